Source: an optimization exercise on an open RTL-to-GDS flow (aim: small area, a short achievable clock period and few clock cycles). Production flows keep margins and buffers that such runs may drop.
RTL that was checked went through simulation tests only; none was proved equivalent to the original.
Runs are listed by start time; runs that overlapped did not see each other's results, and the first one shown may already differ from the original design.
The series may have gaps, and a smaller design here may also do less where the tests do not look.
No functional check of the RTL was part of runs 3 to 5 and 11.

### design/flow/run.sh
#!/bin/bash
# synth_recipe.tcl (not shown) runs the flow's synth.tcl, then flattens the netlist and writes it again
# the make line also repeats each setting of config.mk as NAME=value (left out here)
make -C /OpenROAD-flow-scripts/flow DESIGN_CONFIG=/design/flow/config.mk WORK_HOME=/design/flow/orfs CLKGATE_MAP_FILE= SYNTH_SCRIPT=/design/flow/synth_recipe.tcl finish
### design/flow/config.mk
export PLATFORM = sky130hd
export DESIGN_NAME = fft_core
export DESIGN_NICKNAME = fft_core
export VERILOG_FILES = /design/flow/design.v
export SDC_FILE = /design/flow/constraint.sdc
export NUM_CORES = 4
export LEC_CHECK = 0
export CAP_MARGIN = 20
export CORE_MARGIN = 2
export CORE_UTILIZATION = 40
export PLACE_DENSITY = 0.6
export SLEW_MARGIN = 20
### design/flow/constraint.sdc
create_clock -name core_clock -period 7.0 [get_ports {clk}]
set_input_delay 1.4000 -clock core_clock [delete_from_list [all_inputs] [get_ports {clk}]]
set_output_delay 1.4000 -clock core_clock [all_outputs]
set_load 0.01 [all_outputs]
### design/flow/design.v
module fft_core #(
    parameter DATA_WIDTH = 16,
    parameter N = 16
)(
    input  wire clk,
    input  wire reset,
    input  wire start_fft,
    input  wire [N*DATA_WIDTH-1:0] real_in,    
    input  wire [N*DATA_WIDTH-1:0] imag_in,    
    output wire [N*DATA_WIDTH-1:0] real_out,   
    output wire [N*DATA_WIDTH-1:0] imag_out,   
    output reg  fft_done                       
);
    localparam W = DATA_WIDTH;
    wire [N*W-1:0] s1_r, s1_i;
    reg  [N*W-1:0] st_r, st_i;
    genvar g;
    generate
        for (g = 0; g < 4; g = g + 1) begin : s1
            wire [W-1:0] a_r = real_in[(4*g+0)*W +: W], a_i = imag_in[(4*g+0)*W +: W];
            wire [W-1:0] b_r = real_in[(4*g+1)*W +: W], b_i = imag_in[(4*g+1)*W +: W];
            wire [W-1:0] c_r = real_in[(4*g+2)*W +: W], c_i = imag_in[(4*g+2)*W +: W];
            wire [W-1:0] d_r = real_in[(4*g+3)*W +: W], d_i = imag_in[(4*g+3)*W +: W];
            wire [W-1:0] p = a_r + c_r, q = a_r - c_r;
            wire [W-1:0] r = a_i + c_i, s = a_i - c_i;
            wire [W-1:0] t = b_r + d_r, u = b_r - d_r;
            wire [W-1:0] v = b_i + d_i;
            assign s1_r[(4*g+0)*W +: W] = p + t;
            assign s1_i[(4*g+0)*W +: W] = r + v;
            assign s1_r[(4*g+1)*W +: W] = p - v;
            assign s1_i[(4*g+1)*W +: W] = s + u;
            assign s1_r[(4*g+2)*W +: W] = p - t;
            assign s1_i[(4*g+2)*W +: W] = r - v;
            assign s1_r[(4*g+3)*W +: W] = q + v;
            assign s1_i[(4*g+3)*W +: W] = s - u;
        end
        for (g = 0; g < 4; g = g + 1) begin : s2
            wire [W-1:0] a_r = st_r[(g+0)*W +: W],  a_i = st_i[(g+0)*W +: W];
            wire [W-1:0] b_r = st_r[(g+4)*W +: W],  b_i = st_i[(g+4)*W +: W];
            wire [W-1:0] c_r = st_r[(g+8)*W +: W],  c_i = st_i[(g+8)*W +: W];
            wire [W-1:0] d_r = st_r[(g+12)*W +: W], d_i = st_i[(g+12)*W +: W];
            wire [W-1:0] p = a_r + c_r, q = a_r - c_r;
            wire [W-1:0] r = a_i + c_i, s = a_i - c_i;
            wire [W-1:0] t = b_r + d_r, u = b_r - d_r;
            wire [W-1:0] v = b_i + d_i;
            assign real_out[(g+0)*W +: W]  = p + t;
            assign imag_out[(g+0)*W +: W]  = r + v;
            assign real_out[(g+4)*W +: W]  = p - v;
            assign imag_out[(g+4)*W +: W]  = s + u;
            assign real_out[(g+8)*W +: W]  = p - t;
            assign imag_out[(g+8)*W +: W]  = r - v;
            assign real_out[(g+12)*W +: W] = q + v;
            assign imag_out[(g+12)*W +: W] = s - u;
        end
    endgenerate
    always @(posedge clk) begin
        st_r <= s1_r;
        st_i <= s1_i;
    end
    always @(posedge clk or posedge reset) begin
        if (reset) fft_done <= 1'b0;
        else       fft_done <= start_fft;
    end
endmodule
==> summary.md, run 1 <==
| Metric | Value |
|---|---|
| Outcome | `finished clean` |
| Die Height | `471.8 um` |
| Fraction of layout cells with a size suffix above 1 | `0.04750` |
| Critical Path, Cell by Cell | `inv_1 > ha_1 > or3_1 > o211ai_1 > o31a_1 > a21oi_1 > nor2_1 > nor2_1 > xor2_2 > ha_1 > or4_1 > o21ba_2 > o31ai_2 > a21oi_1 > o21bai_1 > xnor2_1 > clkdlybuf4s50_1` |
| Core area | `217,400 um2` |
| Synthesized area | `87,550 um2` |
| Top cells by area, synth | `ha_1, dfxtp_1, xnor2_1` |
| Slew @ Worst Pin | `1.225 ns` |
| Asr flop ratio synth | `0.001996` |
| HP Class | `in2async` |
| EDFF count, synth | `0` |
| Clk slew on worst S/H paths | `0.07 ns` |
| Most repeated cell in the gate-level netlist after synthesis | `inv_1` |
| # nets final | `14.76k` |
| Finished Layout Cells | `15.17k` |
| Core Rows | `171` |
| Final HPWL DP | `352,700 um` |
| DR vias | `82.63k` |
| Max Fclk | `146.0 MHz` |
| Buf/Inv on CP | `2` |
| Slowest cell on crit path | `or4_1` |
| Ports | `1,028` |
| Wire per inst | `25.96 um` |
| Critical path peak fanout | `7` |
| CP Data Required Time | `5.60 ns` |
| CTS Buffer Depth | `3` |
| Max Slew Vio Count | `0` |
| CTS H-tree depth | `3` |
| DRC Markers | `0` |
| Yosys warns | `1` |
| Max_cap viols | `0` |
| Final setup viols | `0` |
| Area share of the largest cell type after synthesis | `0.2547` |
| Syn Area/Cell | `7.801 um2` |
| Final WL | `394,000 um` |
| Synth Flop Type | `dfxtp_1` |
| Synthesis-to-finish area growth | `20.10%` |
| Cell taking the most area after synthesis | `ha_1` |
| Seq cells post-synth | `501` |
| Min Tclk post-route | `6.850 ns` |
| Commonest cells post-synth | `inv_1, ha_1, xnor2_1, a21oi_1, nor2_1` |
| Drt via density | `5.446` |
| CTS tree | `built` |
| Largest net degree at the start of global routing | `17` |
| Mapped Nets | `13.74k` |
| Final cycle utilization of the critical path | `0.9786` |
| DRT antenna net count | `0` |
| Overall routing resource usage | `0.3395` |
| Die width | `471.8 um` |
| Starting Density | `0.4027` |
| DP Cell Count | `15.01k` |
| CP Capture Type | `output port` |
| Slowest stage delay, CP | `0.58 ns` |
| Gpl congestion | `1.035` |
| Initial antenna violation count | `59` |
| Die area | `222,600 um2` |
| Cts bufs inserted | `67` |
| Synth cell types | `101` |
| Drt pass-1 iters | `5` |
| IO buf count | `1,027` |
| CTS Sinks | `501` |
| RSZ-0062 raised after global routing | `yes` |
| Kind of cell adding the most delay to the critical path | `compound AO/OA/AOI/OAI gates` |
| GRT overflow | `0` |
| Critical setup path kind | `reg2out` |
| Relative slew slack | `0.1774` |
| Worst-case hold slack | `0.8719 ns` |
| Seq/Total Area, Yosys | `0.1146` |
| Clock Root Buffer | `clkbuf_16` |
| Synth Instances | `11.22k` |
| CP Launch Type | `register` |
| Arrival time of the worst setup path | `5.45 ns` |
| Fin. Hold Viols | `0` |
| Vias in the first global route | `80.36k` |
| First-pass GRT wire length | `552,100 um` |
| Starting DRT DRC Count | `6,123` |
[layer usage]
metal / share of wire / global-route usage
met5: 0.00034 / 0
met4: 0.053 / 0.1507
met3: 0.056 / 0.03576
met2: 0.45 / 0.5633
met1: 0.44 / 0.4431
[cells by family after synthesis]
group                    after synthesis  share of synthesized area
adder cells (fa/ha/maj)             2006                     0.3059
buffers and inverters               2056                    0.08951
multiplexers                          21                   0.002444
XOR/XNOR                            1503                     0.1518
AO/OA/AOI/OAI                       2938                     0.2151
flip-flops                           501                     0.1146
AND/OR/NAND/NOR                     2198                     0.1206
[layout by cell type, fill, tap and decap left out, types with 70 or more instances in the layout]
cell type / instances
clkdlybuf4s50_1: 1004
a21o_1: 255
nand2b_1: 141
o21ai_0: 402
dfxtp_1: 498
nor2_1: 885
xnor2_1: 1099
nand2_1: 306
inv_1: 1789
buf_4: 186
nand3_1: 89
xor2_1: 343
nor3_1: 219
a21oi_1: 1051
o21bai_1: 373
o31ai_1: 79
nor2b_1: 190
o21a_1: 87
fa_1: 221
a211oi_1: 70
ha_1: 1758
[worst paths after layout]
kind	endpoint	cells after the start	slack [ns]	start
min in group core_clock	fft_done	1	1.17	start_fft
hold / removal	fft_done	2	0.87	reset
max in group asynchronous	fft_done	2	6.04	reset
setup / recovery	real_out[190]	17	0.15	st_r[180]
[final cells by class]
class / instances / area [um2]
clock inverter: 38 / 519.2
tap: 2854 / 3571
inverter: 1792 / 6726
timing repair buffer: 1212 / 11660
antenna: 25 / 62.56
fill: 21260 / 112200
sequential: 501 / 10040
multi-input combinational: 8666 / 70750
clock buffer: 85 / 1815
[flip-flops by register name, indices dropped and copies added, names as in the netlist]
register / count
st_r: 252
fft_done: 1
st_i: 248
[through the flow]
step	area [um2]	worst slack [ns]	util	setup TNS (ns)
finish	105100	0.1500	0.4837	0
global route	105100	-0.02571	0.4834	-0.1293
CTS	104300	-0.02009	0.4798	-0.02009
detailed placement	101600	0.04899	0.4672	0
global placement	101500	0.1577	0.4671	0
floorplan	87550	1.207	-	0
[repair_timing]
action | in CTS | in global routing
pin swaps | 12 | 36
hold endpoints to repair | 0 | 0
setup buffers | 6 | 12
resized for setup | 86 | 160
endpoints found under the setup margin | 62 | 91
hold buffers | 0 | 0
Testbench counts, summed over its fixed seeds: cycles 2,056.
Power of run 1 is left out: the tool's default activity adds up to more than one toggle a clock period on the data nets, which glitch-free logic cannot reach.
==> run 2: changes to the inputs <==
==> design/flow/flow/run.sh (new file) <==
#!/bin/bash
set -o pipefail
cp standard.sh standard.sh.txt 2>/dev/null
export BUFFER_PORTS_ARGS="-buffer_cell sky130_fd_sc_hd__buf_2"
bash standard.sh > standard.log 2>&1
==> design/flow/standard.sh (new file) <==
#!/bin/bash
# synth_recipe.tcl (not shown) runs the flow's synth.tcl, then flattens the netlist and writes it again
# the make line also repeats each setting of config.mk as NAME=value (left out here)
make -C /OpenROAD-flow-scripts/flow DESIGN_CONFIG=/design/flow/config.mk WORK_HOME=/design/flow/orfs CLKGATE_MAP_FILE= SYNTH_SCRIPT=/design/flow/synth_recipe.tcl "${@:-finish}"
removed: design/flow/run.sh
==> run 2 against run 1 <==
Effect of this change: count of clock-buffer cells in the layout down 13; critical path type unchanged; still clean on timing, DRC and antenna; non-clock buffer count down 67; worst hold slack worse by 0.38 ns; largest cell class unchanged.
==> summary.md, run 2 <==
| Metric | Value |
|---|---|
| Max Slew Vio Count | `0 (unchanged)` |
| Commonest non-fill, non-tap cell in the layout | `inv_1` |
| Synth cell types | `101 (unchanged)` |
| CP Capture Type | `output port` |
| Starting DRT DRC Count | `6,545 (+6.9%)` |
| DRC Markers | `0 (unchanged)` |
| Crit path top cell by count | `a21oi_2` |
| Fill cells | `21.90k (+3.0%)` |
| Die width | `471.8 um (unchanged)` |
| CTS Sinks | `501 (unchanged)` |
| DRT antenna net count | `0 (unchanged)` |
| Relative slew slack | `0.08919 (-0.08825)` |
| Core Rows | `171 (unchanged)` |
| Largest registers | `st_r x252, st_i x248, fft_done x1` |
| Seq cells post-synth | `501 (unchanged)` |
| Dpl cell area | `95,970 um2 (-5.5%)` |
| Most frequent cells in the layout | `inv_1, ha_1, xnor2_1` |
| Critical path peak fanout | `6 (-1)` |
| Commonest cells post-synth | `inv_1, ha_1, xnor2_1, a21oi_1, nor2_1` |
| Min Tclk post-route | `6.788 ns (-0.06167 ns)` |
| Largest net degree at the start of global routing | `18 (+1)` |
| CTS Buffer Depth | `3 (unchanged)` |
| Gpl congestion | `1.020 (-1.4%)` |
| Critical Path, Cell by Cell | `ha_2 > fa_1 > a21o_1 > a21oi_2 > o21bai_1 > a21oi_2 > o21ai_1 > a41o_1 > a21oi_2 > o21bai_2 > xnor2_2 > fa_1 > inv_1 > ha_1 > a21o_1 > a21oi_1 > nor2b_1 > a311oi_2 > xor2_1 > xnor2_1 > buf_2` |
| Cell taking the most area after synthesis | `ha_1` |
| Mapped Nets | `13.74k (unchanged)` |
| Syn Area/Cell | `7.801 um2 (unchanged)` |
| GRT overflow | `0 (unchanged)` |
| EDFF count, synth | `0 (unchanged)` |
| CP Launch Type | `register` |
| Wire per inst | `25.50 um (-1.8%)` |
| Sum Neg Setup Slack | `0 ns (unchanged)` |
| Clk slew on worst S/H paths | `0.07 ns (about the same)` |
| Cts bufs inserted | `61 (-9.0%)` |
| CP Data Required Time | `5.60 ns (about the same)` |
| HP Class | `in2async` |
| Finished Cell Area | `98,930 um2 (-5.9%)` |
| Most repeated cell in the gate-level netlist after synthesis | `inv_1` |
| Fin. Hold Viols | `0 (unchanged)` |
| First-pass GRT wire length | `541,000 um (-2.0%)` |
| Ports | `1,028 (unchanged)` |
| Post-layout utilization of the core | `0.4551 (-0.02855)` |
| Drt pass-1 iters | `8 (+3)` |
| Slowest cell on crit path | `fa_1` |
| Overall routing resource usage | `0.3309 (-0.008573)` |
| Yosys warns | `1 (unchanged)` |
| # hold bufs at CTS | `0 (unchanged)` |
| Synth Flop Type | `dfxtp_1` |
| Largest register FFs | `252 (unchanged)` |
| Synthesized area | `87,550 um2 (unchanged)` |
| Initial antenna violation count | `93 (+58%)` |
| # nets final | `14.69k (-0.49%)` |
| Starting Density | `0.4027 (unchanged)` |
| Synthesis-to-finish area growth | `13.01%` |
| Critical setup path kind | `reg2out` |
| Final setup viols | `0 (unchanged)` |
| Asr flop ratio synth | `0.001996 (unchanged)` |
| Drt via density | `5.481 (+0.64%)` |
| Outcome | `finished clean` |
| Area share of the largest cell type after synthesis | `0.2547 (unchanged)` |
| Max_cap viols | `0 (unchanged)` |
| Seq/Total Area, Yosys | `0.1146 (unchanged)` |
| Largest Register | `st_r` |
| Core area | `217,400 um2 (unchanged)` |
| Slowest stage delay, CP | `0.53 ns (-0.05 ns)` |
| Die area | `222,600 um2 (unchanged)` |
| Synth Instances | `11.22k (unchanged)` |
| Fraction of layout cells with a size suffix above 1 | `0.1178 (+0.07026)` |
| Slew @ Worst Pin | `1.356 ns (+0.1314 ns)` |
| Vias in the first global route | `79.85k (-0.64%)` |
| DR vias | `82.88k (+0.31%)` |
| Die Height | `471.8 um (unchanged)` |
| Final HPWL DP | `344,700 um (-2.3%)` |
| Final WL | `385,600 um (-2.1%)` |
| IO buf count | `1,027 (unchanged)` |
| Final cycle utilization of the critical path | `0.9698 (-0.008810)` |
| Top cells by area, synth | `ha_1, dfxtp_1, xnor2_1` |
| Max Fclk | `147.3 MHz (+0.91%)` |
| Arrival time of the worst setup path | `5.39 ns (-0.06 ns)` |
| Clock Root Buffer | `clkbuf_16` |
| CTS H-tree depth | `2 (-1)` |
| CTS tree | `built` |
-- run 2: worst paths after layout --
check,to,startpoint
max in group asynchronous,fft_done,reset
min,fft_done,reset
max,real_out[255],st_i[112]
min in group core_clock,fft_done,start_fft
-- run 2: critical path: cells and delay by family (launching register included) --
kind / cells / cell delay, ns
AOI/OAI and AO/OA: 11 / 1.97
xor gates and xnor gates: 3 / 0.64
adders and majority gates: 4 / 1.52
buffers and inverters: 2 / 0.24
DFF: 1 / 0.30
and+or+nand+nor: 1 / 0.07
-- run 2: area by class of cell --
class | instances | area, um2 | area share
diodes | 50 | 125.1 | 0.001265
clock buffers | 72 | 1618 | 0.01635
clock inverters | 43 | 675.6 | 0.006829
inverters | 1792 | 6726 | 0.06799
multi-input cells | 8666 | 70150 | 0.7091
flip-flops and latches | 501 | 10030 | 0.1014
well taps | 2854 | 3571 | 0.03609
repair buffers | 1145 | 6030 | 0.06095
-- run 2: per-layer routing --
layer	part of all wire	track usage	wire, um
met1	0.43	0.4296	165100
met4	0.054	0.1475	20860
met2	0.45	0.5520	175200
met5	0.00048	0	184
met3	0.063	0.03440	24280
-- run 2: cells by family (layout without fill, tap and decap cells) --
family,Yosys count,after routing,synth area share
compound gates,2938,2938,0.2151
simple gates,2198,2198,0.1206
buf+inv,2056,3052,0.08951
fa+ha+maj,2006,2006,0.3059
xor+xnor,1503,1503,0.1518
flops,501,501,0.1146
mux,21,21,0.002444
other cells,0,50,0
-- run 2: what timing repair did --
action                                 CTS  global route
gates cloned                             0             0
buffers inserted                         3             7
resized for setup                       18            74
setup endpoints to repair               21            52
endpoints found under the hold margin    0             0
pin swaps                                5            17
-- run 2: stage by stage --
stage,instances,setup WS (ns),hold WS [ns]
after floorplan,11220,1.207,1.129
after global placement,14950,0.3034,1.232
after detailed placement,14950,0.3249,1.233
after CTS,15070,0.0001421,0.4424
after global routing,15090,-0.03952,0.4718
final,15120,0.2117,0.4966
Power of run 2 is left out for the same reason.
==> run 3: changes to the inputs <==
==> design/flow/design.v (replaced) <==
module fft_core #(
    parameter DATA_WIDTH = 16,
    parameter N = 16
)(
    input  wire clk,
    input  wire reset,
    input  wire start_fft,
    input  wire [N*DATA_WIDTH-1:0] real_in,    
    input  wire [N*DATA_WIDTH-1:0] imag_in,    
    output wire [N*DATA_WIDTH-1:0] real_out,   
    output wire [N*DATA_WIDTH-1:0] imag_out,   
    output reg  fft_done                       
);
    localparam W = DATA_WIDTH;
    wire [N*W-1:0] s1_r, s1_i;    
    reg  [N*W-1:0] st_r, st_i;    
    generate if (1) begin : s1g0
            wire [W-1:0] a_r = real_in[0*W +: W], a_i = imag_in[0*W +: W];
            wire [W-1:0] b_r = real_in[1*W +: W], b_i = imag_in[1*W +: W];
            wire [W-1:0] c_r = real_in[2*W +: W], c_i = imag_in[2*W +: W];
            wire [W-1:0] d_r = real_in[3*W +: W], d_i = imag_in[3*W +: W];
            wire [W-1:0] p, q, r, s, t, u, v;
            add_sk add1 (.a(a_r), .b(c_r), .ci(1'b0), .s(p));
            add_sk add2 (.a(a_r), .b(~c_r), .ci(1'b1), .s(q));
            add_sk add3 (.a(a_i), .b(c_i), .ci(1'b0), .s(r));
            add_sk add4 (.a(a_i), .b(~c_i), .ci(1'b1), .s(s));
            add_sk add5 (.a(b_r), .b(d_r), .ci(1'b0), .s(t));
            add_sk add6 (.a(b_r), .b(~d_r), .ci(1'b1), .s(u));
            add_sk add7 (.a(b_i), .b(d_i), .ci(1'b0), .s(v));
            add_sk add8 (.a(p), .b(t), .ci(1'b0), .s(s1_r[0*W +: W]));
            add_sk add9 (.a(r), .b(v), .ci(1'b0), .s(s1_i[0*W +: W]));
            add_sk add10 (.a(p), .b(~v), .ci(1'b1), .s(s1_r[1*W +: W]));
            add_sk add11 (.a(s), .b(u), .ci(1'b0), .s(s1_i[1*W +: W]));
            add_sk add12 (.a(p), .b(~t), .ci(1'b1), .s(s1_r[2*W +: W]));
            add_sk add13 (.a(r), .b(~v), .ci(1'b1), .s(s1_i[2*W +: W]));
            add_sk add14 (.a(q), .b(v), .ci(1'b0), .s(s1_r[3*W +: W]));
            add_sk add15 (.a(s), .b(~u), .ci(1'b1), .s(s1_i[3*W +: W]));
    end endgenerate
    generate if (1) begin : s1g1
            wire [W-1:0] a_r = real_in[4*W +: W], a_i = imag_in[4*W +: W];
            wire [W-1:0] b_r = real_in[5*W +: W], b_i = imag_in[5*W +: W];
            wire [W-1:0] c_r = real_in[6*W +: W], c_i = imag_in[6*W +: W];
            wire [W-1:0] d_r = real_in[7*W +: W], d_i = imag_in[7*W +: W];
            wire [W-1:0] p, q, r, s, t, u, v;
            add_sk add16 (.a(a_r), .b(c_r), .ci(1'b0), .s(p));
            add_sk add17 (.a(a_r), .b(~c_r), .ci(1'b1), .s(q));
            add_sk add18 (.a(a_i), .b(c_i), .ci(1'b0), .s(r));
            add_sk add19 (.a(a_i), .b(~c_i), .ci(1'b1), .s(s));
            add_sk add20 (.a(b_r), .b(d_r), .ci(1'b0), .s(t));
            add_sk add21 (.a(b_r), .b(~d_r), .ci(1'b1), .s(u));
            add_sk add22 (.a(b_i), .b(d_i), .ci(1'b0), .s(v));
            add_sk add23 (.a(p), .b(t), .ci(1'b0), .s(s1_r[4*W +: W]));
            add_sk add24 (.a(r), .b(v), .ci(1'b0), .s(s1_i[4*W +: W]));
            add_sk add25 (.a(p), .b(~v), .ci(1'b1), .s(s1_r[5*W +: W]));
            add_sk add26 (.a(s), .b(u), .ci(1'b0), .s(s1_i[5*W +: W]));
            add_sk add27 (.a(p), .b(~t), .ci(1'b1), .s(s1_r[6*W +: W]));
            add_sk add28 (.a(r), .b(~v), .ci(1'b1), .s(s1_i[6*W +: W]));
            add_sk add29 (.a(q), .b(v), .ci(1'b0), .s(s1_r[7*W +: W]));
            add_sk add30 (.a(s), .b(~u), .ci(1'b1), .s(s1_i[7*W +: W]));
    end endgenerate
    generate if (1) begin : s1g2
            wire [W-1:0] a_r = real_in[8*W +: W], a_i = imag_in[8*W +: W];
            wire [W-1:0] b_r = real_in[9*W +: W], b_i = imag_in[9*W +: W];
            wire [W-1:0] c_r = real_in[10*W +: W], c_i = imag_in[10*W +: W];
            wire [W-1:0] d_r = real_in[11*W +: W], d_i = imag_in[11*W +: W];
            wire [W-1:0] p, q, r, s, t, u, v;
            add_sk add31 (.a(a_r), .b(c_r), .ci(1'b0), .s(p));
            add_sk add32 (.a(a_r), .b(~c_r), .ci(1'b1), .s(q));
            add_sk add33 (.a(a_i), .b(c_i), .ci(1'b0), .s(r));
            add_sk add34 (.a(a_i), .b(~c_i), .ci(1'b1), .s(s));
            add_sk add35 (.a(b_r), .b(d_r), .ci(1'b0), .s(t));
            add_sk add36 (.a(b_r), .b(~d_r), .ci(1'b1), .s(u));
            add_sk add37 (.a(b_i), .b(d_i), .ci(1'b0), .s(v));
            add_sk add38 (.a(p), .b(t), .ci(1'b0), .s(s1_r[8*W +: W]));
            add_sk add39 (.a(r), .b(v), .ci(1'b0), .s(s1_i[8*W +: W]));
            add_sk add40 (.a(p), .b(~v), .ci(1'b1), .s(s1_r[9*W +: W]));
            add_sk add41 (.a(s), .b(u), .ci(1'b0), .s(s1_i[9*W +: W]));
            add_sk add42 (.a(p), .b(~t), .ci(1'b1), .s(s1_r[10*W +: W]));
            add_sk add43 (.a(r), .b(~v), .ci(1'b1), .s(s1_i[10*W +: W]));
            add_sk add44 (.a(q), .b(v), .ci(1'b0), .s(s1_r[11*W +: W]));
            add_sk add45 (.a(s), .b(~u), .ci(1'b1), .s(s1_i[11*W +: W]));
    end endgenerate
    generate if (1) begin : s1g3
            wire [W-1:0] a_r = real_in[12*W +: W], a_i = imag_in[12*W +: W];
            wire [W-1:0] b_r = real_in[13*W +: W], b_i = imag_in[13*W +: W];
            wire [W-1:0] c_r = real_in[14*W +: W], c_i = imag_in[14*W +: W];
            wire [W-1:0] d_r = real_in[15*W +: W], d_i = imag_in[15*W +: W];
            wire [W-1:0] p, q, r, s, t, u, v;
            add_sk add46 (.a(a_r), .b(c_r), .ci(1'b0), .s(p));
            add_sk add47 (.a(a_r), .b(~c_r), .ci(1'b1), .s(q));
            add_sk add48 (.a(a_i), .b(c_i), .ci(1'b0), .s(r));
            add_sk add49 (.a(a_i), .b(~c_i), .ci(1'b1), .s(s));
            add_sk add50 (.a(b_r), .b(d_r), .ci(1'b0), .s(t));
            add_sk add51 (.a(b_r), .b(~d_r), .ci(1'b1), .s(u));
            add_sk add52 (.a(b_i), .b(d_i), .ci(1'b0), .s(v));
            add_sk add53 (.a(p), .b(t), .ci(1'b0), .s(s1_r[12*W +: W]));
            add_sk add54 (.a(r), .b(v), .ci(1'b0), .s(s1_i[12*W +: W]));
            add_sk add55 (.a(p), .b(~v), .ci(1'b1), .s(s1_r[13*W +: W]));
            add_sk add56 (.a(s), .b(u), .ci(1'b0), .s(s1_i[13*W +: W]));
            add_sk add57 (.a(p), .b(~t), .ci(1'b1), .s(s1_r[14*W +: W]));
            add_sk add58 (.a(r), .b(~v), .ci(1'b1), .s(s1_i[14*W +: W]));
            add_sk add59 (.a(q), .b(v), .ci(1'b0), .s(s1_r[15*W +: W]));
            add_sk add60 (.a(s), .b(~u), .ci(1'b1), .s(s1_i[15*W +: W]));
    end endgenerate
    generate if (1) begin : s2g0
            wire [W-1:0] a_r = st_r[0*W +: W], a_i = st_i[0*W +: W];
            wire [W-1:0] b_r = st_r[4*W +: W], b_i = st_i[4*W +: W];
            wire [W-1:0] c_r = st_r[8*W +: W], c_i = st_i[8*W +: W];
            wire [W-1:0] d_r = st_r[12*W +: W], d_i = st_i[12*W +: W];
            wire [W-1:0] p, q, r, s, t, u, v;
            add_sk add61 (.a(a_r), .b(c_r), .ci(1'b0), .s(p));
            add_sk add62 (.a(a_r), .b(~c_r), .ci(1'b1), .s(q));
            add_sk add63 (.a(a_i), .b(c_i), .ci(1'b0), .s(r));
            add_sk add64 (.a(a_i), .b(~c_i), .ci(1'b1), .s(s));
            add_sk add65 (.a(b_r), .b(d_r), .ci(1'b0), .s(t));
            add_sk add66 (.a(b_r), .b(~d_r), .ci(1'b1), .s(u));
            add_sk add67 (.a(b_i), .b(d_i), .ci(1'b0), .s(v));
            add_sk add68 (.a(p), .b(t), .ci(1'b0), .s(real_out[0*W +: W]));
            add_sk add69 (.a(r), .b(v), .ci(1'b0), .s(imag_out[0*W +: W]));
            add_sk add70 (.a(p), .b(~v), .ci(1'b1), .s(real_out[4*W +: W]));
            add_sk add71 (.a(s), .b(u), .ci(1'b0), .s(imag_out[4*W +: W]));
            add_sk add72 (.a(p), .b(~t), .ci(1'b1), .s(real_out[8*W +: W]));
            add_sk add73 (.a(r), .b(~v), .ci(1'b1), .s(imag_out[8*W +: W]));
            add_sk add74 (.a(q), .b(v), .ci(1'b0), .s(real_out[12*W +: W]));
            add_sk add75 (.a(s), .b(~u), .ci(1'b1), .s(imag_out[12*W +: W]));
    end endgenerate
    generate if (1) begin : s2g1
            wire [W-1:0] a_r = st_r[1*W +: W], a_i = st_i[1*W +: W];
            wire [W-1:0] b_r = st_r[5*W +: W], b_i = st_i[5*W +: W];
            wire [W-1:0] c_r = st_r[9*W +: W], c_i = st_i[9*W +: W];
            wire [W-1:0] d_r = st_r[13*W +: W], d_i = st_i[13*W +: W];
            wire [W-1:0] p, q, r, s, t, u, v;
            add_sk add76 (.a(a_r), .b(c_r), .ci(1'b0), .s(p));
            add_sk add77 (.a(a_r), .b(~c_r), .ci(1'b1), .s(q));
            add_sk add78 (.a(a_i), .b(c_i), .ci(1'b0), .s(r));
            add_sk add79 (.a(a_i), .b(~c_i), .ci(1'b1), .s(s));
            add_sk add80 (.a(b_r), .b(d_r), .ci(1'b0), .s(t));
            add_sk add81 (.a(b_r), .b(~d_r), .ci(1'b1), .s(u));
            add_sk add82 (.a(b_i), .b(d_i), .ci(1'b0), .s(v));
            add_sk add83 (.a(p), .b(t), .ci(1'b0), .s(real_out[1*W +: W]));
            add_sk add84 (.a(r), .b(v), .ci(1'b0), .s(imag_out[1*W +: W]));
            add_sk add85 (.a(p), .b(~v), .ci(1'b1), .s(real_out[5*W +: W]));
            add_sk add86 (.a(s), .b(u), .ci(1'b0), .s(imag_out[5*W +: W]));
            add_sk add87 (.a(p), .b(~t), .ci(1'b1), .s(real_out[9*W +: W]));
            add_sk add88 (.a(r), .b(~v), .ci(1'b1), .s(imag_out[9*W +: W]));
            add_sk add89 (.a(q), .b(v), .ci(1'b0), .s(real_out[13*W +: W]));
            add_sk add90 (.a(s), .b(~u), .ci(1'b1), .s(imag_out[13*W +: W]));
    end endgenerate
    generate if (1) begin : s2g2
            wire [W-1:0] a_r = st_r[2*W +: W], a_i = st_i[2*W +: W];
            wire [W-1:0] b_r = st_r[6*W +: W], b_i = st_i[6*W +: W];
            wire [W-1:0] c_r = st_r[10*W +: W], c_i = st_i[10*W +: W];
            wire [W-1:0] d_r = st_r[14*W +: W], d_i = st_i[14*W +: W];
            wire [W-1:0] p, q, r, s, t, u, v;
            add_sk add91 (.a(a_r), .b(c_r), .ci(1'b0), .s(p));
            add_sk add92 (.a(a_r), .b(~c_r), .ci(1'b1), .s(q));
            add_sk add93 (.a(a_i), .b(c_i), .ci(1'b0), .s(r));
            add_sk add94 (.a(a_i), .b(~c_i), .ci(1'b1), .s(s));
            add_sk add95 (.a(b_r), .b(d_r), .ci(1'b0), .s(t));
            add_sk add96 (.a(b_r), .b(~d_r), .ci(1'b1), .s(u));
            add_sk add97 (.a(b_i), .b(d_i), .ci(1'b0), .s(v));
            add_sk add98 (.a(p), .b(t), .ci(1'b0), .s(real_out[2*W +: W]));
            add_sk add99 (.a(r), .b(v), .ci(1'b0), .s(imag_out[2*W +: W]));
            add_sk add100 (.a(p), .b(~v), .ci(1'b1), .s(real_out[6*W +: W]));
            add_sk add101 (.a(s), .b(u), .ci(1'b0), .s(imag_out[6*W +: W]));
            add_sk add102 (.a(p), .b(~t), .ci(1'b1), .s(real_out[10*W +: W]));
            add_sk add103 (.a(r), .b(~v), .ci(1'b1), .s(imag_out[10*W +: W]));
            add_sk add104 (.a(q), .b(v), .ci(1'b0), .s(real_out[14*W +: W]));
            add_sk add105 (.a(s), .b(~u), .ci(1'b1), .s(imag_out[14*W +: W]));
    end endgenerate
    generate if (1) begin : s2g3
            wire [W-1:0] a_r = st_r[3*W +: W], a_i = st_i[3*W +: W];
            wire [W-1:0] b_r = st_r[7*W +: W], b_i = st_i[7*W +: W];
            wire [W-1:0] c_r = st_r[11*W +: W], c_i = st_i[11*W +: W];
            wire [W-1:0] d_r = st_r[15*W +: W], d_i = st_i[15*W +: W];
            wire [W-1:0] p, q, r, s, t, u, v;
            add_sk add106 (.a(a_r), .b(c_r), .ci(1'b0), .s(p));
            add_sk add107 (.a(a_r), .b(~c_r), .ci(1'b1), .s(q));
            add_sk add108 (.a(a_i), .b(c_i), .ci(1'b0), .s(r));
            add_sk add109 (.a(a_i), .b(~c_i), .ci(1'b1), .s(s));
            add_sk add110 (.a(b_r), .b(d_r), .ci(1'b0), .s(t));
            add_sk add111 (.a(b_r), .b(~d_r), .ci(1'b1), .s(u));
            add_sk add112 (.a(b_i), .b(d_i), .ci(1'b0), .s(v));
            add_sk add113 (.a(p), .b(t), .ci(1'b0), .s(real_out[3*W +: W]));
            add_sk add114 (.a(r), .b(v), .ci(1'b0), .s(imag_out[3*W +: W]));
            add_sk add115 (.a(p), .b(~v), .ci(1'b1), .s(real_out[7*W +: W]));
            add_sk add116 (.a(s), .b(u), .ci(1'b0), .s(imag_out[7*W +: W]));
            add_sk add117 (.a(p), .b(~t), .ci(1'b1), .s(real_out[11*W +: W]));
            add_sk add118 (.a(r), .b(~v), .ci(1'b1), .s(imag_out[11*W +: W]));
            add_sk add119 (.a(q), .b(v), .ci(1'b0), .s(real_out[15*W +: W]));
            add_sk add120 (.a(s), .b(~u), .ci(1'b1), .s(imag_out[15*W +: W]));
    end endgenerate
    always @(posedge clk) begin
        st_r <= s1_r;
        st_i <= s1_i;
    end
    always @(posedge clk or posedge reset) begin
        if (reset) fft_done <= 1'b0;
        else       fft_done <= start_fft;
    end
endmodule
module add_sk (
    input  wire [15:0] a,
    input  wire [15:0] b,
    input  wire        ci,
    output wire [15:0] s
);
    wire [15:0] x = a ^ b;
    wire [15:0] y = a & b;
    wire g0_1 = y[0] | (x[0] & ci);
    wire g0_3 = y[2] | (x[2] & y[1]);
    wire p0_3 = x[2] & x[1];
    wire g0_5 = y[4] | (x[4] & y[3]);
    wire p0_5 = x[4] & x[3];
    wire g0_7 = y[6] | (x[6] & y[5]);
    wire p0_7 = x[6] & x[5];
    wire g0_9 = y[8] | (x[8] & y[7]);
    wire p0_9 = x[8] & x[7];
    wire g0_11 = y[10] | (x[10] & y[9]);
    wire p0_11 = x[10] & x[9];
    wire g0_13 = y[12] | (x[12] & y[11]);
    wire p0_13 = x[12] & x[11];
    wire g0_15 = y[14] | (x[14] & y[13]);
    wire p0_15 = x[14] & x[13];
    wire g1_2 = y[1] | (x[1] & g0_1);
    wire g1_3 = g0_3 | (p0_3 & g0_1);
    wire g1_6 = y[5] | (x[5] & g0_5);
    wire p1_6 = x[5] & p0_5;
    wire g1_7 = g0_7 | (p0_7 & g0_5);
    wire p1_7 = p0_7 & p0_5;
    wire g1_10 = y[9] | (x[9] & g0_9);
    wire p1_10 = x[9] & p0_9;
    wire g1_11 = g0_11 | (p0_11 & g0_9);
    wire p1_11 = p0_11 & p0_9;
    wire g1_14 = y[13] | (x[13] & g0_13);
    wire p1_14 = x[13] & p0_13;
    wire g1_15 = g0_15 | (p0_15 & g0_13);
    wire p1_15 = p0_15 & p0_13;
    wire g2_4 = y[3] | (x[3] & g1_3);
    wire g2_5 = g0_5 | (p0_5 & g1_3);
    wire g2_6 = g1_6 | (p1_6 & g1_3);
    wire g2_7 = g1_7 | (p1_7 & g1_3);
    wire g2_12 = y[11] | (x[11] & g1_11);
    wire p2_12 = x[11] & p1_11;
    wire g2_13 = g0_13 | (p0_13 & g1_11);
    wire p2_13 = p0_13 & p1_11;
    wire g2_14 = g1_14 | (p1_14 & g1_11);
    wire p2_14 = p1_14 & p1_11;
    wire g2_15 = g1_15 | (p1_15 & g1_11);
    wire p2_15 = p1_15 & p1_11;
    wire g3_8 = y[7] | (x[7] & g2_7);
    wire g3_9 = g0_9 | (p0_9 & g2_7);
    wire g3_10 = g1_10 | (p1_10 & g2_7);
    wire g3_11 = g1_11 | (p1_11 & g2_7);
    wire g3_12 = g2_12 | (p2_12 & g2_7);
    wire g3_13 = g2_13 | (p2_13 & g2_7);
    wire g3_14 = g2_14 | (p2_14 & g2_7);
    wire g3_15 = g2_15 | (p2_15 & g2_7);
    assign s[0] = x[0] ^ ci;
    assign s[1] = x[1] ^ g0_1;
    assign s[2] = x[2] ^ g1_2;
    assign s[3] = x[3] ^ g1_3;
    assign s[4] = x[4] ^ g2_4;
    assign s[5] = x[5] ^ g2_5;
    assign s[6] = x[6] ^ g2_6;
    assign s[7] = x[7] ^ g2_7;
    assign s[8] = x[8] ^ g3_8;
    assign s[9] = x[9] ^ g3_9;
    assign s[10] = x[10] ^ g3_10;
    assign s[11] = x[11] ^ g3_11;
    assign s[12] = x[12] ^ g3_12;
    assign s[13] = x[13] ^ g3_13;
    assign s[14] = x[14] ^ g3_14;
    assign s[15] = x[15] ^ g3_15;
endmodule
==> run 3 against run 2 <==
Effect of this change: area after synthesis fell by 9.4%; setup slack got worse by 0.063 ns; core utilization rose by 0.56 points; critical path depth fell by 5; fmax fell by 0.92%; synthesized cell count fell by 18%; non-clock buffer count fell by 3; critical path type unchanged; largest cell class unchanged; highest routed layer unchanged.
==> summary.md, run 3 <==
| Metric | Value |
|---|---|
| Outcome | `finished clean` |
| Final cycle utilization of the critical path | `0.9787 (+0.008969)` |
| Mapped Nets | `11.86k (-14%)` |
| Levels on crit path | `16 (-24%)` |
| Core Rows | `163 (-4.7%)` |
| Global routing usage on met1 | `0.4094 (-0.02014)` |
| DRT antenna net count | `0 (unchanged)` |
| Ports | `1,028 (unchanged)` |
| Max Fclk | `146.0 MHz (-0.92%)` |
| Synthesized area | `79,330 um2 (-9.4%)` |
| EDFF count, synth | `0 (unchanged)` |
| Largest registers | `st_r x252, st_i x248, fft_done x1` |
| Relative slew slack | `0.1455 (+0.05634)` |
| Top cells by area, synth | `ha_1, dfxtp_1, xnor2_1` |
| CTS H-tree depth | `2 (unchanged)` |
| Overall routing resource usage | `0.3240 (-0.006904)` |
| CP Capture Type | `output port` |
| Starting DRT DRC Count | `4,901 (-25%)` |
| Drt pass-1 iters | `8 (unchanged)` |
| Kind of cell adding the most delay to the critical path | `adder cells` |
| CTS Buffer Depth | `3 (unchanged)` |
| First-pass GRT wire length | `475,200 um (-12%)` |
| Max Slew Vio Count | `0 (unchanged)` |
| Final setup viols | `0 (unchanged)` |
| Synth cell types | `94 (-6.9%)` |
| Fin. Hold Viols | `0 (unchanged)` |
| Syn Area/Cell | `8.573 um2 (+9.9%)` |
| Largest net degree at the start of global routing | `17 (-1)` |
| Buf/Inv on CP | `1 (-1)` |
| # hold bufs at CTS | `0 (unchanged)` |
| Critical path peak fanout | `7 (+1)` |
| Synth Flop Type | `dfxtp_1` |
| Cts bufs inserted | `61 (unchanged)` |
| Asr flop ratio synth | `0.001996 (unchanged)` |
| Synth Instances | `9,253 (-18%)` |
| Final HPWL DP | `306,700 um (-11%)` |
| Drt via density | `5.309 (-3.1%)` |
| Critical setup path kind | `reg2out` |
| Largest register FFs | `252 (unchanged)` |
| Initial antenna violation count | `64 (-31%)` |
| Most repeated cell in the gate-level netlist after synthesis | `ha_1` |
| Starting Density | `0.4022 (-0.0004878)` |
| Cell taking the most area after synthesis | `ha_1` |
| Arrival time of the worst setup path | `5.45 ns (+0.06 ns)` |
| Slew @ Worst Pin | `1.277 ns (-0.07910 ns)` |
| # nets final | `12.97k (-12%)` |
| Fill cells | `19.42k (-11%)` |
| Sum Neg Setup Slack | `0 ns (unchanged)` |
| Vias in the first global route | `68.79k (-14%)` |
| Top Usage Layer GRT | `met2` |
| Max_cap viols | `0 (unchanged)` |
| Worst setup slack after layout | `0.1489 ns (-0.06278 ns)` |
| Clk slew on worst S/H paths | `0.08 ns (about the same)` |
| Pre-CTS setup slack | `0.6217 ns (+0.2968 ns)` |
| IO buf count | `1,027 (unchanged)` |
| Die area | `201,900 um2 (-9.3%)` |
| Seq cells post-synth | `501 (unchanged)` |
| Multi-input gate area | `63,980 um2 (-8.8%)` |
| Synthesis-to-finish area growth | `14.53%` |
| Largest Register | `st_r` |
| Wire per inst | `25.94 um (+1.8%)` |
| DRC Markers | `0 (unchanged)` |
| Reg area | `10,040 um2 (about the same)` |
| Commonest cells post-synth | `ha_1, inv_1, xnor2_1, nor2_1, a21oi_1` |
| Fraction of layout cells with a size suffix above 1 | `0.1420 (+0.02427)` |
| Clock Root Buffer | `clkbuf_16` |
| Die width | `449.3 um (-4.8%)` |
| DR vias | `69.48k (-16%)` |
| CTS Sinks | `501 (unchanged)` |
| CTS tree | `built` |
| Yosys warns | `1 (unchanged)` |
| Area share of the largest cell type after synthesis | `0.2738 (+0.01912)` |
| Core area | `197,200 um2 (-9.3%)` |
| Worst-case hold slack | `0.4940 ns (-0.002574 ns)` |
| RSZ-0062 raised after global routing | `no` |
| Commonest non-fill, non-tap cell in the layout | `ha_1` |
| M2 GR Usage | `0.5403 (-0.01174)` |
| HP Class | `in2async` |
| Final WL | `339,500 um (-12%)` |
| Critical Path, Cell by Cell | `ha_1 > a21o_1 > a21o_1 > fa_1 > ha_1 > o21ai_0 > nor2_1 > or4_1 > o2111ai_1 > a21oi_1 > maj3_2 > and2_1 > o32a_1 > a41o_1 > xnor2_1 > buf_2` |
| Die Height | `449.3 um (-4.8%)` |
| Most frequent cells in the layout | `ha_1, inv_1, buf_2` |
| CP Data Required Time | `5.60 ns (about the same)` |
| GRT overflow | `0 (unchanged)` |
| Seq/Total Area, Yosys | `0.1265 (+0.01187)` |
| CP Launch Type | `register` |
| Min Tclk post-route | `6.851 ns (+0.06278 ns)` |
| Gpl congestion | `1.025 (+0.56%)` |
| Global-route met3 utilization | `0.04250 (+0.008098)` |
| Slowest cell on crit path | `fa_1` |
| Slowest stage delay, CP | `0.85 ns (+0.32 ns)` |
-- run 3: changes by cell type after synthesis, moves of 122 or more --
cell	change
o21ai_0	-205
o21bai_1	-124
fa_1	+136
inv_1	-371
nor2_1	-193
a21oi_1	-549
xnor2_1	-224
xor2_1	+176
clkbuf_1	-144
a21o_1	-122
-- run 3: routing by layer --
| layer | vias to the layer above | wire (um) |
|---|---|---|
| li1 | 33070 | - |
| met1 | 33780 | 144400 |
| met2 | 2130 | 156500 |
| met3 | 468 | 18490 |
| met4 | 32 | 19950 |
| met5 | - | 214 |
-- run 3: cell families after synthesis --
| logic type | synth area share |
|---|---|
| AO/OA/AOI/OAI | 0.1580 |
| XOR/XNOR | 0.1616 |
| adder cells (fa/ha/maj) | 0.3670 |
| buffers and inverters | 0.07277 |
| flip-flops | 0.1265 |
| multiplexers | 0.0007571 |
| AND/OR/NAND/NOR | 0.1134 |
-- run 3: layout make-up --
| class | count | share of cell area |
|---|---|---|
| diodes | 33 | 0.0009089 |
| clock buffers | 77 | 0.01847 |
| clock inverters | 37 | 0.004820 |
| inverters | 1421 | 0.05875 |
| multi-input cells | 7235 | 0.7042 |
| flip-flops and latches | 501 | 0.1105 |
| well taps | 2640 | 0.03636 |
| repair buffers | 1142 | 0.06607 |
-- run 3: path summary, 6_finish.rpt --
kind                           start             to  slack (ns)
min in group core_clock    start_fft       fft_done        0.80
min                            reset       fft_done        0.49
max                         st_i[97]  real_out[239]        0.15
max in group asynchronous      reset       fft_done        6.42
-- run 3: metrics by stage --
| step | instance area, um2 | cells | utilization |
|---|---|---|---|
| floorplan | 79330 | 9253 | - |
| global route | 90820 | 13070 | 0.4605 |
| global placement | 88200 | 12930 | 0.4473 |
| CTS | 90330 | 13040 | 0.4580 |
| detailed placement | 88200 | 12930 | 0.4473 |
| finish | 90860 | 13090 | 0.4607 |
-- run 3: repair_timing --
| item | CTS | global route |
|---|---|---|
| pin swaps | 0 | 7 |
| buffers inserted | 0 | 9 |
| resized for setup | 2 | 66 |
| setup endpoints to repair | 2 | 48 |
Power of run 3 is left out for the same reason.
==> run 4: changes to the inputs <==
--- a/design/flow/config.mk
+++ b/design/flow/config.mk
@@ -9,4 +9,5 @@
 export CORE_MARGIN = 2
 export CORE_UTILIZATION = 40
 export PLACE_DENSITY = 0.6
+export SETUP_SLACK_MARGIN = 1.5
 export SLEW_MARGIN = 20
==> run 4 against run 3 <==
Effect of this change: the layout now fails its checks (max-capacitance violations, max-slew violations); global-route usage up 0.87 points; fmax up 9.4%; core utilization up 7.3 points; first-iteration DRC count up 4.6%; critical path depth up 5; area after synthesis unchanged; synthesized cell count unchanged; final area up 16%; die area unchanged; cell count up 4.1%; critical path type unchanged; critical endpoint is now real_out[175].
==> summary.md, run 4 <==
| Metric | Value |
|---|---|
| Largest net degree at the start of global routing | `14 (-3)` |
| Yosys warns | `1 (unchanged)` |
| Wire per inst | `26.26 um (+1.2%)` |
| Drt via density | `5.341 (+0.59%)` |
| CTS Buffer Depth | `3 (unchanged)` |
| Fin. Hold Viols | `0 (unchanged)` |
| Post-layout utilization of the core | `0.5335 (+0.07279)` |
| Arrival time of the worst setup path | `4.86 ns (-0.59 ns)` |
| Dpl cell area | `88,220 um2 (about the same)` |
| Max_cap viols | `1 (+1)` |
| Critical setup path kind | `reg2out` |
| Gpl congestion | `1.004 (-2.1%)` |
| Kind of cell adding the most delay to the critical path | `compound AO/OA/AOI/OAI gates` |
| Overall routing resource usage | `0.3327 (+0.008732)` |
| Worst setup slack after layout | `0.7351 ns (+0.5861 ns)` |
| Pre-CTS setup slack | `0.6977 ns (+0.07603 ns)` |
| Synthesis-to-finish area growth | `32.63%` |
| Synth Instances | `9,253 (unchanged)` |
| CTS Sinks | `501 (unchanged)` |
| Most frequent cells in the layout | `ha_1, inv_1, buf_2` |
| RSZ-0062 raised after global routing | `yes` |
| Mapped Nets | `11.86k (unchanged)` |
| EDFF count, synth | `0 (unchanged)` |
| IO buf count | `1,027 (unchanged)` |
| Final HPWL DP | `307,800 um (+0.34%)` |
| CP Data Required Time | `5.60 ns (about the same)` |
| Final WL | `357,700 um (+5.3%)` |
| Max Slew Vio Count | `4 (+4)` |
| Relative slew slack | `-0.008547 (-0.1541)` |
| First-pass GRT wire length | `488,300 um (+2.7%)` |
| Slew @ Worst Pin | `1.500 ns (+0.2226 ns)` |
| Final cycle utilization of the critical path | `0.8950 (-0.08373)` |
| Synth cell types | `94 (unchanged)` |
| Fail Reasons | `max-capacitance violations, max-slew violations` |
| Crit path top cell by count | `nor2_1` |
| Most repeated cell in the gate-level netlist after synthesis | `ha_1` |
| Cell taking the most area after synthesis | `ha_1` |
| Cts bufs inserted | `67 (+9.8%)` |
| Initial antenna violation count | `88 (+38%)` |
| HP Class | `in2async` |
| Fraction of layout cells with a size suffix above 1 | `0.2971 (+0.1550)` |
| Vias in the first global route | `70.96k (+3.2%)` |
| Core area | `197,200 um2 (unchanged)` |
| Ports | `1,028 (unchanged)` |
| Sum Neg Setup Slack | `0 ns (unchanged)` |
| Starting Density | `0.4022 (unchanged)` |
| GRT overflow | `0 (unchanged)` |
| DRT antenna net count | `0 (unchanged)` |
| Slowest cell on crit path | `dfxtp_2` |
| CP Launch Type | `register` |
| CTS tree | `built` |
| Core Rows | `163 (unchanged)` |
| Largest Register | `st_r` |
| DR vias | `72.75k (+4.7%)` |
| Finished Cell Area | `105,200 um2 (+16%)` |
| Critical Path, Cell by Cell | `inv_4 > ha_4 > nand2b_4 > a221oi_4 > nor2_1 > nor2_1 > nor2_1 > xor2_2 > ha_2 > or3_1 > a221oi_2 > o41ai_2 > buf_4 > a21oi_4 > o21bai_2 > a21oi_2 > o21bai_2 > a221o_1 > a221o_1 > xor2_2 > buf_2` |
| DRC Markers | `0 (unchanged)` |
| Clk slew on worst S/H paths | `0.07 ns (about the same)` |
| Syn Area/Cell | `8.573 um2 (unchanged)` |
| Final setup viols | `0 (unchanged)` |
| Largest register FFs | `252 (unchanged)` |
| Buf/Inv on CP | `3 (+2)` |
| Synthesized area | `79,330 um2 (unchanged)` |
| Outcome | `complete, but fails checks` |
| Die area | `201,900 um2 (unchanged)` |
| Max Fclk | `159.6 MHz (+9.4%)` |
| Critical path peak fanout | `3 (-4)` |
| Fill cells | `18.00k (-7.3%)` |
| Synth Flop Type | `dfxtp_1` |
| # nets final | `13.51k (+4.1%)` |
| Starting DRT DRC Count | `5,127 (+4.6%)` |
| Area share of the largest cell type after synthesis | `0.2738 (unchanged)` |
| Min Tclk post-route | `6.265 ns (-0.5861 ns)` |
| Commonest non-fill, non-tap cell in the layout | `ha_1` |
| CP Capture Type | `output port` |
| Die Height | `449.3 um (unchanged)` |
| Die width | `449.3 um (unchanged)` |
| Asr flop ratio synth | `0.001996 (unchanged)` |
| Seq/Total Area, Yosys | `0.1265 (unchanged)` |
| Drt pass-1 iters | `6 (-2)` |
| Commonest cells post-synth | `ha_1, inv_1, xnor2_1, nor2_1, a21oi_1` |
| Clock Root Buffer | `clkbuf_16` |
| Largest registers | `st_r x252, st_i x248, fft_done x1` |
| CTS H-tree depth | `3 (+1)` |
| Top cells by area, synth | `ha_1, dfxtp_1, xnor2_1` |
| Slowest stage delay, CP | `0.37 ns (-0.48 ns)` |
| Seq cells post-synth | `501 (unchanged)` |
==> run 4: path summary, 6_finish.rpt <==
path / from / depth (start not counted) / end
worst max-delay path: st_r[161] / 21 / real_out[175]
worst min-delay path: reset / 2 / fft_done
max in group asynchronous: reset / 2 / fft_done
min in group core_clock: start_fft / 1 / fft_done
==> run 4: cell families (layout without fill, tap and decap cells) <==
logic type / after synthesis / after routing / synth area share
flops: 501 / 501 / 0.1265
mux: 6 / 6 / 0.0007571
xor+xnor: 1452 / 1452 / 0.1616
compound gates: 1834 / 1834 / 0.1580
simple gates: 1829 / 1829 / 0.1134
other cells: 0 / 31 / 0
buf+inv: 1517 / 3215 / 0.07277
fa+ha+maj: 2114 / 2114 / 0.3670
==> run 4: cell type report <==
type                    count  area (um2)  area share
clock buffers              85        1836     0.01745
multi-input cells        7235       72910      0.6929
repair buffers           1673       10970      0.1043
inverters                1421        5384     0.05117
diodes                     31       77.57   0.0007373
well taps                2640        3303     0.03140
flip-flops and latches    501       10230     0.09725
clock inverters            36       500.5    0.004757
==> run 4: repair_timing <==
item / CTS / global route
pin swaps: 252 / 636
resized for setup: 601 / 1416
setup buffers: 198 / 347
endpoints found under the setup margin: 308 / 314
endpoints found under the hold margin: 0 / 0
hold buffers: 0 / 0
==> run 4: through the flow <==
step	hold slack [ns]	std cells
after global routing	0.5111	13610
final	0.5151	13620
after detailed placement	1.235	12930
after CTS	0.4657	13240
after global placement	1.231	12930
after floorplan	1.129	9253
==> run 4: layer usage <==
layer,up-vias,GRT usage,routed length (um),share of wire
met3,584,0.03730,19550,0.055
met2,2281,0.5548,164400,0.46
met4,16,0.1751,25290,0.071
li1,34090,-,-,-
met5,-,0,110,0.00031
met1,35780,0.4212,148300,0.41
Power of run 4 is left out for the same reason.
==> run 5: changes to the inputs <==
==> design/flow/design.v (replaced) <==
module fft_core #(
    parameter DATA_WIDTH = 16,
    parameter N = 16
)(
    input  wire clk,
    input  wire reset,
    input  wire start_fft,
    input  wire [N*DATA_WIDTH-1:0] real_in,    
    input  wire [N*DATA_WIDTH-1:0] imag_in,    
    output wire [N*DATA_WIDTH-1:0] real_out,   
    output wire [N*DATA_WIDTH-1:0] imag_out,   
    output reg  fft_done                       
);
    localparam W = DATA_WIDTH;
    wire [N*W-1:0] s1_r, s1_i;    
    wire [4*7*W-1:0] t2;          
    reg  [4*7*W-1:0] st_t;        
    generate if (1) begin : s1g0
        wire [W-1:0] p, q, r, s, t, u, v;
        addsub_sk u1 (.a(real_in[0*W +: W]), .b(real_in[2*W +: W]), .s(p), .d(q));
        addsub_sk u2 (.a(imag_in[0*W +: W]), .b(imag_in[2*W +: W]), .s(r), .d(s));
        addsub_sk u3 (.a(real_in[1*W +: W]), .b(real_in[3*W +: W]), .s(t), .d(u));
        addsub_sk u4 (.a(imag_in[1*W +: W]), .b(imag_in[3*W +: W]), .s(v), .d());
        addsub_sk u5 (.a(p), .b(t), .s(s1_r[0*W +: W]), .d(s1_r[2*W +: W]));
        addsub_sk u6 (.a(r), .b(v), .s(s1_i[0*W +: W]), .d(s1_i[2*W +: W]));
        addsub_sk u7 (.a(s), .b(u), .s(s1_i[1*W +: W]), .d(s1_i[3*W +: W]));
        addsub_sk u8 (.a(p), .b(v), .s(), .d(s1_r[1*W +: W]));
        addsub_sk u9 (.a(q), .b(v), .s(s1_r[3*W +: W]), .d());
    end endgenerate
    generate if (1) begin : s1g1
        wire [W-1:0] p, q, r, s, t, u, v;
        addsub_sk u10 (.a(real_in[4*W +: W]), .b(real_in[6*W +: W]), .s(p), .d(q));
        addsub_sk u11 (.a(imag_in[4*W +: W]), .b(imag_in[6*W +: W]), .s(r), .d(s));
        addsub_sk u12 (.a(real_in[5*W +: W]), .b(real_in[7*W +: W]), .s(t), .d(u));
        addsub_sk u13 (.a(imag_in[5*W +: W]), .b(imag_in[7*W +: W]), .s(v), .d());
        addsub_sk u14 (.a(p), .b(t), .s(s1_r[4*W +: W]), .d(s1_r[6*W +: W]));
        addsub_sk u15 (.a(r), .b(v), .s(s1_i[4*W +: W]), .d(s1_i[6*W +: W]));
        addsub_sk u16 (.a(s), .b(u), .s(s1_i[5*W +: W]), .d(s1_i[7*W +: W]));
        addsub_sk u17 (.a(p), .b(v), .s(), .d(s1_r[5*W +: W]));
        addsub_sk u18 (.a(q), .b(v), .s(s1_r[7*W +: W]), .d());
    end endgenerate
    generate if (1) begin : s1g2
        wire [W-1:0] p, q, r, s, t, u, v;
        addsub_sk u19 (.a(real_in[8*W +: W]), .b(real_in[10*W +: W]), .s(p), .d(q));
        addsub_sk u20 (.a(imag_in[8*W +: W]), .b(imag_in[10*W +: W]), .s(r), .d(s));
        addsub_sk u21 (.a(real_in[9*W +: W]), .b(real_in[11*W +: W]), .s(t), .d(u));
        addsub_sk u22 (.a(imag_in[9*W +: W]), .b(imag_in[11*W +: W]), .s(v), .d());
        addsub_sk u23 (.a(p), .b(t), .s(s1_r[8*W +: W]), .d(s1_r[10*W +: W]));
        addsub_sk u24 (.a(r), .b(v), .s(s1_i[8*W +: W]), .d(s1_i[10*W +: W]));
        addsub_sk u25 (.a(s), .b(u), .s(s1_i[9*W +: W]), .d(s1_i[11*W +: W]));
        addsub_sk u26 (.a(p), .b(v), .s(), .d(s1_r[9*W +: W]));
        addsub_sk u27 (.a(q), .b(v), .s(s1_r[11*W +: W]), .d());
    end endgenerate
    generate if (1) begin : s1g3
        wire [W-1:0] p, q, r, s, t, u, v;
        addsub_sk u28 (.a(real_in[12*W +: W]), .b(real_in[14*W +: W]), .s(p), .d(q));
        addsub_sk u29 (.a(imag_in[12*W +: W]), .b(imag_in[14*W +: W]), .s(r), .d(s));
        addsub_sk u30 (.a(real_in[13*W +: W]), .b(real_in[15*W +: W]), .s(t), .d(u));
        addsub_sk u31 (.a(imag_in[13*W +: W]), .b(imag_in[15*W +: W]), .s(v), .d());
        addsub_sk u32 (.a(p), .b(t), .s(s1_r[12*W +: W]), .d(s1_r[14*W +: W]));
        addsub_sk u33 (.a(r), .b(v), .s(s1_i[12*W +: W]), .d(s1_i[14*W +: W]));
        addsub_sk u34 (.a(s), .b(u), .s(s1_i[13*W +: W]), .d(s1_i[15*W +: W]));
        addsub_sk u35 (.a(p), .b(v), .s(), .d(s1_r[13*W +: W]));
        addsub_sk u36 (.a(q), .b(v), .s(s1_r[15*W +: W]), .d());
    end endgenerate
    generate if (1) begin : s2g0
        addsub_sk u37 (.a(s1_r[0*W +: W]), .b(s1_r[8*W +: W]), .s(t2[0*W +: W]), .d(t2[1*W +: W]));
        addsub_sk u38 (.a(s1_i[0*W +: W]), .b(s1_i[8*W +: W]), .s(t2[2*W +: W]), .d(t2[3*W +: W]));
        addsub_sk u39 (.a(s1_r[4*W +: W]), .b(s1_r[12*W +: W]), .s(t2[4*W +: W]), .d(t2[5*W +: W]));
        addsub_sk u40 (.a(s1_i[4*W +: W]), .b(s1_i[12*W +: W]), .s(t2[6*W +: W]), .d());
        addsub_sk u41 (.a(st_t[0*W +: W]), .b(st_t[4*W +: W]), .s(real_out[0*W +: W]), .d(real_out[8*W +: W]));
        addsub_sk u42 (.a(st_t[2*W +: W]), .b(st_t[6*W +: W]), .s(imag_out[0*W +: W]), .d(imag_out[8*W +: W]));
        addsub_sk u43 (.a(st_t[3*W +: W]), .b(st_t[5*W +: W]), .s(imag_out[4*W +: W]), .d(imag_out[12*W +: W]));
        addsub_sk u44 (.a(st_t[0*W +: W]), .b(st_t[6*W +: W]), .s(), .d(real_out[4*W +: W]));
        addsub_sk u45 (.a(st_t[1*W +: W]), .b(st_t[6*W +: W]), .s(real_out[12*W +: W]), .d());
    end endgenerate
    generate if (1) begin : s2g1
        addsub_sk u46 (.a(s1_r[1*W +: W]), .b(s1_r[9*W +: W]), .s(t2[7*W +: W]), .d(t2[8*W +: W]));
        addsub_sk u47 (.a(s1_i[1*W +: W]), .b(s1_i[9*W +: W]), .s(t2[9*W +: W]), .d(t2[10*W +: W]));
        addsub_sk u48 (.a(s1_r[5*W +: W]), .b(s1_r[13*W +: W]), .s(t2[11*W +: W]), .d(t2[12*W +: W]));
        addsub_sk u49 (.a(s1_i[5*W +: W]), .b(s1_i[13*W +: W]), .s(t2[13*W +: W]), .d());
        addsub_sk u50 (.a(st_t[7*W +: W]), .b(st_t[11*W +: W]), .s(real_out[1*W +: W]), .d(real_out[9*W +: W]));
        addsub_sk u51 (.a(st_t[9*W +: W]), .b(st_t[13*W +: W]), .s(imag_out[1*W +: W]), .d(imag_out[9*W +: W]));
        addsub_sk u52 (.a(st_t[10*W +: W]), .b(st_t[12*W +: W]), .s(imag_out[5*W +: W]), .d(imag_out[13*W +: W]));
        addsub_sk u53 (.a(st_t[7*W +: W]), .b(st_t[13*W +: W]), .s(), .d(real_out[5*W +: W]));
        addsub_sk u54 (.a(st_t[8*W +: W]), .b(st_t[13*W +: W]), .s(real_out[13*W +: W]), .d());
    end endgenerate
    generate if (1) begin : s2g2
        addsub_sk u55 (.a(s1_r[2*W +: W]), .b(s1_r[10*W +: W]), .s(t2[14*W +: W]), .d(t2[15*W +: W]));
        addsub_sk u56 (.a(s1_i[2*W +: W]), .b(s1_i[10*W +: W]), .s(t2[16*W +: W]), .d(t2[17*W +: W]));
        addsub_sk u57 (.a(s1_r[6*W +: W]), .b(s1_r[14*W +: W]), .s(t2[18*W +: W]), .d(t2[19*W +: W]));
        addsub_sk u58 (.a(s1_i[6*W +: W]), .b(s1_i[14*W +: W]), .s(t2[20*W +: W]), .d());
        addsub_sk u59 (.a(st_t[14*W +: W]), .b(st_t[18*W +: W]), .s(real_out[2*W +: W]), .d(real_out[10*W +: W]));
        addsub_sk u60 (.a(st_t[16*W +: W]), .b(st_t[20*W +: W]), .s(imag_out[2*W +: W]), .d(imag_out[10*W +: W]));
        addsub_sk u61 (.a(st_t[17*W +: W]), .b(st_t[19*W +: W]), .s(imag_out[6*W +: W]), .d(imag_out[14*W +: W]));
        addsub_sk u62 (.a(st_t[14*W +: W]), .b(st_t[20*W +: W]), .s(), .d(real_out[6*W +: W]));
        addsub_sk u63 (.a(st_t[15*W +: W]), .b(st_t[20*W +: W]), .s(real_out[14*W +: W]), .d());
    end endgenerate
    generate if (1) begin : s2g3
        addsub_sk u64 (.a(s1_r[3*W +: W]), .b(s1_r[11*W +: W]), .s(t2[21*W +: W]), .d(t2[22*W +: W]));
        addsub_sk u65 (.a(s1_i[3*W +: W]), .b(s1_i[11*W +: W]), .s(t2[23*W +: W]), .d(t2[24*W +: W]));
        addsub_sk u66 (.a(s1_r[7*W +: W]), .b(s1_r[15*W +: W]), .s(t2[25*W +: W]), .d(t2[26*W +: W]));
        addsub_sk u67 (.a(s1_i[7*W +: W]), .b(s1_i[15*W +: W]), .s(t2[27*W +: W]), .d());
        addsub_sk u68 (.a(st_t[21*W +: W]), .b(st_t[25*W +: W]), .s(real_out[3*W +: W]), .d(real_out[11*W +: W]));
        addsub_sk u69 (.a(st_t[23*W +: W]), .b(st_t[27*W +: W]), .s(imag_out[3*W +: W]), .d(imag_out[11*W +: W]));
        addsub_sk u70 (.a(st_t[24*W +: W]), .b(st_t[26*W +: W]), .s(imag_out[7*W +: W]), .d(imag_out[15*W +: W]));
        addsub_sk u71 (.a(st_t[21*W +: W]), .b(st_t[27*W +: W]), .s(), .d(real_out[7*W +: W]));
        addsub_sk u72 (.a(st_t[22*W +: W]), .b(st_t[27*W +: W]), .s(real_out[15*W +: W]), .d());
    end endgenerate
    always @(posedge clk) begin
        st_t <= t2;
    end
    always @(posedge clk or posedge reset) begin
        if (reset) fft_done <= 1'b0;
        else       fft_done <= start_fft;
    end
endmodule
module addsub_sk (
    input  wire [15:0] a,
    input  wire [15:0] b,
    output wire [15:0] s,
    output wire [15:0] d
);
    wire [15:0] x = a ^ b;
    wire [15:0] y = a & b;
    wire [15:0] z = a & x;      
    wire [15:0] xn = ~x;        
    wire sg0_1 = y[0] | (x[0] & 1'b0);
    wire sg0_3 = y[2] | (x[2] & y[1]);
    wire sp0_3 = x[2] & x[1];
    wire sg0_5 = y[4] | (x[4] & y[3]);
    wire sp0_5 = x[4] & x[3];
    wire sg0_7 = y[6] | (x[6] & y[5]);
    wire sp0_7 = x[6] & x[5];
    wire sg0_9 = y[8] | (x[8] & y[7]);
    wire sp0_9 = x[8] & x[7];
    wire sg0_11 = y[10] | (x[10] & y[9]);
    wire sp0_11 = x[10] & x[9];
    wire sg0_13 = y[12] | (x[12] & y[11]);
    wire sp0_13 = x[12] & x[11];
    wire sg0_15 = y[14] | (x[14] & y[13]);
    wire sp0_15 = x[14] & x[13];
    wire sg1_2 = y[1] | (x[1] & sg0_1);
    wire sg1_3 = sg0_3 | (sp0_3 & sg0_1);
    wire sg1_6 = y[5] | (x[5] & sg0_5);
    wire sp1_6 = x[5] & sp0_5;
    wire sg1_7 = sg0_7 | (sp0_7 & sg0_5);
    wire sp1_7 = sp0_7 & sp0_5;
    wire sg1_10 = y[9] | (x[9] & sg0_9);
    wire sp1_10 = x[9] & sp0_9;
    wire sg1_11 = sg0_11 | (sp0_11 & sg0_9);
    wire sp1_11 = sp0_11 & sp0_9;
    wire sg1_14 = y[13] | (x[13] & sg0_13);
    wire sp1_14 = x[13] & sp0_13;
    wire sg1_15 = sg0_15 | (sp0_15 & sg0_13);
    wire sp1_15 = sp0_15 & sp0_13;
    wire sg2_4 = y[3] | (x[3] & sg1_3);
    wire sg2_5 = sg0_5 | (sp0_5 & sg1_3);
    wire sg2_6 = sg1_6 | (sp1_6 & sg1_3);
    wire sg2_7 = sg1_7 | (sp1_7 & sg1_3);
    wire sg2_12 = y[11] | (x[11] & sg1_11);
    wire sp2_12 = x[11] & sp1_11;
    wire sg2_13 = sg0_13 | (sp0_13 & sg1_11);
    wire sp2_13 = sp0_13 & sp1_11;
    wire sg2_14 = sg1_14 | (sp1_14 & sg1_11);
    wire sp2_14 = sp1_14 & sp1_11;
    wire sg2_15 = sg1_15 | (sp1_15 & sg1_11);
    wire sp2_15 = sp1_15 & sp1_11;
    wire sg3_8 = y[7] | (x[7] & sg2_7);
    wire sg3_9 = sg0_9 | (sp0_9 & sg2_7);
    wire sg3_10 = sg1_10 | (sp1_10 & sg2_7);
    wire sg3_11 = sg1_11 | (sp1_11 & sg2_7);
    wire sg3_12 = sg2_12 | (sp2_12 & sg2_7);
    wire sg3_13 = sg2_13 | (sp2_13 & sg2_7);
    wire sg3_14 = sg2_14 | (sp2_14 & sg2_7);
    wire sg3_15 = sg2_15 | (sp2_15 & sg2_7);
    wire dg0_1 = z[0] | (xn[0] & 1'b1);
    wire dg0_3 = z[2] | (xn[2] & z[1]);
    wire dp0_3 = xn[2] & xn[1];
    wire dg0_5 = z[4] | (xn[4] & z[3]);
    wire dp0_5 = xn[4] & xn[3];
    wire dg0_7 = z[6] | (xn[6] & z[5]);
    wire dp0_7 = xn[6] & xn[5];
    wire dg0_9 = z[8] | (xn[8] & z[7]);
    wire dp0_9 = xn[8] & xn[7];
    wire dg0_11 = z[10] | (xn[10] & z[9]);
    wire dp0_11 = xn[10] & xn[9];
    wire dg0_13 = z[12] | (xn[12] & z[11]);
    wire dp0_13 = xn[12] & xn[11];
    wire dg0_15 = z[14] | (xn[14] & z[13]);
    wire dp0_15 = xn[14] & xn[13];
    wire dg1_2 = z[1] | (xn[1] & dg0_1);
    wire dg1_3 = dg0_3 | (dp0_3 & dg0_1);
    wire dg1_6 = z[5] | (xn[5] & dg0_5);
    wire dp1_6 = xn[5] & dp0_5;
    wire dg1_7 = dg0_7 | (dp0_7 & dg0_5);
    wire dp1_7 = dp0_7 & dp0_5;
    wire dg1_10 = z[9] | (xn[9] & dg0_9);
    wire dp1_10 = xn[9] & dp0_9;
    wire dg1_11 = dg0_11 | (dp0_11 & dg0_9);
    wire dp1_11 = dp0_11 & dp0_9;
    wire dg1_14 = z[13] | (xn[13] & dg0_13);
    wire dp1_14 = xn[13] & dp0_13;
    wire dg1_15 = dg0_15 | (dp0_15 & dg0_13);
    wire dp1_15 = dp0_15 & dp0_13;
    wire dg2_4 = z[3] | (xn[3] & dg1_3);
    wire dg2_5 = dg0_5 | (dp0_5 & dg1_3);
    wire dg2_6 = dg1_6 | (dp1_6 & dg1_3);
    wire dg2_7 = dg1_7 | (dp1_7 & dg1_3);
    wire dg2_12 = z[11] | (xn[11] & dg1_11);
    wire dp2_12 = xn[11] & dp1_11;
    wire dg2_13 = dg0_13 | (dp0_13 & dg1_11);
    wire dp2_13 = dp0_13 & dp1_11;
    wire dg2_14 = dg1_14 | (dp1_14 & dg1_11);
    wire dp2_14 = dp1_14 & dp1_11;
    wire dg2_15 = dg1_15 | (dp1_15 & dg1_11);
    wire dp2_15 = dp1_15 & dp1_11;
    wire dg3_8 = z[7] | (xn[7] & dg2_7);
    wire dg3_9 = dg0_9 | (dp0_9 & dg2_7);
    wire dg3_10 = dg1_10 | (dp1_10 & dg2_7);
    wire dg3_11 = dg1_11 | (dp1_11 & dg2_7);
    wire dg3_12 = dg2_12 | (dp2_12 & dg2_7);
    wire dg3_13 = dg2_13 | (dp2_13 & dg2_7);
    wire dg3_14 = dg2_14 | (dp2_14 & dg2_7);
    wire dg3_15 = dg2_15 | (dp2_15 & dg2_7);
    assign s[0] = x[0] ^ 1'b0;
    assign d[0] = xn[0] ^ 1'b1;
    assign s[1] = x[1] ^ sg0_1;
    assign d[1] = xn[1] ^ dg0_1;
    assign s[2] = x[2] ^ sg1_2;
    assign d[2] = xn[2] ^ dg1_2;
    assign s[3] = x[3] ^ sg1_3;
    assign d[3] = xn[3] ^ dg1_3;
    assign s[4] = x[4] ^ sg2_4;
    assign d[4] = xn[4] ^ dg2_4;
    assign s[5] = x[5] ^ sg2_5;
    assign d[5] = xn[5] ^ dg2_5;
    assign s[6] = x[6] ^ sg2_6;
    assign d[6] = xn[6] ^ dg2_6;
    assign s[7] = x[7] ^ sg2_7;
    assign d[7] = xn[7] ^ dg2_7;
    assign s[8] = x[8] ^ sg3_8;
    assign d[8] = xn[8] ^ dg3_8;
    assign s[9] = x[9] ^ sg3_9;
    assign d[9] = xn[9] ^ dg3_9;
    assign s[10] = x[10] ^ sg3_10;
    assign d[10] = xn[10] ^ dg3_10;
    assign s[11] = x[11] ^ sg3_11;
    assign d[11] = xn[11] ^ dg3_11;
    assign s[12] = x[12] ^ sg3_12;
    assign d[12] = xn[12] ^ dg3_12;
    assign s[13] = x[13] ^ sg3_13;
    assign d[13] = xn[13] ^ dg3_13;
    assign s[14] = x[14] ^ sg3_14;
    assign d[14] = xn[14] ^ dg3_14;
    assign s[15] = x[15] ^ sg3_15;
    assign d[15] = xn[15] ^ dg3_15;
endmodule
--- a/design/flow/config.mk
+++ b/design/flow/config.mk
@@ -9,5 +9,4 @@
 export CORE_MARGIN = 2
 export CORE_UTILIZATION = 40
 export PLACE_DENSITY = 0.6
-export SETUP_SLACK_MARGIN = 1.5
 export SLEW_MARGIN = 20
==> run 5 against run 4 <==
Effect of this change: the run now finishes clean; non-clock buffer count increased by 234; core utilization decreased by 4.4 points; synthesized cell count decreased by 5.0%; wire length decreased by 11%; area after synthesis decreased by 8.4%; critical path depth decreased by 7; flip-flop and latch count decreased by 72; fmax decreased by 8.4%; first-iteration DRC count decreased by 12%; die area decreased by 8.3%; count of clock-buffer cells in the layout decreased by 9; largest cell class unchanged.
==> summary.md, run 5 <==
| Metric | Value |
|---|---|
| Commonest non-fill, non-tap cell in the layout | `ha_1` |
| Clock Root Buffer | `clkbuf_16` |
| Min Tclk post-route | `6.837 ns (+0.5720 ns)` |
| CTS H-tree depth | `2 (-1)` |
| Largest family of logic cells by synthesized area | `adder cells` |
| Outcome | `finished clean` |
| Starting Density | `0.4022 (about the same)` |
| Drt via density | `5.375 (+0.65%)` |
| DRC Markers | `0 (unchanged)` |
| Max Fclk | `146.3 MHz (-8.4%)` |
| Fin. Hold Viols | `0 (unchanged)` |
| DRT antenna net count | `0 (unchanged)` |
| Crit path top cell by count | `nand2_1` |
| Final cycle utilization of the critical path | `0.9767 (+0.08172)` |
| Slowest stage delay, CP | `0.69 ns (+0.32 ns)` |
| Slowest cell on crit path | `o311ai_0` |
| Cts bufs inserted | `56 (-16%)` |
| Largest register FFs | `428 (+70%)` |
| Critical path peak fanout | `5 (+2)` |
| Arrival time of the worst setup path | `5.44 ns (+0.58 ns)` |
| Largest net degree at the start of global routing | `16 (+2)` |
| Area share of the largest cell type after synthesis | `0.2351 (-0.03868)` |
| Synth cell types | `119 (+27%)` |
| Vias in the first global route | `68.09k (-4.0%)` |
| Buf/Inv on CP | `1 (-2)` |
| Clk slew on worst S/H paths | `0.06 ns (about the same)` |
| Gpl congestion | `1.025 (+2.0%)` |
| IO buf count | `1,027 (unchanged)` |
| Core Rows | `156 (-4.3%)` |
| Overall routing resource usage | `0.3294 (-0.003338)` |
| Seq cells post-synth | `429 (-14%)` |
| HP Class | `in2async` |
| # nets final | `12.59k (-6.8%)` |
| Final setup viols | `0 (unchanged)` |
| Largest registers | `st_t x428, fft_done x1` |
| Synth Instances | `8,793 (-5.0%)` |
| Largest Register | `st_t` |
| Wire per inst | `24.45 um (-6.9%)` |
| CTS tree | `built` |
| Asr flop ratio synth | `0.002331 (+0.0003350)` |
| Drt pass-1 iters | `7 (+1)` |
| Area share of fa/ha/maj cells after synthesis | `0.2909 (-0.07609)` |
| Top cells by area, synth | `ha_1, xnor2_1, dfxtp_1` |
| CP Capture Type | `output port` |
| Critical Path, Cell by Cell | `ha_1 > nor2b_1 > o311a_1 > o311ai_0 > a221oi_1 > o31a_1 > nand2_1 > nand2_1 > a31oi_1 > o21ai_0 > a211oi_1 > a21oi_1 > xnor2_1 > buf_2` |
| Slew @ Worst Pin | `1.134 ns (-0.3656 ns)` |
| Starting DRT DRC Count | `4,499 (-12%)` |
| GRT overflow | `0 (unchanged)` |
| First-pass GRT wire length | `445,400 um (-8.8%)` |
| Ports | `1,028 (unchanged)` |
| Max Slew Vio Count | `0 (-4)` |
| Post-CTS Setup Repair Bufs | `0 (-100%)` |
| EDFF count, synth | `0 (unchanged)` |
| CP Launch Type | `register` |
| XOR/XNOR share of the synthesized area | `0.1932 (+0.03170)` |
| Post-Synth Simple-Gate Area | `0.1171 (+0.003666)` |
| DR vias | `69.68k (-4.2%)` |
| Multiplexer share of the synthesized area | `0.02072 (+0.01997)` |
| Synthesis-to-finish area growth | `21.66%` |
| Die area | `185,100 um2 (-8.3%)` |
| Die Height | `430.3 um (-4.2%)` |
| Die width | `430.3 um (-4.2%)` |
| Synthesized area | `72,690 um2 (-8.4%)` |
| Yosys warns | `1 (unchanged)` |
| RSZ-0062 raised after global routing | `no` |
| Commonest cells post-synth | `ha_1, inv_1, xnor2_1, a21oi_1` |
| Initial antenna violation count | `44 (-50%)` |
| Cell taking the most area after synthesis | `ha_1` |
| Core area | `180,700 um2 (-8.4%)` |
| Fraction of layout cells with a size suffix above 1 | `0.2053 (-0.09178)` |
| Post-layout utilization of the core | `0.4893 (-0.04420)` |
| Post-synthesis compound-gate area fraction | `0.1893 (+0.03134)` |
| CTS Sinks | `429 (-14%)` |
| Final WL | `316,900 um (-11%)` |
| Final HPWL DP | `284,600 um (-7.5%)` |
| Synth Flop Type | `dfxtp_1` |
| Relative slew slack | `0.2342 (+0.2427)` |
| Seq/Total Area, Yosys | `0.1182 (-0.008274)` |
| Most frequent cells in the layout | `ha_1, inv_1, buf_2` |
| Max_cap viols | `0 (-1)` |
| Kind of cell adding the most delay to the critical path | `compound AO/OA/AOI/OAI gates` |
| Syn Area/Cell | `8.267 um2 (-3.6%)` |
| Mapped Nets | `10.87k (-8.4%)` |
| Critical setup path kind | `reg2out` |
| CTS Buffer Depth | `3 (unchanged)` |
| CP Data Required Time | `5.60 ns (about the same)` |
| Most repeated cell in the gate-level netlist after synthesis | `ha_1` |
run 5: changes by cell type in the layout (fill, tap and decap cells not counted), sizes merged, moves of 48 or more:
cell / before / now
o21ai: 220 / 292
nand2: 200 / 359
buf: 1673 / 1907
fa: 360 / 196
nor2: 693 / 527
a21o: 133 / 186
a22oi: 1 / 49
xnor2: 913 / 1032
ha: 1736 / 1366
inv: 1426 / 1091
o31ai: 40 / 106
mux2i: 6 / 122
o21bai: 251 / 128
dfxtp: 500 / 428
run 5: area by class of cell:
class,count,area [um2]
flip-flops and latches,429,8593
clock buffers,76,1608
well taps,2370,2965
repair buffers,1907,11780
inverters,1086,4076
diodes,35,87.58
fillers,17600,92310
multi-input cells,7034,58980
clock inverters,25,337.8
run 5: what timing repair did:
action,in CTS,in global routing
setup endpoints to repair,0,1
hold buffers,0,0
resized for setup,0,1
hold endpoints to repair,0,0
run 5: worst max path at each step:
| stage | from | to | slack, ns | cells after the start |
|---|---|---|---|---|
| after floorplan | imag_in[192] | st_t[223] | 0.35 | 23 |
| after global placement | imag_in[209] | st_t[415] | -0.37 | 25 |
| after detailed placement | imag_in[209] | st_t[415] | -0.29 | 25 |
| after CTS | st_t[209] | real_out[95] | 0.16 | 15 |
| after global routing | st_t[209] | real_out[95] | 0.07 | 15 |
| final | st_t[113] | real_out[159] | 0.16 | 14 |
run 5: stage by stage:
step                      cells  hold slack (ns)  area (um2)  worst slack (ns)  TNS, ns
after floorplan            8793            1.129       72690            0.3546        0
after global placement    12830            1.233       86390           -0.3654   -1.429
after detailed placement  12830            1.235       86390           -0.2851   -1.512
after CTS                 12930           0.5141       88340            0.1575        0
after global routing      12950           0.5264       88390           0.06732        0
final                     12960           0.5522       88430            0.1630        0
run 5: kinds of logic (layout without fill, tap and decap cells):
logic type / after synthesis / count (layout)
fa+ha+maj: 1575 / 1575
other cells: 0 / 35
mux: 147 / 147
xor+xnor: 1573 / 1573
simple gates: 1745 / 1745
buf+inv: 1330 / 3094
flops: 429 / 429
compound gates: 1994 / 1994
run 5: routing by layer:
metal | wire length (um) | vias up | GRT usage
met3 | 17250 | 495 | 0.03026
met2 | 142800 | 2212 | 0.5421
met5 | 55 | - | 0
met4 | 22100 | 8 | 0.1951
met1 | 134800 | 33480 | 0.4189
li1 | - | 33480 | -
Power of run 5 is left out for the same reason.
==> run 6: changes to the inputs <==
==> design/flow/design.v (replaced) <==
module fft_core #(
    parameter DATA_WIDTH = 16,
    parameter N = 16
)(
    input  wire clk,
    input  wire reset,
    input  wire start_fft,
    input  wire [N*DATA_WIDTH-1:0] real_in,    
    input  wire [N*DATA_WIDTH-1:0] imag_in,    
    output wire [N*DATA_WIDTH-1:0] real_out,   
    output wire [N*DATA_WIDTH-1:0] imag_out,   
    output reg  fft_done                       
);
    localparam W = DATA_WIDTH;
    wire [N*W-1:0] s1_r, s1_i;    
    wire [4*7*W-1:0] t2;          
    reg  [4*7*W-1:0] st_t;        
    generate if (1) begin : s1g0
        wire [W-1:0] p, q, r, s, t, u, v;
        addsub_blk4 u1 (.a(real_in[0*W +: W]), .b(real_in[2*W +: W]), .s(p), .d(q));
        addsub_blk4 u2 (.a(imag_in[0*W +: W]), .b(imag_in[2*W +: W]), .s(r), .d(s));
        addsub_blk4 u3 (.a(real_in[1*W +: W]), .b(real_in[3*W +: W]), .s(t), .d(u));
        addsub_blk4 u4 (.a(imag_in[1*W +: W]), .b(imag_in[3*W +: W]), .s(v), .d());
        addsub_blk4 u5 (.a(p), .b(t), .s(s1_r[0*W +: W]), .d(s1_r[2*W +: W]));
        addsub_blk4 u6 (.a(r), .b(v), .s(s1_i[0*W +: W]), .d(s1_i[2*W +: W]));
        addsub_blk4 u7 (.a(s), .b(u), .s(s1_i[1*W +: W]), .d(s1_i[3*W +: W]));
        addsub_blk4 u8 (.a(p), .b(v), .s(), .d(s1_r[1*W +: W]));
        addsub_blk4 u9 (.a(q), .b(v), .s(s1_r[3*W +: W]), .d());
    end endgenerate
    generate if (1) begin : s1g1
        wire [W-1:0] p, q, r, s, t, u, v;
        addsub_blk4 u10 (.a(real_in[4*W +: W]), .b(real_in[6*W +: W]), .s(p), .d(q));
        addsub_blk4 u11 (.a(imag_in[4*W +: W]), .b(imag_in[6*W +: W]), .s(r), .d(s));
        addsub_blk4 u12 (.a(real_in[5*W +: W]), .b(real_in[7*W +: W]), .s(t), .d(u));
        addsub_blk4 u13 (.a(imag_in[5*W +: W]), .b(imag_in[7*W +: W]), .s(v), .d());
        addsub_blk4 u14 (.a(p), .b(t), .s(s1_r[4*W +: W]), .d(s1_r[6*W +: W]));
        addsub_blk4 u15 (.a(r), .b(v), .s(s1_i[4*W +: W]), .d(s1_i[6*W +: W]));
        addsub_blk4 u16 (.a(s), .b(u), .s(s1_i[5*W +: W]), .d(s1_i[7*W +: W]));
        addsub_blk4 u17 (.a(p), .b(v), .s(), .d(s1_r[5*W +: W]));
        addsub_blk4 u18 (.a(q), .b(v), .s(s1_r[7*W +: W]), .d());
    end endgenerate
    generate if (1) begin : s1g2
        wire [W-1:0] p, q, r, s, t, u, v;
        addsub_blk4 u19 (.a(real_in[8*W +: W]), .b(real_in[10*W +: W]), .s(p), .d(q));
        addsub_blk4 u20 (.a(imag_in[8*W +: W]), .b(imag_in[10*W +: W]), .s(r), .d(s));
        addsub_blk4 u21 (.a(real_in[9*W +: W]), .b(real_in[11*W +: W]), .s(t), .d(u));
        addsub_blk4 u22 (.a(imag_in[9*W +: W]), .b(imag_in[11*W +: W]), .s(v), .d());
        addsub_blk4 u23 (.a(p), .b(t), .s(s1_r[8*W +: W]), .d(s1_r[10*W +: W]));
        addsub_blk4 u24 (.a(r), .b(v), .s(s1_i[8*W +: W]), .d(s1_i[10*W +: W]));
        addsub_blk4 u25 (.a(s), .b(u), .s(s1_i[9*W +: W]), .d(s1_i[11*W +: W]));
        addsub_blk4 u26 (.a(p), .b(v), .s(), .d(s1_r[9*W +: W]));
        addsub_blk4 u27 (.a(q), .b(v), .s(s1_r[11*W +: W]), .d());
    end endgenerate
    generate if (1) begin : s1g3
        wire [W-1:0] p, q, r, s, t, u, v;
        addsub_blk4 u28 (.a(real_in[12*W +: W]), .b(real_in[14*W +: W]), .s(p), .d(q));
        addsub_blk4 u29 (.a(imag_in[12*W +: W]), .b(imag_in[14*W +: W]), .s(r), .d(s));
        addsub_blk4 u30 (.a(real_in[13*W +: W]), .b(real_in[15*W +: W]), .s(t), .d(u));
        addsub_blk4 u31 (.a(imag_in[13*W +: W]), .b(imag_in[15*W +: W]), .s(v), .d());
        addsub_blk4 u32 (.a(p), .b(t), .s(s1_r[12*W +: W]), .d(s1_r[14*W +: W]));
        addsub_blk4 u33 (.a(r), .b(v), .s(s1_i[12*W +: W]), .d(s1_i[14*W +: W]));
        addsub_blk4 u34 (.a(s), .b(u), .s(s1_i[13*W +: W]), .d(s1_i[15*W +: W]));
        addsub_blk4 u35 (.a(p), .b(v), .s(), .d(s1_r[13*W +: W]));
        addsub_blk4 u36 (.a(q), .b(v), .s(s1_r[15*W +: W]), .d());
    end endgenerate
    generate if (1) begin : s2g0
        addsub_blk4 u37 (.a(s1_r[0*W +: W]), .b(s1_r[8*W +: W]), .s(t2[0*W +: W]), .d(t2[1*W +: W]));
        addsub_blk4 u38 (.a(s1_i[0*W +: W]), .b(s1_i[8*W +: W]), .s(t2[2*W +: W]), .d(t2[3*W +: W]));
        addsub_blk4 u39 (.a(s1_r[4*W +: W]), .b(s1_r[12*W +: W]), .s(t2[4*W +: W]), .d(t2[5*W +: W]));
        addsub_blk4 u40 (.a(s1_i[4*W +: W]), .b(s1_i[12*W +: W]), .s(t2[6*W +: W]), .d());
        addsub_blk4 u41 (.a(st_t[0*W +: W]), .b(st_t[4*W +: W]), .s(real_out[0*W +: W]), .d(real_out[8*W +: W]));
        addsub_blk4 u42 (.a(st_t[2*W +: W]), .b(st_t[6*W +: W]), .s(imag_out[0*W +: W]), .d(imag_out[8*W +: W]));
        addsub_blk4 u43 (.a(st_t[3*W +: W]), .b(st_t[5*W +: W]), .s(imag_out[4*W +: W]), .d(imag_out[12*W +: W]));
        addsub_blk4 u44 (.a(st_t[0*W +: W]), .b(st_t[6*W +: W]), .s(), .d(real_out[4*W +: W]));
        addsub_blk4 u45 (.a(st_t[1*W +: W]), .b(st_t[6*W +: W]), .s(real_out[12*W +: W]), .d());
    end endgenerate
    generate if (1) begin : s2g1
        addsub_blk4 u46 (.a(s1_r[1*W +: W]), .b(s1_r[9*W +: W]), .s(t2[7*W +: W]), .d(t2[8*W +: W]));
        addsub_blk4 u47 (.a(s1_i[1*W +: W]), .b(s1_i[9*W +: W]), .s(t2[9*W +: W]), .d(t2[10*W +: W]));
        addsub_blk4 u48 (.a(s1_r[5*W +: W]), .b(s1_r[13*W +: W]), .s(t2[11*W +: W]), .d(t2[12*W +: W]));
        addsub_blk4 u49 (.a(s1_i[5*W +: W]), .b(s1_i[13*W +: W]), .s(t2[13*W +: W]), .d());
        addsub_blk4 u50 (.a(st_t[7*W +: W]), .b(st_t[11*W +: W]), .s(real_out[1*W +: W]), .d(real_out[9*W +: W]));
        addsub_blk4 u51 (.a(st_t[9*W +: W]), .b(st_t[13*W +: W]), .s(imag_out[1*W +: W]), .d(imag_out[9*W +: W]));
        addsub_blk4 u52 (.a(st_t[10*W +: W]), .b(st_t[12*W +: W]), .s(imag_out[5*W +: W]), .d(imag_out[13*W +: W]));
        addsub_blk4 u53 (.a(st_t[7*W +: W]), .b(st_t[13*W +: W]), .s(), .d(real_out[5*W +: W]));
        addsub_blk4 u54 (.a(st_t[8*W +: W]), .b(st_t[13*W +: W]), .s(real_out[13*W +: W]), .d());
    end endgenerate
    generate if (1) begin : s2g2
        addsub_blk4 u55 (.a(s1_r[2*W +: W]), .b(s1_r[10*W +: W]), .s(t2[14*W +: W]), .d(t2[15*W +: W]));
        addsub_blk4 u56 (.a(s1_i[2*W +: W]), .b(s1_i[10*W +: W]), .s(t2[16*W +: W]), .d(t2[17*W +: W]));
        addsub_blk4 u57 (.a(s1_r[6*W +: W]), .b(s1_r[14*W +: W]), .s(t2[18*W +: W]), .d(t2[19*W +: W]));
        addsub_blk4 u58 (.a(s1_i[6*W +: W]), .b(s1_i[14*W +: W]), .s(t2[20*W +: W]), .d());
        addsub_blk4 u59 (.a(st_t[14*W +: W]), .b(st_t[18*W +: W]), .s(real_out[2*W +: W]), .d(real_out[10*W +: W]));
        addsub_blk4 u60 (.a(st_t[16*W +: W]), .b(st_t[20*W +: W]), .s(imag_out[2*W +: W]), .d(imag_out[10*W +: W]));
        addsub_blk4 u61 (.a(st_t[17*W +: W]), .b(st_t[19*W +: W]), .s(imag_out[6*W +: W]), .d(imag_out[14*W +: W]));
        addsub_blk4 u62 (.a(st_t[14*W +: W]), .b(st_t[20*W +: W]), .s(), .d(real_out[6*W +: W]));
        addsub_blk4 u63 (.a(st_t[15*W +: W]), .b(st_t[20*W +: W]), .s(real_out[14*W +: W]), .d());
    end endgenerate
    generate if (1) begin : s2g3
        addsub_blk4 u64 (.a(s1_r[3*W +: W]), .b(s1_r[11*W +: W]), .s(t2[21*W +: W]), .d(t2[22*W +: W]));
        addsub_blk4 u65 (.a(s1_i[3*W +: W]), .b(s1_i[11*W +: W]), .s(t2[23*W +: W]), .d(t2[24*W +: W]));
        addsub_blk4 u66 (.a(s1_r[7*W +: W]), .b(s1_r[15*W +: W]), .s(t2[25*W +: W]), .d(t2[26*W +: W]));
        addsub_blk4 u67 (.a(s1_i[7*W +: W]), .b(s1_i[15*W +: W]), .s(t2[27*W +: W]), .d());
        addsub_blk4 u68 (.a(st_t[21*W +: W]), .b(st_t[25*W +: W]), .s(real_out[3*W +: W]), .d(real_out[11*W +: W]));
        addsub_blk4 u69 (.a(st_t[23*W +: W]), .b(st_t[27*W +: W]), .s(imag_out[3*W +: W]), .d(imag_out[11*W +: W]));
        addsub_blk4 u70 (.a(st_t[24*W +: W]), .b(st_t[26*W +: W]), .s(imag_out[7*W +: W]), .d(imag_out[15*W +: W]));
        addsub_blk4 u71 (.a(st_t[21*W +: W]), .b(st_t[27*W +: W]), .s(), .d(real_out[7*W +: W]));
        addsub_blk4 u72 (.a(st_t[22*W +: W]), .b(st_t[27*W +: W]), .s(real_out[15*W +: W]), .d());
    end endgenerate
    always @(posedge clk) begin
        st_t <= t2;
    end
    always @(posedge clk or posedge reset) begin
        if (reset) fft_done <= 1'b0;
        else       fft_done <= start_fft;
    end
endmodule
module addsub_blk4 (
    input  wire [15:0] a,
    input  wire [15:0] b,
    output wire [15:0] s,
    output wire [15:0] d
);
    wire [15:0] x = a ^ b;
    wire [15:0] y = a & b;
    wire [15:0] z = a & x;      
    wire [15:0] xn = ~x;        
    wire sg0_1 = y[0] | (x[0] & 1'b0);
    wire sg0_5 = y[4] | (x[4] & y[3]);
    wire sp0_5 = x[4] & x[3];
    wire sg0_9 = y[8] | (x[8] & y[7]);
    wire sp0_9 = x[8] & x[7];
    wire sg0_13 = y[12] | (x[12] & y[11]);
    wire sp0_13 = x[12] & x[11];
    wire sg1_2 = y[1] | (x[1] & sg0_1);
    wire sg1_6 = y[5] | (x[5] & sg0_5);
    wire sp1_6 = x[5] & sp0_5;
    wire sg1_10 = y[9] | (x[9] & sg0_9);
    wire sp1_10 = x[9] & sp0_9;
    wire sg1_14 = y[13] | (x[13] & sg0_13);
    wire sp1_14 = x[13] & sp0_13;
    wire sg2_3 = y[2] | (x[2] & sg1_2);
    wire sg2_7 = y[6] | (x[6] & sg1_6);
    wire sp2_7 = x[6] & sp1_6;
    wire sg2_11 = y[10] | (x[10] & sg1_10);
    wire sp2_11 = x[10] & sp1_10;
    wire sg2_15 = y[14] | (x[14] & sg1_14);
    wire sp2_15 = x[14] & sp1_14;
    wire sg3_7 = sg2_7 | (sp2_7 & sg2_3);
    wire sg3_15 = sg2_15 | (sp2_15 & sg2_11);
    wire sp3_15 = sp2_15 & sp2_11;
    wire sg4_11 = sg2_11 | (sp2_11 & sg3_7);
    wire sg4_15 = sg3_15 | (sp3_15 & sg3_7);
    wire sg5_4 = y[3] | (x[3] & sg2_3);
    wire sg5_5 = sg0_5 | (sp0_5 & sg2_3);
    wire sg5_6 = sg1_6 | (sp1_6 & sg2_3);
    wire sg5_8 = y[7] | (x[7] & sg3_7);
    wire sg5_9 = sg0_9 | (sp0_9 & sg3_7);
    wire sg5_10 = sg1_10 | (sp1_10 & sg3_7);
    wire sg5_12 = y[11] | (x[11] & sg4_11);
    wire sg5_13 = sg0_13 | (sp0_13 & sg4_11);
    wire sg5_14 = sg1_14 | (sp1_14 & sg4_11);
    wire dg0_1 = z[0] | (xn[0] & 1'b1);
    wire dg0_5 = z[4] | (xn[4] & z[3]);
    wire dp0_5 = xn[4] & xn[3];
    wire dg0_9 = z[8] | (xn[8] & z[7]);
    wire dp0_9 = xn[8] & xn[7];
    wire dg0_13 = z[12] | (xn[12] & z[11]);
    wire dp0_13 = xn[12] & xn[11];
    wire dg1_2 = z[1] | (xn[1] & dg0_1);
    wire dg1_6 = z[5] | (xn[5] & dg0_5);
    wire dp1_6 = xn[5] & dp0_5;
    wire dg1_10 = z[9] | (xn[9] & dg0_9);
    wire dp1_10 = xn[9] & dp0_9;
    wire dg1_14 = z[13] | (xn[13] & dg0_13);
    wire dp1_14 = xn[13] & dp0_13;
    wire dg2_3 = z[2] | (xn[2] & dg1_2);
    wire dg2_7 = z[6] | (xn[6] & dg1_6);
    wire dp2_7 = xn[6] & dp1_6;
    wire dg2_11 = z[10] | (xn[10] & dg1_10);
    wire dp2_11 = xn[10] & dp1_10;
    wire dg2_15 = z[14] | (xn[14] & dg1_14);
    wire dp2_15 = xn[14] & dp1_14;
    wire dg3_7 = dg2_7 | (dp2_7 & dg2_3);
    wire dg3_15 = dg2_15 | (dp2_15 & dg2_11);
    wire dp3_15 = dp2_15 & dp2_11;
    wire dg4_11 = dg2_11 | (dp2_11 & dg3_7);
    wire dg4_15 = dg3_15 | (dp3_15 & dg3_7);
    wire dg5_4 = z[3] | (xn[3] & dg2_3);
    wire dg5_5 = dg0_5 | (dp0_5 & dg2_3);
    wire dg5_6 = dg1_6 | (dp1_6 & dg2_3);
    wire dg5_8 = z[7] | (xn[7] & dg3_7);
    wire dg5_9 = dg0_9 | (dp0_9 & dg3_7);
    wire dg5_10 = dg1_10 | (dp1_10 & dg3_7);
    wire dg5_12 = z[11] | (xn[11] & dg4_11);
    wire dg5_13 = dg0_13 | (dp0_13 & dg4_11);
    wire dg5_14 = dg1_14 | (dp1_14 & dg4_11);
    assign s[0] = x[0] ^ 1'b0;
    assign d[0] = xn[0] ^ 1'b1;
    assign s[1] = x[1] ^ sg0_1;
    assign d[1] = xn[1] ^ dg0_1;
    assign s[2] = x[2] ^ sg1_2;
    assign d[2] = xn[2] ^ dg1_2;
    assign s[3] = x[3] ^ sg2_3;
    assign d[3] = xn[3] ^ dg2_3;
    assign s[4] = x[4] ^ sg5_4;
    assign d[4] = xn[4] ^ dg5_4;
    assign s[5] = x[5] ^ sg5_5;
    assign d[5] = xn[5] ^ dg5_5;
    assign s[6] = x[6] ^ sg5_6;
    assign d[6] = xn[6] ^ dg5_6;
    assign s[7] = x[7] ^ sg3_7;
    assign d[7] = xn[7] ^ dg3_7;
    assign s[8] = x[8] ^ sg5_8;
    assign d[8] = xn[8] ^ dg5_8;
    assign s[9] = x[9] ^ sg5_9;
    assign d[9] = xn[9] ^ dg5_9;
    assign s[10] = x[10] ^ sg5_10;
    assign d[10] = xn[10] ^ dg5_10;
    assign s[11] = x[11] ^ sg4_11;
    assign d[11] = xn[11] ^ dg4_11;
    assign s[12] = x[12] ^ sg5_12;
    assign d[12] = xn[12] ^ dg5_12;
    assign s[13] = x[13] ^ sg5_13;
    assign d[13] = xn[13] ^ dg5_13;
    assign s[14] = x[14] ^ sg5_14;
    assign d[14] = xn[14] ^ dg5_14;
    assign s[15] = x[15] ^ sg4_15;
    assign d[15] = xn[15] ^ dg4_15;
endmodule
==> run 6 against run 5 <==
Effect of this change: still clean; cell count shrank 2.3%; area after synthesis shrank 8.0%; via count shrank 7.0%; first-iteration DRC count shrank 15%; count of clock-buffer cells in the layout shrank 5; flip-flop and latch count is the same; highest routed layer unchanged.
==> summary.md, run 6 <==
| Metric | Value |
|---|---|
| Dpl cell area | `85,300 um2 (-1.3%)` |
| CTS Sinks | `429 (unchanged)` |
| Yosys warns | `1 (unchanged)` |
| Core Rows | `150 (-3.8%)` |
| Ports | `1,028 (unchanged)` |
| Fin. Hold Viols | `0 (unchanged)` |
| DRT antenna net count | `0 (unchanged)` |
| Arrival time of the worst setup path | `5.54 ns (+0.10 ns)` |
| Final setup viols | `0 (unchanged)` |
| Overall routing resource usage | `0.3428 (+0.01343)` |
| DR WL met3 | `18,060 um (+4.7%)` |
| Synth Flop Type | `dfxtp_1` |
| Min Tclk post-route | `6.937 ns (+0.09960 ns)` |
| Die Height | `412.9 um (-4.0%)` |
| Seq/Total Area, Yosys | `0.1285 (+0.01029)` |
| Largest register FFs | `428 (unchanged)` |
| Slew @ Worst Pin | `1.217 ns (+0.08230 ns)` |
| Top cells by area, synth | `ha_1, dfxtp_1, xnor2_1` |
| DP Cell Count | `12.51k (-2.5%)` |
| # nets final | `12.32k (-2.1%)` |
| CP Launch Type | `register` |
| Slowest cell on crit path | `fa_1` |
| Drt via density | `5.116 (-4.8%)` |
| Largest Register | `st_t` |
| CTS Buffer Depth | `3 (unchanged)` |
| Cts bufs inserted | `58 (+3.6%)` |
| Starting DRT DRC Count | `3,824 (-15%)` |
| Clk slew on worst S/H paths | `0.07 ns (about the same)` |
| Wire per inst | `23.81 um (-2.6%)` |
| Finished Layout Cells | `12.66k (-2.3%)` |
| Largest net degree at the start of global routing | `17 (+1)` |
| DRC Markers | `0 (unchanged)` |
| GRT overflow | `0 (unchanged)` |
| Final HPWL DP | `273,600 um (-3.9%)` |
| Crit path launch | `st_t[320]` |
| Met2 WL | `142,300 um (-0.30%)` |
| Critical setup path kind | `reg2out` |
| IO buf count | `1,027 (unchanged)` |
| Slowest stage delay, CP | `0.50 ns (-0.19 ns)` |
| Mapped Nets | `9,897 (-9.0%)` |
| CTS tree | `built` |
| CTS H-tree depth | `2 (unchanged)` |
| Die area | `170,500 um2 (-7.9%)` |
| Fraction of layout cells with a size suffix above 1 | `0.2673 (+0.06205)` |
| Critical Path, Cell by Cell | `ha_1 > inv_1 > fa_1 > inv_1 > fa_1 > nor2b_1 > o21ai_0 > a21boi_0 > buf_4 > o21ai_0 > a21oi_1 > o21ai_1 > a21boi_2 > o21ai_1 > a21oi_1 > o21ai_1 > a21boi_0 > nor4_1 > a311oi_2 > buf_2` |
| Max Slew Vio Count | `0 (unchanged)` |
| Synthesized area | `66,870 um2 (-8.0%)` |
| Most frequent cells in the layout | `buf_4, ha_1, inv_1` |
| Drt pass-1 iters | `5 (-2)` |
| Cell taking the most area after synthesis | `ha_1` |
| Relative slew slack | `0.1861 (-0.04802)` |
| Syn Area/Cell | `8.422 um2 (+1.9%)` |
| # hold bufs at CTS | `0 (unchanged)` |
| DR top layer | `met5` |
| Post-layout utilization of the core | `0.5253 (+0.03604)` |
| Most repeated cell in the gate-level netlist after synthesis | `ha_1` |
| Outcome | `finished clean` |
| DR vias | `64.77k (-7.0%)` |
| Asr flop ratio synth | `0.002331 (unchanged)` |
| Commonest non-fill, non-tap cell in the layout | `buf_4` |
| CP Data Required Time | `5.60 ns (about the same)` |
| EDFF count, synth | `0 (unchanged)` |
| Die width | `412.9 um (-4.0%)` |
| Synth Instances | `7,940 (-9.7%)` |
| Max Fclk | `144.2 MHz (-1.4%)` |
| Vias in the first global route | `64.75k (-4.9%)` |
| Seq cells post-synth | `429 (unchanged)` |
| Final WL | `301,500 um (-4.9%)` |
| CP Capture Type | `output port` |
| Synth cell types | `104 (-13%)` |
| M1 WL | `130,200 um (-3.4%)` |
| Crit path top cell by count | `o21ai_1` |
| Sum Neg Setup Slack | `0 ns (unchanged)` |
| Worst Setup EP | `imag_out[15]` |
| Largest registers | `st_t x428, fft_done x1` |
| Core area | `166,700 um2 (-7.8%)` |
| Starting Density | `0.4012 (-0.0009247)` |
| Finished Cell Area | `87,550 um2 (-1.0%)` |
| Clock Root Buffer | `clkbuf_16` |
| Critical path peak fanout | `4 (-1)` |
| Initial antenna violation count | `101 (+130%)` |
| HP Class | `in2async` |
| Commonest cells post-synth | `ha_1, inv_1, xnor2_1, xor2_1, nor2_1` |
| Max_cap viols | `0 (unchanged)` |
| Final cycle utilization of the critical path | `0.9909 (+0.01423)` |
| Synthesis-to-finish area growth | `30.92%` |
| First-pass GRT wire length | `420,600 um (-5.6%)` |
| Area share of the largest cell type after synthesis | `0.2099 (-0.02520)` |
| Gpl congestion | `1.015 (-0.89%)` |
run 6: cell count changes in the layout (fill, tap and decap cells not counted), sizes merged, moves of 33 or more:
cell | before | now
nor2b | 135 | 182
xnor2 | 1032 | 884
ha | 1366 | 1122
a21oi | 548 | 484
nand2b | 202 | 129
a211oi | 60 | 103
nand3 | 72 | 34
a22oi | 49 | 16
nor3 | 177 | 103
a21o | 186 | 135
and2 | 59 | 106
buf | 1907 | 2511
fa | 196 | 320
run 6: through the flow:
stage / worst slack (ns) / hold WS [ns]
3_5_place_dp: -0.4723 / 1.235
5_1_grt: -0.01865 / 0.5077
2_1_floorplan: 0.07084 / 1.129
4_1_cts: 0.005369 / 0.4807
6_report: 0.06343 / 0.5178
3_3_place_gp: -0.4671 / 1.233
run 6: worst max-delay path, delay by kind of cell (launching register included):
family	cells	cell delay [ns]
compound gates	11	2.38
fa+ha+maj	3	0.95
buf+inv	4	0.57
simple gates	2	0.54
flops	1	0.39
run 6: repair_timing:
action,4_1_cts,5_1_grt
gates resized for setup,12,37
endpoints found under the setup margin,14,43
setup buffers,0,0
pin swaps,0,0
run 6: metal layers:
layer | GRT usage | vias up
met5 | 0 | -
met3 | 0.04560 | 399
met1 | 0.4391 | 31070
met2 | 0.5903 | 1901
met4 | 0.1143 | 36
li1 | - | 31370
run 6: final cells by class:
type | instances | area, um2
fillers | 16080 | 79110
well taps | 2204 | 2758
repair buffers | 2511 | 16320
clock inverters | 36 | 469.2
clock buffers | 71 | 1592
flip-flops and latches | 429 | 8594
diodes | 46 | 115.1
inverters | 1106 | 4151
multi-input cells | 6258 | 53550
run 6: worst min path at each step:
stage / from / endpoint / cells past startpoint
2_1_floorplan: reset / fft_done / 1
5_1_grt: reset / fft_done / 2
3_3_place_gp: reset / fft_done / 2
6_report: reset / fft_done / 2
4_1_cts: reset / fft_done / 2
3_5_place_dp: reset / fft_done / 2
run 6: cell families (layout without fill, tap and decap cells):
| family | count (synthesis) | in the layout | share of synthesized area |
|---|---|---|---|
| multiplexers | 133 | 133 | 0.02038 |
| buffers and inverters | 1253 | 3724 | 0.07181 |
| adder cells (fa/ha/maj) | 1474 | 1474 | 0.3108 |
| AND/OR/NAND/NOR | 1555 | 1555 | 0.1121 |
| flip-flops | 429 | 429 | 0.1285 |
| AO/OA/AOI/OAI | 1661 | 1661 | 0.1658 |
| other | 0 | 46 | 0 |
| XOR/XNOR | 1435 | 1435 | 0.1907 |
Testbench counts for the RTL of run 6, summed over its fixed seeds: cycles 2,056.
Power of run 6 is left out for the same reason.
==> run 7: changes to the inputs <==
--- a/design/flow/config.mk
+++ b/design/flow/config.mk
@@ -7,6 +7,8 @@
 export LEC_CHECK = 0
 export CAP_MARGIN = 20
 export CORE_MARGIN = 2
-export CORE_UTILIZATION = 40
-export PLACE_DENSITY = 0.6
+export CORE_UTILIZATION = 55
+export GPL_TIMING_DRIVEN = 0
+export PLACE_DENSITY = 0.7
+export SETUP_SLACK_MARGIN = 0.2
 export SLEW_MARGIN = 20
==> run 7 against run 6 <==
Effect of this change: wire length fell by 13%; cell count fell by 15%; via count fell by 5.1%; setup slack improved by 0.12 ns; count of clock-buffer cells in the layout fell by 2; global-route usage rose by 6.3 points; final area fell by 10%; highest routed layer unchanged; sequential share of layout area rose by 1.1 points; core utilization rose by 13 points.
==> summary.md, run 7 <==
| Metric | Value |
|---|---|
| Starting Density | `0.5559 (+0.1547)` |
| RSZ-0062 raised after global routing | `yes` |
| Die area | `124,400 um2 (-27%)` |
| Largest net degree at the start of global routing | `15 (-2)` |
| DRT antenna net count | `0 (unchanged)` |
| DR vias | `61.48k (-5.1%)` |
| Most frequent cells in the layout | `ha_1, inv_1, buf_2` |
| Ports | `1,028 (unchanged)` |
| Cell taking the most area after synthesis | `ha_1` |
| Seq/Total Area, Yosys | `0.1285 (unchanged)` |
| Drt pass-1 iters | `8 (+3)` |
| DP Cell Count | `10.58k (-15%)` |
| Global routing usage on met1 | `0.5008 (+0.06172)` |
| Reg area | `8593 um2 (about the same)` |
| Final HPWL DP | `230,200 um (-16%)` |
| Critical setup path kind | `in2reg` |
| Commonest cells post-synth | `ha_1, inv_1, xnor2_1, xor2_1, nor2_1` |
| Cts bufs inserted | `53 (-8.6%)` |
| Die width | `352.7 um (-15%)` |
| Outcome | `finished clean` |
| Wire per inst | `24.30 um (+2.1%)` |
| Drt via density | `5.698 (+11%)` |
| Gpl congestion | `1.021 (+0.53%)` |
| DRC Markers | `0 (unchanged)` |
| Synthesized area | `66,870 um2 (unchanged)` |
| Top cells by area, synth | `ha_1, dfxtp_1, xnor2_1` |
| Synth Instances | `7,940 (unchanged)` |
| Commonest non-fill, non-tap cell in the layout | `ha_1` |
| Critical path peak fanout | `4 (unchanged)` |
| Clk slew on worst S/H paths | `0.07 ns (about the same)` |
| First-pass GRT wire length | `373,100 um (-11%)` |
| Die Height | `352.7 um (-15%)` |
| EDFF count, synth | `0 (unchanged)` |
| Core area | `120,300 um2 (-28%)` |
| Initial antenna violation count | `96 (-5.0%)` |
| Multi-input gate area | `55,510 um2 (+3.7%)` |
| Mapped Nets | `9,897 (unchanged)` |
| Max Fclk | `146.6 MHz (+1.7%)` |
| Final setup viols | `0 (unchanged)` |
| CP Data Required Time | `7.47 ns (+1.87 ns)` |
| Seq cells post-synth | `429 (unchanged)` |
| Final cycle utilization of the critical path | `0.9743 (-0.01667)` |
| Overall routing resource usage | `0.4055 (+0.06270)` |
| Slew @ Worst Pin | `1.209 ns (-0.008124 ns)` |
| Relative slew slack | `0.1885 (+0.002377)` |
| Clock Root Buffer | `clkbuf_16` |
| Fin. Hold Viols | `0 (unchanged)` |
| Syn Area/Cell | `8.422 um2 (unchanged)` |
| Yosys warns | `1 (unchanged)` |
| Core Rows | `127 (-15%)` |
| HP Class | `in2async` |
| Vias in the first global route | `60.25k (-6.9%)` |
| Finished Layout Cells | `10.79k (-15%)` |
| CTS Buffer Depth | `3 (unchanged)` |
| Final WL | `262,200 um (-13%)` |
| Max Slew Vio Count | `0 (unchanged)` |
| Largest register FFs | `428 (unchanged)` |
| CTS tree | `built` |
| Fill cells | `10.38k (-35%)` |
| # hold bufs at CTS | `0 (unchanged)` |
| IO buf count | `1,027 (unchanged)` |
| Asr flop ratio synth | `0.002331 (unchanged)` |
| Synth cell types | `104 (unchanged)` |
| CTS H-tree depth | `2 (unchanged)` |
| # nets final | `11.05k (-10%)` |
| Area share of the largest cell type after synthesis | `0.2099 (unchanged)` |
| Global-route met3 utilization | `0.06111 (+0.01552)` |
| Arrival time of the worst setup path | `7.29 ns (+1.75 ns)` |
| Largest registers | `st_t x428, fft_done x1` |
| Synth Flop Type | `dfxtp_1` |
| Starting DRT DRC Count | `4,965 (+30%)` |
| Min Tclk post-route | `6.820 ns (-0.1167 ns)` |
| CTS Sinks | `429 (unchanged)` |
| CP Capture Type | `register` |
| Most repeated cell in the gate-level netlist after synthesis | `ha_1` |
| Max_cap viols | `0 (unchanged)` |
| M2 GR Usage | `0.6910 (+0.1007)` |
| Largest Register | `st_t` |
| Top Usage Layer GRT | `met2` |
| Synthesis-to-finish area growth | `17.46%` |
| GRT overflow | `0 (unchanged)` |
| Fraction of layout cells with a size suffix above 1 | `0.1855 (-0.08179)` |
| CP Launch Type | `input pin` |
run 7: cell counts after synthesis:
Identical to the previous run, type by type.
run 7: metal layers:
layer | vias to the layer above | share of wire
met5 | - | 0.00080
met4 | 30 | 0.058
met3 | 572 | 0.083
met2 | 2565 | 0.47
met1 | 29510 | 0.39
li1 | 28800 | -
run 7: area by class of cell:
| type | count | area share |
|---|---|---|
| Multi-Input combinational cell | 6258 | 0.7067 |
| Sequential cell | 429 | 0.1094 |
| Timing Repair Buffer | 1093 | 0.07216 |
| Inverter | 1106 | 0.05285 |
| Tap cell | 1612 | 0.02568 |
| Clock buffer | 69 | 0.01907 |
| Buffer | 147 | 0.008634 |
| Clock inverter | 29 | 0.004014 |
| Antenna cell | 47 | 0.001497 |
run 7: final timing paths:
kind                               from         to  slack [ns]  depth (start not counted)
min in group core_clock       start_fft   fft_done        0.86                          1
worst min-delay path              reset   fft_done        0.57                          2
worst max-delay path       imag_in[208]  st_t[335]        0.18                         24
max in group asynchronous         reset   fft_done        6.34                          2
run 7: cells by family (layout without fill, tap and decap cells):
| group | after synthesis | count (layout) | synth area share |
|---|---|---|---|
| AO/OA/AOI/OAI | 1661 | 1661 | 0.1658 |
| XOR/XNOR | 1435 | 1435 | 0.1907 |
| adder cells (fa/ha/maj) | 1474 | 1474 | 0.3108 |
| buffers and inverters | 1253 | 2444 | 0.07181 |
| flip-flops | 429 | 429 | 0.1285 |
| multiplexers | 133 | 133 | 0.02038 |
| other | 0 | 47 | 0 |
| AND/OR/NAND/NOR | 1555 | 1555 | 0.1121 |
run 7: stage by stage:
stage	hold WS [ns]	worst slack, ns	cell area [um2]	utilization	setup TNS, ns
detailed placement	1.239	-1.873	74050	0.6156	-114.77
global placement	1.235	-1.849	74050	0.6156	-103.39
global route	0.5753	0.02630	78500	0.6526	0
finish	0.5744	0.1801	78550	0.6530	0
floorplan	1.129	0.2113	66890	-	0
CTS	0.5441	0.1176	76810	0.6385	0
run 7: critical path, cell delays in order:
cell      delay (ns)
buf_2           0.10
ha_1            0.20
inv_1           0.08
fa_2            0.22
fa_2            0.29
nor2b_2         0.07
o31a_1          0.29
buf_4           0.18
o211ai_1        0.37
a21oi_1         0.16
or3_1           0.42
fa_1            0.42
xnor2_2         0.40
inv_1           0.14
ha_1            0.38
or2_2           0.30
o22ai_2         0.22
o21ai_2         0.12
xnor2_1         0.14
ha_1            0.37
a21oi_1         0.16
o21ai_1         0.10
xnor2_1         0.17
xnor2_2         0.56
run 7: repair_timing:
action / CTS / global route
endpoints found under the setup margin: 123 / 125
setup buffers: 18 / 48
pin swaps: 37 / 92
resized for setup: 192 / 288
Power of run 7 is left out for the same reason.
==> run 8: changes to the inputs <==
==> design/flow/flow/run.sh (replaced) <==
#!/bin/bash
set -o pipefail
cp standard.sh standard.sh.txt 2>/dev/null
export BUFFER_PORTS_ARGS="-buffer_cell sky130_fd_sc_hd__buf_1"
bash standard.sh > standard.log 2>&1
--- a/design/flow/config.mk
+++ b/design/flow/config.mk
@@ -7,8 +7,9 @@
 export LEC_CHECK = 0
 export CAP_MARGIN = 20
 export CORE_MARGIN = 2
-export CORE_UTILIZATION = 55
+export CORE_UTILIZATION = 65
+export CTS_BUF_LIST = sky130_fd_sc_hd__clkbuf_8
 export GPL_TIMING_DRIVEN = 0
-export PLACE_DENSITY = 0.7
+export PLACE_DENSITY = 0.8
 export SETUP_SLACK_MARGIN = 0.2
 export SLEW_MARGIN = 20
==> run 8 against run 7 <==
Effect of this change: non-clock buffer count down 26; sequential share of layout area up 0.32 points; fmax down 0.55%; synthesized cell count unchanged; first-iteration DRC count up 25%; core utilization up 9.6 points; final area down 2.8%; count of clock-buffer cells in the layout up 34; largest cell class unchanged; critical path depth down 5; via count up 3.8%; cell count down 1.9%; still clean; wire length down 0.53%.
==> summary.md, run 8 <==
| Metric | Value |
|---|---|
| Most frequent cells in the layout | `inv_1, ha_1, buf_1` |
| Wire per inst | `24.64 um (+1.4%)` |
| Largest register FFs | `428 (unchanged)` |
| Post-layout utilization of the core | `0.7491 (+0.09610)` |
| CP Launch Type | `input pin` |
| Top cells by area, synth | `ha_1, dfxtp_1, xnor2_1` |
| Pre-CTS setup slack | `-1.658 ns (+0.2148 ns)` |
| Gpl congestion | `1.047 (+2.5%)` |
| Cell taking the most area after synthesis | `ha_1` |
| CTS Sinks | `429 (unchanged)` |
| Core area | `101,900 um2 (-15%)` |
| IO buf count | `1,027 (unchanged)` |
| Syn Area/Cell | `8.422 um2 (unchanged)` |
| Clk slew on worst S/H paths | `0.07 ns (about the same)` |
| Final setup viols | `0 (unchanged)` |
| Commonest non-fill, non-tap cell in the layout | `inv_1` |
| RSZ-0062 raised after global routing | `yes` |
| Critical setup path kind | `in2reg` |
| Vias in the first global route | `62.68k (+4.0%)` |
| CP Data Required Time | `7.66 ns (+0.19 ns)` |
| # nets final | `11.05k (+0.045%)` |
| Max Fclk | `145.8 MHz (-0.55%)` |
| Fraction of layout cells with a size suffix above 1 | `0.06888 (-0.1166)` |
| DRT antenna net count | `0 (unchanged)` |
| CP Capture Type | `register` |
| Core Rows | `117 (-7.9%)` |
| Final WL | `260,900 um (-0.53%)` |
| Final HPWL DP | `224,500 um (-2.5%)` |
| Seq/Total Area, Yosys | `0.1285 (unchanged)` |
| Cts bufs inserted | `84 (+58%)` |
| Largest registers | `st_t x428, fft_done x1` |
| Min Tclk post-route | `6.858 ns (+0.03764 ns)` |
| Relative slew slack | `0.1202 (-0.06827)` |
| CTS tree | `built` |
| Ports | `1,028 (unchanged)` |
| Die Height | `324.8 um (-7.9%)` |
| Max_cap viols | `0 (unchanged)` |
| CTS Buffer Depth | `3 (unchanged)` |
| Arrival time of the worst setup path | `7.52 ns (+0.23 ns)` |
| Finished Cell Area | `76,320 um2 (-2.8%)` |
| Largest Register | `st_t` |
| Starting DRT DRC Count | `6,203 (+25%)` |
| Commonest cells post-synth | `ha_1, inv_1, xnor2_1, xor2_1, nor2_1` |
| GRT overflow | `0 (unchanged)` |
| Fill cells | `7,493 (-28%)` |
| Area share of the largest cell type after synthesis | `0.2099 (unchanged)` |
| Seq cells post-synth | `429 (unchanged)` |
| First-pass GRT wire length | `371,300 um (-0.49%)` |
| Outcome | `finished clean` |
| Die area | `105,500 um2 (-15%)` |
| Yosys warns | `1 (unchanged)` |
| Clock Root Buffer | `clkbuf_8` |
| DRC Markers | `0 (unchanged)` |
| EDFF count, synth | `0 (unchanged)` |
| Overall routing resource usage | `0.4704 (+0.06485)` |
| Slew @ Worst Pin | `1.310 ns (+0.1017 ns)` |
| Max Slew Vio Count | `0 (unchanged)` |
| Fin. Hold Viols | `0 (unchanged)` |
| Die width | `324.8 um (-7.9%)` |
| DR vias | `63.82k (+3.8%)` |
| CTS H-tree depth | `3 (+1)` |
| Drt pass-1 iters | `22 (+14)` |
| Worst setup slack after layout | `0.1425 ns (-0.03764 ns)` |
| Synth cell types | `104 (unchanged)` |
| Synth Instances | `7,940 (unchanged)` |
| Final cycle utilization of the critical path | `0.9796 (+0.005377)` |
| Synth Flop Type | `dfxtp_1` |
| Largest net degree at the start of global routing | `12 (-3)` |
| Most repeated cell in the gate-level netlist after synthesis | `ha_1` |
| Drt via density | `6.029 (+5.8%)` |
| Starting Density | `0.6563 (+0.1004)` |
| Initial antenna violation count | `90 (-6.3%)` |
| Synthesized area | `66,870 um2 (unchanged)` |
| Mapped Nets | `9,897 (unchanged)` |
| Dpl cell area | `72,460 um2 (-2.1%)` |
| Synthesis-to-finish area growth | `14.13%` |
| HP Class | `in2async` |
| Critical path peak fanout | `4 (unchanged)` |
| Asr flop ratio synth | `0.002331 (unchanged)` |
run 8: routing by layer:
layer | up-vias | share of wire | wire [um] | global-route usage
met3 | 1099 | 0.12 | 30180 | 0.1208
met4 | 46 | 0.086 | 22480 | 0.3437
li1 | 28830 | - | - | -
met2 | 3626 | 0.45 | 117600 | 0.7677
met5 | - | 0.0016 | 413 | 0
met1 | 30220 | 0.35 | 90230 | 0.5326
run 8: stage by stage:
stage / std cells / hold WS (ns) / TNS [ns]
2_1_floorplan: 7940 / 1.129 / 0
3_3_place_gp: 10340 / 1.209 / -81.65
3_5_place_dp: 10340 / 1.211 / -83.84
4_1_cts: 10500 / 0.4245 / 0
5_1_grt: 10560 / 0.4559 / 0
6_report: 10590 / 0.4439 / 0
run 8: kinds of logic after synthesis:
group	share of synthesized area
fa+ha+maj	0.3108
compound gates	0.1658
flops	0.1285
simple gates	0.1121
mux	0.02038
xor+xnor	0.1907
buf+inv	0.07181
run 8: final cells by class:
class | instances | area, um2 | share of cell area
multi-input combinational | 6258 | 55020 | 0.7209
timing repair buffer | 1067 | 4182 | 0.05479
inverter | 1106 | 4151 | 0.05439
tap | 1368 | 1712 | 0.02243
clock inverter | 51 | 432.9 | 0.005672
sequential | 429 | 8596 | 0.1126
buffer | 147 | 669.4 | 0.008771
clock buffer | 103 | 1418 | 0.01857
antenna | 57 | 142.6 | 0.001869
run 8: worst max-delay path, cell delays in order:
cell and delay [ns]:
buf_1 0.11, ha_1 0.35, and2_1 0.20, o311ai_0 0.82, a211o_1 0.33, a311oi_1 0.22
o311ai_1 0.76, a21bo_2 0.23, a21bo_2 0.22, ha_1 0.37, o21a_1 0.15, o31ai_2 0.13
nand2b_1 0.16, fa_1 0.59, ha_1 0.46, a211oi_2 0.41, o31ai_1 0.16, a21oi_1 0.19
xor2_1 0.25
run 8: path summary, 6_finish.rpt:
check | endpoint | start | depth (start not counted)
setup / recovery | st_t[367] | real_in[129] | 19
hold / removal | fft_done | reset | 2
max in group asynchronous | fft_done | reset | 2
min in group core_clock | fft_done | start_fft | 1
run 8: what timing repair did:
action                     CTS  global route
setup endpoints to repair  103           141
setup buffers                7            33
pin swaps                   12            52
resized for setup          138           263
hold buffers                 0             0
Power of run 8 is left out for the same reason.
==> run 9: changes to the inputs <==
--- a/design/flow/config.mk
+++ b/design/flow/config.mk
@@ -7,9 +7,9 @@
 export LEC_CHECK = 0
 export CAP_MARGIN = 20
 export CORE_MARGIN = 2
-export CORE_UTILIZATION = 65
+export CORE_UTILIZATION = 55
 export CTS_BUF_LIST = sky130_fd_sc_hd__clkbuf_8
 export GPL_TIMING_DRIVEN = 0
-export PLACE_DENSITY = 0.8
-export SETUP_SLACK_MARGIN = 0.2
+export PLACE_DENSITY = 0.7
+export SETUP_SLACK_MARGIN = 0.6
 export SLEW_MARGIN = 20
==> run 9 against run 8 <==
Effect of this change: fmax grew 5.6%; critical path depth is 4 higher; cell count up 3.2%; wire length is 2.7% higher; critical path type unchanged; sequential share of layout area is 0.59 points lower; first-iteration DRC count decreased by 13%; via count down 2.3%; non-clock buffer count increased by 128; worst hold slack got worse by 0.0010 ns; final area rose by 5.6%; core utilization fell by 7.9 points; global-route usage fell by 6.2 points.
==> summary.md, run 9 <==
| Metric | Value |
|---|---|
| Outcome | `finished clean` |
| Syn Area/Cell | `8.422 um2 (unchanged)` |
| Finished Layout Cells | `10.93k (+3.2%)` |
| Sum Neg Setup Slack | `0 ns (unchanged)` |
| DR vias | `62.37k (-2.3%)` |
| Most repeated cell in the gate-level netlist after synthesis | `ha_1` |
| Asr flop ratio synth | `0.002331 (unchanged)` |
| Cts bufs inserted | `85 (+1.2%)` |
| # hold bufs at CTS | `0 (unchanged)` |
| Synthesized area | `66,870 um2 (unchanged)` |
| Final WL | `268,000 um (+2.7%)` |
| Ports | `1,028 (unchanged)` |
| EDFF count, synth | `0 (unchanged)` |
| Core area | `120,300 um2 (+18%)` |
| Vias in the first global route | `60.20k (-4.0%)` |
| Finished Cell Area | `80,610 um2 (+5.6%)` |
| Arrival time of the worst setup path | `7.08 ns (-0.44 ns)` |
| Critical setup path kind | `in2reg` |
| Drt via density | `5.708 (-5.3%)` |
| Synth cell types | `104 (unchanged)` |
| Critical path peak fanout | `4 (unchanged)` |
| Max Slew Vio Count | `0 (unchanged)` |
| Most frequent cells in the layout | `inv_1, ha_1, buf_1` |
| Die Height | `352.7 um (+8.6%)` |
| Largest Register | `st_t` |
| Relative slew slack | `0.1653 (+0.04507)` |
| Clock Root Buffer | `clkbuf_8` |
| Drt pass-1 iters | `12 (-45%)` |
| Seq cells post-synth | `429 (unchanged)` |
| Wire per inst | `24.52 um (-0.48%)` |
| Largest net degree at the start of global routing | `13 (+1)` |
| Die width | `352.7 um (+8.6%)` |
| Slew @ Worst Pin | `1.243 ns (-0.06712 ns)` |
| Cell taking the most area after synthesis | `ha_1` |
| Area share of the largest cell type after synthesis | `0.2099 (unchanged)` |
| Crit path launch | `imag_in[96]` |
| Mapped Nets | `9,897 (unchanged)` |
| CTS tree | `built` |
| GRT overflow | `0 (unchanged)` |
| CTS H-tree depth | `3 (unchanged)` |
| CP Capture Type | `register` |
| Final setup viols | `0 (unchanged)` |
| Starting Density | `0.5559 (-0.1004)` |
| Starting DRT DRC Count | `5,405 (-13%)` |
| DRT antenna net count | `0 (unchanged)` |
| Fraction of layout cells with a size suffix above 1 | `0.1303 (+0.06141)` |
| CP Data Required Time | `7.58 ns (-0.08 ns)` |
| Die area | `124,400 um2 (+18%)` |
| Max_cap viols | `0 (unchanged)` |
| Overall routing resource usage | `0.4088 (-0.06157)` |
| Gpl congestion | `1.042 (-0.44%)` |
| Min Tclk post-route | `6.493 ns (-0.3643 ns)` |
| Core Rows | `127 (+8.5%)` |
| CP Launch Type | `input pin` |
| DP Cell Count | `10.58k (+2.4%)` |
| Max Fclk | `154.0 MHz (+5.6%)` |
| Worst-case hold slack | `0.4429 ns (-0.001000 ns)` |
| IO buf count | `1,027 (unchanged)` |
| Top cells by area, synth | `ha_1, dfxtp_1, xnor2_1` |
| Final cycle utilization of the critical path | `0.9276 (-0.05204)` |
| Yosys warns | `1 (unchanged)` |
| Synth Instances | `7,940 (unchanged)` |
| RSZ-0062 raised after global routing | `yes` |
| Final HPWL DP | `231,100 um (+2.9%)` |
| CTS Buffer Depth | `3 (unchanged)` |
| Largest register FFs | `428 (unchanged)` |
| Clk slew on worst S/H paths | `0.06 ns (about the same)` |
| Commonest cells post-synth | `ha_1, inv_1, xnor2_1, xor2_1, nor2_1` |
| Seq/Total Area, Yosys | `0.1285 (unchanged)` |
| CTS Sinks | `429 (unchanged)` |
| HP Class | `in2async` |
| First-pass GRT wire length | `375,100 um (+1.0%)` |
| Dpl cell area | `73,220 um2 (+1.0%)` |
| # nets final | `11.18k (+1.2%)` |
| Initial antenna violation count | `68 (-24%)` |
| Fin. Hold Viols | `0 (unchanged)` |
| Largest registers | `st_t x428, fft_done x1` |
| DRC Markers | `0 (unchanged)` |
| Synth Flop Type | `dfxtp_1` |
| Synthesis-to-finish area growth | `20.55%` |
| Commonest non-fill, non-tap cell in the layout | `inv_1` |
-- run 9: cell types whose count changed in the layout (fill, tap and decap cells not counted), sizes merged --
cell and change:
inv -4, buf +127, diode -29, clkinvlp -1, clkbuf +2, clkinv +3, bufinv -1
-- run 9: path summary, 6_finish.rpt --
path / to / slack [ns] / cells past startpoint
max in group asynchronous: fft_done / 6.47 / 2
min: fft_done / 0.44 / 2
min in group core_clock: fft_done / 0.75 / 1
max: st_t[335] / 0.51 / 23
-- run 9: repair_timing --
item	4_1_cts	5_1_grt
pin swaps	73	226
endpoints found under the setup margin	208	166
resized for setup	353	584
endpoints found under the hold margin	0	0
setup buffers	51	116
-- run 9: routing by layer --
metal  vias to the layer above  GRT usage  part of all wire
met5                         -          0           0.00069
li1                      29020          -                 -
met2                      2586     0.6937              0.47
met1                     30160     0.5049              0.39
met3                       573    0.06292             0.084
met4                        28     0.1970             0.059
-- run 9: per-stage QoR --
step	setup WS [ns]	utilization
global placement	-1.478	0.6087
CTS	0.4432	0.6399
finish	0.5067	0.6702
floorplan	0.4774	-
detailed placement	-1.519	0.6087
global route	0.4109	0.6699
-- run 9: cell type report --
class,instances,area (um2)
diodes,28,70.07
plain buffers,147,733.2
clock buffers,104,1431
clock inverters,48,416.7
fillers,10290,39670
inverters,1106,4161
multi-input cells,6258,57960
flip-flops and latches,429,8603
well taps,1612,2017
repair buffers,1195,5224
-- run 9: worst max-delay path, stage by stage --
cell	delay [ns]
buf_1	0.14
ha_1	0.18
inv_1	0.06
fa_1	0.37
fa_2	0.39
o21bai_1	0.15
a21oi_1	0.15
o21bai_1	0.29
a21o_1	0.24
a21o_1	0.20
a41oi_4	0.20
nand2b_1	0.20
fa_2	0.51
ha_2	0.35
a211oi_4	0.34
a21oi_1	0.10
xor2_1	0.19
ha_2	0.23
buf_4	0.14
o41ai_4	0.41
o21ai_1	0.12
xnor2_1	0.17
xnor2_2	0.53
-- run 9: cells by family after synthesis --
kind of cell / count (synthesis) / synth area share
AOI/OAI and AO/OA: 1661 / 0.1658
and+or+nand+nor: 1555 / 0.1121
adders and majority gates: 1474 / 0.3108
xor gates and xnor gates: 1435 / 0.1907
buffers and inverters: 1253 / 0.07181
DFF: 429 / 0.1285
muxes: 133 / 0.02038
Power of run 9 is left out for the same reason.
==> run 10: changes to the inputs <==
--- a/design/flow/config.mk
+++ b/design/flow/config.mk
@@ -11,5 +11,5 @@
 export CTS_BUF_LIST = sky130_fd_sc_hd__clkbuf_8
 export GPL_TIMING_DRIVEN = 0
 export PLACE_DENSITY = 0.7
-export SETUP_SLACK_MARGIN = 0.6
+export SETUP_SLACK_MARGIN = 0.2
 export SLEW_MARGIN = 20
==> run 10 against run 9 <==
Effect of this change: still clean on timing, DRC and antenna; first-iteration DRC count decreased by 12%; count of clock-buffer cells in the layout stayed put; area after synthesis did not move; synthesized cell count unchanged; highest routed layer unchanged.
==> summary.md, run 10 <==
| Metric | Value |
|---|---|
| DRC Markers | `0 (unchanged)` |
| Syn Area/Cell | `8.422 um2 (unchanged)` |
| Die width | `352.7 um (unchanged)` |
| Area share of fa/ha/maj cells after synthesis | `0.3108 (unchanged)` |
| Yosys warns | `1 (unchanged)` |
| Wire per inst | `24.11 um (-1.7%)` |
| Initial antenna violation count | `71 (+4.4%)` |
| Slew @ Worst Pin | `1.277 ns (+0.03403 ns)` |
| Largest registers | `st_t x428, fft_done x1` |
| Max Fclk | `147.6 MHz (-4.2%)` |
| CTS tree | `built` |
| Clk slew on worst S/H paths | `0.06 ns (about the same)` |
| Max Slew Vio Count | `0 (unchanged)` |
| Multi-input gate area | `55,220 um2 (-4.7%)` |
| Seq/Total Area, Yosys | `0.1285 (unchanged)` |
| Cell taking the most area after synthesis | `ha_1` |
| Ports | `1,028 (unchanged)` |
| CTS H-tree depth | `3 (unchanged)` |
| Drt pass-1 iters | `8 (-4)` |
| Overall routing resource usage | `0.4040 (-0.004776)` |
| Starting Density | `0.5559 (unchanged)` |
| Post-Synth Simple-Gate Area | `0.1121 (unchanged)` |
| Slowest cell on crit path | `fa_2` |
| Die area | `124,400 um2 (unchanged)` |
| Final HPWL DP | `229,100 um (-0.88%)` |
| Most frequent cells in the layout | `inv_1, ha_1, buf_1` |
| Asr flop ratio synth | `0.002331 (unchanged)` |
| Synth Instances | `7,940 (unchanged)` |
| DRT antenna net count | `0 (unchanged)` |
| Largest Register | `st_t` |
| Buf/Inv on CP | `6 (+3)` |
| Reg area | `8594 um2 (-0.10%)` |
| Commonest cells post-synth | `ha_1, inv_1, xnor2_1, xor2_1, nor2_1` |
| Core area | `120,300 um2 (unchanged)` |
| Outcome | `finished clean` |
| Top cells by area, synth | `ha_1, dfxtp_1, xnor2_1` |
| First-pass GRT wire length | `370,300 um (-1.3%)` |
| Multiplexer share of the synthesized area | `0.02038 (unchanged)` |
| Cts bufs inserted | `88 (+3.5%)` |
| Clock Root Buffer | `clkbuf_8` |
| CTS Sinks | `429 (unchanged)` |
| Mapped Nets | `9,897 (unchanged)` |
| DR vias | `61.41k (-1.5%)` |
| Synth Flop Type | `dfxtp_1` |
| Post-synthesis compound-gate area fraction | `0.1658 (unchanged)` |
| DP Cell Count | `10.58k (unchanged)` |
| EDFF count, synth | `0 (unchanged)` |
| Starting DRT DRC Count | `4,768 (-12%)` |
| Largest family of logic cells by synthesized area | `adder cells` |
| Synthesized area | `66,870 um2 (unchanged)` |
| CP Capture Type | `register` |
| Relative slew slack | `0.1425 (-0.02285)` |
| Critical Path, Cell by Cell | `buf_1 > ha_1 > inv_1 > fa_1 > fa_2 > fa_2 > inv_1 > ha_4 > o311a_4 > o31ai_2 > maj3_1 > a21o_1 > mux2i_1 > xnor2_1 > inv_1 > ha_1 > inv_1 > o21bai_1 > a21oi_1 > o21bai_1 > inv_1 > fa_1 > xnor2_1` |
| Die Height | `352.7 um (unchanged)` |
| Kind of cell adding the most delay to the critical path | `adder cells` |
| Fraction of layout cells with a size suffix above 1 | `0.07133 (-0.05896)` |
| Max_cap viols | `0 (unchanged)` |
| # nets final | `11.06k (-1.1%)` |
| CP Launch Type | `input pin` |
| Final setup viols | `0 (unchanged)` |
| Arrival time of the worst setup path | `7.41 ns (+0.33 ns)` |
| RSZ-0062 raised after global routing | `yes` |
| Min Tclk post-route | `6.776 ns (+0.2828 ns)` |
| Crit path launch | `real_in[0]` |
| Fill cells | `10.78k (+4.8%)` |
| Slowest stage delay, CP | `0.61 ns (+0.08 ns)` |
| Finished Layout Cells | `10.82k (-1.0%)` |
| Largest register FFs | `428 (unchanged)` |
| Final cycle utilization of the critical path | `0.9680 (+0.04040)` |
| Synth cell types | `104 (unchanged)` |
| XOR/XNOR share of the synthesized area | `0.1907 (unchanged)` |
| IO buf count | `1,027 (unchanged)` |
| CTS Buffer Depth | `3 (unchanged)` |
| GRT overflow | `0 (unchanged)` |
| Critical path peak fanout | `5 (+1)` |
| Vias in the first global route | `59.57k (-1.0%)` |
| Fin. Hold Viols | `0 (unchanged)` |
| Seq cells post-synth | `429 (unchanged)` |
| Most repeated cell in the gate-level netlist after synthesis | `ha_1` |
| HP Class | `in2async` |
| Final WL | `260,900 um (-2.6%)` |
| CP Data Required Time | `7.63 ns (+0.05 ns)` |
| Largest net degree at the start of global routing | `13 (unchanged)` |
| # hold bufs at CTS | `0 (unchanged)` |
| Synthesis-to-finish area growth | `14.92%` |
| Area share of the largest cell type after synthesis | `0.2099 (unchanged)` |
| Gpl congestion | `1.012 (-2.9%)` |
| Commonest non-fill, non-tap cell in the layout | `inv_1` |
| Core Rows | `127 (unchanged)` |
| Critical setup path kind | `in2reg` |
| Drt via density | `5.676 (-0.55%)` |
| Crit path top cell by count | `inv_1` |
==> run 10: changes by cell type in the layout (fill, tap and decap cells not counted), moves of 33 or more <==
cell | before | now
a21oi_1 | 415 | 459
a21oi_2 | 62 | 22
buf_4 | 184 | 68
fa_1 | 253 | 294
fa_2 | 67 | 26
ha_1 | 1060 | 1106
ha_4 | 41 | 8
o21ai_0 | 183 | 224
xnor2_1 | 802 | 839
==> run 10: cell type report <==
type                    count  area share
diodes                     37    0.001205
plain buffers             147    0.008694
clock buffers             104     0.01863
clock inverters            52    0.005894
inverters                1106     0.05402
multi-input cells        6258      0.7185
flip-flops and latches    429      0.1118
well taps                1612     0.02624
repair buffers           1073     0.05498
==> run 10: worst max-delay path by stage <==
stage | slack [ns] | end | cells after the start
after floorplan | 0.21 | st_t[431] | 24
after global placement | -2.01 | st_t[335] | 24
after detailed placement | -2.11 | st_t[335] | 23
after CTS | 0.03 | st_t[335] | 24
after global routing | 0.07 | st_t[271] | 25
final | 0.22 | st_t[124] | 23
==> run 10: cells by family (layout without fill, tap and decap cells) <==
logic type,Yosys count,count (layout)
muxes,133,133
buffers and inverters,1253,2482
AOI/OAI and AO/OA,1661,1661
adders and majority gates,1474,1474
xor gates and xnor gates,1435,1435
other,0,37
DFF,429,429
and+or+nand+nor,1555,1555
==> run 10: per-stage QoR <==
stage / setup TNS [ns] / setup slack [ns] / cell area (um2) / util / hold slack [ns]
final: 0 / 0.2239 / 76850 / 0.6389 / 0.4515
after global routing: 0 / 0.07225 / 76820 / 0.6387 / 0.4362
after CTS: 0 / 0.03152 / 75370 / 0.6266 / 0.3917
after detailed placement: -114.93 / -2.110 / 72770 / 0.6050 / 1.219
after global placement: -106.12 / -2.007 / 72760 / 0.6049 / 1.210
after floorplan: 0 / 0.2113 / 66890 / - / 1.129
==> run 10: what timing repair did <==
action | CTS | global route
buffers inserted | 18 | 27
pin swaps | 24 | 54
setup endpoints to repair | 132 | 131
gates resized for setup | 151 | 276
==> run 10: metal layers <==
layer	routed length, um	vias up	GRT usage
li1	-	28820	-
met1	103300	29650	0.5010
met2	121400	2391	0.6814
met3	20770	527	0.05625
met4	15240	22	0.2079
met5	139	-	0
Power of run 10 is left out for the same reason.
==> run 11: changes to the inputs <==
==> design/flow/design.v (replaced) <==
module fft_core #(
    parameter DATA_WIDTH = 16,
    parameter N = 16
)(
    input  wire clk,
    input  wire reset,
    input  wire start_fft,
    input  wire [N*DATA_WIDTH-1:0] real_in,    
    input  wire [N*DATA_WIDTH-1:0] imag_in,    
    output wire [N*DATA_WIDTH-1:0] real_out,   
    output wire [N*DATA_WIDTH-1:0] imag_out,   
    output reg  fft_done                       
);
    localparam W = DATA_WIDTH;
    wire [N*W-1:0] s1_r, s1_i;    
    wire [4*7*W-1:0] t2;          
    reg  [4*7*W-1:0] st_t;        
    generate if (1) begin : s1g0
        wire [W-1:0] p, q, r, s, t, u, v;
        addsub_blk5 u1 (.a(real_in[0*W +: W]), .b(real_in[2*W +: W]), .s(p), .d(q));
        addsub_blk5 u2 (.a(imag_in[0*W +: W]), .b(imag_in[2*W +: W]), .s(r), .d(s));
        addsub_blk5 u3 (.a(real_in[1*W +: W]), .b(real_in[3*W +: W]), .s(t), .d(u));
        addsub_blk5 u4 (.a(imag_in[1*W +: W]), .b(imag_in[3*W +: W]), .s(v), .d());
        addsub_blk5 u5 (.a(p), .b(t), .s(s1_r[0*W +: W]), .d(s1_r[2*W +: W]));
        addsub_blk5 u6 (.a(r), .b(v), .s(s1_i[0*W +: W]), .d(s1_i[2*W +: W]));
        addsub_blk5 u7 (.a(s), .b(u), .s(s1_i[1*W +: W]), .d(s1_i[3*W +: W]));
        addsub_blk5 u8 (.a(p), .b(v), .s(), .d(s1_r[1*W +: W]));
        addsub_blk5 u9 (.a(q), .b(v), .s(s1_r[3*W +: W]), .d());
    end endgenerate
    generate if (1) begin : s1g1
        wire [W-1:0] p, q, r, s, t, u, v;
        addsub_blk5 u10 (.a(real_in[4*W +: W]), .b(real_in[6*W +: W]), .s(p), .d(q));
        addsub_blk5 u11 (.a(imag_in[4*W +: W]), .b(imag_in[6*W +: W]), .s(r), .d(s));
        addsub_blk5 u12 (.a(real_in[5*W +: W]), .b(real_in[7*W +: W]), .s(t), .d(u));
        addsub_blk5 u13 (.a(imag_in[5*W +: W]), .b(imag_in[7*W +: W]), .s(v), .d());
        addsub_blk5 u14 (.a(p), .b(t), .s(s1_r[4*W +: W]), .d(s1_r[6*W +: W]));
        addsub_blk5 u15 (.a(r), .b(v), .s(s1_i[4*W +: W]), .d(s1_i[6*W +: W]));
        addsub_blk5 u16 (.a(s), .b(u), .s(s1_i[5*W +: W]), .d(s1_i[7*W +: W]));
        addsub_blk5 u17 (.a(p), .b(v), .s(), .d(s1_r[5*W +: W]));
        addsub_blk5 u18 (.a(q), .b(v), .s(s1_r[7*W +: W]), .d());
    end endgenerate
    generate if (1) begin : s1g2
        wire [W-1:0] p, q, r, s, t, u, v;
        addsub_blk5 u19 (.a(real_in[8*W +: W]), .b(real_in[10*W +: W]), .s(p), .d(q));
        addsub_blk5 u20 (.a(imag_in[8*W +: W]), .b(imag_in[10*W +: W]), .s(r), .d(s));
        addsub_blk5 u21 (.a(real_in[9*W +: W]), .b(real_in[11*W +: W]), .s(t), .d(u));
        addsub_blk5 u22 (.a(imag_in[9*W +: W]), .b(imag_in[11*W +: W]), .s(v), .d());
        addsub_blk5 u23 (.a(p), .b(t), .s(s1_r[8*W +: W]), .d(s1_r[10*W +: W]));
        addsub_blk5 u24 (.a(r), .b(v), .s(s1_i[8*W +: W]), .d(s1_i[10*W +: W]));
        addsub_blk5 u25 (.a(s), .b(u), .s(s1_i[9*W +: W]), .d(s1_i[11*W +: W]));
        addsub_blk5 u26 (.a(p), .b(v), .s(), .d(s1_r[9*W +: W]));
        addsub_blk5 u27 (.a(q), .b(v), .s(s1_r[11*W +: W]), .d());
    end endgenerate
    generate if (1) begin : s1g3
        wire [W-1:0] p, q, r, s, t, u, v;
        addsub_blk5 u28 (.a(real_in[12*W +: W]), .b(real_in[14*W +: W]), .s(p), .d(q));
        addsub_blk5 u29 (.a(imag_in[12*W +: W]), .b(imag_in[14*W +: W]), .s(r), .d(s));
        addsub_blk5 u30 (.a(real_in[13*W +: W]), .b(real_in[15*W +: W]), .s(t), .d(u));
        addsub_blk5 u31 (.a(imag_in[13*W +: W]), .b(imag_in[15*W +: W]), .s(v), .d());
        addsub_blk5 u32 (.a(p), .b(t), .s(s1_r[12*W +: W]), .d(s1_r[14*W +: W]));
        addsub_blk5 u33 (.a(r), .b(v), .s(s1_i[12*W +: W]), .d(s1_i[14*W +: W]));
        addsub_blk5 u34 (.a(s), .b(u), .s(s1_i[13*W +: W]), .d(s1_i[15*W +: W]));
        addsub_blk5 u35 (.a(p), .b(v), .s(), .d(s1_r[13*W +: W]));
        addsub_blk5 u36 (.a(q), .b(v), .s(s1_r[15*W +: W]), .d());
    end endgenerate
    generate if (1) begin : s2g0
        addsub_blk5 u37 (.a(s1_r[0*W +: W]), .b(s1_r[8*W +: W]), .s(t2[0*W +: W]), .d(t2[1*W +: W]));
        addsub_blk5 u38 (.a(s1_i[0*W +: W]), .b(s1_i[8*W +: W]), .s(t2[2*W +: W]), .d(t2[3*W +: W]));
        addsub_blk5 u39 (.a(s1_r[4*W +: W]), .b(s1_r[12*W +: W]), .s(t2[4*W +: W]), .d(t2[5*W +: W]));
        addsub_blk5 u40 (.a(s1_i[4*W +: W]), .b(s1_i[12*W +: W]), .s(t2[6*W +: W]), .d());
        addsub_blk5 u41 (.a(st_t[0*W +: W]), .b(st_t[4*W +: W]), .s(real_out[0*W +: W]), .d(real_out[8*W +: W]));
        addsub_blk5 u42 (.a(st_t[2*W +: W]), .b(st_t[6*W +: W]), .s(imag_out[0*W +: W]), .d(imag_out[8*W +: W]));
        addsub_blk5 u43 (.a(st_t[3*W +: W]), .b(st_t[5*W +: W]), .s(imag_out[4*W +: W]), .d(imag_out[12*W +: W]));
        addsub_blk5 u44 (.a(st_t[0*W +: W]), .b(st_t[6*W +: W]), .s(), .d(real_out[4*W +: W]));
        addsub_blk5 u45 (.a(st_t[1*W +: W]), .b(st_t[6*W +: W]), .s(real_out[12*W +: W]), .d());
    end endgenerate
    generate if (1) begin : s2g1
        addsub_blk5 u46 (.a(s1_r[1*W +: W]), .b(s1_r[9*W +: W]), .s(t2[7*W +: W]), .d(t2[8*W +: W]));
        addsub_blk5 u47 (.a(s1_i[1*W +: W]), .b(s1_i[9*W +: W]), .s(t2[9*W +: W]), .d(t2[10*W +: W]));
        addsub_blk5 u48 (.a(s1_r[5*W +: W]), .b(s1_r[13*W +: W]), .s(t2[11*W +: W]), .d(t2[12*W +: W]));
        addsub_blk5 u49 (.a(s1_i[5*W +: W]), .b(s1_i[13*W +: W]), .s(t2[13*W +: W]), .d());
        addsub_blk5 u50 (.a(st_t[7*W +: W]), .b(st_t[11*W +: W]), .s(real_out[1*W +: W]), .d(real_out[9*W +: W]));
        addsub_blk5 u51 (.a(st_t[9*W +: W]), .b(st_t[13*W +: W]), .s(imag_out[1*W +: W]), .d(imag_out[9*W +: W]));
        addsub_blk5 u52 (.a(st_t[10*W +: W]), .b(st_t[12*W +: W]), .s(imag_out[5*W +: W]), .d(imag_out[13*W +: W]));
        addsub_blk5 u53 (.a(st_t[7*W +: W]), .b(st_t[13*W +: W]), .s(), .d(real_out[5*W +: W]));
        addsub_blk5 u54 (.a(st_t[8*W +: W]), .b(st_t[13*W +: W]), .s(real_out[13*W +: W]), .d());
    end endgenerate
    generate if (1) begin : s2g2
        addsub_blk5 u55 (.a(s1_r[2*W +: W]), .b(s1_r[10*W +: W]), .s(t2[14*W +: W]), .d(t2[15*W +: W]));
        addsub_blk5 u56 (.a(s1_i[2*W +: W]), .b(s1_i[10*W +: W]), .s(t2[16*W +: W]), .d(t2[17*W +: W]));
        addsub_blk5 u57 (.a(s1_r[6*W +: W]), .b(s1_r[14*W +: W]), .s(t2[18*W +: W]), .d(t2[19*W +: W]));
        addsub_blk5 u58 (.a(s1_i[6*W +: W]), .b(s1_i[14*W +: W]), .s(t2[20*W +: W]), .d());
        addsub_blk5 u59 (.a(st_t[14*W +: W]), .b(st_t[18*W +: W]), .s(real_out[2*W +: W]), .d(real_out[10*W +: W]));
        addsub_blk5 u60 (.a(st_t[16*W +: W]), .b(st_t[20*W +: W]), .s(imag_out[2*W +: W]), .d(imag_out[10*W +: W]));
        addsub_blk5 u61 (.a(st_t[17*W +: W]), .b(st_t[19*W +: W]), .s(imag_out[6*W +: W]), .d(imag_out[14*W +: W]));
        addsub_blk5 u62 (.a(st_t[14*W +: W]), .b(st_t[20*W +: W]), .s(), .d(real_out[6*W +: W]));
        addsub_blk5 u63 (.a(st_t[15*W +: W]), .b(st_t[20*W +: W]), .s(real_out[14*W +: W]), .d());
    end endgenerate
    generate if (1) begin : s2g3
        addsub_blk5 u64 (.a(s1_r[3*W +: W]), .b(s1_r[11*W +: W]), .s(t2[21*W +: W]), .d(t2[22*W +: W]));
        addsub_blk5 u65 (.a(s1_i[3*W +: W]), .b(s1_i[11*W +: W]), .s(t2[23*W +: W]), .d(t2[24*W +: W]));
        addsub_blk5 u66 (.a(s1_r[7*W +: W]), .b(s1_r[15*W +: W]), .s(t2[25*W +: W]), .d(t2[26*W +: W]));
        addsub_blk5 u67 (.a(s1_i[7*W +: W]), .b(s1_i[15*W +: W]), .s(t2[27*W +: W]), .d());
        addsub_blk5 u68 (.a(st_t[21*W +: W]), .b(st_t[25*W +: W]), .s(real_out[3*W +: W]), .d(real_out[11*W +: W]));
        addsub_blk5 u69 (.a(st_t[23*W +: W]), .b(st_t[27*W +: W]), .s(imag_out[3*W +: W]), .d(imag_out[11*W +: W]));
        addsub_blk5 u70 (.a(st_t[24*W +: W]), .b(st_t[26*W +: W]), .s(imag_out[7*W +: W]), .d(imag_out[15*W +: W]));
        addsub_blk5 u71 (.a(st_t[21*W +: W]), .b(st_t[27*W +: W]), .s(), .d(real_out[7*W +: W]));
        addsub_blk5 u72 (.a(st_t[22*W +: W]), .b(st_t[27*W +: W]), .s(real_out[15*W +: W]), .d());
    end endgenerate
    always @(posedge clk) begin
        st_t <= t2;
    end
    always @(posedge clk or posedge reset) begin
        if (reset) fft_done <= 1'b0;
        else       fft_done <= start_fft;
    end
endmodule
module addsub_blk5 (
    input  wire [15:0] a,
    input  wire [15:0] b,
    output wire [15:0] s,
    output wire [15:0] d
);
    wire [15:0] x = a ^ b;
    wire [15:0] y = a & b;
    wire [15:0] z = a & x;      
    wire [15:0] xn = ~x;        
    wire sg0_1 = y[0] | (x[0] & 1'b0);
    wire sg0_6 = y[5] | (x[5] & y[4]);
    wire sp0_6 = x[5] & x[4];
    wire sg0_11 = y[10] | (x[10] & y[9]);
    wire sp0_11 = x[10] & x[9];
    wire sg1_2 = y[1] | (x[1] & sg0_1);
    wire sg1_7 = y[6] | (x[6] & sg0_6);
    wire sp1_7 = x[6] & sp0_6;
    wire sg1_12 = y[11] | (x[11] & sg0_11);
    wire sp1_12 = x[11] & sp0_11;
    wire sg2_3 = y[2] | (x[2] & sg1_2);
    wire sg2_8 = y[7] | (x[7] & sg1_7);
    wire sp2_8 = x[7] & sp1_7;
    wire sg2_13 = y[12] | (x[12] & sg1_12);
    wire sp2_13 = x[12] & sp1_12;
    wire sg3_4 = y[3] | (x[3] & sg2_3);
    wire sg3_9 = y[8] | (x[8] & sg2_8);
    wire sp3_9 = x[8] & sp2_8;
    wire sg3_14 = y[13] | (x[13] & sg2_13);
    wire sp3_14 = x[13] & sp2_13;
    wire sg4_9 = sg3_9 | (sp3_9 & sg3_4);
    wire sg5_14 = sg3_14 | (sp3_14 & sg4_9);
    wire sg6_5 = y[4] | (x[4] & sg3_4);
    wire sg6_6 = sg0_6 | (sp0_6 & sg3_4);
    wire sg6_7 = sg1_7 | (sp1_7 & sg3_4);
    wire sg6_8 = sg2_8 | (sp2_8 & sg3_4);
    wire sg6_10 = y[9] | (x[9] & sg4_9);
    wire sg6_11 = sg0_11 | (sp0_11 & sg4_9);
    wire sg6_12 = sg1_12 | (sp1_12 & sg4_9);
    wire sg6_13 = sg2_13 | (sp2_13 & sg4_9);
    wire sg6_15 = y[14] | (x[14] & sg5_14);
    wire dg0_1 = z[0] | (xn[0] & 1'b1);
    wire dg0_6 = z[5] | (xn[5] & z[4]);
    wire dp0_6 = xn[5] & xn[4];
    wire dg0_11 = z[10] | (xn[10] & z[9]);
    wire dp0_11 = xn[10] & xn[9];
    wire dg1_2 = z[1] | (xn[1] & dg0_1);
    wire dg1_7 = z[6] | (xn[6] & dg0_6);
    wire dp1_7 = xn[6] & dp0_6;
    wire dg1_12 = z[11] | (xn[11] & dg0_11);
    wire dp1_12 = xn[11] & dp0_11;
    wire dg2_3 = z[2] | (xn[2] & dg1_2);
    wire dg2_8 = z[7] | (xn[7] & dg1_7);
    wire dp2_8 = xn[7] & dp1_7;
    wire dg2_13 = z[12] | (xn[12] & dg1_12);
    wire dp2_13 = xn[12] & dp1_12;
    wire dg3_4 = z[3] | (xn[3] & dg2_3);
    wire dg3_9 = z[8] | (xn[8] & dg2_8);
    wire dp3_9 = xn[8] & dp2_8;
    wire dg3_14 = z[13] | (xn[13] & dg2_13);
    wire dp3_14 = xn[13] & dp2_13;
    wire dg4_9 = dg3_9 | (dp3_9 & dg3_4);
    wire dg5_14 = dg3_14 | (dp3_14 & dg4_9);
    wire dg6_5 = z[4] | (xn[4] & dg3_4);
    wire dg6_6 = dg0_6 | (dp0_6 & dg3_4);
    wire dg6_7 = dg1_7 | (dp1_7 & dg3_4);
    wire dg6_8 = dg2_8 | (dp2_8 & dg3_4);
    wire dg6_10 = z[9] | (xn[9] & dg4_9);
    wire dg6_11 = dg0_11 | (dp0_11 & dg4_9);
    wire dg6_12 = dg1_12 | (dp1_12 & dg4_9);
    wire dg6_13 = dg2_13 | (dp2_13 & dg4_9);
    wire dg6_15 = z[14] | (xn[14] & dg5_14);
    assign s[0] = x[0] ^ 1'b0;
    assign d[0] = xn[0] ^ 1'b1;
    assign s[1] = x[1] ^ sg0_1;
    assign d[1] = xn[1] ^ dg0_1;
    assign s[2] = x[2] ^ sg1_2;
    assign d[2] = xn[2] ^ dg1_2;
    assign s[3] = x[3] ^ sg2_3;
    assign d[3] = xn[3] ^ dg2_3;
    assign s[4] = x[4] ^ sg3_4;
    assign d[4] = xn[4] ^ dg3_4;
    assign s[5] = x[5] ^ sg6_5;
    assign d[5] = xn[5] ^ dg6_5;
    assign s[6] = x[6] ^ sg6_6;
    assign d[6] = xn[6] ^ dg6_6;
    assign s[7] = x[7] ^ sg6_7;
    assign d[7] = xn[7] ^ dg6_7;
    assign s[8] = x[8] ^ sg6_8;
    assign d[8] = xn[8] ^ dg6_8;
    assign s[9] = x[9] ^ sg4_9;
    assign d[9] = xn[9] ^ dg4_9;
    assign s[10] = x[10] ^ sg6_10;
    assign d[10] = xn[10] ^ dg6_10;
    assign s[11] = x[11] ^ sg6_11;
    assign d[11] = xn[11] ^ dg6_11;
    assign s[12] = x[12] ^ sg6_12;
    assign d[12] = xn[12] ^ dg6_12;
    assign s[13] = x[13] ^ sg6_13;
    assign d[13] = xn[13] ^ dg6_13;
    assign s[14] = x[14] ^ sg5_14;
    assign d[14] = xn[14] ^ dg5_14;
    assign s[15] = x[15] ^ sg6_15;
    assign d[15] = xn[15] ^ dg6_15;
endmodule
==> run 11 against run 10 <==
Effect of this change: global-route usage increased by 1.1 points; worst hold slack worse by 0.054 ns; critical path depth is 3 higher; via count shrank 3.0%; first-iteration DRC count up 13%; largest cell class unchanged; area after synthesis fell by 3.5%; critical endpoint is now st_t[351]; synthesized cell count fell by 5.8%; sequential share of layout area down 0.13 points; setup slack worse by 0.011 ns.
==> summary.md, run 11 <==
| Metric | Value |
|---|---|
| Top cells by area, synth | `ha_1, dfxtp_1, xnor2_1` |
| Buf/Inv on CP | `3 (-3)` |
| HP Class | `in2async` |
| Initial antenna violation count | `66 (-7.0%)` |
| Die Height | `346.5 um (-1.7%)` |
| Slowest stage delay, CP | `0.66 ns (+0.05 ns)` |
| Synthesized area | `64,530 um2 (-3.5%)` |
| Commonest non-fill, non-tap cell in the layout | `buf_1` |
| RSZ-0062 raised after global routing | `yes` |
| CTS Buffer Depth | `3 (unchanged)` |
| Gpl congestion | `1.034 (+2.1%)` |
| GRT overflow | `0 (unchanged)` |
| Largest net degree at the start of global routing | `14 (+1)` |
| Vias in the first global route | `57.29k (-3.8%)` |
| Max Slew Vio Count | `0 (unchanged)` |
| Die width | `346.5 um (-1.7%)` |
| CP Data Required Time | `7.67 ns (+0.04 ns)` |
| Relative slew slack | `0.1623 (+0.01980)` |
| DR vias | `59.59k (-3.0%)` |
| DRC Markers | `0 (unchanged)` |
| Fin. Hold Viols | `0 (unchanged)` |
| Seq/Total Area, Yosys | `0.1332 (+0.004659)` |
| Outcome | `finished clean` |
| CTS tree | `built` |
| Critical path peak fanout | `5 (unchanged)` |
| CP Capture Type | `register` |
| Slowest cell on crit path | `nor3_1` |
| DRT antenna net count | `0 (unchanged)` |
| Die area | `120,100 um2 (-3.5%)` |
| Largest Register | `st_t` |
| Starting DRT DRC Count | `5,379 (+13%)` |
| Kind of cell adding the most delay to the critical path | `adder cells` |
| Most frequent cells in the layout | `buf_1, ha_1, inv_1` |
| Fraction of layout cells with a size suffix above 1 | `0.1358 (+0.06449)` |
| Final cycle utilization of the critical path | `0.9696 (+0.001586)` |
| Final WL | `261,700 um (+0.30%)` |
| Starting Density | `0.5553 (-0.0005972)` |
| CTS Sinks | `429 (unchanged)` |
| Synth cell types | `103 (-0.96%)` |
| Yosys warns | `1 (unchanged)` |
| Seq cells post-synth | `429 (unchanged)` |
| Final setup viols | `0 (unchanged)` |
| # hold bufs at CTS | `0 (unchanged)` |
| CP Launch Type | `input pin` |
| Mapped Nets | `9,409 (-4.9%)` |
| Max Fclk | `147.3 MHz (-0.16%)` |
| # nets final | `10.75k (-2.8%)` |
| Core Rows | `125 (-1.6%)` |
| Synth Flop Type | `dfxtp_1` |
| Final HPWL DP | `225,700 um (-1.5%)` |
| Slew @ Worst Pin | `1.248 ns (-0.02948 ns)` |
| Clk slew on worst S/H paths | `0.07 ns (about the same)` |
| Core area | `116,200 um2 (-3.4%)` |
| Commonest cells post-synth | `ha_1, inv_1, xnor2_1, nor2_1, xor2_1` |
| Synthesis-to-finish area growth | `20.63%` |
| Wire per inst | `25.04 um (+3.8%)` |
| Syn Area/Cell | `8.632 um2 (+2.5%)` |
| EDFF count, synth | `0 (unchanged)` |
| Critical setup path kind | `in2reg` |
| CTS H-tree depth | `3 (unchanged)` |
| Max_cap viols | `0 (unchanged)` |
| First-pass GRT wire length | `362,300 um (-2.2%)` |
| Asr flop ratio synth | `0.002331 (unchanged)` |
| Cts bufs inserted | `84 (-4.5%)` |
| IO buf count | `1,027 (unchanged)` |
| Drt via density | `5.703 (+0.47%)` |
| Arrival time of the worst setup path | `7.46 ns (+0.05 ns)` |
| Cell taking the most area after synthesis | `ha_1` |
| Crit path top cell by count | `fa_2` |
| Clock Root Buffer | `clkbuf_8` |
| Min Tclk post-route | `6.787 ns (+0.01110 ns)` |
| Largest registers | `st_t x428, fft_done x1` |
| Synth Instances | `7,476 (-5.8%)` |
| Overall routing resource usage | `0.4149 (+0.01087)` |
| Most repeated cell in the gate-level netlist after synthesis | `ha_1` |
| Area share of the largest cell type after synthesis | `0.2005 (-0.009451)` |
| Post-layout utilization of the core | `0.6699 (+0.03102)` |
| Ports | `1,028 (unchanged)` |
| Largest register FFs | `428 (unchanged)` |
| Drt pass-1 iters | `6 (-2)` |
==> run 11: cell types whose count changed in the layout (fill, tap and decap cells not counted), moves of 56 or more <==
cell and delta:
ha_1 -123, o21a_1 +80, clkbuf_1 -56, buf_4 +186, xor2_1 -111, a21oi_2 +57
a21o_1 -63, fa_2 +95, nand2b_1 +81, a21oi_1 -245, nand2_1 -84, inv_1 -165
==> run 11: cells by family after synthesis <==
group,after synthesis,synth area share
flops,429,0.1332
fa+ha+maj,1456,0.3258
xor+xnor,1339,0.1833
mux,128,0.02036
simple gates,1653,0.1281
buf+inv,1074,0.06406
compound gates,1397,0.1452
==> run 11: repair_timing <==
item	CTS	global route
setup buffers	86	146
setup endpoints to repair	109	97
cloned	0	0
pin swaps	90	243
gates resized for setup	317	459
==> run 11: cell type report <==
| cell class | count | area [um2] |
|---|---|---|
| Timing Repair Buffer | 1259 | 5679 |
| Buffer | 97 | 518.0 |
| Clock buffer | 99 | 1363 |
| Sequential cell | 429 | 8607 |
| Multi-Input combinational cell | 5973 | 55380 |
| Inverter | 977 | 3684 |
| Clock inverter | 53 | 614.3 |
| Antenna cell | 38 | 95.09 |
| Fill cell | 9790 | 38360 |
| Tap cell | 1524 | 1907 |
==> run 11: per-layer routing <==
metal  vias up  wire, um  GRT usage
li1      27520         -          -
met1     28820    102600     0.5185
met2      2616    119300     0.6850
met3       612     23820    0.07875
met4        22     15760     0.2040
met5         -       134          0
==> run 11: worst max-delay path by stage <==
stage | from | to | slack [ns] | depth (start not counted)
after floorplan | real_in[0] | st_t[15] | 0.16 | 26
after global placement | imag_in[144] | st_t[287] | -1.64 | 26
after detailed placement | imag_in[144] | st_t[287] | -1.75 | 26
after CTS | imag_in[144] | st_t[287] | 0.09 | 27
after global routing | imag_in[16] | st_t[351] | 0.04 | 28
final | imag_in[16] | st_t[351] | 0.21 | 26
==> run 11: per-stage QoR <==
stage	instance area, um2	setup WS (ns)	setup TNS, ns	hold WS, ns	instances
floorplan	64980	0.1587	0	1.129	7476
global placement	70740	-1.638	-73.02	1.209	10030
detailed placement	70750	-1.754	-81.58	1.213	10030
CTS	74850	0.09213	0	0.3629	10270
global route	77810	0.03897	0	0.3978	10440
finish	77850	0.2128	0	0.3978	10450
Power of run 11 is left out for the same reason.
==> run 12: changes to the inputs <==
--- a/design/flow/design.v
+++ b/design/flow/design.v
@@ -17,10 +17,10 @@
     reg  [4*7*W-1:0] st_t;        
     generate if (1) begin : s1g0
         wire [W-1:0] p, q, r, s, t, u, v;
-        addsub_blk5 u1 (.a(real_in[0*W +: W]), .b(real_in[2*W +: W]), .s(p), .d(q));
-        addsub_blk5 u2 (.a(imag_in[0*W +: W]), .b(imag_in[2*W +: W]), .s(r), .d(s));
-        addsub_blk5 u3 (.a(real_in[1*W +: W]), .b(real_in[3*W +: W]), .s(t), .d(u));
-        addsub_blk5 u4 (.a(imag_in[1*W +: W]), .b(imag_in[3*W +: W]), .s(v), .d());
+        addsub_blk4 u1 (.a(real_in[0*W +: W]), .b(real_in[2*W +: W]), .s(p), .d(q));
+        addsub_blk4 u2 (.a(imag_in[0*W +: W]), .b(imag_in[2*W +: W]), .s(r), .d(s));
+        addsub_blk4 u3 (.a(real_in[1*W +: W]), .b(real_in[3*W +: W]), .s(t), .d(u));
+        addsub_blk4 u4 (.a(imag_in[1*W +: W]), .b(imag_in[3*W +: W]), .s(v), .d());
         addsub_blk5 u5 (.a(p), .b(t), .s(s1_r[0*W +: W]), .d(s1_r[2*W +: W]));
         addsub_blk5 u6 (.a(r), .b(v), .s(s1_i[0*W +: W]), .d(s1_i[2*W +: W]));
         addsub_blk5 u7 (.a(s), .b(u), .s(s1_i[1*W +: W]), .d(s1_i[3*W +: W]));
@@ -29,10 +29,10 @@
     end endgenerate
     generate if (1) begin : s1g1
         wire [W-1:0] p, q, r, s, t, u, v;
-        addsub_blk5 u10 (.a(real_in[4*W +: W]), .b(real_in[6*W +: W]), .s(p), .d(q));
-        addsub_blk5 u11 (.a(imag_in[4*W +: W]), .b(imag_in[6*W +: W]), .s(r), .d(s));
-        addsub_blk5 u12 (.a(real_in[5*W +: W]), .b(real_in[7*W +: W]), .s(t), .d(u));
-        addsub_blk5 u13 (.a(imag_in[5*W +: W]), .b(imag_in[7*W +: W]), .s(v), .d());
+        addsub_blk4 u10 (.a(real_in[4*W +: W]), .b(real_in[6*W +: W]), .s(p), .d(q));
+        addsub_blk4 u11 (.a(imag_in[4*W +: W]), .b(imag_in[6*W +: W]), .s(r), .d(s));
+        addsub_blk4 u12 (.a(real_in[5*W +: W]), .b(real_in[7*W +: W]), .s(t), .d(u));
+        addsub_blk4 u13 (.a(imag_in[5*W +: W]), .b(imag_in[7*W +: W]), .s(v), .d());
         addsub_blk5 u14 (.a(p), .b(t), .s(s1_r[4*W +: W]), .d(s1_r[6*W +: W]));
         addsub_blk5 u15 (.a(r), .b(v), .s(s1_i[4*W +: W]), .d(s1_i[6*W +: W]));
         addsub_blk5 u16 (.a(s), .b(u), .s(s1_i[5*W +: W]), .d(s1_i[7*W +: W]));
@@ -41,10 +41,10 @@
     end endgenerate
     generate if (1) begin : s1g2
         wire [W-1:0] p, q, r, s, t, u, v;
-        addsub_blk5 u19 (.a(real_in[8*W +: W]), .b(real_in[10*W +: W]), .s(p), .d(q));
-        addsub_blk5 u20 (.a(imag_in[8*W +: W]), .b(imag_in[10*W +: W]), .s(r), .d(s));
-        addsub_blk5 u21 (.a(real_in[9*W +: W]), .b(real_in[11*W +: W]), .s(t), .d(u));
-        addsub_blk5 u22 (.a(imag_in[9*W +: W]), .b(imag_in[11*W +: W]), .s(v), .d());
+        addsub_blk4 u19 (.a(real_in[8*W +: W]), .b(real_in[10*W +: W]), .s(p), .d(q));
+        addsub_blk4 u20 (.a(imag_in[8*W +: W]), .b(imag_in[10*W +: W]), .s(r), .d(s));
+        addsub_blk4 u21 (.a(real_in[9*W +: W]), .b(real_in[11*W +: W]), .s(t), .d(u));
+        addsub_blk4 u22 (.a(imag_in[9*W +: W]), .b(imag_in[11*W +: W]), .s(v), .d());
         addsub_blk5 u23 (.a(p), .b(t), .s(s1_r[8*W +: W]), .d(s1_r[10*W +: W]));
         addsub_blk5 u24 (.a(r), .b(v), .s(s1_i[8*W +: W]), .d(s1_i[10*W +: W]));
         addsub_blk5 u25 (.a(s), .b(u), .s(s1_i[9*W +: W]), .d(s1_i[11*W +: W]));
@@ -53,10 +53,10 @@
     end endgenerate
     generate if (1) begin : s1g3
         wire [W-1:0] p, q, r, s, t, u, v;
-        addsub_blk5 u28 (.a(real_in[12*W +: W]), .b(real_in[14*W +: W]), .s(p), .d(q));
-        addsub_blk5 u29 (.a(imag_in[12*W +: W]), .b(imag_in[14*W +: W]), .s(r), .d(s));
-        addsub_blk5 u30 (.a(real_in[13*W +: W]), .b(real_in[15*W +: W]), .s(t), .d(u));
-        addsub_blk5 u31 (.a(imag_in[13*W +: W]), .b(imag_in[15*W +: W]), .s(v), .d());
+        addsub_blk4 u28 (.a(real_in[12*W +: W]), .b(real_in[14*W +: W]), .s(p), .d(q));
+        addsub_blk4 u29 (.a(imag_in[12*W +: W]), .b(imag_in[14*W +: W]), .s(r), .d(s));
+        addsub_blk4 u30 (.a(real_in[13*W +: W]), .b(real_in[15*W +: W]), .s(t), .d(u));
+        addsub_blk4 u31 (.a(imag_in[13*W +: W]), .b(imag_in[15*W +: W]), .s(v), .d());
         addsub_blk5 u32 (.a(p), .b(t), .s(s1_r[12*W +: W]), .d(s1_r[14*W +: W]));
         addsub_blk5 u33 (.a(r), .b(v), .s(s1_i[12*W +: W]), .d(s1_i[14*W +: W]));
         addsub_blk5 u34 (.a(s), .b(u), .s(s1_i[13*W +: W]), .d(s1_i[15*W +: W]));
@@ -114,6 +114,119 @@
         if (reset) fft_done <= 1'b0;
         else       fft_done <= start_fft;
     end
+endmodule
+module addsub_blk4 (
+    input  wire [15:0] a,
+    input  wire [15:0] b,
+    output wire [15:0] s,
+    output wire [15:0] d
+);
+    wire [15:0] x = a ^ b;
+    wire [15:0] y = a & b;
+    wire [15:0] z = a & x;      
+    wire [15:0] xn = ~x;        
+    wire sg0_1 = y[0] | (x[0] & 1'b0);
+    wire sg0_5 = y[4] | (x[4] & y[3]);
+    wire sp0_5 = x[4] & x[3];
+    wire sg0_9 = y[8] | (x[8] & y[7]);
+    wire sp0_9 = x[8] & x[7];
+    wire sg0_13 = y[12] | (x[12] & y[11]);
+    wire sp0_13 = x[12] & x[11];
+    wire sg1_2 = y[1] | (x[1] & sg0_1);
+    wire sg1_6 = y[5] | (x[5] & sg0_5);
+    wire sp1_6 = x[5] & sp0_5;
+    wire sg1_10 = y[9] | (x[9] & sg0_9);
+    wire sp1_10 = x[9] & sp0_9;
+    wire sg1_14 = y[13] | (x[13] & sg0_13);
+    wire sp1_14 = x[13] & sp0_13;
+    wire sg2_3 = y[2] | (x[2] & sg1_2);
+    wire sg2_7 = y[6] | (x[6] & sg1_6);
+    wire sp2_7 = x[6] & sp1_6;
+    wire sg2_11 = y[10] | (x[10] & sg1_10);
+    wire sp2_11 = x[10] & sp1_10;
+    wire sg2_15 = y[14] | (x[14] & sg1_14);
+    wire sp2_15 = x[14] & sp1_14;
+    wire sg3_7 = sg2_7 | (sp2_7 & sg2_3);
+    wire sg3_15 = sg2_15 | (sp2_15 & sg2_11);
+    wire sp3_15 = sp2_15 & sp2_11;
+    wire sg4_11 = sg2_11 | (sp2_11 & sg3_7);
+    wire sg4_15 = sg3_15 | (sp3_15 & sg3_7);
+    wire sg5_4 = y[3] | (x[3] & sg2_3);
+    wire sg5_5 = sg0_5 | (sp0_5 & sg2_3);
+    wire sg5_6 = sg1_6 | (sp1_6 & sg2_3);
+    wire sg5_8 = y[7] | (x[7] & sg3_7);
+    wire sg5_9 = sg0_9 | (sp0_9 & sg3_7);
+    wire sg5_10 = sg1_10 | (sp1_10 & sg3_7);
+    wire sg5_12 = y[11] | (x[11] & sg4_11);
+    wire sg5_13 = sg0_13 | (sp0_13 & sg4_11);
+    wire sg5_14 = sg1_14 | (sp1_14 & sg4_11);
+    wire dg0_1 = z[0] | (xn[0] & 1'b1);
+    wire dg0_5 = z[4] | (xn[4] & z[3]);
+    wire dp0_5 = xn[4] & xn[3];
+    wire dg0_9 = z[8] | (xn[8] & z[7]);
+    wire dp0_9 = xn[8] & xn[7];
+    wire dg0_13 = z[12] | (xn[12] & z[11]);
+    wire dp0_13 = xn[12] & xn[11];
+    wire dg1_2 = z[1] | (xn[1] & dg0_1);
+    wire dg1_6 = z[5] | (xn[5] & dg0_5);
+    wire dp1_6 = xn[5] & dp0_5;
+    wire dg1_10 = z[9] | (xn[9] & dg0_9);
+    wire dp1_10 = xn[9] & dp0_9;
+    wire dg1_14 = z[13] | (xn[13] & dg0_13);
+    wire dp1_14 = xn[13] & dp0_13;
+    wire dg2_3 = z[2] | (xn[2] & dg1_2);
+    wire dg2_7 = z[6] | (xn[6] & dg1_6);
+    wire dp2_7 = xn[6] & dp1_6;
+    wire dg2_11 = z[10] | (xn[10] & dg1_10);
+    wire dp2_11 = xn[10] & dp1_10;
+    wire dg2_15 = z[14] | (xn[14] & dg1_14);
+    wire dp2_15 = xn[14] & dp1_14;
+    wire dg3_7 = dg2_7 | (dp2_7 & dg2_3);
+    wire dg3_15 = dg2_15 | (dp2_15 & dg2_11);
+    wire dp3_15 = dp2_15 & dp2_11;
+    wire dg4_11 = dg2_11 | (dp2_11 & dg3_7);
+    wire dg4_15 = dg3_15 | (dp3_15 & dg3_7);
+    wire dg5_4 = z[3] | (xn[3] & dg2_3);
+    wire dg5_5 = dg0_5 | (dp0_5 & dg2_3);
+    wire dg5_6 = dg1_6 | (dp1_6 & dg2_3);
+    wire dg5_8 = z[7] | (xn[7] & dg3_7);
+    wire dg5_9 = dg0_9 | (dp0_9 & dg3_7);
+    wire dg5_10 = dg1_10 | (dp1_10 & dg3_7);
+    wire dg5_12 = z[11] | (xn[11] & dg4_11);
+    wire dg5_13 = dg0_13 | (dp0_13 & dg4_11);
+    wire dg5_14 = dg1_14 | (dp1_14 & dg4_11);
+    assign s[0] = x[0] ^ 1'b0;
+    assign d[0] = xn[0] ^ 1'b1;
+    assign s[1] = x[1] ^ sg0_1;
+    assign d[1] = xn[1] ^ dg0_1;
+    assign s[2] = x[2] ^ sg1_2;
+    assign d[2] = xn[2] ^ dg1_2;
+    assign s[3] = x[3] ^ sg2_3;
+    assign d[3] = xn[3] ^ dg2_3;
+    assign s[4] = x[4] ^ sg5_4;
+    assign d[4] = xn[4] ^ dg5_4;
+    assign s[5] = x[5] ^ sg5_5;
+    assign d[5] = xn[5] ^ dg5_5;
+    assign s[6] = x[6] ^ sg5_6;
+    assign d[6] = xn[6] ^ dg5_6;
+    assign s[7] = x[7] ^ sg3_7;
+    assign d[7] = xn[7] ^ dg3_7;
+    assign s[8] = x[8] ^ sg5_8;
+    assign d[8] = xn[8] ^ dg5_8;
+    assign s[9] = x[9] ^ sg5_9;
+    assign d[9] = xn[9] ^ dg5_9;
+    assign s[10] = x[10] ^ sg5_10;
+    assign d[10] = xn[10] ^ dg5_10;
+    assign s[11] = x[11] ^ sg4_11;
+    assign d[11] = xn[11] ^ dg4_11;
+    assign s[12] = x[12] ^ sg5_12;
+    assign d[12] = xn[12] ^ dg5_12;
+    assign s[13] = x[13] ^ sg5_13;
+    assign d[13] = xn[13] ^ dg5_13;
+    assign s[14] = x[14] ^ sg5_14;
+    assign d[14] = xn[14] ^ dg5_14;
+    assign s[15] = x[15] ^ sg4_15;
+    assign d[15] = xn[15] ^ dg4_15;
 endmodule
 module addsub_blk5 (
     input  wire [15:0] a,
==> run 12 against run 11 <==
Effect of this change: cell count fell by 0.64%; flip-flop and latch count did not move; final area fell by 2.1%; area after synthesis rose by 0.60%; via count fell by 1.1%; count of clock-buffer cells in the layout rose by 5; still clean; worst hold slack improved by 0.026 ns; non-clock buffer count fell by 127.
==> summary.md, run 12 <==
| Metric | Value |
|---|---|
| DRC Markers | `0 (unchanged)` |
| M1 WL | `103,200 um (+0.60%)` |
| Commonest non-fill, non-tap cell in the layout | `ha_1` |
| CP Data Required Time | `7.59 ns (-0.08 ns)` |
| Arrival time of the worst setup path | `7.32 ns (-0.14 ns)` |
| DR vias | `58.91k (-1.1%)` |
| Syn Area/Cell | `8.614 um2 (-0.21%)` |
| Final HPWL DP | `229,300 um (+1.6%)` |
| Synth Flop Type | `dfxtp_1` |
| Vias in the first global route | `56.78k (-0.89%)` |
| Critical setup path kind | `in2reg` |
| Fill cells | `10.38k (+6.0%)` |
| Gpl congestion | `1.058 (+2.4%)` |
| Die width | `347.6 um (+0.29%)` |
| Fin. Hold Viols | `0 (unchanged)` |
| DR top layer | `met5` |
| CTS Sinks | `429 (unchanged)` |
| Drt pass-1 iters | `8 (+2)` |
| Largest Register | `st_t` |
| Clock Root Buffer | `clkbuf_8` |
| Yosys warns | `1 (unchanged)` |
| Largest register FFs | `428 (unchanged)` |
| Initial antenna violation count | `73 (+11%)` |
| DRT antenna net count | `0 (unchanged)` |
| Most frequent cells in the layout | `ha_1, buf_1, inv_1` |
| # nets final | `10.69k (-0.59%)` |
| Slew @ Worst Pin | `1.094 ns (-0.1540 ns)` |
| Critical path peak fanout | `6 (+1)` |
| Synth Instances | `7,536 (+0.80%)` |
| Largest registers | `st_t x428, fft_done x1` |
| Largest net degree at the start of global routing | `13 (-1)` |
| First-pass GRT wire length | `361,300 um (-0.28%)` |
| CTS Buffer Depth | `3 (unchanged)` |
| Outcome | `finished clean` |
| Sum Neg Setup Slack | `0 ns (unchanged)` |
| Cell taking the most area after synthesis | `ha_1` |
| Wire per inst | `25.09 um (+0.22%)` |
| Starting Density | `0.5520 (-0.003357)` |
| Seq cells post-synth | `429 (unchanged)` |
| RSZ-0062 raised after global routing | `yes` |
| Final setup viols | `0 (unchanged)` |
| CP Launch Type | `input pin` |
| Overall routing resource usage | `0.4133 (-0.001562)` |
| Seq/Total Area, Yosys | `0.1324 (-0.0007879)` |
| Synth cell types | `95 (-7.8%)` |
| CP Capture Type | `register` |
| CTS tree | `built` |
| IO buf count | `1,027 (unchanged)` |
| Max_cap viols | `0 (unchanged)` |
| Core area | `117,600 um2 (+1.2%)` |
| EDFF count, synth | `0 (unchanged)` |
| Fraction of layout cells with a size suffix above 1 | `0.1010 (-0.03483)` |
| Final cycle utilization of the critical path | `0.9613 (-0.008271)` |
| Most repeated cell in the gate-level netlist after synthesis | `ha_1` |
| Asr flop ratio synth | `0.002331 (unchanged)` |
| Max Fclk | `148.6 MHz (+0.86%)` |
| Starting DRT DRC Count | `4,666 (-13%)` |
| Relative slew slack | `0.2656 (+0.1034)` |
| Synthesis-to-finish area growth | `17.43%` |
| Pre-CTS setup slack | `-1.342 ns (+0.4125 ns)` |
| Met2 WL | `119,700 um (+0.31%)` |
| Cts bufs inserted | `87 (+3.6%)` |
| Worst setup slack after layout | `0.2707 ns (+0.05790 ns)` |
| Die Height | `347.6 um (+0.29%)` |
| Final WL | `260,500 um (-0.43%)` |
| Area share of the largest cell type after synthesis | `0.2031 (+0.002669)` |
| DR WL met3 | `24,500 um (+2.8%)` |
| Mapped Nets | `9,473 (+0.68%)` |
| Die area | `120,800 um2 (+0.59%)` |
| Min Tclk post-route | `6.729 ns (-0.05790 ns)` |
| Core Rows | `126 (+0.80%)` |
| Max Slew Vio Count | `0 (unchanged)` |
| Synthesized area | `64,920 um2 (+0.60%)` |
| Ports | `1,028 (unchanged)` |
| GRT overflow | `0 (unchanged)` |
| Clk slew on worst S/H paths | `0.06 ns (about the same)` |
| HP Class | `in2async` |
| Top cells by area, synth | `ha_1, dfxtp_1, xnor2_1` |
| CTS H-tree depth | `3 (unchanged)` |
| Drt via density | `5.674 (-0.51%)` |
| Commonest cells post-synth | `ha_1, inv_1, xnor2_1, nor2_1, xor2_1` |
[run 12: cell count changes after synthesis, sizes merged, moves of 17 or more]
cell / before / now
xnor2: 893 / 910
o21ai: 284 / 267
ha: 1034 / 1054
a21oi: 316 / 392
or3: 26 / 44
nor3: 153 / 113
o21a: 146 / 111
[run 12: critical path: stages]
cell and delay [ns]:
clkbuf_2 0.11, ha_1 0.14, inv_1 0.05, fa_2 0.34, fa_2 0.48, fa_2 0.54
buf_4 0.18, fa_1 0.42, fa_1 0.45, xnor2_1 0.33, ha_1 0.39, o311a_1 0.41
a211oi_1 0.39, a2111oi_2 0.11, a311o_1 0.38, o211a_1 0.26, a211o_1 0.30, nand3_1 0.15
nor2b_1 0.47
[run 12: cell families after synthesis]
family	Yosys count	share of synthesized area
xor+xnor	1369	0.1869
compound gates	1429	0.1470
fa+ha+maj	1455	0.3218
buf+inv	1076	0.06368
simple gates	1647	0.1274
flops	429	0.1324
mux	131	0.02085
[run 12: worst paths after layout]
kind                               from        end  slack, ns  cells past startpoint
min                               reset   fft_done       0.42                      2
max in group asynchronous         reset   fft_done       6.49                      2
max                        imag_in[112]  st_t[429]       0.27                     19
min in group core_clock       start_fft   fft_done       0.72                      1
[run 12: metrics by stage]
stage               utilization  hold WS (ns)  instance area, um2  cells
finish                   0.6482        0.4242               76230  10380
global route             0.6480        0.4444               76220  10380
CTS                      0.6302        0.3867               74110  10290
detailed placement       0.6015         1.213               70750  10100
global placement         0.6014         1.207               70730  10100
floorplan                     -         1.129               64950   7536
[run 12: metal layers]
layer  global-route usage  vias up
met4               0.1719       46
met1               0.5161    28560
met5                    0        -
met3              0.08726      517
li1                     -    27490
met2               0.6910     2295
[run 12: cell type report]
class | count | area, um2 | area share
clock buffers | 104 | 1431 | 0.01878
flip-flops and latches | 429 | 8602 | 0.1128
multi-input cells | 6031 | 54860 | 0.7196
diodes | 23 | 57.56 | 0.0007550
inverters | 976 | 3664 | 0.04806
well taps | 1536 | 1922 | 0.02521
clock inverters | 54 | 569.3 | 0.007468
plain buffers | 100 | 493.0 | 0.006467
repair buffers | 1129 | 4639 | 0.06086
[run 12: what timing repair did]
item	in CTS	in global routing
hold buffers	0	0
setup endpoints to repair	125	104
gates cloned	0	0
resized for setup	255	390
pin swaps	43	135
setup buffers	31	71
Testbench counts for the RTL of run 12, summed over its fixed seeds: cycles 2,056.
Power of run 12 is left out for the same reason.
==> run 13: changes to the inputs <==
--- a/design/flow/design.v
+++ b/design/flow/design.v
@@ -17,10 +17,10 @@
     reg  [4*7*W-1:0] st_t;        
     generate if (1) begin : s1g0
         wire [W-1:0] p, q, r, s, t, u, v;
-        addsub_blk4 u1 (.a(real_in[0*W +: W]), .b(real_in[2*W +: W]), .s(p), .d(q));
-        addsub_blk4 u2 (.a(imag_in[0*W +: W]), .b(imag_in[2*W +: W]), .s(r), .d(s));
-        addsub_blk4 u3 (.a(real_in[1*W +: W]), .b(real_in[3*W +: W]), .s(t), .d(u));
-        addsub_blk4 u4 (.a(imag_in[1*W +: W]), .b(imag_in[3*W +: W]), .s(v), .d());
+        addsub_blk3 u1 (.a(real_in[0*W +: W]), .b(real_in[2*W +: W]), .s(p), .d(q));
+        addsub_blk3 u2 (.a(imag_in[0*W +: W]), .b(imag_in[2*W +: W]), .s(r), .d(s));
+        addsub_blk3 u3 (.a(real_in[1*W +: W]), .b(real_in[3*W +: W]), .s(t), .d(u));
+        addsub_blk3 u4 (.a(imag_in[1*W +: W]), .b(imag_in[3*W +: W]), .s(v), .d());
         addsub_blk5 u5 (.a(p), .b(t), .s(s1_r[0*W +: W]), .d(s1_r[2*W +: W]));
         addsub_blk5 u6 (.a(r), .b(v), .s(s1_i[0*W +: W]), .d(s1_i[2*W +: W]));
         addsub_blk5 u7 (.a(s), .b(u), .s(s1_i[1*W +: W]), .d(s1_i[3*W +: W]));
@@ -29,10 +29,10 @@
     end endgenerate
     generate if (1) begin : s1g1
         wire [W-1:0] p, q, r, s, t, u, v;
-        addsub_blk4 u10 (.a(real_in[4*W +: W]), .b(real_in[6*W +: W]), .s(p), .d(q));
-        addsub_blk4 u11 (.a(imag_in[4*W +: W]), .b(imag_in[6*W +: W]), .s(r), .d(s));
-        addsub_blk4 u12 (.a(real_in[5*W +: W]), .b(real_in[7*W +: W]), .s(t), .d(u));
-        addsub_blk4 u13 (.a(imag_in[5*W +: W]), .b(imag_in[7*W +: W]), .s(v), .d());
+        addsub_blk3 u10 (.a(real_in[4*W +: W]), .b(real_in[6*W +: W]), .s(p), .d(q));
+        addsub_blk3 u11 (.a(imag_in[4*W +: W]), .b(imag_in[6*W +: W]), .s(r), .d(s));
+        addsub_blk3 u12 (.a(real_in[5*W +: W]), .b(real_in[7*W +: W]), .s(t), .d(u));
+        addsub_blk3 u13 (.a(imag_in[5*W +: W]), .b(imag_in[7*W +: W]), .s(v), .d());
         addsub_blk5 u14 (.a(p), .b(t), .s(s1_r[4*W +: W]), .d(s1_r[6*W +: W]));
         addsub_blk5 u15 (.a(r), .b(v), .s(s1_i[4*W +: W]), .d(s1_i[6*W +: W]));
         addsub_blk5 u16 (.a(s), .b(u), .s(s1_i[5*W +: W]), .d(s1_i[7*W +: W]));
@@ -41,10 +41,10 @@
     end endgenerate
     generate if (1) begin : s1g2
         wire [W-1:0] p, q, r, s, t, u, v;
-        addsub_blk4 u19 (.a(real_in[8*W +: W]), .b(real_in[10*W +: W]), .s(p), .d(q));
-        addsub_blk4 u20 (.a(imag_in[8*W +: W]), .b(imag_in[10*W +: W]), .s(r), .d(s));
-        addsub_blk4 u21 (.a(real_in[9*W +: W]), .b(real_in[11*W +: W]), .s(t), .d(u));
-        addsub_blk4 u22 (.a(imag_in[9*W +: W]), .b(imag_in[11*W +: W]), .s(v), .d());
+        addsub_blk3 u19 (.a(real_in[8*W +: W]), .b(real_in[10*W +: W]), .s(p), .d(q));
+        addsub_blk3 u20 (.a(imag_in[8*W +: W]), .b(imag_in[10*W +: W]), .s(r), .d(s));
+        addsub_blk3 u21 (.a(real_in[9*W +: W]), .b(real_in[11*W +: W]), .s(t), .d(u));
+        addsub_blk3 u22 (.a(imag_in[9*W +: W]), .b(imag_in[11*W +: W]), .s(v), .d());
         addsub_blk5 u23 (.a(p), .b(t), .s(s1_r[8*W +: W]), .d(s1_r[10*W +: W]));
         addsub_blk5 u24 (.a(r), .b(v), .s(s1_i[8*W +: W]), .d(s1_i[10*W +: W]));
         addsub_blk5 u25 (.a(s), .b(u), .s(s1_i[9*W +: W]), .d(s1_i[11*W +: W]));
@@ -53,10 +53,10 @@
     end endgenerate
     generate if (1) begin : s1g3
         wire [W-1:0] p, q, r, s, t, u, v;
-        addsub_blk4 u28 (.a(real_in[12*W +: W]), .b(real_in[14*W +: W]), .s(p), .d(q));
-        addsub_blk4 u29 (.a(imag_in[12*W +: W]), .b(imag_in[14*W +: W]), .s(r), .d(s));
-        addsub_blk4 u30 (.a(real_in[13*W +: W]), .b(real_in[15*W +: W]), .s(t), .d(u));
-        addsub_blk4 u31 (.a(imag_in[13*W +: W]), .b(imag_in[15*W +: W]), .s(v), .d());
+        addsub_blk3 u28 (.a(real_in[12*W +: W]), .b(real_in[14*W +: W]), .s(p), .d(q));
+        addsub_blk3 u29 (.a(imag_in[12*W +: W]), .b(imag_in[14*W +: W]), .s(r), .d(s));
+        addsub_blk3 u30 (.a(real_in[13*W +: W]), .b(real_in[15*W +: W]), .s(t), .d(u));
+        addsub_blk3 u31 (.a(imag_in[13*W +: W]), .b(imag_in[15*W +: W]), .s(v), .d());
         addsub_blk5 u32 (.a(p), .b(t), .s(s1_r[12*W +: W]), .d(s1_r[14*W +: W]));
         addsub_blk5 u33 (.a(r), .b(v), .s(s1_i[12*W +: W]), .d(s1_i[14*W +: W]));
         addsub_blk5 u34 (.a(s), .b(u), .s(s1_i[13*W +: W]), .d(s1_i[15*W +: W]));
@@ -115,7 +115,7 @@
         else       fft_done <= start_fft;
     end
 endmodule
-module addsub_blk4 (
+module addsub_blk3 (
     input  wire [15:0] a,
     input  wire [15:0] b,
     output wire [15:0] s,
@@ -126,107 +126,103 @@
     wire [15:0] z = a & x;      
     wire [15:0] xn = ~x;        
     wire sg0_1 = y[0] | (x[0] & 1'b0);
-    wire sg0_5 = y[4] | (x[4] & y[3]);
-    wire sp0_5 = x[4] & x[3];
-    wire sg0_9 = y[8] | (x[8] & y[7]);
-    wire sp0_9 = x[8] & x[7];
+    wire sg0_4 = y[3] | (x[3] & y[2]);
+    wire sp0_4 = x[3] & x[2];
+    wire sg0_7 = y[6] | (x[6] & y[5]);
+    wire sp0_7 = x[6] & x[5];
+    wire sg0_10 = y[9] | (x[9] & y[8]);
+    wire sp0_10 = x[9] & x[8];
     wire sg0_13 = y[12] | (x[12] & y[11]);
     wire sp0_13 = x[12] & x[11];
     wire sg1_2 = y[1] | (x[1] & sg0_1);
-    wire sg1_6 = y[5] | (x[5] & sg0_5);
-    wire sp1_6 = x[5] & sp0_5;
-    wire sg1_10 = y[9] | (x[9] & sg0_9);
-    wire sp1_10 = x[9] & sp0_9;
+    wire sg1_5 = y[4] | (x[4] & sg0_4);
+    wire sp1_5 = x[4] & sp0_4;
+    wire sg1_8 = y[7] | (x[7] & sg0_7);
+    wire sp1_8 = x[7] & sp0_7;
+    wire sg1_11 = y[10] | (x[10] & sg0_10);
+    wire sp1_11 = x[10] & sp0_10;
     wire sg1_14 = y[13] | (x[13] & sg0_13);
     wire sp1_14 = x[13] & sp0_13;
-    wire sg2_3 = y[2] | (x[2] & sg1_2);
-    wire sg2_7 = y[6] | (x[6] & sg1_6);
-    wire sp2_7 = x[6] & sp1_6;
-    wire sg2_11 = y[10] | (x[10] & sg1_10);
-    wire sp2_11 = x[10] & sp1_10;
-    wire sg2_15 = y[14] | (x[14] & sg1_14);
-    wire sp2_15 = x[14] & sp1_14;
-    wire sg3_7 = sg2_7 | (sp2_7 & sg2_3);
-    wire sg3_15 = sg2_15 | (sp2_15 & sg2_11);
-    wire sp3_15 = sp2_15 & sp2_11;
-    wire sg4_11 = sg2_11 | (sp2_11 & sg3_7);
-    wire sg4_15 = sg3_15 | (sp3_15 & sg3_7);
-    wire sg5_4 = y[3] | (x[3] & sg2_3);
-    wire sg5_5 = sg0_5 | (sp0_5 & sg2_3);
-    wire sg5_6 = sg1_6 | (sp1_6 & sg2_3);
-    wire sg5_8 = y[7] | (x[7] & sg3_7);
-    wire sg5_9 = sg0_9 | (sp0_9 & sg3_7);
-    wire sg5_10 = sg1_10 | (sp1_10 & sg3_7);
-    wire sg5_12 = y[11] | (x[11] & sg4_11);
-    wire sg5_13 = sg0_13 | (sp0_13 & sg4_11);
-    wire sg5_14 = sg1_14 | (sp1_14 & sg4_11);
+    wire sg2_5 = sg1_5 | (sp1_5 & sg1_2);
+    wire sg2_11 = sg1_11 | (sp1_11 & sg1_8);
+    wire sp2_11 = sp1_11 & sp1_8;
+    wire sg3_8 = sg1_8 | (sp1_8 & sg2_5);
+    wire sg3_11 = sg2_11 | (sp2_11 & sg2_5);
+    wire sg4_14 = sg1_14 | (sp1_14 & sg3_11);
+    wire sg5_3 = y[2] | (x[2] & sg1_2);
+    wire sg5_4 = sg0_4 | (sp0_4 & sg1_2);
+    wire sg5_6 = y[5] | (x[5] & sg2_5);
+    wire sg5_7 = sg0_7 | (sp0_7 & sg2_5);
+    wire sg5_9 = y[8] | (x[8] & sg3_8);
+    wire sg5_10 = sg0_10 | (sp0_10 & sg3_8);
+    wire sg5_12 = y[11] | (x[11] & sg3_11);
+    wire sg5_13 = sg0_13 | (sp0_13 & sg3_11);
+    wire sg5_15 = y[14] | (x[14] & sg4_14);
     wire dg0_1 = z[0] | (xn[0] & 1'b1);
-    wire dg0_5 = z[4] | (xn[4] & z[3]);
-    wire dp0_5 = xn[4] & xn[3];
-    wire dg0_9 = z[8] | (xn[8] & z[7]);
-    wire dp0_9 = xn[8] & xn[7];
+    wire dg0_4 = z[3] | (xn[3] & z[2]);
+    wire dp0_4 = xn[3] & xn[2];
+    wire dg0_7 = z[6] | (xn[6] & z[5]);
+    wire dp0_7 = xn[6] & xn[5];
+    wire dg0_10 = z[9] | (xn[9] & z[8]);
+    wire dp0_10 = xn[9] & xn[8];
     wire dg0_13 = z[12] | (xn[12] & z[11]);
     wire dp0_13 = xn[12] & xn[11];
     wire dg1_2 = z[1] | (xn[1] & dg0_1);
-    wire dg1_6 = z[5] | (xn[5] & dg0_5);
-    wire dp1_6 = xn[5] & dp0_5;
-    wire dg1_10 = z[9] | (xn[9] & dg0_9);
-    wire dp1_10 = xn[9] & dp0_9;
+    wire dg1_5 = z[4] | (xn[4] & dg0_4);
+    wire dp1_5 = xn[4] & dp0_4;
+    wire dg1_8 = z[7] | (xn[7] & dg0_7);
+    wire dp1_8 = xn[7] & dp0_7;
+    wire dg1_11 = z[10] | (xn[10] & dg0_10);
+    wire dp1_11 = xn[10] & dp0_10;
     wire dg1_14 = z[13] | (xn[13] & dg0_13);
     wire dp1_14 = xn[13] & dp0_13;
-    wire dg2_3 = z[2] | (xn[2] & dg1_2);
-    wire dg2_7 = z[6] | (xn[6] & dg1_6);
-    wire dp2_7 = xn[6] & dp1_6;
-    wire dg2_11 = z[10] | (xn[10] & dg1_10);
-    wire dp2_11 = xn[10] & dp1_10;
-    wire dg2_15 = z[14] | (xn[14] & dg1_14);
-    wire dp2_15 = xn[14] & dp1_14;
-    wire dg3_7 = dg2_7 | (dp2_7 & dg2_3);
-    wire dg3_15 = dg2_15 | (dp2_15 & dg2_11);
-    wire dp3_15 = dp2_15 & dp2_11;
-    wire dg4_11 = dg2_11 | (dp2_11 & dg3_7);
-    wire dg4_15 = dg3_15 | (dp3_15 & dg3_7);
-    wire dg5_4 = z[3] | (xn[3] & dg2_3);
-    wire dg5_5 = dg0_5 | (dp0_5 & dg2_3);
-    wire dg5_6 = dg1_6 | (dp1_6 & dg2_3);
-    wire dg5_8 = z[7] | (xn[7] & dg3_7);
-    wire dg5_9 = dg0_9 | (dp0_9 & dg3_7);
-    wire dg5_10 = dg1_10 | (dp1_10 & dg3_7);
-    wire dg5_12 = z[11] | (xn[11] & dg4_11);
-    wire dg5_13 = dg0_13 | (dp0_13 & dg4_11);
-    wire dg5_14 = dg1_14 | (dp1_14 & dg4_11);
+    wire dg2_5 = dg1_5 | (dp1_5 & dg1_2);
+    wire dg2_11 = dg1_11 | (dp1_11 & dg1_8);
+    wire dp2_11 = dp1_11 & dp1_8;
+    wire dg3_8 = dg1_8 | (dp1_8 & dg2_5);
+    wire dg3_11 = dg2_11 | (dp2_11 & dg2_5);
+    wire dg4_14 = dg1_14 | (dp1_14 & dg3_11);
+    wire dg5_3 = z[2] | (xn[2] & dg1_2);
+    wire dg5_4 = dg0_4 | (dp0_4 & dg1_2);
+    wire dg5_6 = z[5] | (xn[5] & dg2_5);
+    wire dg5_7 = dg0_7 | (dp0_7 & dg2_5);
+    wire dg5_9 = z[8] | (xn[8] & dg3_8);
+    wire dg5_10 = dg0_10 | (dp0_10 & dg3_8);
+    wire dg5_12 = z[11] | (xn[11] & dg3_11);
+    wire dg5_13 = dg0_13 | (dp0_13 & dg3_11);
+    wire dg5_15 = z[14] | (xn[14] & dg4_14);
     assign s[0] = x[0] ^ 1'b0;
     assign d[0] = xn[0] ^ 1'b1;
     assign s[1] = x[1] ^ sg0_1;
     assign d[1] = xn[1] ^ dg0_1;
     assign s[2] = x[2] ^ sg1_2;
     assign d[2] = xn[2] ^ dg1_2;
-    assign s[3] = x[3] ^ sg2_3;
-    assign d[3] = xn[3] ^ dg2_3;
+    assign s[3] = x[3] ^ sg5_3;
+    assign d[3] = xn[3] ^ dg5_3;
     assign s[4] = x[4] ^ sg5_4;
     assign d[4] = xn[4] ^ dg5_4;
-    assign s[5] = x[5] ^ sg5_5;
-    assign d[5] = xn[5] ^ dg5_5;
+    assign s[5] = x[5] ^ sg2_5;
+    assign d[5] = xn[5] ^ dg2_5;
     assign s[6] = x[6] ^ sg5_6;
     assign d[6] = xn[6] ^ dg5_6;
-    assign s[7] = x[7] ^ sg3_7;
-    assign d[7] = xn[7] ^ dg3_7;
-    assign s[8] = x[8] ^ sg5_8;
-    assign d[8] = xn[8] ^ dg5_8;
+    assign s[7] = x[7] ^ sg5_7;
+    assign d[7] = xn[7] ^ dg5_7;
+    assign s[8] = x[8] ^ sg3_8;
+    assign d[8] = xn[8] ^ dg3_8;
     assign s[9] = x[9] ^ sg5_9;
     assign d[9] = xn[9] ^ dg5_9;
     assign s[10] = x[10] ^ sg5_10;
     assign d[10] = xn[10] ^ dg5_10;
-    assign s[11] = x[11] ^ sg4_11;
-    assign d[11] = xn[11] ^ dg4_11;
+    assign s[11] = x[11] ^ sg3_11;
+    assign d[11] = xn[11] ^ dg3_11;
     assign s[12] = x[12] ^ sg5_12;
     assign d[12] = xn[12] ^ dg5_12;
     assign s[13] = x[13] ^ sg5_13;
     assign d[13] = xn[13] ^ dg5_13;
-    assign s[14] = x[14] ^ sg5_14;
-    assign d[14] = xn[14] ^ dg5_14;
-    assign s[15] = x[15] ^ sg4_15;
-    assign d[15] = xn[15] ^ dg4_15;
+    assign s[14] = x[14] ^ sg4_14;
+    assign d[14] = xn[14] ^ dg4_14;
+    assign s[15] = x[15] ^ sg5_15;
+    assign d[15] = xn[15] ^ dg5_15;
 endmodule
 module addsub_blk5 (
     input  wire [15:0] a,
==> run 13 against run 12 <==
Effect of this change: still clean; final area is 1.9% lower; first-iteration DRC count is 6.6% lower; fmax is 0.11% higher; count of clock-buffer cells in the layout is 2 lower; core utilization is 0.49 points lower; non-clock buffer count is 23 lower; area after synthesis is 0.79% lower; critical path type unchanged.
==> summary.md, run 13 <==
| Metric | Value |
|---|---|
| Die area | `119,800 um2 (-0.79%)` |
| Synth cell types | `98 (+3.2%)` |
| Commonest cells post-synth | `ha_1, inv_1, xnor2_1, xor2_1, nor2_1` |
| DP Cell Count | `9,961 (-1.4%)` |
| Clk slew on worst S/H paths | `0.07 ns (about the same)` |
| Critical setup path kind | `in2reg` |
| Core Rows | `125 (-0.79%)` |
| Largest net degree at the start of global routing | `14 (+1)` |
| Crit path launch | `real_in[16]` |
| Final WL | `249,400 um (-4.3%)` |
| Dpl cell area | `70,210 um2 (-0.76%)` |
| Clock Root Buffer | `clkbuf_8` |
| Seq/Total Area, Yosys | `0.1334 (+0.001060)` |
| Synthesized area | `64,400 um2 (-0.79%)` |
| GRT overflow | `0 (unchanged)` |
| Seq cells post-synth | `429 (unchanged)` |
| Final HPWL DP | `220,300 um (-3.9%)` |
| HP Class | `in2async` |
| Starting Density | `0.5542 (+0.002226)` |
| Arrival time of the worst setup path | `7.36 ns (+0.04 ns)` |
| Most repeated cell in the gate-level netlist after synthesis | `ha_1` |
| Commonest non-fill, non-tap cell in the layout | `ha_1` |
| DR vias | `57.22k (-2.9%)` |
| Syn Area/Cell | `8.691 um2 (+0.89%)` |
| Max Fclk | `148.8 MHz (+0.11%)` |
| Core area | `116,200 um2 (-1.2%)` |
| Max_cap viols | `0 (unchanged)` |
| DRC Markers | `0 (unchanged)` |
| Outcome | `finished clean` |
| Worst-case hold slack | `0.4624 ns (+0.03816 ns)` |
| Reg area | `8601 um2 (about the same)` |
| Drt via density | `5.595 (-1.4%)` |
| Synth Instances | `7,410 (-1.7%)` |
| # nets final | `10.57k (-1.2%)` |
| Fin. Hold Viols | `0 (unchanged)` |
| CTS Sinks | `429 (unchanged)` |
| CTS Buffer Depth | `3 (unchanged)` |
| Yosys warns | `1 (unchanged)` |
| Final setup viols | `0 (unchanged)` |
| Most frequent cells in the layout | `ha_1, buf_1, inv_1` |
| Ports | `1,028 (unchanged)` |
| Largest Register | `st_t` |
| Largest register FFs | `428 (unchanged)` |
| Critical path peak fanout | `7 (+1)` |
| EDFF count, synth | `0 (unchanged)` |
| First-pass GRT wire length | `352,200 um (-2.5%)` |
| Min Tclk post-route | `6.722 ns (-0.007330 ns)` |
| Post-layout utilization of the core | `0.6433 (-0.004936)` |
| Relative slew slack | `0.2158 (-0.04985)` |
| IO buf count | `1,027 (unchanged)` |
| Die Height | `346.2 um (-0.39%)` |
| CTS tree | `built` |
| # hold bufs at CTS | `0 (unchanged)` |
| CTS H-tree depth | `3 (unchanged)` |
| DRT antenna net count | `0 (unchanged)` |
| Initial antenna violation count | `75 (+2.7%)` |
| Fill cells | `10.21k (-1.6%)` |
| CP Capture Type | `register` |
| Cts bufs inserted | `81 (-6.9%)` |
| Synthesis-to-finish area growth | `16.07%` |
| Final cycle utilization of the critical path | `0.9603 (-0.001047)` |
| Top cells by area, synth | `ha_1, dfxtp_1, fa_1` |
| Drt pass-1 iters | `7 (-1)` |
| Starting DRT DRC Count | `4,360 (-6.6%)` |
| Max Slew Vio Count | `0 (unchanged)` |
| CP Data Required Time | `7.64 ns (+0.05 ns)` |
| Vias in the first global route | `56.50k (-0.49%)` |
| Wire per inst | `24.38 um (-2.8%)` |
| Synth Flop Type | `dfxtp_1` |
| Asr flop ratio synth | `0.002331 (unchanged)` |
| Mapped Nets | `9,375 (-1.0%)` |
| Fraction of layout cells with a size suffix above 1 | `0.09277 (-0.008220)` |
| Gpl congestion | `1.015 (-4.1%)` |
| Largest registers | `st_t x428, fft_done x1` |
| Finished Layout Cells | `10.23k (-1.5%)` |
| Area share of the largest cell type after synthesis | `0.2071 (+0.003958)` |
| Die width | `346.2 um (-0.39%)` |
| Overall routing resource usage | `0.4028 (-0.01051)` |
| Slew @ Worst Pin | `1.168 ns (+0.07425 ns)` |
| Cell taking the most area after synthesis | `ha_1` |
| Finished Cell Area | `74,750 um2 (-1.9%)` |
| CP Launch Type | `input pin` |
| RSZ-0062 raised after global routing | `yes` |
| Multi-input gate area | `53,830 um2 (-1.9%)` |
## run 13: timing repair
| action | CTS | global route |
|---|---|---|
| setup endpoints to repair | 110 | 107 |
| pin swaps | 41 | 98 |
| buffers inserted | 32 | 51 |
| gates resized for setup | 200 | 318 |
| gates cloned | 0 | 0 |
## run 13: worst max-delay path by stage
stage,endpoint,slack [ns]
after floorplan,st_t[79],0.20
after global placement,st_t[271],-1.96
after detailed placement,st_t[127],-2.06
after CTS,st_t[127],0.03
after global routing,st_t[335],0.07
final,st_t[255],0.28
## run 13: critical path, stage by stage
cell and delay, ns:
buf_1 0.09, ha_1 0.21, fa_1 0.41, nor2b_1 0.15
o21ai_0 0.14, nand2b_1 0.23, a21oi_2 0.29, fa_1 0.46
inv_1 0.08, ha_2 0.33, a311oi_4 0.36, o31ai_2 0.15
mux2_2 0.33, o211ai_1 0.24, o21ai_0 0.14, xor2_1 0.19
inv_1 0.06, ha_1 0.26, clkbuf_1 0.19, or3b_2 0.50
o41ai_1 0.08, a21oi_1 0.14, nand3b_1 0.14, nand3b_1 0.16
a22oi_1 0.32, a21oi_1 0.15, xor2_1 0.15
## run 13: cells by family after synthesis
logic type | count (synthesis) | synth area share
buffers and inverters | 1031 | 0.06155
DFF | 429 | 0.1334
muxes | 128 | 0.02077
xor gates and xnor gates | 1358 | 0.1861
and+or+nand+nor | 1585 | 0.1226
adders and majority gates | 1492 | 0.3334
AOI/OAI and AO/OA | 1387 | 0.1421
## run 13: final cells by class
cell class	count	area share
repair buffers	1110	0.06063
inverters	935	0.04698
flip-flops and latches	429	0.1151
diodes	36	0.001205
clock inverters	45	0.005524
plain buffers	96	0.006227
well taps	1524	0.02551
clock buffers	102	0.01878
multi-input cells	5950	0.7201
## run 13: through the flow
step	setup TNS, ns	setup WS, ns
2_1_floorplan	0	0.2004
3_3_place_gp	-84.08	-1.958
3_5_place_dp	-91.24	-2.060
4_1_cts	0	0.02767
5_1_grt	0	0.06824
6_report	0	0.2781
## run 13: metal layers
metal	vias to the layer above	GRT usage	wire length, um
met5	-	0	245
met4	36	0.1876	13630
met3	501	0.08331	22580
met2	2117	0.6858	116400
met1	27530	0.4861	96500
li1	27030	-	-
Testbench counts for the RTL of run 13, summed over its fixed seeds: cycles 2,056.
Power of run 13 is left out for the same reason.
==> run 14: changes to the inputs <==
--- a/design/flow/config.mk
+++ b/design/flow/config.mk
@@ -11,5 +11,5 @@
 export CTS_BUF_LIST = sky130_fd_sc_hd__clkbuf_8
 export GPL_TIMING_DRIVEN = 0
 export PLACE_DENSITY = 0.7
-export SETUP_SLACK_MARGIN = 0.2
+export SETUP_SLACK_MARGIN = 0.4
 export SLEW_MARGIN = 20
==> run 14 against run 13 <==
Effect of this change: worst hold slack got worse by 0.010 ns; sequential share of layout area shrank 0.37 points; non-clock buffer count increased by 97; die area did not move; count of clock-buffer cells in the layout is the same.
==> summary.md, run 14 <==
| Metric | Value |
|---|---|
| Synth Flop Type | `dfxtp_1` |
| Core Rows | `125 (unchanged)` |
| Fraction of layout cells with a size suffix above 1 | `0.1348 (+0.04207)` |
| Clk slew on worst S/H paths | `0.06 ns (about the same)` |
| CTS Sinks | `429 (unchanged)` |
| Cell taking the most area after synthesis | `ha_1` |
| Synth Instances | `7,410 (unchanged)` |
| Post-synthesis compound-gate area fraction | `0.1421 (unchanged)` |
| HP Class | `in2async` |
| DR top layer | `met5` |
| Die area | `119,800 um2 (unchanged)` |
| M1 WL | `98,500 um (+2.1%)` |
| Fin. Hold Viols | `0 (unchanged)` |
| Cts bufs inserted | `82 (+1.2%)` |
| Largest net degree at the start of global routing | `13 (-1)` |
| CTS tree | `built` |
| XOR/XNOR share of the synthesized area | `0.1861 (unchanged)` |
| Final cycle utilization of the critical path | `0.9565 (-0.003750)` |
| Wire per inst | `24.53 um (+0.62%)` |
| Critical path peak fanout | `4 (-3)` |
| Outcome | `finished clean` |
| Seq cells post-synth | `429 (unchanged)` |
| Mapped Nets | `9,375 (unchanged)` |
| Post-Synth Simple-Gate Area | `0.1226 (unchanged)` |
| Top cells by area, synth | `ha_1, dfxtp_1, fa_1` |
| Final WL | `253,200 um (+1.5%)` |
| DRC Markers | `0 (unchanged)` |
| Area share of fa/ha/maj cells after synthesis | `0.3334 (unchanged)` |
| Fill cells | `10.06k (-1.6%)` |
| Drt via density | `5.642 (+0.84%)` |
| CP Launch Type | `input pin` |
| Commonest non-fill, non-tap cell in the layout | `ha_1` |
| First-pass GRT wire length | `353,600 um (+0.41%)` |
| Drt pass-1 iters | `7 (unchanged)` |
| Arrival time of the worst setup path | `7.26 ns (-0.10 ns)` |
| Clock Root Buffer | `clkbuf_8` |
| Multiplexer share of the synthesized area | `0.02077 (unchanged)` |
| DRT antenna net count | `0 (unchanged)` |
| Most frequent cells in the layout | `ha_1, buf_1, inv_1` |
| CTS Buffer Depth | `3 (unchanged)` |
| Ports | `1,028 (unchanged)` |
| Met2 WL | `118,700 um (+1.9%)` |
| Largest Register | `st_t` |
| Asr flop ratio synth | `0.002331 (unchanged)` |
| Final HPWL DP | `220,800 um (+0.23%)` |
| Gpl congestion | `1.018 (+0.25%)` |
| Syn Area/Cell | `8.691 um2 (unchanged)` |
| CP Capture Type | `register` |
| Commonest cells post-synth | `ha_1, inv_1, xnor2_1, xor2_1, nor2_1` |
| IO buf count | `1,027 (unchanged)` |
| Most repeated cell in the gate-level netlist after synthesis | `ha_1` |
| EDFF count, synth | `0 (unchanged)` |
| Starting DRT DRC Count | `4,736 (+8.6%)` |
| Core area | `116,200 um2 (unchanged)` |
| Starting Density | `0.5542 (unchanged)` |
| GRT overflow | `0 (unchanged)` |
| Largest register FFs | `428 (unchanged)` |
| Synthesized area | `64,400 um2 (unchanged)` |
| # nets final | `10.67k (+0.93%)` |
| Vias in the first global route | `56.23k (-0.48%)` |
| Finished Cell Area | `77,270 um2 (+3.4%)` |
| Dpl cell area | `70,530 um2 (+0.46%)` |
| Yosys warns | `1 (unchanged)` |
| Final setup viols | `0 (unchanged)` |
| CP Data Required Time | `7.57 ns (-0.07 ns)` |
| Area share of the largest cell type after synthesis | `0.2071 (unchanged)` |
| Relative slew slack | `0.1900 (-0.02580)` |
| Initial antenna violation count | `77 (+2.7%)` |
| Max_cap viols | `0 (unchanged)` |
| Seq/Total Area, Yosys | `0.1334 (unchanged)` |
| Min Tclk post-route | `6.696 ns (-0.02625 ns)` |
| DR vias | `58.21k (+1.7%)` |
| Synthesis-to-finish area growth | `19.98%` |
| Largest registers | `st_t x428, fft_done x1` |
| Overall routing resource usage | `0.4048 (+0.001950)` |
| RSZ-0062 raised after global routing | `yes` |
| Max Fclk | `149.4 MHz (+0.39%)` |
| Largest family of logic cells by synthesized area | `adder cells` |
| Slew @ Worst Pin | `1.206 ns (+0.03842 ns)` |
| Die Height | `346.2 um (unchanged)` |
| Max Slew Vio Count | `0 (unchanged)` |
| Synth cell types | `98 (unchanged)` |
| Critical setup path kind | `in2reg` |
| Die width | `346.2 um (unchanged)` |
| CTS H-tree depth | `3 (unchanged)` |
| DR WL met3 | `22,190 um (-1.7%)` |
-- run 14: cell counts after synthesis --
No cell type changed its count.
-- run 14: cell families (layout without fill, tap and decap cells) --
kind of cell / Yosys count / after routing
AND/OR/NAND/NOR: 1585 / 1585
adder cells (fa/ha/maj): 1492 / 1492
AO/OA/AOI/OAI: 1387 / 1387
XOR/XNOR: 1358 / 1358
buffers and inverters: 1031 / 2387
flip-flops: 429 / 429
multiplexers: 128 / 128
other: 0 / 28
-- run 14: worst max-delay path by stage --
stage / startpoint / endpoint / slack [ns] / cells after the start
after global routing: imag_in[64] / st_t[335] / 0.18 / 26
after floorplan: imag_in[16] / st_t[47] / 0.40 / 24
final: imag_in[80] / st_t[335] / 0.30 / 23
after detailed placement: imag_in[16] / st_t[127] / -1.73 / 25
after global placement: imag_in[16] / st_t[127] / -1.66 / 25
after CTS: imag_in[208] / st_t[106] / 0.23 / 25
-- run 14: metal layers --
layer / vias to the layer above / GRT usage
li1: 27190 / -
met1: 28120 / 0.5077
met2: 2384 / 0.6902
met3: 494 / 0.05758
met4: 28 / 0.1791
met5: - / 0
-- run 14: cell type report --
class / count / area, um2 / area share
multi-input combinational: 5950 / 55570 / 0.7192
sequential: 429 / 8608 / 0.1114
timing repair buffer: 1207 / 5300 / 0.06859
inverter: 935 / 3512 / 0.04545
tap: 1524 / 1907 / 0.02468
clock buffer: 102 / 1404 / 0.01817
buffer: 96 / 470.5 / 0.006088
clock inverter: 47 / 426.7 / 0.005522
antenna: 28 / 70.07 / 0.0009068
-- run 14: what timing repair did --
action | 4_1_cts | 5_1_grt
resized for setup | 304 | 526
hold buffers | 0 | 0
pin swaps | 84 | 267
endpoints found under the hold margin | 0 | 0
setup buffers | 60 | 120
endpoints found under the setup margin | 146 | 111
-- run 14: stage by stage --
stage,setup slack (ns),hold WS (ns),util,std cells,TNS [ns]
after global placement,-1.657,1.210,0.6069,9961,-67.90
after detailed placement,-1.731,1.208,0.6070,9961,-71.64
final,0.3043,0.4523,0.6649,10320,0
after floorplan,0.3993,1.129,-,7410,0
after global routing,0.1762,0.4732,0.6648,10310,0
after CTS,0.2338,0.3990,0.6377,10170,0
-- run 14: critical path: stages --
cell and delay, ns:
buf_1 0.07, ha_2 0.19, fa_2 0.39, a21o_1 0.18, a21o_4 0.25, a2111oi_4 0.50
buf_4 0.19, buf_6 0.09, nor3_2 0.04, o41a_1 0.49, or2_4 0.30, fa_2 0.64
ha_4 0.25, nor4_4 0.37, nor2_1 0.10, xor2_1 0.16, ha_1 0.32, o21a_1 0.14
o21ai_1 0.13, nand2b_1 0.11, fa_2 0.37, xnor2_2 0.16, xnor3_2 0.41
Power of run 14 is left out for the same reason.
==> run 15: changes to the inputs <==
--- a/design/flow/config.mk
+++ b/design/flow/config.mk
@@ -11,5 +11,5 @@
 export CTS_BUF_LIST = sky130_fd_sc_hd__clkbuf_8
 export GPL_TIMING_DRIVEN = 0
 export PLACE_DENSITY = 0.7
-export SETUP_SLACK_MARGIN = 0.4
+export SETUP_SLACK_MARGIN = 0.1
 export SLEW_MARGIN = 20
==> run 15 against run 14 <==
Effect of this change: critical path depth grew 3; setup slack lost 0.096 ns; synthesized cell count is the same; critical endpoint is now st_t[255]; largest cell class unchanged; highest routed layer unchanged.
==> summary.md, run 15 <==
| Metric | Value |
|---|---|
| Largest register FFs | `428 (unchanged)` |
| Fin. Hold Viols | `0 (unchanged)` |
| Top cells by area, synth | `ha_1, dfxtp_1, fa_1` |
| Area share of the largest cell type after synthesis | `0.2071 (unchanged)` |
| Die area | `119,800 um2 (unchanged)` |
| Slew @ Worst Pin | `1.169 ns (-0.03754 ns)` |
| Max Fclk | `147.2 MHz (-1.4%)` |
| Core Rows | `125 (unchanged)` |
| Pre-CTS setup slack | `-1.847 ns (-0.1164 ns)` |
| CTS Buffer Depth | `3 (unchanged)` |
| Min Tclk post-route | `6.792 ns (+0.09637 ns)` |
| Seq cells post-synth | `429 (unchanged)` |
| RSZ-0062 raised after global routing | `yes` |
| Max Slew Vio Count | `0 (unchanged)` |
| CP Capture Type | `register` |
| Critical path peak fanout | `7 (+3)` |
| Synthesized area | `64,400 um2 (unchanged)` |
| CP Data Required Time | `7.62 ns (+0.05 ns)` |
| Slowest stage delay, CP | `0.58 ns (-0.06 ns)` |
| Max_cap viols | `0 (unchanged)` |
| DRC Markers | `0 (unchanged)` |
| Final cycle utilization of the critical path | `0.9703 (+0.01377)` |
| Most repeated cell in the gate-level netlist after synthesis | `ha_1` |
| Mapped Nets | `9,375 (unchanged)` |
| CP Launch Type | `input pin` |
| First-pass GRT wire length | `354,800 um (+0.32%)` |
| Slowest cell on crit path | `fa_1` |
| CTS Sinks | `429 (unchanged)` |
| CTS tree | `built` |
| Arrival time of the worst setup path | `7.41 ns (+0.15 ns)` |
| Largest net degree at the start of global routing | `13 (unchanged)` |
| Final setup viols | `0 (unchanged)` |
| Cell taking the most area after synthesis | `ha_1` |
| Sum Neg Setup Slack | `0 ns (unchanged)` |
| GRT overflow | `0 (unchanged)` |
| Crit path top cell by count | `ha_1` |
| # nets final | `10.56k (-1.0%)` |
| Worst setup slack after layout | `0.2079 ns (-0.09637 ns)` |
| Final HPWL DP | `223,500 um (+1.2%)` |
| Synth Flop Type | `dfxtp_1` |
| Starting Density | `0.5542 (unchanged)` |
| Drt via density | `5.647 (about the same)` |
| Fraction of layout cells with a size suffix above 1 | `0.08774 (-0.04710)` |
| Commonest cells post-synth | `ha_1, inv_1, xnor2_1, xor2_1, nor2_1` |
| Post-layout utilization of the core | `0.6425 (-0.02242)` |
| Gpl congestion | `1.005 (-1.3%)` |
| Vias in the first global route | `56.68k (+0.79%)` |
| Syn Area/Cell | `8.691 um2 (unchanged)` |
| Most frequent cells in the layout | `ha_1, buf_1, inv_1` |
| Die width | `346.2 um (unchanged)` |
| Final WL | `253,500 um (+0.12%)` |
| Synth cell types | `98 (unchanged)` |
| Initial antenna violation count | `74 (-3.9%)` |
| Die Height | `346.2 um (unchanged)` |
| Largest Register | `st_t` |
| Synthesis-to-finish area growth | `15.94%` |
| Core area | `116,200 um2 (unchanged)` |
| Commonest non-fill, non-tap cell in the layout | `ha_1` |
| Relative slew slack | `0.2152 (+0.02521)` |
| Wire per inst | `24.83 um (+1.2%)` |
| Yosys warns | `1 (unchanged)` |
| Ports | `1,028 (unchanged)` |
| Cts bufs inserted | `81 (-1.2%)` |
| HP Class | `in2async` |
| DR vias | `57.64k (-0.98%)` |
| CTS H-tree depth | `3 (unchanged)` |
| IO buf count | `1,027 (unchanged)` |
| Critical setup path kind | `in2reg` |
| Starting DRT DRC Count | `4,332 (-8.5%)` |
| Largest registers | `st_t x428, fft_done x1` |
| Synth Instances | `7,410 (unchanged)` |
| Clk slew on worst S/H paths | `0.06 ns (about the same)` |
| Clock Root Buffer | `clkbuf_8` |
| Asr flop ratio synth | `0.002331 (unchanged)` |
| Drt pass-1 iters | `8 (+1)` |
| EDFF count, synth | `0 (unchanged)` |
| Seq/Total Area, Yosys | `0.1334 (unchanged)` |
| Overall routing resource usage | `0.4060 (+0.001250)` |
| DRT antenna net count | `0 (unchanged)` |
| Outcome | `finished clean` |
==> run 15: changes by cell type in the layout (fill, tap and decap cells not counted), sizes merged <==
cell | previous run | this run
diode | 28 | 33
buf | 1227 | 1120
bufinv | 6 | 8
clkbuf | 178 | 172
clkinv | 17 | 15
inv | 952 | 950
==> run 15: repair_timing <==
action                     in CTS  in global routing
pin swaps                      29                 92
setup buffers                  21                 50
hold buffers                    0                  0
resized for setup             158                336
setup endpoints to repair     103                100
==> run 15: final timing paths <==
kind | startpoint | endpoint | slack, ns | depth (start not counted)
setup / recovery | real_in[0] | st_t[255] | 0.21 | 26
hold / removal | reset | fft_done | 0.45 | 2
max in group asynchronous | reset | fft_done | 6.46 | 2
min in group core_clock | start_fft | fft_done | 0.76 | 1
==> run 15: area by class of cell <==
| class | count | area, um2 |
|---|---|---|
| Clock buffer | 99 | 1363 |
| Clock inverter | 45 | 470.5 |
| Timing Repair Buffer | 1098 | 4422 |
| Inverter | 935 | 3510 |
| Antenna cell | 33 | 82.58 |
| Multi-Input combinational cell | 5950 | 53860 |
| Fill cell | 10220 | 41540 |
| Tap cell | 1524 | 1907 |
| Buffer | 95 | 455.4 |
| Sequential cell | 429 | 8600 |
==> run 15: kinds of logic (layout without fill, tap and decap cells) <==
logic type,after synthesis,after routing,synth area share
AOI/OAI and AO/OA,1387,1387,0.1421
xor gates and xnor gates,1358,1358,0.1861
adders and majority gates,1492,1492,0.3334
buffers and inverters,1031,2272,0.06155
DFF,429,429,0.1334
muxes,128,128,0.02077
other,0,33,0
and+or+nand+nor,1585,1585,0.1226
==> run 15: per-layer routing <==
metal / track usage / vias to the layer above / share of wire
met5: 0 / - / 0.00075
met4: 0.2010 / 30 / 0.056
met3: 0.07923 / 529 / 0.090
met2: 0.6868 / 2288 / 0.47
met1: 0.4920 / 27800 / 0.38
li1: - / 26990 / -
==> run 15: stage by stage <==
step | instance area (um2) | hold slack (ns) | std cells
floorplan | 64410 | 1.129 | 7410
global placement | 70170 | 1.210 | 9961
detailed placement | 70180 | 1.216 | 9961
CTS | 72810 | 0.4244 | 10130
global route | 74640 | 0.4635 | 10200
finish | 74670 | 0.4544 | 10210
==> run 15: worst max-delay path, delay by kind of cell <==
kind / cells / cell delay (ns)
multiplexers: 1 / 0.35
XOR/XNOR: 2 / 0.37
buffers and inverters: 4 / 0.46
AO/OA/AOI/OAI: 10 / 2.12
adder cells (fa/ha/maj): 5 / 1.73
AND/OR/NAND/NOR: 4 / 0.94
Power of run 15 is left out for the same reason.
==> run 16: changes to the inputs <==
--- a/design/flow/config.mk
+++ b/design/flow/config.mk
@@ -7,9 +7,9 @@
 export LEC_CHECK = 0
 export CAP_MARGIN = 20
 export CORE_MARGIN = 2
-export CORE_UTILIZATION = 55
+export CORE_UTILIZATION = 60
 export CTS_BUF_LIST = sky130_fd_sc_hd__clkbuf_8
 export GPL_TIMING_DRIVEN = 0
-export PLACE_DENSITY = 0.7
-export SETUP_SLACK_MARGIN = 0.1
+export PLACE_DENSITY = 0.75
+export SETUP_SLACK_MARGIN = 0.2
 export SLEW_MARGIN = 20
==> run 16 against run 15 <==
Effect of this change: critical endpoint is now real_out[95]; largest cell class unchanged; critical path type is now reg2out; via count grew 1.8%; flip-flop and latch count is the same; highest routed layer unchanged; critical path depth shrank 9; sequential share of layout area shrank 0.072 points; still clean on timing, DRC and antenna; final area grew 0.60%.
==> summary.md, run 16 <==
| Metric | Value |
|---|---|
| Outcome | `finished clean` |
| Max_cap viols | `0 (unchanged)` |
| First-pass GRT wire length | `352,000 um (-0.77%)` |
| Ports | `1,028 (unchanged)` |
| Fin. Hold Viols | `0 (unchanged)` |
| Area share of the largest cell type after synthesis | `0.2071 (unchanged)` |
| Max Fclk | `148.5 MHz (+0.88%)` |
| Commonest non-fill, non-tap cell in the layout | `ha_1` |
| Largest register FFs | `428 (unchanged)` |
| Synth Flop Type | `dfxtp_1` |
| Clk slew on worst S/H paths | `0.07 ns (about the same)` |
| EDFF count, synth | `0 (unchanged)` |
| Vias in the first global route | `57.99k (+2.3%)` |
| CTS H-tree depth | `3 (unchanged)` |
| Drt via density | `5.793 (+2.6%)` |
| Core area | `106,800 um2 (-8.1%)` |
| CTS Sinks | `429 (unchanged)` |
| DRT antenna net count | `0 (unchanged)` |
| Relative slew slack | `0.2301 (+0.01496)` |
| CP Capture Type | `output port` |
| Cell taking the most area after synthesis | `ha_1` |
| Largest Register | `st_t` |
| Fraction of layout cells with a size suffix above 1 | `0.09995 (+0.01222)` |
| Min Tclk post-route | `6.733 ns (-0.05905 ns)` |
| DRC Markers | `0 (unchanged)` |
| Kind of cell adding the most delay to the critical path | `adder cells` |
| Syn Area/Cell | `8.691 um2 (unchanged)` |
| Final setup viols | `0 (unchanged)` |
| Final HPWL DP | `217,800 um (-2.6%)` |
| Levels on crit path | `17 (-35%)` |
| Starting Density | `0.6033 (+0.04907)` |
| RSZ-0062 raised after global routing | `yes` |
| Buf/Inv on CP | `2 (-2)` |
| Clock Root Buffer | `clkbuf_8` |
| Seq cells post-synth | `429 (unchanged)` |
| Slowest stage delay, CP | `0.41 ns (-0.17 ns)` |
| Die width | `331.6 um (-4.2%)` |
| Top cells by area, synth | `ha_1, dfxtp_1, fa_1` |
| Starting DRT DRC Count | `4,521 (+4.4%)` |
| Most frequent cells in the layout | `ha_1, buf_1, inv_1` |
| Critical path peak fanout | `6 (-1)` |
| Slowest cell on crit path | `maj3_1` |
| Largest registers | `st_t x428, fft_done x1` |
| CP Data Required Time | `5.60 ns (-2.02 ns)` |
| Drt pass-1 iters | `6 (-2)` |
| Final WL | `250,100 um (-1.3%)` |
| Most repeated cell in the gate-level netlist after synthesis | `ha_1` |
| Die area | `110,000 um2 (-8.2%)` |
| HP Class | `in2async` |
| Synthesis-to-finish area growth | `16.63%` |
| Slew @ Worst Pin | `1.147 ns (-0.02228 ns)` |
| Core Rows | `120 (-4.0%)` |
| Crit path top cell by count | `maj3_1` |
| Commonest cells post-synth | `ha_1, inv_1, xnor2_1, xor2_1, nor2_1` |
| Fill cells | `8,635 (-15%)` |
| Die Height | `331.6 um (-4.2%)` |
| Wire per inst | `24.69 um (-0.55%)` |
| Synthesized area | `64,400 um2 (unchanged)` |
| Seq/Total Area, Yosys | `0.1334 (unchanged)` |
| # hold bufs at CTS | `0 (unchanged)` |
| Worst setup slack after layout | `0.2670 ns (+0.05905 ns)` |
| GRT overflow | `0 (unchanged)` |
| CTS tree | `built` |
| Max Slew Vio Count | `0 (unchanged)` |
| Final cycle utilization of the critical path | `0.9619 (-0.008435)` |
| Worst Setup EP | `real_out[95]` |
| Gpl congestion | `1.054 (+4.9%)` |
| Mapped Nets | `9,375 (unchanged)` |
| Synth Instances | `7,410 (unchanged)` |
| IO buf count | `1,027 (unchanged)` |
| Initial antenna violation count | `85 (+15%)` |
| Yosys warns | `1 (unchanged)` |
| CP Launch Type | `register` |
| Cts bufs inserted | `80 (-1.2%)` |
| Critical Path, Cell by Cell | `inv_1 > ha_1 > or2_2 > a31oi_2 > maj3_2 > nand2_1 > o2111a_1 > o31ai_1 > a31oi_1 > nand2b_1 > a22oi_2 > maj3_1 > o21ai_1 > maj3_1 > maj3_1 > xnor2_1 > buf_1` |
| Critical setup path kind | `reg2out` |
| Pre-CTS setup slack | `-1.747 ns (+0.09988 ns)` |
| Synth cell types | `98 (unchanged)` |
| Arrival time of the worst setup path | `5.33 ns (-2.08 ns)` |
| CTS Buffer Depth | `3 (unchanged)` |
| DR vias | `58.67k (+1.8%)` |
| # nets final | `10.58k (+0.26%)` |
| Overall routing resource usage | `0.4357 (+0.02972)` |
| Largest net degree at the start of global routing | `12 (-1)` |
| Crit path launch | `st_t[352]` |
| Asr flop ratio synth | `0.002331 (unchanged)` |
-- run 16: timing repair --
item | 4_1_cts | 5_1_grt
resized for setup | 208 | 370
setup buffers | 41 | 57
endpoints found under the setup margin | 105 | 105
pin swaps | 59 | 125
gates cloned | 0 | 0
-- run 16: layout make-up --
cell class | instances | area [um2] | share of cell area
clock inverters | 48 | 464.2 | 0.006180
diodes | 40 | 100.1 | 0.001333
well taps | 1403 | 1755 | 0.02337
clock buffers | 101 | 1390 | 0.01851
flip-flops and latches | 429 | 8597 | 0.1145
repair buffers | 1125 | 4632 | 0.06167
plain buffers | 96 | 461.7 | 0.006147
inverters | 935 | 3510 | 0.04673
multi-input cells | 5950 | 54200 | 0.7216
-- run 16: cells by family after synthesis --
kind of cell / synth area share
XOR/XNOR: 0.1861
AND/OR/NAND/NOR: 0.1226
AO/OA/AOI/OAI: 0.1421
adder cells (fa/ha/maj): 0.3334
flip-flops: 0.1334
multiplexers: 0.02077
buffers and inverters: 0.06155
-- run 16: through the flow --
step	instance area [um2]	TNS (ns)	instances	hold slack (ns)	util
global placement	70050	-72.90	9840	1.206	0.6562
finish	75110	0	10130	0.5030	0.7036
floorplan	64440	0	7410	1.129	-
CTS	73070	0	10030	0.4665	0.6845
global route	75090	0	10120	0.5270	0.7034
detailed placement	70050	-79.64	9840	1.208	0.6562
-- run 16: worst min-delay path by stage --
stage	startpoint	to	slack (ns)	cells after the start
floorplan	reset	fft_done	1.13	1
global placement	reset	fft_done	1.21	2
detailed placement	reset	fft_done	1.21	2
CTS	reset	fft_done	0.47	2
global route	reset	fft_done	0.53	2
finish	reset	fft_done	0.50	2
-- run 16: routing by layer --
metal,vias to the layer above,global-route usage,part of all wire
li1,27010,-,-
met1,28290,0.5066,0.37
met2,2575,0.7290,0.46
met3,741,0.1004,0.10
met4,58,0.2656,0.071
met5,-,0,0.0014
Power of run 16 is left out for the same reason.

## port drivers added, routing unchanged
Ports are ideal in the flow. The routed layouts listed here were re-timed in OpenROAD. Step 1 sets driving cells, clkbuf_16 on the clock port and buf_2 on the other inputs (assumed; they add their load-dependent delay and slew). Step 2 adds t to the input delays and takes it off the output delays; t is the mean of the earliest and latest rising clock arrival at the registers after step 1. Input paths then give back, and output paths get back, about the clock's delay inside the block. Three values: ideal ports, drivers, drivers and shift; two values: the first two.
| run | shift t [ns] | setup slack, ns | hold slack, ns | clock arrival spread, ns | worst register clock-pin slew, ns |
|---|---|---|---|---|---|
| run 1 | 0.750 | 0.150 / 0.068 / 0.353 | 0.872 / 0.817 / 1.567 | 0.040 / 0.040 | 0.08 / 0.08 |
| run 2 | 0.768 | 0.212 / 0.133 / 0.664 | 0.497 / 0.443 / 1.211 | 0.067 / 0.067 | 0.08 / 0.08 |
| run 3 | 0.778 | 0.149 / 0.054 / 0.787 | 0.494 / 0.421 / 1.199 | 0.077 / 0.077 | 0.08 / 0.08 |
| run 4 | 0.780 | 0.735 / 0.635 / 0.950 | 0.515 / 0.434 / 1.213 | 0.039 / 0.039 | 0.08 / 0.08 |
| run 5 | 0.754 | 0.163 / 0.074 / -0.415 | 0.552 / 0.482 / 1.236 | 0.038 / 0.038 | 0.07 / 0.07 |
| run 6 | 0.781 | 0.063 / -0.021 / -0.411 | 0.518 / 0.453 / 1.234 | 0.029 / 0.030 | 0.08 / 0.08 |
| run 7 | 0.724 | 0.180 / 0.234 / -0.490 | 0.574 / 0.538 / 1.262 | 0.025 / 0.025 | 0.07 / 0.07 |
| run 8 | 0.838 | 0.142 / 0.196 / -0.641 | 0.444 / 0.389 / 1.227 | 0.054 / 0.053 | 0.08 / 0.08 |
| run 9 | 0.839 | 0.507 / 0.509 / -0.282 | 0.443 / 0.399 / 1.238 | 0.049 / 0.050 | 0.08 / 0.08 |
| run 10 | 0.826 | 0.224 / 0.268 / -0.558 | 0.452 / 0.413 / 1.239 | 0.046 / 0.046 | 0.08 / 0.08 |
| run 11 | 0.849 | 0.213 / 0.171 / -0.615 | 0.398 / 0.346 / 1.194 | 0.051 / 0.051 | 0.07 / 0.07 |
| run 12 | 0.832 | 0.271 / 0.203 / -0.517 | 0.424 / 0.378 / 1.210 | 0.052 / 0.052 | 0.07 / 0.07 |
| run 13 | 0.812 | 0.278 / 0.249 / -0.483 | 0.462 / 0.409 / 1.221 | 0.056 / 0.055 | 0.07 / 0.07 |
| run 14 | 0.833 | 0.304 / 0.360 / -0.473 | 0.452 / 0.394 / 1.227 | 0.041 / 0.041 | 0.09 / 0.09 |
| run 15 | 0.824 | 0.208 / 0.173 / -0.558 | 0.454 / 0.397 / 1.220 | 0.069 / 0.069 | 0.08 / 0.08 |
| run 16 | 0.794 | 0.267 / 0.187 / -0.442 | 0.503 / 0.449 / 1.243 | 0.058 / 0.058 | 0.08 / 0.08 |
Met with ideal ports but missed after step 2: setup timing in 12 of these runs. The setup slack of run 11, which loses most, moves by -0.042 ns with the drivers and by -0.828 ns with both steps.
